What follows belongs to an exercise in optimizing a design on an open flow for small area, a short achievable clock period and few clock cycles; a production flow would make more cautious choices. Where RTL was checked, it was by simulation tests only, not by an equivalence proof against the original. The runs stand in the order in which they began. Some may have run side by side, so a run need not build on the results above it, and the first need not be the original design. The series may have gaps, and a smaller design here may also do less where the tests do not look. The RTL of runs 2 to 8 was laid out without a check of its function. Power is estimated from default activity; no workload was simulated.

**flow/design.v**
```verilog
module SingleCycleCPU(halt, clk, rst,
                      imem_addr, imem_data,
                      dmem_addr, dmem_size, dmem_wdata, dmem_we, dmem_rdata);
   output halt;
   input clk, rst;
   output [32-1:0] imem_addr;
   input  [32-1:0] imem_data;
   output [32-1:0] dmem_addr;
   output [1:0]             dmem_size;
   output [32-1:0] dmem_wdata;
   output                   dmem_we;
   input  [32-1:0] dmem_rdata;
   wire [32-1:0] PC, InstWord;
   wire [32-1:0] DataAddr, StoreData, DataWord;
   wire [1:0]  MemSize, load_size, store_size;
   wire        MemWrEn;
   wire [4:0]  Rsrc1, Rsrc2, Rdst;
   wire [32-1:0] Rdata1, Rdata2, RWrdata, EU_out;
   wire [32-1 :0] immediate, immediate_i, immediate_j, immediate_b, immediate_st;
   wire        RWrEn;
   wire        ALUSrc, EACalc_control, muldiv_control;
   wire        Inv_R_type, Inv_I_type, Inv_Loads, Inv_B_type, Inv_J_type, Inv_U_type, Inv_S_type, Inv_MulDiv;
   wire [32-1:0] NPC, PC_Plus_4;
   wire [6:0]  opcode;
   wire [6:0]  funct7;
   wire [2:0]  funct3;
   wire branch_taken;
   wire [32-1:0] branch_target;
   wire [32-1:0] jal_target;
   wire [32-1:0] jalr_target;
   wire [31:0] imm_upper;    
   wire [32-1:0] lui_result; 
   wire [32-1:0] auipc_result;
   wire invalid_op;
   assign halt = invalid_op;
   assign Inv_R_type = ((opcode == 7'b0110011) && 
                       (((funct7 == 7'b0100000) && ((funct3 == 3'b000) || (funct3 == 3'b101)))||
                       ((funct7 == 7'b0000000) && ((funct3 == 3'b000)||(funct3 == 3'b100) || (funct3 == 3'b110) || 
                       (funct3 == 3'b111) || (funct3 == 3'b001) || (funct3 == 3'b101) || 
                       (funct3 == 3'b010) || (funct3 == 3'b011)))
                        ));
   assign Inv_I_type = ((opcode == 7'b0010011) && ((funct3 == 3'b000 || funct3 == 3'b100 
                         || funct3 == 3'b110 || funct3 == 3'b111 || funct3 == 3'b001 || funct3 == 3'b101 ||
                         funct3 == 3'b101 || funct3 == 3'b010 || funct3 == 3'b011)))
                        || ((opcode == 7'b1100111) && (funct3 == 3'b000)) ;
   assign Inv_Loads =  ((opcode == 7'b0000011) && ((funct3 == 3'b000 || funct3 == 3'b100) || 
                        ((funct3 == 3'b010) && (DataAddr[1:0] == 2'b00)) || 
                        ((funct3 == 3'b001|| funct3 == 3'b101) && (DataAddr[0] == 1'b0))));
   assign Inv_B_type = ((opcode == 7'b1100011) && ((funct3 == 3'b000) || (funct3 == 3'b001)
                        || (funct3 == 3'b100) || (funct3 == 3'b101) || (funct3 == 3'b110) || (funct3 == 3'b111)));
   assign Inv_J_type = (opcode == 7'b1101111);
   assign Inv_U_type = ((opcode == 7'b0110111) || (opcode == 7'b0010111));
   assign Inv_S_type = ((opcode == 7'b0100011) && ((funct3 == 3'b000) || 
                        ((funct3 == 3'b001) && (DataAddr[0] == 1'b0)) 
                        || ((funct3 == 3'b010) && (DataAddr[1:0] == 2'b00))));
   assign Inv_MulDiv = ((opcode == 7'b0110011) && (funct7 == 7'b0000001) && (funct3 == 3'b000 || funct3 == 3'b001
                        || funct3 == 3'b010 || funct3 == 3'b011 || funct3 == 3'b100 || funct3 == 3'b101 
                        || funct3 == 3'b110 || funct3 == 3'b111));
   assign invalid_op = !(Inv_R_type || Inv_I_type || Inv_Loads || Inv_B_type || Inv_J_type || Inv_U_type || Inv_S_type || Inv_MulDiv ); 
   assign imem_addr = PC;
   assign InstWord = imem_data;
   assign dmem_addr = DataAddr;
   assign dmem_size = MemSize;
   assign dmem_wdata = StoreData;
   assign dmem_we = MemWrEn;
   assign DataWord = dmem_rdata;
   RegFile RF(.AddrA(Rsrc1), .DataOutA(Rdata1), 
	           .AddrB(Rsrc2), .DataOutB(Rdata2), 
	           .AddrW(Rdst), .DataInW(RWrdata), .WenW(RWrEn), .CLK(clk));
   Reg PC_REG(.Din(NPC), .Qout(PC), .WE(1'b1), .CLK(clk), .RST(rst));
   assign opcode = InstWord[6:0];   
   assign Rdst = InstWord[11:7]; 
   assign Rsrc1 = InstWord[19:15]; 
   assign funct3 = InstWord[14:12];   
   assign immediate_i = {{20{InstWord[31]}}, InstWord[31:20]};   
   assign immediate_b = {{19{InstWord[31]}}, InstWord[31], InstWord[7], InstWord[30:25], InstWord[11:8], 1'b0};
   assign immediate_j = {{11{InstWord[31]}}, InstWord[31], InstWord[19:12], InstWord[20], InstWord[30:21], 1'b0};  
   assign immediate_st = {{20{InstWord[31]}}, InstWord[31:25], InstWord[11:7]};  
   assign Rsrc2 = InstWord[24:20];
   assign funct7 = InstWord[31:25];   
   assign imm_upper = {InstWord[31:12], 12'b0}; 
   assign immediate = (opcode == 7'b0100011) ? immediate_st :
                      ((opcode == 7'b0000011 || opcode == 7'b0010011)) ? immediate_i : 32'h00;
   assign ALUSrc = (opcode == 7'b0010011) ? 1'b1 : 1'b0;
   assign EACalc_control =  (opcode == 7'b0000011 || opcode == 7'b0100011) ? 1'b1: 1'b0;
   assign muldiv_control = (opcode == 7'b0110011) && (funct7 == 7'b0000001) ? 1'b1: 1'b0;
   assign MemWrEn = !invalid_op && (opcode == 7'b0100011);
   assign DataAddr = (opcode == 7'b0000011 || opcode == 7'b0100011) ? EU_out: 32'h0000;
   assign StoreData = ((opcode == 7'b0100011) && (funct3 == 3'b000)) ? {{24{Rdata2[7]}}, Rdata2[7:0]} :
                      ((opcode == 7'b0100011) && ((funct3 == 3'b001))) ? {{16{Rdata2[15]}}, Rdata2[15:0]} :
                      ((opcode == 7'b0100011) && (funct3 == 3'b010)) ? Rdata2 : 32'h00;
   assign load_size = ((opcode == 7'b0000011) && ((funct3 == 3'b000) || (funct3 == 3'b100))) ? 2'b00 :
                      ((opcode == 7'b0000011) && ((funct3 == 3'b001) || (funct3 == 3'b101))) ? 2'b01 :
                      ((opcode == 7'b0000011) && (funct3 == 3'b010)) ? 2'b10 : 2'b00;
   assign store_size = ((opcode == 7'b0100011) && (funct3 == 3'b000)) ? 2'b00 :
                       ((opcode == 7'b0100011) && ((funct3 == 3'b001))) ? 2'b01 :
                       ((opcode == 7'b0100011) && (funct3 == 3'b010)) ? 2'b10 : 2'b00;
   assign MemSize = (opcode == 7'b0000011) ? load_size :
                    (opcode == 7'b0100011) ? store_size : 2'b00;
   assign RWrEn = (opcode == 7'b0110011 || opcode == 7'b0010011 || opcode == 7'b0000011 ||
                   opcode == 7'b0110111 || opcode == 7'b0010111 || opcode== 7'b0110011 ||
                   opcode == 7'b1101111 || opcode == 7'b1100111);
   assign RWrdata = (opcode == 7'b0000011 && funct3 == 3'b010) ? DataWord :
                    (opcode == 7'b0000011 && funct3 == 3'b001) ? {{16{DataWord[15]}}, DataWord[15:0]} :
                    (opcode == 7'b0000011 && funct3 == 3'b000) ? {{24{DataWord[7]}}, DataWord[7:0]} :
                    (opcode == 7'b0000011 && funct3 == 3'b100) ? {24'b0, DataWord[7:0]} :
                    (opcode == 7'b0000011 && funct3 == 3'b101) ? {16'b0, DataWord[15:0]} :
                    (opcode == 7'b0110011 || opcode == 7'b0010011 || opcode == 7'b0110011) ? EU_out : 
                    (opcode == 7'b1101111 || opcode == 7'b1100111) ? PC_Plus_4 :
                    (opcode == 7'b0110111) ? lui_result :
                    (opcode == 7'b0010111) ? auipc_result :
                    32'h00000000;
   assign branch_target = PC + immediate_b;
   assign branch_taken = (opcode == 7'b1100011) && (
     (funct3 == 3'b000  && (Rdata1 == Rdata2)) ||    
     (funct3 == 3'b001  && (Rdata1 != Rdata2)) ||    
     (funct3 == 3'b100  && ($signed(Rdata1) < $signed(Rdata2))) ||  
     (funct3 == 3'b101  && ($signed(Rdata1) >= $signed(Rdata2))) ||  
     (funct3 == 3'b110 && (Rdata1 < Rdata2)) ||     
     (funct3 == 3'b111 && (Rdata1 >= Rdata2))       
   );
   assign jal_target = PC + immediate_j;
   assign jalr_target = (Rdata1 + immediate_i) & ~1;
   assign lui_result = imm_upper;
   assign auipc_result = PC + imm_upper;
   ExecutionUnit EU(.out(EU_out),
                    .opA(Rdata1), 
                    .opB(Rdata2), 
                    .func(funct3), 
                    .auxFunc(funct7), 
                    .imm(immediate), 
                    .aluSrc(ALUSrc),
                    .EACalc(EACalc_control),
                    .MulDiv(muldiv_control));
   assign PC_Plus_4 = PC + 4;
   assign NPC = (opcode == 7'b1101111)  ? jal_target :
                (opcode == 7'b1100111) ? jalr_target :
                branch_taken             ? branch_target :
                PC_Plus_4;
endmodule  
module ALU_imm(out1, rs1, imm1, funca, eaCalc);
   output [32-1:0] out1;
   input [32-1:0]  rs1, imm1;
   input [2:0] 	 funca;
   input eaCalc;
   wire [32-1:0] add = rs1 + imm1; 
   wire [32-1:0] subtract = rs1 - imm1;
   wire [32-1:0] ored = rs1 | imm1;
   wire [32-1:0] anded = rs1 & imm1;
   wire [32-1:0] xored = rs1 ^ imm1;
   wire [32-1:0] signed_lt = ($signed(rs1) < $signed(imm1)) ? 32'b1 : 32'b0;  
   wire [32-1:0] unsigned_lt = (rs1 < imm1) ? 32'b1 : 32'b0;
   wire [32-1:0] sll = rs1 << imm1[4:0];
   wire [32-1:0] srl = rs1 >> imm1[4:0];
   wire [32-1:0] sra =($signed(rs1)) >>> imm1[4:0];
   assign out1 = (eaCalc)? add:
                (funca == 3'b000) ? add :
                (funca == 3'b100) ? xored:
                (funca == 3'b110) ? ored :
                (funca == 3'b111) ? anded:
                (funca == 3'b010) ? signed_lt :
                (funca == 3'b011) ? unsigned_lt :
                (funca == 3'b001 && imm1[11:5] == 7'b0000000) ? sll :
                (funca == 3'b101 && imm1[11:5] == 7'b0000000) ? srl :
                (funca == 3'b101 && imm1[11:5] == 7'b0100000) ? sra : 32'h00000000;
endmodule
module MultDiv (out3, inputA, inputB, funcc, auxFuncc);
   output [32-1:0] out3;
   input  [32-1:0]  inputA, inputB;
   input  [2:0] 	 funcc;
   input  [6:0] 	 auxFuncc;
   wire signed [(32 * 2)-1:0] signed_inputA = {{32{inputA[32-1]}}, inputA};
   wire signed [(32 * 2)-1:0] signed_inputB = {{32{inputB[32-1]}}, inputB};
   wire  [(32 * 2)-1:0] unsigned_inputA = {{32{1'b0}}, inputA};
   wire  [(32 * 2)-1:0] unsigned_inputB = {{32{1'b0}}, inputB};
   wire [(32 * 2)-1:0] mul = inputA * inputB;
   wire [(32 * 2)-1:0] mul_ss = signed_inputA * signed_inputB;
   wire [(32 * 2)-1:0] mul_su = signed_inputA * unsigned_inputB;
   wire [(32 * 2)-1:0] mul_uu = unsigned_inputA * unsigned_inputB;
   wire div_by_zero = (inputB == 32'h00000000);
   wire div_ovf = (inputA == 32'h80000000) && (inputB == 32'hffffffff);
   wire [32-1:0] signed_div_raw = $signed(inputA) / $signed(inputB);
   wire [32-1:0] signed_rem_raw = $signed(inputA) % $signed(inputB);
   wire [32-1:0] signed_div = div_by_zero ? 32'hffffffff : div_ovf ? 32'h80000000 : signed_div_raw;
   wire [32-1:0] unsigned_div = div_by_zero ? 32'hffffffff : inputA / inputB;
   wire [32-1:0] signed_remainder = div_by_zero ? inputA : div_ovf ? 32'h00000000 : signed_rem_raw;
   wire [32-1:0] unsigned_remainder = div_by_zero ? inputA : inputA % inputB;
   assign out3 = (funcc == 3'b000 && auxFuncc == 7'b0000001) ? mul[31:0] :
                 (funcc == 3'b001 && auxFuncc == 7'b0000001) ? mul_ss[63:32] :
                 (funcc == 3'b010 && auxFuncc == 7'b0000001) ? mul_su[63:32] :
                 (funcc == 3'b011 && auxFuncc == 7'b0000001) ? mul_uu[63:32] :
                 (funcc == 3'b100 && auxFuncc == 7'b0000001) ? signed_div:
                 (funcc == 3'b101 && auxFuncc == 7'b0000001) ? unsigned_div :
                 (funcc == 3'b110 && auxFuncc == 7'b0000001) ? signed_remainder :
                 (funcc == 3'b111 && auxFuncc == 7'b0000001) ? unsigned_remainder : 32'h00;
endmodule
module ALU_reg(out2, inA, inB, funcb, auxFuncb);
   output [32-1:0] out2;
   input [32-1:0]  inA, inB;
   input [2:0] 	 funcb;
   input [6:0] 	 auxFuncb;
   wire [32-1:0] add = inA + inB; 
   wire [32-1:0] subtract = inA - inB;
   wire [32-1:0] ored = inA | inB;
   wire [32-1:0] anded = inA & inB;
   wire [32-1:0] xored = inA ^ inB;
   wire [32-1:0] signed_lt = ($signed(inA) < $signed(inB)) ? 32'b1 : 32'b0;  
   wire [32-1:0] unsigned_lt = (inA < inB) ? 32'b1 : 32'b0;
   wire [32-1:0] sll = inA << inB[4:0];
   wire [32-1:0] srl = inA >> inB[4:0];
   wire [32-1:0] sra =($signed(inA)) >>> inB[4:0];
   assign out2 = (funcb == 3'b000 && auxFuncb == 7'b0000000) ? add :
                (funcb == 3'b000 && auxFuncb == 7'b0100000) ? subtract :
                (funcb == 3'b001 && auxFuncb == 7'b0000000) ? sll :
                (funcb == 3'b010 && auxFuncb == 7'b0000000) ? signed_lt :
                (funcb == 3'b011 && auxFuncb == 7'b0000000) ? unsigned_lt :
                (funcb == 3'b100 && auxFuncb == 7'b0000000) ? xored:
                (funcb == 3'b101 && auxFuncb == 7'b0000000) ? srl :
                (funcb == 3'b101 && auxFuncb == 7'b0100000) ? sra :
                (funcb == 3'b110 && auxFuncb == 7'b0000000) ? ored :
                (funcb == 3'b111 && auxFuncb == 7'b0000000) ? anded : 32'h00000000;
endmodule
module ALU_mux(out4, aluSrc1, eaCalc, muldiv, immresult, regresult, muldivresult);
   output [32-1 :0] out4;
   input  aluSrc1, eaCalc, muldiv;
   input [32-1:0]  immresult, regresult, muldivresult;
   assign out4 = (muldiv) ? muldivresult :
                 (eaCalc) ? immresult:
                 (aluSrc1)? immresult: regresult;
endmodule
module ExecutionUnit(out, opA, opB, func, auxFunc, imm, aluSrc, EACalc, MulDiv);
   output [32-1:0] out;
   input [32-1:0]  opA, opB, imm;
   input [2:0] 	 func;
   input [6:0] 	 auxFunc;
   input aluSrc, EACalc, MulDiv;
   wire [32-1:0] imm_result;
   wire [32-1:0] reg_result;
   wire [32-1:0] muldiv_result;
   ALU_imm imm_ops(.out1(imm_result), 
                   .rs1(opA), 
                   .imm1(imm), 
                   .funca(func),
                   .eaCalc(EACalc));
   ALU_reg reg_ops(.out2(reg_result),
                   .inA(opA),
                  .inB(opB), 
                  .funcb(func), 
                  .auxFuncb(auxFunc));
   MultDiv multiplier(.out3(muldiv_result),
                      .inputA(opA),
                      .inputB(opB),
                      .funcc(func),
                      .auxFuncc(auxFunc));
   ALU_mux mux (.out4(out),
               .aluSrc1(aluSrc),
               .eaCalc(EACalc),
               .muldiv(MulDiv),
               .immresult(imm_result),
               .regresult(reg_result),
               .muldivresult(muldiv_result));
endmodule  
module RegFile(AddrA, DataOutA,
	       AddrB, DataOutB,
	       AddrW, DataInW, WenW, CLK);
   input [4:0] AddrA, AddrB, AddrW;
   output [31:0] DataOutA, DataOutB;  
   input [31:0]  DataInW;
   input 	 WenW, CLK;
   reg [31:0] 	 Mem[0:31];
   assign DataOutA = (AddrA == 0) ? 32'h00000000 : Mem[AddrA];
   assign DataOutB = (AddrB == 0) ? 32'h00000000 : Mem[AddrB]; 
   always @ (posedge CLK) begin
     if (WenW) begin
       Mem[AddrW] <= DataInW;
     end
      Mem[0] <= 0;  
   end
endmodule  
module Reg(Din, Qout, WE, CLK, RST);
   parameter width = 32;
   parameter init = 0;
   input [width-1:0] Din;
   output [width-1:0] Qout;
   input 	      WE, CLK, RST;
   reg [width-1:0]    Qout;
   always @ (posedge CLK or negedge RST)
     if (!RST)
       Qout <= init;
     else
       if (WE)
	     Qout <= Din;
endmodule  
```
**flow/run.sh**
```bash
#!/bin/bash
# synth_recipe.tcl (not shown) runs the flow's synth.tcl, then flattens the netlist and writes it again
# the make line also repeats each setting of config.mk as NAME=value (left out here)
make -C /OpenROAD-flow-scripts/flow DESIGN_CONFIG=/design/flow/config.mk WORK_HOME=/design/flow/orfs CLKGATE_MAP_FILE= SYNTH_SCRIPT=/design/flow/synth_recipe.tcl finish
```
**flow/config.mk**
```make
export PLATFORM = sky130hd
export DESIGN_NAME = SingleCycleCPU
export DESIGN_NICKNAME = SingleCycleCPU
export VERILOG_FILES = /design/flow/design.v
export SDC_FILE = /design/flow/constraint.sdc
export NUM_CORES = 8
export LEC_CHECK = 0
export CAP_MARGIN = 20
export CORE_MARGIN = 2
export CORE_UTILIZATION = 40
export SLEW_MARGIN = 20
```
**flow/constraint.sdc**
```tcl
create_clock -name core_clock -period 230.0 [get_ports {clk}]
set_input_delay 46.0000 -clock core_clock [delete_from_list [all_inputs] [get_ports {clk}]]
set_output_delay 46.0000 -clock core_clock [all_outputs]
set_load 0.01 [all_outputs]
```
==> impl_metrics.ini, run 1 <==
[synthesis]
ys_types = 126
synthesis.area_um2 = 205000
netlist_instances = 23100
syn_avg_cell_area_um2 = 8.88
yosysTopAreaCell = sky130_fd_sc_hd__fa_1
synth-warning-count = 2
yosysTopAreaCellShare_pct = 22.3
synth.most_common_cell = sky130_fd_sc_hd__inv_1
synth-async-reset-ratio_pct = 3.03
synth.cells.most_frequent = 2969 x sky130_fd_sc_hd__inv_1, 2286 x sky130_fd_sc_hd__fa_1, 2219 x sky130_fd_sc_hd__nor2_1
synth-seq-area-share_pct = 14.9
synth-edff-count = 992
synth_nets = 27400
dominantRegCellSynth = sky130_fd_sc_hd__edfxtp_1
ys_seq_elements = 1023
yosys-top-cells-area = sky130_fd_sc_hd__fa_1 22%, sky130_fd_sc_hd__edfxtp_1 15%, sky130_fd_sc_hd__ha_1 12%

[min_path]
min_path_type = reg2reg
whs_path_depth = 2
hold_start = PC_REG.Qout[1]$_DFFE_PN0P_
whs_endpoint = PC_REG.Qout[1]$_DFFE_PN0P_

[sta]
timing.final.setup_violations = 0
setup_tns_ns = 0
layout_min_cycle_time_ns = 208.45
fmaxAchievable_mhz = 4.80
max_slew_margin_pct = 5.93
min_period_over_period_pct = 90.6
rsz0062_at_grt = false
hold_viol = 0
worst_slew_pin_slew_ns = 1.40
drv_slew = 0
fin_skew_ns = 0.0971

[cts]
post_cts_resized = 0
clk_pin_slew_worst_paths_ns = 0.07
cts_max_path_buffers = 3
cts.hold.buffers_added = 0
ctsRootBufferMaster = sky130_fd_sc_hd__clkbuf_16
cts_buffers = 86
cts_tree = built
cts-htree-levels = 3
cts.repair_timing.setup_buffer_count = 0
clk-insertion-delay-late_ns = 0.73
number_of_clock_sinks = 1023

[global_routing]
grt_antenna_before_repair = 168
grt_pass1_vias = 188000
maximum_number_of_pins_on_one_net_before_global_route_repair = 93
grtUsageTotal_pct = 42.9
total_congestion_overflow = 0
grt_first_pass_wirelength_mm = 1550

[finish]
drive_gt1_share_pct = 9.15
syn2layout_area_growth_pct = 7.95
filler_cell_count = 49900
nNetsFinal = 27400
multiInputGateArea_um2 = 160000
sequential_cell_area_um2 = 30600

[run]
cap_viol_max_count = 0

[placed_design]
finalWeightedCongestion = 1.11
hpwl_after_detailed_placement_mm = 896
portBuffers = 164

[drt]
post_drt_via_cell_ratio = 6.54
drt_first_iter_violations = 27400
drc = 0
final_antenna_net_count = 0
wirelength_mm = 1140
wl_per_cell_um = 38.1
vias = 196000
firstDrtPassIters = 9

[setup_path]
worst-endpoint-required_ns = 184.00
cp_slowest_cell = sky130_fd_sc_hd__o31ai_1
critical_path.max_fanout = 67
worstSetupEndpointType = primary output
critical_path.most_common_cell = sky130_fd_sc_hd__a21oi_1
worstSetupStartpointType = primary input
slack_of_the_worst_reg_to_reg_path_ns = 113.93
cpPeakStageDelay_ns = 1.00
worst-r2r-cell-count = 396
reg2reg_to = RF.Mem[30][28]$_DFFE_PP_
startpoint_of_the_worst_slack_reg_to_reg_timing_path = RF.Mem[2][11]$_DFFE_PP_
crit_type = in2out
timing.critical_path.arrival_ns = 162.45

[die]
fp.coreArea_um2 = 510000
dieArea_um2 = 518000
boundaryPins = 166
floorplan.die.width_um = 720
die_height_um = 720
initial_core_util_pct = 40.2
floorplan.rows = 262

[run_status]
status = no timing/DRC/antenna violations
-- cell families (layout without fill, tap and decap cells) --
| logic type | count (synthesis) | after routing | share of synthesized area (%) |
|---|---|---|---|
| AOI/OAI and AO/OA | 5441 | 5441 | 17.4 |
| xor gates and xnor gates | 956 | 956 | 4.08 |
| adders and majority gates | 4279 | 4279 | 34.5 |
| buffers and inverters | 4043 | 4066 | 7.63 |
| DFF | 1023 | 1023 | 14.9 |
| muxes | 899 | 899 | 7.30 |
| other | 1 | 120 | 0.00183 |
| and+or+nand+nor | 6451 | 6451 | 14.2 |
-- state kept, by name, summed over array words and instances, names as in the netlist --
| register | count |
|---|---|
| RF.Mem | 992 |
| PC_REG.Qout | 31 |
-- critical path, delay by kind of cell --
family	cells	cell delay, ns
and+or+nand+nor	115	33.75
AOI/OAI and AO/OA	214	59.68
muxes	2	0.64
buffers and inverters	34	10.43
xor gates and xnor gates	2	0.70
adders and majority gates	33	10.63
-- worst max-delay path by stage --
stage | end | slack [ns] | from | cells after the start
after floorplan | dmem_addr[30] | 42.97 | imem_data[21] | 436
after global placement | dmem_addr[24] | 26.69 | imem_data[20] | 400
after detailed placement | dmem_addr[24] | 25.08 | imem_data[20] | 397
after CTS | dmem_addr[24] | 24.64 | imem_data[20] | 399
after global routing | dmem_addr[30] | 15.61 | imem_data[20] | 405
final | dmem_addr[24] | 21.55 | imem_data[20] | 400
-- layout make-up --
cell class | count | share of cell area [%]
multi-input combinational | 18000 | 72.4
sequential | 1023 | 13.8
antenna | 119 | 0.135
clock inverter | 64 | 0.396
timing repair buffer | 906 | 3.34
clock buffer | 93 | 0.984
tap | 6732 | 3.81
inverter | 3003 | 5.11
-- per-stage QoR --
step                      std cells  hold WS, ns  area, um^2  util (%)  setup WS (ns)
after detailed placement      29700        0.735      218000      42.7          25.08
after CTS                     29800        0.746      221000      43.3          24.64
final                         30000        0.774      221000      43.4          21.55
after global routing          29900        0.802      221000      43.4          15.61
after floorplan               23100        0.675      205000         -          42.97
after global placement        29700        0.731      218000      42.7          26.69
-- metal layers --
metal / share of wire, % / global-route usage (%)
met5: 0.098 / 0.398
met4: 8.1 / 28.3
met3: 13 / 16.1
met2: 41 / 60.8
met1: 38 / 54.3
-- cell usage in the layout (no fill, tap or decap), drive strengths merged, types with 142 or more instances in the layout --
| cell type | netlist | final |
|---|---|---|
| inv | 2982 | 2991 |
| fa | 2286 | 2286 |
| nor2 | 2221 | 2221 |
| nand2 | 2016 | 2016 |
| ha | 1993 | 1993 |
| a21oi | 1406 | 1406 |
| o21ai | 1153 | 1153 |
| edfxtp | 992 | 992 |
| buf | 385 | 755 |
| xnor2 | 621 | 621 |
| nor3 | 558 | 558 |
| mux4 | 457 | 457 |
| o21a | 403 | 403 |
| nand3 | 365 | 365 |
| a21o | 364 | 364 |
| xor2 | 335 | 335 |
| a31oi | 254 | 254 |
| mux2i | 242 | 242 |
| a211oi | 222 | 222 |
| mux2 | 200 | 200 |
| o211ai | 180 | 180 |
| or3 | 173 | 173 |
| and3 | 161 | 161 |
| nand2b | 156 | 156 |
| clkdlybuf4s50 | 0 | 151 |
| nand4 | 146 | 146 |
| o31ai | 142 | 142 |
Power of run 1 is not shown: default switching activity piles up to over one toggle a cycle in this logic, so the estimate is an artifact.
==> run 2, diff against run 1 <==
==> flow/design.v (replaced) <==
module SingleCycleCPU(halt, clk, rst,
                      imem_addr, imem_data,
                      dmem_addr, dmem_size, dmem_wdata, dmem_we, dmem_rdata);
   output halt;
   input  clk, rst;
   output [31:0] imem_addr;
   input  [31:0] imem_data;
   output [31:0] dmem_addr;
   output [1:0]  dmem_size;
   output [31:0] dmem_wdata;
   output        dmem_we;
   input  [31:0] dmem_rdata;
   reg [31:0] fpc;           
   reg [31:0] ir;            
   reg        ir_v;
   reg        halt_r;
   reg        w_v;           
   reg        w_ld;          
   reg [4:0]  w_rd;
   reg [2:0]  w_f3;
   reg [31:0] w_data;        
   reg [31:0] st_data;
   reg        st_we;
   reg        m_busy;
   reg [32:0] m_acc;         
   reg [35:0] m_lo;          
   reg [3:0]  m_cnt;         
   reg        m_bp;          
   reg [31:0] rf [1:31];
   assign imem_addr  = fpc;
   assign dmem_addr  = w_data;
   assign dmem_size  = w_f3[1:0];
   assign dmem_wdata = st_data;
   assign dmem_we    = st_we;
   assign halt       = halt_r;
   wire [6:0] op  = ir[6:0];
   wire [2:0] f3  = ir[14:12];
   wire [6:0] f7  = ir[31:25];
   wire [4:0] rd  = ir[11:7];
   wire [4:0] rs1 = ir[19:15];
   wire [4:0] rs2 = ir[24:20];
   wire is_op    = (op == 7'b0110011);
   wire is_opimm = (op == 7'b0010011);
   wire is_load  = (op == 7'b0000011);
   wire is_store = (op == 7'b0100011);
   wire is_br    = (op == 7'b1100011);
   wire is_jal   = (op == 7'b1101111);
   wire is_jalr  = (op == 7'b1100111);
   wire is_lui   = (op == 7'b0110111);
   wire is_auipc = (op == 7'b0010111);
   wire f7_zero  = (f7 == 7'b0000000);
   wire f7_alt   = (f7 == 7'b0100000);
   wire f7_m     = (f7 == 7'b0000001);
   wire is_m     = is_op & f7_m;
   wire [31:0] imm_i = {{20{ir[31]}}, ir[31:20]};
   wire [31:0] imm_s = {{20{ir[31]}}, ir[31:25], ir[11:7]};
   wire [31:0] imm_b = {{19{ir[31]}}, ir[31], ir[7], ir[30:25], ir[11:8], 1'b0};
   wire [31:0] imm_j = {{11{ir[31]}}, ir[31], ir[19:12], ir[20], ir[30:21], 1'b0};
   wire [31:0] imm_u = {ir[31:12], 12'b0};
   wire [31:0] rf_a = (rs1 == 5'd0) ? 32'd0 : rf[rs1];
   wire [31:0] rf_b = (rs2 == 5'd0) ? 32'd0 : rf[rs2];
   wire fwd_a = w_v & ~w_ld & (w_rd == rs1);
   wire fwd_b = w_v & ~w_ld & (w_rd == rs2);
   wire [31:0] a = fwd_a ? w_data : rf_a;
   wire [31:0] b = fwd_b ? w_data : rf_b;
   wire uses1 = ~(is_lui | is_auipc | is_jal);
   wire uses2 = is_op | is_store | is_br;
   wire lu_stall = ir_v & w_v & w_ld &
                   (((w_rd == rs1) & uses1) | ((w_rd == rs2) & uses2));
   wire [31:0] opb = (is_op | is_br) ? b : (is_store ? imm_s : imm_i);
   wire alu_sub = is_br | (is_op & f7[5] & (f3 == 3'b000)) |
                  ((is_op | is_opimm) & (f3[2:1] == 2'b01));
   wire [32:0] sum33;
   rca #(32) u_add(.a(a), .b(alu_sub ? ~opb : opb), .ci(alu_sub), .s(sum33));
   wire [31:0] sum = sum33[31:0];
   wire ltu = ~sum33[32];
   wire lt  = (a[31] ^ opb[31]) ? a[31] : sum[31];
   wire eq  = (sum == 32'd0);
   reg br_t;
   always @* begin
      case (f3)
        3'b000: br_t = eq;
        3'b001: br_t = ~eq;
        3'b100: br_t = lt;
        3'b101: br_t = ~lt;
        3'b110: br_t = ltu;
        3'b111: br_t = ~ltu;
        default: br_t = 1'b0;
      endcase
   end
   wire sh_ok  = is_op | (f3[2] ? (f7_zero | f7_alt) : f7_zero);
   wire sh_sra = f3[2] & f7[5];
   wire mul_sa = (f3[1:0] != 2'b11);       
   wire mul_sb = ~f3[1];                   
   wire [32:0] xa = {mul_sa & a[31], a};
   wire [32:0] xb = {mul_sb & b[31], b};
   wire [31:0] ea = ~(xa[31:0] ^ {32{xa[32]}});
   wire [31:0] eb = ~(xb[31:0] ^ {32{xb[32]}});
   wire [7:0] ta, tb;
   genvar gi;
   generate for (gi = 1; gi <= 8; gi = gi + 1) begin : g_fit
      assign ta[gi-1] = &ea[31:4*gi-1];
      assign tb[gi-1] = &eb[31:4*gi-1];
   end endgenerate
   wire mul_swap = |(ta & ~tb);            
   wire [32:0] mier  = mul_swap ? xa : xb;
   wire [32:0] mcand = mul_swap ? xb : xa;
   wire [8:0]  tm = {1'b1, ta | tb};       
   wire [8:0]  mchunks = tm & ~{tm[7:0], 1'b0};
   wire [3:0]  mbits = m_busy ? m_lo[3:0] : mier[3:0];
   wire [32:0] acc0  = m_busy ? m_acc : 33'd0;
   wire [35:0] lo_in = m_busy ? m_lo : {{3{mier[32]}}, mier};
   wire [33:0] bsum0, bsum1, bsum2, bsum3;
   wire [32:0] acc1 = bsum0[33:1], acc2 = bsum1[33:1], acc3 = bsum2[33:1], acc4 = bsum3[33:1];
   booth_row u_b0(.acc(acc0), .m(mcand), .cur(mbits[0]), .prev(m_busy & m_bp), .s(bsum0));
   booth_row u_b1(.acc(acc1), .m(mcand), .cur(mbits[1]), .prev(mbits[0]), .s(bsum1));
   booth_row u_b2(.acc(acc2), .m(mcand), .cur(mbits[2]), .prev(mbits[1]), .s(bsum2));
   booth_row u_b3(.acc(acc3), .m(mcand), .cur(mbits[3]), .prev(mbits[2]), .s(bsum3));
   wire [35:0] lo_nx = {bsum3[0], bsum2[0], bsum1[0], bsum0[0], lo_in[35:4]};
   wire [3:0] mul_ci = m_busy ? m_cnt : 4'd0;     
   wire mul_last = tm[mul_ci];
   wire mul_c9 = mchunks[8];
   reg [5:0] mul_amt;
   always @* begin
      case (1'b1)
        mchunks[0]: mul_amt = 6'd28;
        mchunks[1]: mul_amt = 6'd24;
        mchunks[2]: mul_amt = 6'd20;
        mchunks[3]: mul_amt = 6'd16;
        mchunks[4]: mul_amt = 6'd12;
        mchunks[5]: mul_amt = 6'd8;
        mchunks[6]: mul_amt = 6'd4;
        mchunks[7]: mul_amt = 6'd0;
        default:    mul_amt = 6'd28;
      endcase
   end
   wire mul_low = (f3[1:0] == 2'b00) | mul_c9;    
   wire dsgn = ~f3[0];
   wire negA = dsgn & a[31];
   wire negB = dsgn & b[31];
   wire [31:0] absA = negA ? (~a + 32'd1) : a;
   wire [31:0] absB = negB ? (~b + 32'd1) : b;
   wire bz = (b == 32'd0);
   wire [5:0] lzA, lzB;
   clz32 u_lza(.x(absA), .n(lzA));
   clz32 u_lzb(.x(absB), .n(lzB));
   wire a_lt = (lzA > lzB);                   
   wire [5:0] dsh = lzB - lzA;                
   wire [5:0] dn  = (dsh + 6'd2) & 6'b111110;  
   wire [3:0] dpairs_m1 = dn[4:1] - 4'd1;     
   wire [3:0] dj = m_cnt;
   wire [31:0] absA_sh = absA >> {dj, 1'b0};
   wire dbit1 = absA_sh[1];
   wire dbit0 = absA_sh[0];
   wire [32:0] dt1, dt2;
   wire dge1_c, dge2_c;
   wire [32:0] dr1 = {m_acc[31:0], dbit1};
   rca #(33) u_ds1(.a(dr1), .b(~{1'b0, absB}), .ci(1'b1), .s({dge1_c, dt1}));
   wire [31:0] drem1 = dge1_c ? dt1[31:0] : dr1[31:0];
   wire [32:0] dr2 = {drem1, dbit0};
   rca #(33) u_ds2(.a(dr2), .b(~{1'b0, absB}), .ci(1'b1), .s({dge2_c, dt2}));
   wire [31:0] drem2 = dge2_c ? dt2[31:0] : dr2[31:0];
   wire [31:0] dquo2 = {m_lo[29:0], dge1_c, dge2_c};
   wire div_last = (m_cnt == 4'd0);
   wire is_rem = f3[1];
   wire dneg = is_rem ? negA : (negA ^ negB);
   wire [31:0] dres_raw = is_rem ? drem2 : dquo2;
   wire [31:0] dres = dneg ? (~dres_raw + 32'd1) : dres_raw;
   wire [31:0] dres_early = is_rem ? a : {32{bz}};
   wire is_mul = is_m & ~f3[2];
   wire is_div = is_m & f3[2];
   reg [31:0] fs_hi, fs_lo;
   reg [5:0]  fs_amt;
   always @* begin
      if (is_mul) begin
         fs_hi  = mul_low ? acc4[31:0] : {32{acc4[32]}};
         fs_lo  = mul_low ? lo_nx[35:4] : acc4[31:0];
         fs_amt = mul_amt;
      end else if (is_div) begin
         fs_hi  = 32'd0;
         fs_lo  = absA;
         fs_amt = dn;
      end else if (f3[2]) begin                  
         fs_hi  = {32{sh_sra & a[31]}};
         fs_lo  = a;
         fs_amt = {1'b0, opb[4:0]};
      end else begin                             
         fs_hi  = a;
         fs_lo  = 32'd0;
         fs_amt = 6'd32 - {1'b0, opb[4:0]};
      end
   end
   wire [31:0] fs_out;
   funnel u_fs(.hi(fs_hi), .lo(fs_lo), .amt(fs_amt), .y(fs_out));
   wire m_go = ir_v & is_m & ~lu_stall & ~halt_r;
   wire m_done = is_mul ? mul_last :
                 (m_busy ? div_last : (bz | a_lt));
   wire m_stall = m_go & ~m_done;
   wire [31:0] m_res = is_mul ? fs_out : (m_busy ? dres : dres_early);
   reg [31:0] alu;
   always @* begin
      case (f3)
        3'b000: alu = sum;
        3'b001: alu = sh_ok ? fs_out : 32'd0;
        3'b010: alu = {31'd0, lt};
        3'b011: alu = {31'd0, ltu};
        3'b100: alu = a ^ opb;
        3'b101: alu = sh_ok ? fs_out : 32'd0;
        3'b110: alu = a | opb;
        default: alu = a & opb;
      endcase
   end
   wire [31:0] imm_pc = is_br ? imm_b : (is_jal ? imm_j : imm_u);
   wire [31:0] imm_pcm4;
   dec4 u_dec(.x(imm_pc), .y(imm_pcm4));
   wire [32:0] pcadd33;
   rca #(32) u_pcadd(.a(fpc), .b(imm_pcm4), .ci(1'b0), .s(pcadd33));
   wire [31:0] pcadd = pcadd33[31:0];
   wire [31:0] x_res = is_lui ? imm_u :
                       is_auipc ? pcadd :
                       (is_jal | is_jalr) ? fpc :
                       is_m ? m_res :
                       (is_load | is_store) ? sum : alu;
   wire ok_op   = is_op & (f7_zero | f7_m | (f7_alt & ((f3 == 3'b000) | (f3 == 3'b101))));
   wire ok_load = is_load & ((f3 == 3'b000) | (f3 == 3'b100) |
                             ((f3 == 3'b010) & (sum[1:0] == 2'b00)) |
                             (((f3 == 3'b001) | (f3 == 3'b101)) & ~sum[0]));
   wire ok_store = is_store & ((f3 == 3'b000) | ((f3 == 3'b001) & ~sum[0]) |
                               ((f3 == 3'b010) & (sum[1:0] == 2'b00)));
   wire legal = ok_op | is_opimm | is_lui | is_auipc | is_jal |
                (is_jalr & (f3 == 3'b000)) | (is_br & (f3[2:1] != 2'b01)) |
                ok_load | ok_store;
   wire stall  = lu_stall | m_stall;
   wire x_go   = ir_v & ~stall & legal & ~halt_r;
   wire x_halt = ir_v & ~lu_stall & ~legal;
   wire take   = is_jal | is_jalr | (is_br & br_t);
   wire redirect = x_go & take;
   wire [31:0] target = is_jalr ? {sum[31:1], 1'b0} : pcadd;
   wire writes_rd = is_op | is_opimm | is_load | is_lui | is_auipc | is_jal | is_jalr;
   wire [31:0] fpc_inc;
   inc4 u_inc(.x(fpc), .y(fpc_inc));
   wire [31:0] ld_val;
   assign ld_val[7:0]   = dmem_rdata[7:0];
   wire ld_fill = ~w_f3[2] & (w_f3[0] ? dmem_rdata[15] : dmem_rdata[7]);
   assign ld_val[15:8]  = (w_f3[1:0] == 2'b00) ? {8{ld_fill}} : dmem_rdata[15:8];
   assign ld_val[31:16] = w_f3[1] ? dmem_rdata[31:16] : {16{ld_fill}};
   wire [31:0] wb_val = w_ld ? ld_val : w_data;
   always @(posedge clk)
      if (w_v) rf[w_rd] <= wb_val;
   always @(posedge clk or negedge rst) begin
      if (!rst) begin
         fpc    <= 32'd0;
         ir_v   <= 1'b0;
         halt_r <= 1'b0;
         w_v    <= 1'b0;
         st_we  <= 1'b0;
         m_busy <= 1'b0;
      end else begin
         if (!halt_r) begin
            if (redirect)
               fpc <= target;
            else if (!stall)
               fpc <= fpc_inc;
            if (!stall)
               ir_v <= ~redirect;
         end
         halt_r <= halt_r | x_halt;
         w_v    <= x_go & writes_rd & (rd != 5'd0);
         st_we  <= x_go & is_store;
         m_busy <= m_stall;
      end
   end
   always @(posedge clk) begin
      if (!stall)
         ir <= imem_data;
      w_ld    <= is_load;
      w_rd    <= rd;
      w_f3    <= f3;
      w_data  <= x_res;
      st_data <= b;
      if (m_go) begin
         if (is_mul) begin
            m_acc <= acc4;
            m_lo  <= lo_nx;
            m_bp  <= mbits[3];
            m_cnt <= mul_ci + 4'd1;
         end else if (!m_busy) begin
            m_acc <= {1'b0, fs_out};
            m_lo  <= 36'd0;
            m_cnt <= dpairs_m1;
         end else begin
            m_acc <= {1'b0, drem2};
            m_lo  <= {4'd0, dquo2};
            m_cnt <= m_cnt - 4'd1;
         end
      end
   end
endmodule
module rca #(parameter W = 32) (a, b, ci, s);
   input  [W-1:0] a, b;
   input          ci;
   output [W:0]   s;
   wire [W:0] c;
   assign c[0] = ci;
   genvar i;
   generate for (i = 0; i < W; i = i + 1) begin : g
      assign s[i]   = a[i] ^ b[i] ^ c[i];
      assign c[i+1] = (a[i] & b[i]) | (c[i] & (a[i] ^ b[i]));
   end endgenerate
   assign s[W] = c[W];
endmodule
module booth_row(acc, m, cur, prev, s);
   input  [32:0] acc, m;
   input         cur, prev;
   output [33:0] s;
   wire sub = cur & ~prev;
   wire add = prev & ~cur;
   wire [32:0] mm = ({33{sub}} ^ m) & {33{sub | add}};
   wire [34:0] t;
   rca #(34) u(.a({acc[32], acc}), .b({mm[32], mm}), .ci(sub), .s(t));
   assign s = t[33:0];
endmodule
module dec4(x, y);
   input  [31:0] x;
   output [31:0] y;
   wire [32:2] z;
   assign z[2] = 1'b1;
   genvar i;
   generate for (i = 2; i < 32; i = i + 1) begin : g
      assign y[i]   = x[i] ^ z[i];
      assign z[i+1] = z[i] & ~x[i];
   end endgenerate
   assign y[1:0] = x[1:0];
endmodule
module inc4(x, y);
   input  [31:0] x;
   output [31:0] y;
   wire [32:2] z;
   assign z[2] = 1'b1;
   genvar i;
   generate for (i = 2; i < 32; i = i + 1) begin : g
      assign y[i]   = x[i] ^ z[i];
      assign z[i+1] = z[i] & x[i];
   end endgenerate
   assign y[1:0] = x[1:0];
endmodule
module clz32(x, n);
   input  [31:0] x;
   output reg [5:0] n;
   integer i;
   always @* begin
      n = 6'd32;
      for (i = 0; i < 32; i = i + 1)
         if (x[i]) n = 6'd31 - i;
   end
endmodule
module funnel(hi, lo, amt, y);
   input  [31:0] hi, lo;
   input  [5:0]  amt;
   output [31:0] y;
   wire [62:0] s5 = amt[5] ? {31'd0, hi} : {hi[30:0], lo};
   wire [46:0] s4 = amt[4] ? s5[62:16] : s5[46:0];
   wire [38:0] s3 = amt[3] ? s4[46:8]  : s4[38:0];
   wire [34:0] s2 = amt[2] ? s3[38:4]  : s3[34:0];
   wire [32:0] s1 = amt[1] ? s2[34:2]  : s2[32:0];
   assign y = amt[0] ? s1[32:1] : s1[31:0];
endmodule
==> run 2 against run 1 <==
Sequential share of layout area rose by 24 points; maximum frequency grew to 4.3 times the previous value; hold slack got worse by 0.22 ns; critical path depth fell by 399.
==> impl_metrics.ini, run 2 <==
[finish]
syn2layout_area_growth_pct = 12.6
design_area_um2 = 93000
drive_gt1_share_pct = 17.6
mostFrequentLayoutCells = 1098 x sky130_fd_sc_hd__edfxtp_1, 561 x sky130_fd_sc_hd__nor2_1, 516 x sky130_fd_sc_hd__nand2_1, 418 x sky130_fd_sc_hd__a21oi_1, 402 x sky130_fd_sc_hd__mux4_2
layout_commonest_cell = sky130_fd_sc_hd__edfxtp_1
largest_registers = rf: 992 flops, m_lo: 36 flops, m_acc: 33 flops
largest_register_ffs = 992
nNetsFinal = 7633
largest_register = rf

[die]
floorplan.rows = 166
initial_core_util_pct = 40.3
fp.coreArea_um2 = 205000
boundaryPins = 166
die_height_um = 458
dieArea_um2 = 210000
floorplan.die.width_um = 458

[setup_path]
cp_top_family = buffers and inverters
worst-endpoint-required_ns = 184.00
critical_path.max_fanout = 6
reg2reg_to = w_data[26]$_DFF_P_
worst_path_buf_inv = 1
worstSetupStartpointType = flip-flop
worst-r2r-cell-count = 101
slack_of_the_worst_reg_to_reg_path_ns = 188.69
cpPeakStageDelay_ns = 0.80
worstSetupEndpointType = primary output
cp_cell_sequence = clkdlybuf4s50_1
crit_type = reg2out
timing.critical_path.arrival_ns = 2.31
cp_slowest_cell = sky130_fd_sc_hd__clkdlybuf4s50_1

[synthesis]
synthesis.area_um2 = 82600
synth-edff-count = 1098
netlist_instances = 7090
yosysTopAreaCell = sky130_fd_sc_hd__edfxtp_1
ys_types = 133
dominantRegCellSynth = sky130_fd_sc_hd__edfxtp_1
synth-seq-area-share_pct = 43.0
syn_avg_cell_area_um2 = 11.7
synth-warning-count = 2
yosys-top-cells-area = sky130_fd_sc_hd__edfxtp_1 40%, sky130_fd_sc_hd__mux4_2 11%, sky130_fd_sc_hd__fa_1 6.2%
synth.most_common_cell = sky130_fd_sc_hd__edfxtp_1
synth_nets = 7560
yosysTopAreaCellShare_pct = 39.9
synth.cells.most_frequent = 1098 x sky130_fd_sc_hd__edfxtp_1, 600 x sky130_fd_sc_hd__nor2_1, 521 x sky130_fd_sc_hd__nand2_1
ys_seq_elements = 1217
synth-async-reset-ratio_pct = 2.96

[sta]
fmaxAchievable_mhz = 20.7
timing.final.setup_violations = 0
hold_viol = 0
setup_tns_ns = 0
max_slew_margin_pct = 14.8
drv_slew = 0
layout_min_cycle_time_ns = 48.31
min_period_over_period_pct = 21.0
fin_skew_ns = 0.105
rsz0062_at_grt = false
worst_slew_pin_slew_ns = 1.28

[cts]
ctsRootBufferMaster = sky130_fd_sc_hd__clkbuf_16
cts_buffers = 139
cts.repair_timing.setup_buffer_count = 0
cts.hold.buffers_added = 0
post_cts_resized = 0
cts-htree-levels = 4
clk_pin_slew_worst_paths_ns = 0.06
number_of_clock_sinks = 1217
clk-insertion-delay-late_ns = 0.88
cts_max_path_buffers = 3
cts_tree = built

[power_and_ir_drop]
relative_contribution_of_combinational_cells_to_total_power_pct = 46.0
power_dens_cells_nw_per_um2 = 9.90
power_switching_share_pct = 43.8
power.static_leakage_nw = 32.7
seq_power_share_pct = 27.5
power_frac_clock_pct = 26.4
ir_drop_uv = 27.0
p_int_mw = 0.517
net-switching-power_mw = 0.404

[global_routing]
total_congestion_overflow = 0
maximum_number_of_pins_on_one_net_before_global_route_repair = 100
grt_antenna_before_repair = 47
grt_first_pass_wirelength_mm = 560
grt_pass1_vias = 65800
grtUsageTotal_pct = 38.8

[drt]
drt_first_iter_violations = 12700
vias = 69900
post_drt_via_cell_ratio = 6.99
wl_per_cell_um = 41.5
drc = 0
final_antenna_net_count = 0
wirelength_mm = 415
firstDrtPassIters = 9

[min_path]
whs_endpoint = fpc[17]$_DFFE_PN0P_
hold_start = fpc[17]$_DFFE_PN0P_
min_path_type = reg2reg
whs_path_depth = 2

[placed_design]
place_area_um2 = 87900
portBuffers = 164
finalWeightedCongestion = 1.07
hpwl_after_detailed_placement_mm = 285

[run_status]
status = no timing/DRC/antenna violations

[run]
cap_viol_max_count = 0
run 2: cell types whose count changed after synthesis, moves of 386 or more:
| cell | delta |
|---|---|
| sky130_fd_sc_hd__inv_1 | -2715 |
| sky130_fd_sc_hd__fa_1 | -2031 |
| sky130_fd_sc_hd__ha_1 | -1844 |
| sky130_fd_sc_hd__nor2_1 | -1619 |
| sky130_fd_sc_hd__nand2_1 | -1495 |
| sky130_fd_sc_hd__a21oi_1 | -960 |
| sky130_fd_sc_hd__o21ai_0 | -766 |
| sky130_fd_sc_hd__xnor2_1 | -449 |
| sky130_fd_sc_hd__nor3_1 | -438 |
| sky130_fd_sc_hd__clkbuf_1 | -386 |
run 2: worst max path at each step:
stage / from / end / slack, ns / depth (start not counted)
floorplan: dmem_rdata[7] / rf[10][10]$_DFFE_PP_ / 181.82 / 3
global placement: dmem_rdata[7] / rf[10][15]$_DFFE_PP_ / 181.04 / 3
detailed placement: dmem_rdata[7] / rf[15][14]$_DFFE_PP_ / 180.93 / 3
CTS: w_data[6]$_SDFF_PP0_ / dmem_addr[6] / 181.71 / 1
global route: w_data[6]$_SDFF_PP0_ / dmem_addr[6] / 181.69 / 1
finish: w_data[6]$_SDFF_PP0_ / dmem_addr[6] / 181.69 / 1
run 2: logic make-up after synthesis:
| kind of cell | share of synthesized area [%] |
|---|---|
| xor gates and xnor gates | 2.99 |
| DFF | 43.0 |
| adders and majority gates | 8.44 |
| AOI/OAI and AO/OA | 14.2 |
| buffers and inverters | 4.70 |
| and+or+nand+nor | 10.0 |
| muxes | 16.6 |
| other | 0.00454 |
run 2: area by class of cell:
cell class / count / area (um^2)
well taps: 2688 / 3360
multi-input cells: 5057 / 44000
inverters: 271 / 1020
flip-flops and latches: 1217 / 35600
fillers: 18500 / 112000
clock inverters: 84 / 1260
diodes: 25 / 62.6
clock buffers: 173 / 3720
repair buffers: 477 / 4070
run 2: power by group through the flow:
stage	Combinational [mW]	Clock (mW)	Sequential (mW)
after floorplan	0.208	0	0.257
after global placement	0.391	0	0.258
after detailed placement	0.396	0	0.258
after CTS	0.397	0.244	0.254
after global routing	0.432	0.253	0.254
final	0.424	0.243	0.254
run 2: layer usage:
layer / GRT usage, % / vias to the layer above / part of all wire [%]
met5: 0 / - / 0.039
li1: - / 27300 / -
met2: 56.8 / 6022 / 43
met4: 32.7 / 26 / 10
met1: 46.3 / 35000 / 33
met3: 12.7 / 1597 / 13
run 2: stage by stage:
stage,instances,hold WS [ns],util (%),worst slack [ns],power (mW)
floorplan,7090,0.346,-,181.82,0.465
global placement,9708,0.519,42.8,181.04,0.649
detailed placement,9709,0.543,42.9,180.93,0.654
CTS,9966,0.562,45.3,181.71,0.895
global route,9970,0.581,45.4,181.69,0.938
finish,9992,0.551,45.4,181.69,0.921
==> run 3, diff against run 2 <==
--- a/flow/design.v
+++ b/flow/design.v
@@ -19,14 +19,13 @@
    reg [4:0]  w_rd;
    reg [2:0]  w_f3;
    reg [31:0] w_data;        
-   reg [31:0] st_data;
+   reg [31:0] st_data;       
    reg        st_we;
    reg        m_busy;
-   reg [32:0] m_acc;         
-   reg [35:0] m_lo;          
-   reg [3:0]  m_cnt;         
-   reg        m_bp;          
-   reg [31:0] rf [1:31];
+   reg        m_acc_hi;      
+   reg [3:0]  m_lo_hi;
+   reg [3:0]  m_cnt;
+   reg        m_bp;
    assign imem_addr  = fpc;
    assign dmem_addr  = w_data;
    assign dmem_size  = w_f3[1:0];
@@ -57,8 +56,10 @@
    wire [31:0] imm_b = {{19{ir[31]}}, ir[31], ir[7], ir[30:25], ir[11:8], 1'b0};
    wire [31:0] imm_j = {{11{ir[31]}}, ir[31], ir[19:12], ir[20], ir[30:21], 1'b0};
    wire [31:0] imm_u = {ir[31:12], 12'b0};
-   wire [31:0] rf_a = (rs1 == 5'd0) ? 32'd0 : rf[rs1];
-   wire [31:0] rf_b = (rs2 == 5'd0) ? 32'd0 : rf[rs2];
+   wire [31:0] wb_val;
+   wire [31:0] rf_a, rf_b;
+   regfile u_rf(.clk(clk), .ra(rs1), .rb(rs2), .qa(rf_a), .qb(rf_b),
+                .we(w_v), .wa(w_rd), .wd(wb_val));
    wire fwd_a = w_v & ~w_ld & (w_rd == rs1);
    wire fwd_b = w_v & ~w_ld & (w_rd == rs2);
    wire [31:0] a = fwd_a ? w_data : rf_a;
@@ -90,96 +91,29 @@
    end
    wire sh_ok  = is_op | (f3[2] ? (f7_zero | f7_alt) : f7_zero);
    wire sh_sra = f3[2] & f7[5];
-   wire mul_sa = (f3[1:0] != 2'b11);       
-   wire mul_sb = ~f3[1];                   
-   wire [32:0] xa = {mul_sa & a[31], a};
-   wire [32:0] xb = {mul_sb & b[31], b};
-   wire [31:0] ea = ~(xa[31:0] ^ {32{xa[32]}});
-   wire [31:0] eb = ~(xb[31:0] ^ {32{xb[32]}});
-   wire [7:0] ta, tb;
-   genvar gi;
-   generate for (gi = 1; gi <= 8; gi = gi + 1) begin : g_fit
-      assign ta[gi-1] = &ea[31:4*gi-1];
-      assign tb[gi-1] = &eb[31:4*gi-1];
-   end endgenerate
-   wire mul_swap = |(ta & ~tb);            
-   wire [32:0] mier  = mul_swap ? xa : xb;
-   wire [32:0] mcand = mul_swap ? xb : xa;
-   wire [8:0]  tm = {1'b1, ta | tb};       
-   wire [8:0]  mchunks = tm & ~{tm[7:0], 1'b0};
-   wire [3:0]  mbits = m_busy ? m_lo[3:0] : mier[3:0];
-   wire [32:0] acc0  = m_busy ? m_acc : 33'd0;
-   wire [35:0] lo_in = m_busy ? m_lo : {{3{mier[32]}}, mier};
-   wire [33:0] bsum0, bsum1, bsum2, bsum3;
-   wire [32:0] acc1 = bsum0[33:1], acc2 = bsum1[33:1], acc3 = bsum2[33:1], acc4 = bsum3[33:1];
-   booth_row u_b0(.acc(acc0), .m(mcand), .cur(mbits[0]), .prev(m_busy & m_bp), .s(bsum0));
-   booth_row u_b1(.acc(acc1), .m(mcand), .cur(mbits[1]), .prev(mbits[0]), .s(bsum1));
-   booth_row u_b2(.acc(acc2), .m(mcand), .cur(mbits[2]), .prev(mbits[1]), .s(bsum2));
-   booth_row u_b3(.acc(acc3), .m(mcand), .cur(mbits[3]), .prev(mbits[2]), .s(bsum3));
-   wire [35:0] lo_nx = {bsum3[0], bsum2[0], bsum1[0], bsum0[0], lo_in[35:4]};
-   wire [3:0] mul_ci = m_busy ? m_cnt : 4'd0;     
-   wire mul_last = tm[mul_ci];
-   wire mul_c9 = mchunks[8];
-   reg [5:0] mul_amt;
-   always @* begin
-      case (1'b1)
-        mchunks[0]: mul_amt = 6'd28;
-        mchunks[1]: mul_amt = 6'd24;
-        mchunks[2]: mul_amt = 6'd20;
-        mchunks[3]: mul_amt = 6'd16;
-        mchunks[4]: mul_amt = 6'd12;
-        mchunks[5]: mul_amt = 6'd8;
-        mchunks[6]: mul_amt = 6'd4;
-        mchunks[7]: mul_amt = 6'd0;
-        default:    mul_amt = 6'd28;
-      endcase
-   end
-   wire mul_low = (f3[1:0] == 2'b00) | mul_c9;    
-   wire dsgn = ~f3[0];
-   wire negA = dsgn & a[31];
-   wire negB = dsgn & b[31];
-   wire [31:0] absA = negA ? (~a + 32'd1) : a;
-   wire [31:0] absB = negB ? (~b + 32'd1) : b;
-   wire bz = (b == 32'd0);
-   wire [5:0] lzA, lzB;
-   clz32 u_lza(.x(absA), .n(lzA));
-   clz32 u_lzb(.x(absB), .n(lzB));
-   wire a_lt = (lzA > lzB);                   
-   wire [5:0] dsh = lzB - lzA;                
-   wire [5:0] dn  = (dsh + 6'd2) & 6'b111110;  
-   wire [3:0] dpairs_m1 = dn[4:1] - 4'd1;     
-   wire [3:0] dj = m_cnt;
-   wire [31:0] absA_sh = absA >> {dj, 1'b0};
-   wire dbit1 = absA_sh[1];
-   wire dbit0 = absA_sh[0];
-   wire [32:0] dt1, dt2;
-   wire dge1_c, dge2_c;
-   wire [32:0] dr1 = {m_acc[31:0], dbit1};
-   rca #(33) u_ds1(.a(dr1), .b(~{1'b0, absB}), .ci(1'b1), .s({dge1_c, dt1}));
-   wire [31:0] drem1 = dge1_c ? dt1[31:0] : dr1[31:0];
-   wire [32:0] dr2 = {drem1, dbit0};
-   rca #(33) u_ds2(.a(dr2), .b(~{1'b0, absB}), .ci(1'b1), .s({dge2_c, dt2}));
-   wire [31:0] drem2 = dge2_c ? dt2[31:0] : dr2[31:0];
-   wire [31:0] dquo2 = {m_lo[29:0], dge1_c, dge2_c};
-   wire div_last = (m_cnt == 4'd0);
-   wire is_rem = f3[1];
-   wire dneg = is_rem ? negA : (negA ^ negB);
-   wire [31:0] dres_raw = is_rem ? drem2 : dquo2;
-   wire [31:0] dres = dneg ? (~dres_raw + 32'd1) : dres_raw;
-   wire [31:0] dres_early = is_rem ? a : {32{bz}};
    wire is_mul = is_m & ~f3[2];
    wire is_div = is_m & f3[2];
+   wire [31:0] fs_out;
+   wire [31:0] md_fs_hi, md_fs_lo;
+   wire [5:0]  md_fs_amt;
+   wire        md_done;
+   wire [31:0] md_res;
+   wire [32:0] md_acc_d;
+   wire [35:0] md_lo_d;
+   wire [3:0]  md_cnt_d;
+   wire        md_bp_d;
+   mdu u_md(.a(a), .b(b), .f3(f3), .busy(m_busy), .cnt(m_cnt), .bp(m_bp),
+            .acc_q({m_acc_hi, w_data}), .lo_q({m_lo_hi, st_data}),
+            .fs_hi(md_fs_hi), .fs_lo(md_fs_lo), .fs_amt(md_fs_amt), .fs_out(fs_out),
+            .done(md_done), .res(md_res),
+            .acc_d(md_acc_d), .lo_d(md_lo_d), .cnt_d(md_cnt_d), .bp_d(md_bp_d));
    reg [31:0] fs_hi, fs_lo;
    reg [5:0]  fs_amt;
    always @* begin
-      if (is_mul) begin
-         fs_hi  = mul_low ? acc4[31:0] : {32{acc4[32]}};
-         fs_lo  = mul_low ? lo_nx[35:4] : acc4[31:0];
-         fs_amt = mul_amt;
-      end else if (is_div) begin
-         fs_hi  = 32'd0;
-         fs_lo  = absA;
-         fs_amt = dn;
+      if (is_m) begin
+         fs_hi  = md_fs_hi;
+         fs_lo  = md_fs_lo;
+         fs_amt = md_fs_amt;
       end else if (f3[2]) begin                  
          fs_hi  = {32{sh_sra & a[31]}};
          fs_lo  = a;
@@ -190,13 +124,9 @@
          fs_amt = 6'd32 - {1'b0, opb[4:0]};
       end
    end
-   wire [31:0] fs_out;
    funnel u_fs(.hi(fs_hi), .lo(fs_lo), .amt(fs_amt), .y(fs_out));
    wire m_go = ir_v & is_m & ~lu_stall & ~halt_r;
-   wire m_done = is_mul ? mul_last :
-                 (m_busy ? div_last : (bz | a_lt));
-   wire m_stall = m_go & ~m_done;
-   wire [31:0] m_res = is_mul ? fs_out : (m_busy ? dres : dres_early);
+   wire m_stall = m_go & ~md_done;
    reg [31:0] alu;
    always @* begin
       case (f3)
@@ -219,7 +149,7 @@
    wire [31:0] x_res = is_lui ? imm_u :
                        is_auipc ? pcadd :
                        (is_jal | is_jalr) ? fpc :
-                       is_m ? m_res :
+                       is_m ? md_res :
                        (is_load | is_store) ? sum : alu;
    wire ok_op   = is_op & (f7_zero | f7_m | (f7_alt & ((f3 == 3'b000) | (f3 == 3'b101))));
    wire ok_load = is_load & ((f3 == 3'b000) | (f3 == 3'b100) |
@@ -244,9 +174,7 @@
    wire ld_fill = ~w_f3[2] & (w_f3[0] ? dmem_rdata[15] : dmem_rdata[7]);
    assign ld_val[15:8]  = (w_f3[1:0] == 2'b00) ? {8{ld_fill}} : dmem_rdata[15:8];
    assign ld_val[31:16] = w_f3[1] ? dmem_rdata[31:16] : {16{ld_fill}};
-   wire [31:0] wb_val = w_ld ? ld_val : w_data;
-   always @(posedge clk)
-      if (w_v) rf[w_rd] <= wb_val;
+   assign wb_val = w_ld ? ld_val : w_data;
    always @(posedge clk or negedge rst) begin
       if (!rst) begin
          fpc    <= 32'd0;
@@ -273,28 +201,161 @@
    always @(posedge clk) begin
       if (!stall)
          ir <= imem_data;
-      w_ld    <= is_load;
-      w_rd    <= rd;
-      w_f3    <= f3;
-      w_data  <= x_res;
-      st_data <= b;
-      if (m_go) begin
-         if (is_mul) begin
-            m_acc <= acc4;
-            m_lo  <= lo_nx;
-            m_bp  <= mbits[3];
-            m_cnt <= mul_ci + 4'd1;
-         end else if (!m_busy) begin
-            m_acc <= {1'b0, fs_out};
-            m_lo  <= 36'd0;
-            m_cnt <= dpairs_m1;
-         end else begin
-            m_acc <= {1'b0, drem2};
-            m_lo  <= {4'd0, dquo2};
-            m_cnt <= m_cnt - 4'd1;
-         end
+      w_ld     <= is_load;
+      w_rd     <= rd;
+      w_f3     <= f3;
+      w_data   <= m_stall ? md_acc_d[31:0] : x_res;
+      st_data  <= m_stall ? md_lo_d[31:0] : b;
+      m_acc_hi <= md_acc_d[32];
+      m_lo_hi  <= md_lo_d[35:32];
+      m_cnt    <= md_cnt_d;
+      m_bp     <= md_bp_d;
+   end
+endmodule
+module regfile(clk, ra, rb, qa, qb, we, wa, wd);
+   input         clk;
+   input  [4:0]  ra, rb, wa;
+   output [31:0] qa, qb;
+   input         we;
+   input  [31:0] wd;
+   reg [31:0] r [1:31];
+   always @(posedge clk)
+      if (we) r[wa] <= wd;
+   reg [31:0] oa, ob;
+   integer k;
+   always @* begin
+      oa = 32'd0;
+      ob = 32'd0;
+      for (k = 1; k < 32; k = k + 1) begin
+         oa = oa | ({32{ra == k}} & r[k]);
+         ob = ob | ({32{rb == k}} & r[k]);
       end
    end
+   assign qa = oa;
+   assign qb = ob;
+endmodule
+module mdu(a, b, f3, busy, cnt, bp, acc_q, lo_q,
+           fs_hi, fs_lo, fs_amt, fs_out,
+           done, res, acc_d, lo_d, cnt_d, bp_d);
+   input  [31:0] a, b;
+   input  [2:0]  f3;
+   input         busy;
+   input  [3:0]  cnt;
+   input         bp;
+   input  [32:0] acc_q;
+   input  [35:0] lo_q;
+   output reg [31:0] fs_hi, fs_lo;
+   output reg [5:0]  fs_amt;
+   input  [31:0] fs_out;
+   output        done;
+   output [31:0] res;
+   output [32:0] acc_d;
+   output [35:0] lo_d;
+   output [3:0]  cnt_d;
+   output        bp_d;
+   wire is_div = f3[2];
+   wire mul_sa = (f3[1:0] != 2'b11);       
+   wire mul_sb = ~f3[1];                   
+   wire [32:0] xa = {mul_sa & a[31], a};
+   wire [32:0] xb = {mul_sb & b[31], b};
+   wire [31:0] ea = ~(xa[31:0] ^ {32{xa[32]}});
+   wire [31:0] eb = ~(xb[31:0] ^ {32{xb[32]}});
+   wire [7:0] ta, tb;
+   genvar gi;
+   generate for (gi = 1; gi <= 8; gi = gi + 1) begin : g_fit
+      assign ta[gi-1] = &ea[31:4*gi-1];
+      assign tb[gi-1] = &eb[31:4*gi-1];
+   end endgenerate
+   wire mul_swap = |(ta & ~tb);            
+   wire [32:0] mier  = mul_swap ? xa : xb;
+   wire [32:0] mcand = mul_swap ? xb : xa;
+   wire [8:0]  tm = {1'b1, ta | tb};       
+   wire [8:0]  mchunks = tm & ~{tm[7:0], 1'b0};
+   wire [3:0]  mbits = busy ? lo_q[3:0] : mier[3:0];
+   wire        mprev = busy & bp;
+   wire [32:0] acc0  = busy ? acc_q : 33'd0;
+   wire [35:0] lo_in = busy ? lo_q : {{3{mier[32]}}, mier};
+   wire [34:0] t0, t1;
+   booth4_row u_r0(.acc(acc0), .m(mcand), .b({mbits[1:0], mprev}), .s(t0));
+   booth4_row u_r1(.acc(t0[34:2]), .m(mcand), .b(mbits[3:1]), .s(t1));
+   wire [32:0] macc = t1[34:2];
+   wire [35:0] mlo = {t1[1:0], t0[1:0], lo_in[35:4]};
+   wire [3:0]  mul_ci = busy ? cnt : 4'd0;    
+   wire        mul_last = tm[mul_ci];
+   wire        mul_c9 = mchunks[8];
+   reg  [5:0]  mul_amt;                       
+   always @* begin
+      case (1'b1)
+        mchunks[1]: mul_amt = 6'd24;
+        mchunks[2]: mul_amt = 6'd20;
+        mchunks[3]: mul_amt = 6'd16;
+        mchunks[4]: mul_amt = 6'd12;
+        mchunks[5]: mul_amt = 6'd8;
+        mchunks[6]: mul_amt = 6'd4;
+        mchunks[7]: mul_amt = 6'd0;
+        default:    mul_amt = 6'd28;
+      endcase
+   end
+   wire mul_low = (f3[1:0] == 2'b00) | mul_c9;    
+   wire dsgn = ~f3[0];
+   wire negA = dsgn & a[31];
+   wire negB = dsgn & b[31];
+   wire [31:0] absA = negA ? (~a + 32'd1) : a;
+   wire [31:0] absB = negB ? (~b + 32'd1) : b;
+   wire bz = (b == 32'd0);
+   wire [5:0] lzA, lzB;
+   clz32 u_lza(.x(absA), .n(lzA));
+   clz32 u_lzb(.x(absB), .n(lzB));
+   wire a_lt = (lzA > lzB);                    
+   wire [5:0] dsh = lzB - lzA;                 
+   wire [5:0] dn  = (dsh + 6'd2) & 6'b111110;  
+   wire [3:0] dpairs_m1 = dn[4:1] - 4'd1;
+   wire [31:0] absA_sh = absA >> {cnt, 1'b0};
+   wire [32:0] dt1, dt2;
+   wire dge1, dge2;
+   wire [32:0] dr1 = {acc_q[31:0], absA_sh[1]};
+   rca #(33) u_ds1(.a(dr1), .b(~{1'b0, absB}), .ci(1'b1), .s({dge1, dt1}));
+   wire [31:0] drem1 = dge1 ? dt1[31:0] : dr1[31:0];
+   wire [32:0] dr2 = {drem1, absA_sh[0]};
+   rca #(33) u_ds2(.a(dr2), .b(~{1'b0, absB}), .ci(1'b1), .s({dge2, dt2}));
+   wire [31:0] drem2 = dge2 ? dt2[31:0] : dr2[31:0];
+   wire [31:0] dquo2 = {lo_q[29:0], dge1, dge2};
+   wire is_rem = f3[1];
+   wire dneg = is_rem ? negA : (negA ^ negB);
+   wire [31:0] dres_raw = is_rem ? drem2 : dquo2;
+   wire [31:0] dres = dneg ? (~dres_raw + 32'd1) : dres_raw;
+   wire [31:0] dres_early = is_rem ? a : {32{bz}};
+   always @* begin
+      if (!is_div) begin
+         fs_hi  = mul_low ? macc[31:0] : {32{macc[32]}};
+         fs_lo  = mul_low ? mlo[35:4] : macc[31:0];
+         fs_amt = mul_amt;
+      end else begin
+         fs_hi  = 32'd0;
+         fs_lo  = absA;
+         fs_amt = dn;
+      end
+   end
+   assign done  = is_div ? (busy ? (cnt == 4'd0) : (bz | a_lt)) : mul_last;
+   assign res   = is_div ? (busy ? dres : dres_early) : fs_out;
+   assign acc_d = is_div ? {1'b0, busy ? drem2 : fs_out} : macc;
+   assign lo_d  = is_div ? {4'd0, busy ? dquo2 : 32'd0} : mlo;
+   assign cnt_d = is_div ? (busy ? cnt - 4'd1 : dpairs_m1) : mul_ci + 4'd1;
+   assign bp_d  = mbits[3];
+endmodule
+module booth4_row(acc, m, b, s);
+   input  [32:0] acc, m;
+   input  [2:0]  b;
+   output [34:0] s;
+   wire one = b[1] ^ b[0];
+   wire two = (b[2] & ~b[1] & ~b[0]) | (~b[2] & b[1] & b[0]);
+   wire neg = b[2];
+   wire [34:0] m1 = {{2{m[32]}}, m};
+   wire [34:0] m2 = {m[32], m, 1'b0};
+   wire [34:0] mm = (({35{one}} & m1) | ({35{two}} & m2)) ^ {35{neg}};
+   wire [35:0] t;
+   rca #(35) u(.a({{2{acc[32]}}, acc}), .b(mm), .ci(neg), .s(t));
+   assign s = t[34:0];
 endmodule
 module rca #(parameter W = 32) (a, b, ci, s);
    input  [W-1:0] a, b;
@@ -309,17 +370,6 @@
    end endgenerate
    assign s[W] = c[W];
 endmodule
-module booth_row(acc, m, cur, prev, s);
-   input  [32:0] acc, m;
-   input         cur, prev;
-   output [33:0] s;
-   wire sub = cur & ~prev;
-   wire add = prev & ~cur;
-   wire [32:0] mm = ({33{sub}} ^ m) & {33{sub | add}};
-   wire [34:0] t;
-   rca #(34) u(.a({acc[32], acc}), .b({mm[32], mm}), .ci(sub), .s(t));
-   assign s = t[33:0];
-endmodule
 module dec4(x, y);
    input  [31:0] x;
    output [31:0] y;
==> flow/flow/run.sh (new file) <==
#!/bin/bash
# Standard layout (standard.sh), with abc mapping for area (flow/area.abc).
set -euo pipefail
here=$(pwd)
export MY_ABC_SCRIPT=$here/flow/area.abc
sed "s#SYNTH_SCRIPT=[^ ]*#SYNTH_SCRIPT=$here/flow/synth.tcl#" standard.sh > my_standard.sh
grep -q "SYNTH_SCRIPT=$here/flow/synth.tcl" my_standard.sh
bash my_standard.sh > flow_make.log 2>&1
==> flow/flow/area.abc (new file) <==
&get -n
&st
&dch
&nf -R 1000
&put
==> flow/flow/synth.tcl (new file) <==
# The standard flow's synthesis script (synth_recipe.tcl), with abc run on flow/area.abc
proc synth {args} { yosys synth -nofsm -noshare {*}$args }
proc abc {args} {
  set i [lsearch -exact $args -script]
  if { $i >= 0 } { lset args [expr {$i + 1}] $::env(MY_ABC_SCRIPT) }
  yosys abc {*}$args
}
source $::env(SCRIPTS_DIR)/synth.tcl
# left out here: clear keep_hierarchy, flatten, clean up, hide names made inside functions, write 1_2_yosys.v
==> flow/standard.sh (new file) <==
#!/bin/bash
# synth_recipe.tcl (not shown) runs the flow's synth.tcl, then flattens the netlist and writes it again
# the make line also repeats each setting of config.mk as NAME=value (left out here)
make -C /OpenROAD-flow-scripts/flow DESIGN_CONFIG=/design/flow/config.mk WORK_HOME=/design/flow/orfs CLKGATE_MAP_FILE= SYNTH_SCRIPT=/design/flow/synth_recipe.tcl "${@:-finish}"
removed: flow/run.sh
==> run 3 against run 2 <==
Critical path depth unchanged; final cell count fell by 10%; register-to-register slack got worse by 2.9 ns; sequential share of layout area rose by 4.0 points; clock power down 16%; sequential power fell by 4%; total power down 12%; critical endpoint is now dmem_addr[11]; sequential cell count shrank 74; cell area is 15% lower; area after synthesis decreased by 19%.
==> impl_metrics.ini, run 3 <==
[drt]
wirelength_mm = 376
wl_per_cell_um = 42.0
post_drt_via_cell_ratio = 7.41
final_antenna_net_count = 0
drc = 0
vias = 66400
firstDrtPassIters = 11
drt_first_iter_violations = 14800

[power_and_ir_drop]
relative_contribution_of_combinational_cells_to_total_power_pct = 44.4
power_frac_clock_pct = 25.4
net-switching-power_mw = 0.348
power.static_leakage_nw = 26.1
ir_drop_uv = 7.69
p_int_mw = 0.459
power_switching_share_pct = 43.1
seq_power_share_pct = 30.2
power_dens_cells_nw_per_um2 = 10.2

[finish]
drive_gt1_share_pct = 9.48
mostFrequentLayoutCells = 1024 x sky130_fd_sc_hd__edfxtp_1, 614 x sky130_fd_sc_hd__nand2_1, 480 x sky130_fd_sc_hd__nor2_1, 453 x sky130_fd_sc_hd__o21ai_0, 389 x sky130_fd_sc_hd__a21oi_1
largest_register = u_rf.r
nNetsFinal = 7052
largest_register_ffs = 992
syn2layout_area_growth_pct = 18.0
filler_cell_count = 15300
layout_commonest_cell = sky130_fd_sc_hd__edfxtp_1
design_area_um2 = 78900
finalNonFillerCells = 8969

[setup_path]
reg2reg_to = w_data[27]$_DFF_P_
slack_of_the_worst_reg_to_reg_path_ns = 185.76
cpPeakStageDelay_ns = 0.91
worst-endpoint-required_ns = 184.00
cp_slowest_cell = sky130_fd_sc_hd__dfxtp_1
startpoint_of_the_worst_slack_reg_to_reg_timing_path = ir[18]$_DFFE_PN_
timing.critical_path.depth = 1
worst_path_buf_inv = 1
timing.critical_path.arrival_ns = 2.44
cp_cell_sequence = clkdlybuf4s50_1
worst_setup_path_endpoint = dmem_addr[11]
critical_path.max_fanout = 7
cp_top_family = flip-flops
worst-r2r-cell-count = 115
worstSetupEndpointType = primary output
critical_path.startpoint = w_data[11]$_DFF_P_
crit_type = reg2out
worstSetupStartpointType = flip-flop

[cts]
clk-insertion-delay-late_ns = 0.82
ctsRootBufferMaster = sky130_fd_sc_hd__clkbuf_16
clk_pin_slew_worst_paths_ns = 0.06
number_of_clock_sinks = 1143
cts_max_path_buffers = 3
cts-htree-levels = 4
post_cts_resized = 0
cts_buffers = 130
cts.hold.buffers_added = 0
cts_tree = built
cts.repair_timing.setup_buffer_count = 0

[synthesis]
ys_seq_elements = 1143
ys_types = 65
synth-edff-count = 1024
dominantRegCellSynth = sky130_fd_sc_hd__edfxtp_1
yosysTopAreaCell = sky130_fd_sc_hd__edfxtp_1
yosysTopAreaCellShare_pct = 46.0
synth-seq-area-share_pct = 49.8
synth.cells.most_frequent = 1024 x sky130_fd_sc_hd__edfxtp_1, 615 x sky130_fd_sc_hd__nand2_1, 533 x sky130_fd_sc_hd__nor2_1
netlist_instances = 6052
synth-async-reset-ratio_pct = 3.15
yosys-top-cells-area = sky130_fd_sc_hd__edfxtp_1 46%, sky130_fd_sc_hd__fa_1 5.7%, sky130_fd_sc_hd__a222oi_1 3.8%
synth.most_common_cell = sky130_fd_sc_hd__edfxtp_1
synth_nets = 6452
synth-warning-count = 4
synthesis.area_um2 = 66900
syn_avg_cell_area_um2 = 11.1

[sta]
worst_slew_pin_slew_ns = 1.33
hold_viol = 0
setup_tns_ns = 0
fin_skew_ns = 0.0381
fmaxAchievable_mhz = 20.6
rsz0062_at_grt = false
min_period_over_period_pct = 21.1
timing.final.setup_violations = 0
layout_min_cycle_time_ns = 48.44
max_slew_margin_pct = 10.7
drv_slew = 0
setup_ws_ns = 181.56

[die]
initial_core_util_pct = 40.1
floorplan.die.width_um = 413
boundaryPins = 166
fp.coreArea_um2 = 167000
die_height_um = 413
floorplan.rows = 150
dieArea_um2 = 170000

[global_routing]
grtUsageTotal_pct = 42.9
total_congestion_overflow = 0
grt_pass1_vias = 61900
maximum_number_of_pins_on_one_net_before_global_route_repair = 76
grt_first_pass_wirelength_mm = 504
grt_antenna_before_repair = 28

[placed_design]
finalWeightedCongestion = 1.08
dp_cells = 8720
place_ws_ns = 180.58
portBuffers = 164
hpwl_after_detailed_placement_mm = 245
place_area_um2 = 74500

[min_path]
min_path_type = reg2reg

[run]
cap_viol_max_count = 0

[run_status]
status = no timing/DRC/antenna violations
## run 3: worst min-delay path by stage
stage / from / to / slack, ns / depth (start not counted)
final: ir[10]$_DFFE_PN_ / w_rd[3]$_DFF_P_ / 0.51 / 0
after global routing: ir[10]$_DFFE_PN_ / w_rd[3]$_DFF_P_ / 0.52 / 0
after CTS: ir[10]$_DFFE_PN_ / w_rd[3]$_DFF_P_ / 0.51 / 0
after global placement: ir[10]$_DFFE_PN_ / w_rd[3]$_DFF_P_ / 0.50 / 0
after detailed placement: ir[10]$_DFFE_PN_ / w_rd[3]$_DFF_P_ / 0.49 / 0
after floorplan: ir[9]$_DFFE_PN_ / w_rd[2]$_DFF_P_ / 0.38 / 0
## run 3: cell families after synthesis
| logic type | Yosys count | share of synthesized area, % |
|---|---|---|
| AOI/OAI and AO/OA | 2254 | 24.0 |
| buffers and inverters | 247 | 1.40 |
| DFF | 1143 | 49.8 |
| adders and majority gates | 334 | 8.37 |
| xor gates and xnor gates | 183 | 2.40 |
| other | 1 | 0.00561 |
| and+or+nand+nor | 1741 | 11.7 |
| muxes | 149 | 2.36 |
## run 3: final cells by class
class | count | area, um^2 | area share, %
Tap cell | 2204 | 2760 | 3.49
Sequential cell | 1143 | 33300 | 42.2
Antenna cell | 13 | 32.5 | 0.0412
Timing Repair Buffer | 471 | 3980 | 5.04
Clock buffer | 168 | 3470 | 4.39
Inverter | 244 | 916 | 1.16
Clock inverter | 64 | 627 | 0.794
Multi-Input combinational cell | 4662 | 33800 | 42.9
## run 3: per-layer routing
| layer | global-route usage, % | share of wire (%) | vias up |
|---|---|---|---|
| met5 | 0 | 0.020 | - |
| met4 | 33.4 | 9.6 | 10 |
| met3 | 16.2 | 15 | 1711 |
| met2 | 62.8 | 42 | 6478 |
| met1 | 50.8 | 33 | 32200 |
| li1 | - | - | 26000 |
## run 3: power by group through the flow
stage | clock (mW) | combinational (mW) | sequential [mW]
after CTS | 0.204 | 0.335 | 0.243
after floorplan | 0 | 0.184 | 0.246
after global placement | 0 | 0.332 | 0.247
after global routing | 0.213 | 0.367 | 0.244
final | 0.205 | 0.358 | 0.243
after detailed placement | 0 | 0.334 | 0.248
## run 3: per-stage QoR
step | utilization [%] | hold WS, ns | power (mW)
after global placement | 44.7 | 0.499 | 0.580
after floorplan | - | 0.384 | 0.430
final | 47.4 | 0.515 | 0.807
after global routing | 47.3 | 0.515 | 0.823
after CTS | 47.2 | 0.511 | 0.783
after detailed placement | 44.7 | 0.492 | 0.581
==> run 4, diff against run 3 <==
--- a/flow/design.v
+++ b/flow/design.v
@@ -26,6 +26,10 @@
    reg [3:0]  m_lo_hi;
    reg [3:0]  m_cnt;
    reg        m_bp;
+   reg        btb_v;
+   reg [12:2] btb_tag;
+   reg [12:2] btb_tgt;
+   reg        ir_pred;       
    assign imem_addr  = fpc;
    assign dmem_addr  = w_data;
    assign dmem_size  = w_f3[1:0];
@@ -164,8 +168,15 @@
    wire x_go   = ir_v & ~stall & legal & ~halt_r;
    wire x_halt = ir_v & ~lu_stall & ~legal;
    wire take   = is_jal | is_jalr | (is_br & br_t);
-   wire redirect = x_go & take;
-   wire [31:0] target = is_jalr ? {sum[31:1], 1'b0} : pcadd;
+   wire mispred  = ir_pred & ~(is_br & br_t);
+   wire redirect = x_go & (ir_pred ? mispred : take);
+   wire [12:2] fall_lo = btb_tag + 11'd1;
+   wire [31:0] fall = {18'd0, (btb_tag == 11'h7ff), fall_lo, 2'b00};
+   wire [31:0] target = ir_pred ? fall : (is_jalr ? {sum[31:1], 1'b0} : pcadd);
+   wire [12:2] xpc_lo = fpc[12:2] - 11'd1;
+   wire btb_install = x_go & ~ir_pred & is_br & br_t & ir[31] &
+                      (fpc[31:13] == 19'd0) & (pcadd[31:13] == 19'd0) & (fpc[12:2] != 11'd0);
+   wire pred_hit = btb_v & (fpc[31:13] == 19'd0) & (fpc[12:2] == btb_tag);
    wire writes_rd = is_op | is_opimm | is_load | is_lui | is_auipc | is_jal | is_jalr;
    wire [31:0] fpc_inc;
    inc4 u_inc(.x(fpc), .y(fpc_inc));
@@ -183,15 +194,20 @@
          w_v    <= 1'b0;
          st_we  <= 1'b0;
          m_busy <= 1'b0;
+         btb_v  <= 1'b0;
       end else begin
          if (!halt_r) begin
             if (redirect)
                fpc <= target;
             else if (!stall)
-               fpc <= fpc_inc;
+               fpc <= pred_hit ? {19'd0, btb_tgt, 2'b00} : fpc_inc;
             if (!stall)
                ir_v <= ~redirect;
          end
+         if (btb_install)
+            btb_v <= 1'b1;
+         else if (x_go & mispred)
+            btb_v <= 1'b0;
          halt_r <= halt_r | x_halt;
          w_v    <= x_go & writes_rd & (rd != 5'd0);
          st_we  <= x_go & is_store;
@@ -199,8 +215,14 @@
       end
    end
    always @(posedge clk) begin
-      if (!stall)
-         ir <= imem_data;
+      if (!stall) begin
+         ir      <= imem_data;
+         ir_pred <= pred_hit;
+      end
+      if (btb_install) begin
+         btb_tag <= xpc_lo;
+         btb_tgt <= pcadd[12:2];
+      end
       w_ld     <= is_load;
       w_rd     <= rd;
       w_f3     <= f3;
==> flow/flow/run.sh (replaced) <==
#!/bin/bash
# Standard layout (standard.sh) with: abc mapping for area (flow/area.abc),
# buf_2 port buffers, and repair_timing aiming at the port-bound period.
set -euo pipefail
here=$(pwd)
export MY_ABC_SCRIPT=$here/flow/area.abc
sed -e "s#SYNTH_SCRIPT=[^ ]*#SYNTH_SCRIPT=$here/flow/synth.tcl#" \
    -e 's#"${@:-finish}"#"BUFFER_PORTS_ARGS=-buffer_cell sky130_fd_sc_hd__buf_2" SETUP_SLACK_MARGIN=183 "${@:-finish}"#' \
    standard.sh > my_standard.sh
grep -q "SYNTH_SCRIPT=$here/flow/synth.tcl" my_standard.sh
grep -q "SETUP_SLACK_MARGIN=183" my_standard.sh
bash my_standard.sh > flow_make.log 2>&1
==> run 4 against run 3 <==
Critical path depth stayed put; still clean; sequential cell count rose by 24; clock power fell by 2%; combinational power grew 5%; sequential share of layout area decreased by 0.25 points; register-to-register slack about the same.
==> impl_metrics.ini, run 4 <==
[setup_path]
cp_slowest_cell = sky130_fd_sc_hd__dfrtp_2
cp_top_family = flip-flops
timing.critical_path.arrival_ns = 1.44
worstSetupStartpointType = flip-flop
cp_cell_sequence = buf_6
worst_path_buf_inv = 1
crit_type = reg2out
slack_of_the_worst_reg_to_reg_path_ns = 185.77
critical_path.max_fanout = 2
cpPeakStageDelay_ns = 0.47
worstSetupEndpointType = primary output
worst-endpoint-required_ns = 184.00

[finish]
largest_register = u_rf.r
drive_gt1_share_pct = 15.3
design_area_um2 = 81600
syn2layout_area_growth_pct = 19.3
filler_cell_count = 15400
largest_register_ffs = 992
nNetsFinal = 7371
mostFrequentLayoutCells = 1047 x sky130_fd_sc_hd__edfxtp_1, 649 x sky130_fd_sc_hd__nand2_1, 467 x sky130_fd_sc_hd__a21oi_1, 465 x sky130_fd_sc_hd__nor2_1, 457 x sky130_fd_sc_hd__o21ai_0
finish.utilization_pct = 48.1
layout_commonest_cell = sky130_fd_sc_hd__edfxtp_1

[drt]
post_drt_via_cell_ratio = 7.45
vias = 69300
drt_first_iter_violations = 14100
firstDrtPassIters = 11
drc = 0
final_antenna_net_count = 0
wirelength_mm = 410
wl_per_cell_um = 44.1

[global_routing]
maximum_number_of_pins_on_one_net_before_global_route_repair = 126
grt_first_pass_wirelength_mm = 545
grt_pass1_vias = 64900
grt_antenna_before_repair = 43
grtUsageTotal_pct = 45.6
total_congestion_overflow = 0

[power_and_ir_drop]
power_switching_share_pct = 43.5
power.static_leakage_nw = 28.1
net-switching-power_mw = 0.358
ir_drop_uv = 7.75
total_power_mw = 0.823
power_frac_clock_pct = 24.3
p_int_mw = 0.465
relative_contribution_of_combinational_cells_to_total_power_pct = 45.8
power_dens_cells_nw_per_um2 = 10.1
seq_power_share_pct = 29.9

[cts]
cts_buffers = 119
clk_pin_slew_worst_paths_ns = 0.07
cts.hold.buffers_added = 0
clk-insertion-delay-late_ns = 0.83
cts_tree = built
number_of_clock_sinks = 1167
cts-htree-levels = 3
cts_max_path_buffers = 3
ctsRootBufferMaster = sky130_fd_sc_hd__clkbuf_16

[synthesis]
synth_adder_area_share_pct = 8.24
synth.most_common_cell = sky130_fd_sc_hd__edfxtp_1
synth_nets = 6618
yosysTopAreaCellShare_pct = 46.0
fraction_of_synthesized_cell_area_in_xor_and_xnor_cells_pct = 2.61
synth_simple_gate_area_share_pct = 11.8
yosys-top-cells-area = sky130_fd_sc_hd__edfxtp_1 46%, sky130_fd_sc_hd__fa_1 5.5%, sky130_fd_sc_hd__a222oi_1 3.8%
synth-async-reset-ratio_pct = 3.17
dominantRegCellSynth = sky130_fd_sc_hd__edfxtp_1
synth-edff-count = 1047
syn_avg_cell_area_um2 = 11.0
synth-warning-count = 4
netlist_instances = 6215
ys_seq_elements = 1167
synthesis.area_um2 = 68400
synth-compound-area-share_pct = 23.5
synth-seq-area-share_pct = 49.8
synth_top_family_by_area = compound AO/OA/AOI/OAI gates
yosysTopAreaCell = sky130_fd_sc_hd__edfxtp_1
synth_mux_area_share_pct = 2.65
synth.cells.most_frequent = 1047 x sky130_fd_sc_hd__edfxtp_1, 652 x sky130_fd_sc_hd__nand2_1, 520 x sky130_fd_sc_hd__nor2_1
ys_types = 64

[sta]
timing.final.setup_violations = 0
fin_skew_ns = 0.0687
fmaxAchievable_mhz = 21.1
setup_tns_ns = 0
layout_min_cycle_time_ns = 47.44
min_period_over_period_pct = 20.6
worst_slew_pin_slew_ns = 1.30
rsz0062_at_grt = true
hold_viol = 0
max_slew_margin_pct = 13.3
setup_ws_ns = 182.56
drv_slew = 0

[placed_design]
place_area_um2 = 75600
place_ws_ns = 181.47
hpwl_after_detailed_placement_mm = 270
portBuffers = 164
finalWeightedCongestion = 1.07

[die]
dieArea_um2 = 174000
boundaryPins = 166
die_height_um = 417
floorplan.rows = 151
initial_core_util_pct = 40.3
fp.coreArea_um2 = 170000
floorplan.die.width_um = 417

[run_status]
status = no timing/DRC/antenna violations

[min_path]
min_path_type = reg2reg

[run]
cap_viol_max_count = 0
==> run 4: what timing repair did <==
action	in CTS	in global routing
resized for setup	245	12
setup endpoints to repair	459	318
buffers inserted	101	9
gates cloned	2	5
pin swaps	5	5
==> run 4: cell families after synthesis <==
kind of cell	count (synthesis)
muxes	175
adders and majority gates	337
buffers and inverters	261
other	1
xor gates and xnor gates	204
DFF	1167
and+or+nand+nor	1786
AOI/OAI and AO/OA	2284
==> run 4: per-stage QoR <==
| step | hold WS [ns] | instances |
|---|---|---|
| 2_1_floorplan | 0.377 | 6215 |
| 3_3_place_gp | 0.532 | 8943 |
| 3_5_place_dp | 0.551 | 8944 |
| 4_1_cts | 0.567 | 9270 |
| 5_1_grt | 0.603 | 9295 |
| 6_report | 0.561 | 9310 |
==> run 4: final cells by class <==
class | count | area (um^2) | area share (%)
Sequential cell | 1167 | 34200 | 42.0
Antenna cell | 22 | 55.1 | 0.0675
Timing Repair Buffer | 629 | 5090 | 6.24
Inverter | 257 | 965 | 1.18
Tap cell | 2218 | 2780 | 3.40
Multi-Input combinational cell | 4794 | 34500 | 42.3
Clock inverter | 73 | 733 | 0.899
Clock buffer | 150 | 3200 | 3.92
==> run 4: power by group through the flow <==
stage                     clock, mW  sequential [mW]  combinational, mW
final                         0.200            0.246              0.377
after global routing          0.207            0.246              0.386
after CTS                     0.199            0.246              0.356
after detailed placement          0            0.252              0.346
after global placement            0            0.251              0.345
after floorplan                   0            0.252              0.186
==> run 4: worst paths after layout <==
| kind | cells past startpoint | startpoint | endpoint |
|---|---|---|---|
| max reg2reg | 121 | ir[18]$_DFFE_PN_ | w_data[31]$_DFF_P_ |
| min reg2reg | 2 | btb_v$_DFFE_PN0P_ | btb_v$_DFFE_PN0P_ |
| min in group asynchronous | 1 | rst | fpc[7]$_DFFE_PN0P_ |
| max in group asynchronous | 1 | rst | m_busy$_DFF_PN0_ |
| max | 1 | fpc[13]$_DFFE_PN0P_ | imem_addr[13] |
| min | 2 | btb_v$_DFFE_PN0P_ | btb_v$_DFFE_PN0P_ |
==> run 4: per-layer routing <==
layer  part of all wire, %  GRT usage [%]
met3                    15           18.8
met5                 0.093           1.56
met2                    42           66.4
met4                    12           42.7
met1                    32           50.3
==> run 5, diff against run 4 <==
--- a/flow/design.v
+++ b/flow/design.v
@@ -30,6 +30,10 @@
    reg [12:2] btb_tag;
    reg [12:2] btb_tgt;
    reg        ir_pred;       
+   reg        btb_ev;
+   reg [4:0]  btb_rs;
+   reg        btb_r1;        
+   reg [2:0]  btb_f3;
    assign imem_addr  = fpc;
    assign dmem_addr  = w_data;
    assign dmem_size  = w_f3[1:0];
@@ -177,6 +181,21 @@
    wire btb_install = x_go & ~ir_pred & is_br & br_t & ir[31] &
                       (fpc[31:13] == 19'd0) & (pcadd[31:13] == 19'd0) & (fpc[12:2] != 11'd0);
    wire pred_hit = btb_v & (fpc[31:13] == 19'd0) & (fpc[12:2] == btb_tag);
+   wire ev_use = btb_ev & x_go & (is_opimm | (is_op & ~is_m)) & (rd == btb_rs);
+   wire ev_z = (alu == 32'd0);
+   wire ev_s = alu[31];
+   reg  ev_take;
+   always @* begin
+      case (btb_f3)
+        3'b000: ev_take = ev_z;
+        3'b001: ev_take = ~ev_z;
+        3'b100: ev_take = btb_r1 ? ev_s : (~ev_s & ~ev_z);
+        3'b101: ev_take = btb_r1 ? ~ev_s : (ev_s | ev_z);
+        3'b110: ev_take = btb_r1 ? 1'b0 : ~ev_z;
+        default: ev_take = btb_r1 ? 1'b1 : ev_z;
+      endcase
+   end
+   wire pred_take = pred_hit & (~ev_use | ev_take);
    wire writes_rd = is_op | is_opimm | is_load | is_lui | is_auipc | is_jal | is_jalr;
    wire [31:0] fpc_inc;
    inc4 u_inc(.x(fpc), .y(fpc_inc));
@@ -200,7 +219,7 @@
             if (redirect)
                fpc <= target;
             else if (!stall)
-               fpc <= pred_hit ? {19'd0, btb_tgt, 2'b00} : fpc_inc;
+               fpc <= pred_take ? {19'd0, btb_tgt, 2'b00} : fpc_inc;
             if (!stall)
                ir_v <= ~redirect;
          end
@@ -217,11 +236,15 @@
    always @(posedge clk) begin
       if (!stall) begin
          ir      <= imem_data;
-         ir_pred <= pred_hit;
+         ir_pred <= pred_take;
       end
       if (btb_install) begin
          btb_tag <= xpc_lo;
          btb_tgt <= pcadd[12:2];
+         btb_ev  <= ((rs1 == 5'd0) | (rs2 == 5'd0)) & ((rs1 | rs2) != 5'd0);
+         btb_rs  <= rs1 | rs2;
+         btb_r1  <= (rs2 == 5'd0);
+         btb_f3  <= f3;
       end
       w_ld     <= is_load;
       w_rd     <= rd;
@@ -322,8 +345,9 @@
    wire dsgn = ~f3[0];
    wire negA = dsgn & a[31];
    wire negB = dsgn & b[31];
-   wire [31:0] absA = negA ? (~a + 32'd1) : a;
-   wire [31:0] absB = negB ? (~b + 32'd1) : b;
+   wire [31:0] absA, absB;
+   cneg u_na(.x(a), .n(negA), .y(absA));
+   cneg u_nb(.x(b), .n(negB), .y(absB));
    wire bz = (b == 32'd0);
    wire [5:0] lzA, lzB;
    clz32 u_lza(.x(absA), .n(lzA));
@@ -345,7 +369,8 @@
    wire is_rem = f3[1];
    wire dneg = is_rem ? negA : (negA ^ negB);
    wire [31:0] dres_raw = is_rem ? drem2 : dquo2;
-   wire [31:0] dres = dneg ? (~dres_raw + 32'd1) : dres_raw;
+   wire [31:0] dres;
+   cneg u_nr(.x(dres_raw), .n(dneg), .y(dres));
    wire [31:0] dres_early = is_rem ? a : {32{bz}};
    always @* begin
       if (!is_div) begin
@@ -379,6 +404,18 @@
    rca #(35) u(.a({{2{acc[32]}}, acc}), .b(mm), .ci(neg), .s(t));
    assign s = t[34:0];
 endmodule
+module cneg(x, n, y);
+   input  [31:0] x;
+   input         n;
+   output [31:0] y;
+   wire [32:0] any;
+   assign any[0] = 1'b0;
+   genvar i;
+   generate for (i = 0; i < 32; i = i + 1) begin : g
+      assign any[i+1] = any[i] | x[i];
+      assign y[i] = x[i] ^ (n & any[i]);
+   end endgenerate
+endmodule
 module rca #(parameter W = 32) (a, b, ci, s);
    input  [W-1:0] a, b;
    input          ci;
==> flow/flow/run.sh (replaced) <==
#!/bin/bash
# Standard layout (standard.sh) with: abc mapping for area (flow/area.abc),
# buf_2 port buffers, and a clock tree from clkbuf_4 / clkbuf_8.
set -euo pipefail
here=$(pwd)
export MY_ABC_SCRIPT=$here/flow/area.abc
sed -e "s#SYNTH_SCRIPT=[^ ]*#SYNTH_SCRIPT=$here/flow/synth.tcl#" \
    -e 's#"${@:-finish}"#"BUFFER_PORTS_ARGS=-buffer_cell sky130_fd_sc_hd__buf_2" "CTS_BUF_LIST=sky130_fd_sc_hd__clkbuf_4 sky130_fd_sc_hd__clkbuf_8" "${@:-finish}"#' \
    standard.sh > my_standard.sh
grep -q "SYNTH_SCRIPT=$here/flow/synth.tcl" my_standard.sh
bash my_standard.sh > flow_make.log 2>&1
==> run 5 against run 4 <==
Still clean; global-route usage decreased by 4.2 points; register-to-register slack got worse by 0.26 ns; sequential cell count increased by 10; cell area decreased by 2.5%; setup slack got worse by 0.58 ns; combinational power decreased by 17%; routed wire length decreased by 9.4%; non-clock buffer count decreased by 147; largest cell class is now registers; largest power group unchanged.
==> impl_metrics.ini, run 5 <==
[run_status]
status = no timing/DRC/antenna violations

[power_and_ir_drop]
ir_drop_uv = 6.98
net-switching-power_mw = 0.316
total_power_mw = 0.760
power_frac_clock_pct = 26.2
power_switching_share_pct = 41.5
power.static_leakage_nw = 27.3
relative_contribution_of_combinational_cells_to_total_power_pct = 41.1
seq_power_share_pct = 32.7
p_int_mw = 0.444
power_dens_cells_nw_per_um2 = 9.55

[drt]
wirelength_mm = 372
wl_per_cell_um = 40.0
firstDrtPassIters = 14
final_antenna_net_count = 0
drt_first_iter_violations = 14700
drc = 0
post_drt_via_cell_ratio = 7.28
vias = 67600

[setup_path]
worst-r2r-cell-count = 140
startpoint_of_the_worst_slack_reg_to_reg_timing_path = ir[15]$_DFFE_PN_
timing.critical_path.arrival_ns = 48.58
critical_path.max_fanout = 31
crit_type = in2reg
reg2reg_to = w_data[31]$_DFF_P_
cp_slowest_cell = sky130_fd_sc_hd__or2_0
worstSetupEndpointType = flip-flop
worst-endpoint-required_ns = 230.56
slack_of_the_worst_reg_to_reg_path_ns = 185.51
worstSetupStartpointType = primary input
cp_cell_sequence = buf_2 > mux2i_1 > or3_1 > buf_4 > or2_0 > a31oi_4
cpPeakStageDelay_ns = 0.84

[finish]
drive_gt1_share_pct = 13.4
largest_register = u_rf.r
finish.utilization_pct = 46.9
largest_register_ffs = 992
layout_commonest_cell = sky130_fd_sc_hd__edfxtp_1
syn2layout_area_growth_pct = 16.2
nNetsFinal = 7284
mostFrequentLayoutCells = 1057 x sky130_fd_sc_hd__edfxtp_1, 620 x sky130_fd_sc_hd__nand2_1, 537 x sky130_fd_sc_hd__o21ai_0, 485 x sky130_fd_sc_hd__a21oi_1, 442 x sky130_fd_sc_hd__nor2_1
filler_cell_count = 15700

[sta]
worst_slew_pin_slew_ns = 1.30
drv_slew = 0
fin_skew_ns = 0.0536
rsz0062_at_grt = false
min_period_over_period_pct = 20.9
layout_min_cycle_time_ns = 48.02
max_slew_margin_pct = 12.7
hold_ws_ns = 0.575
fmaxAchievable_mhz = 20.8
setup_tns_ns = 0
hold_viol = 0
timing.final.setup_violations = 0

[cts]
post_cts_resized = 0
cts_buffers = 195
ctsRootBufferMaster = sky130_fd_sc_hd__clkbuf_8
clk_pin_slew_worst_paths_ns = 0.06
cts_max_path_buffers = 3
cts_tree = built
cts.hold.buffers_added = 0
number_of_clock_sinks = 1177
clk-insertion-delay-late_ns = 1.01
cts.repair_timing.setup_buffer_count = 0
cts-htree-levels = 4

[die]
fp.coreArea_um2 = 170000
floorplan.rows = 151
die_height_um = 418
dieArea_um2 = 175000
boundaryPins = 166
floorplan.die.width_um = 418
initial_core_util_pct = 40.4

[synthesis]
yosysTopAreaCellShare_pct = 46.4
synth_nets = 6609
synth-seq-area-share_pct = 50.1
netlist_instances = 6209
syn_avg_cell_area_um2 = 11.0
yosys-top-cells-area = sky130_fd_sc_hd__edfxtp_1 46%, sky130_fd_sc_hd__fa_1 5.5%, sky130_fd_sc_hd__a222oi_1 5.4%
synth.most_common_cell = sky130_fd_sc_hd__edfxtp_1
synth-warning-count = 4
synth-edff-count = 1057
yosysTopAreaCell = sky130_fd_sc_hd__edfxtp_1
ys_seq_elements = 1177
dominantRegCellSynth = sky130_fd_sc_hd__edfxtp_1
synth-async-reset-ratio_pct = 3.14
synthesis.area_um2 = 68500
ys_types = 64
synth.cells.most_frequent = 1057 x sky130_fd_sc_hd__edfxtp_1, 625 x sky130_fd_sc_hd__nand2_1, 556 x sky130_fd_sc_hd__o21ai_0

[min_path]
whs_path_depth = 3
hold_start = btb_tgt[5]$_DFFE_PP_
min_path_type = reg2reg
whs_endpoint = fpc[5]$_DFFE_PN0P_

[placed_design]
portBuffers = 164
hpwl_after_detailed_placement_mm = 243
finalWeightedCongestion = 1.05

[global_routing]
grtUsageTotal_pct = 41.4
maximum_number_of_pins_on_one_net_before_global_route_repair = 117
total_congestion_overflow = 0
grt_antenna_before_repair = 27
grt_pass1_vias = 63900
grt_first_pass_wirelength_mm = 504

[run]
cap_viol_max_count = 0
## run 5: cell types whose count changed after synthesis, moves of 27 or more
cell | previous run | this run
sky130_fd_sc_hd__a222oi_1 | 263 | 372
sky130_fd_sc_hd__o21ai_0 | 484 | 556
sky130_fd_sc_hd__o22ai_1 | 95 | 65
sky130_fd_sc_hd__nand2_1 | 652 | 625
sky130_fd_sc_hd__o221ai_1 | 36 | 9
sky130_fd_sc_hd__a22oi_1 | 219 | 322
sky130_fd_sc_hd__a221oi_1 | 182 | 130
sky130_fd_sc_hd__nor2_1 | 520 | 478
sky130_fd_sc_hd__nand3_1 | 131 | 159
sky130_fd_sc_hd__a22o_1 | 134 | 64
sky130_fd_sc_hd__a221o_1 | 130 | 33
sky130_fd_sc_hd__xnor2_1 | 149 | 176
## run 5: how the worst max path moves through the flow
| stage | from | to | slack (ns) | cells past startpoint |
|---|---|---|---|---|
| final | dmem_rdata[15] | u_rf.r[5][9]$_DFFE_PP_ | 181.98 | 6 |
| after global routing | dmem_rdata[15] | u_rf.r[17][9]$_DFFE_PP_ | 182.02 | 6 |
| after CTS | dmem_rdata[15] | u_rf.r[1][11]$_DFFE_PP_ | 182.02 | 6 |
| after detailed placement | dmem_rdata[15] | u_rf.r[25][11]$_DFFE_PP_ | 180.97 | 6 |
| after global placement | dmem_rdata[7] | u_rf.r[10][9]$_DFFE_PP_ | 181.06 | 6 |
| after floorplan | dmem_rdata[15] | u_rf.r[10][10]$_DFFE_PP_ | 181.63 | 4 |
## run 5: area by class of cell
class,instances,area [um^2],area share (%)
diodes,21,52.6,0.0660
clock buffers,246,3090,3.89
well taps,2218,2780,3.49
flip-flops and latches,1177,34300,43.2
clock inverters,115,993,1.25
inverters,242,908,1.14
multi-input cells,4786,34200,42.9
repair buffers,482,3250,4.08
## run 5: cell families after synthesis
family | Yosys count | synth area share, %
AO/OA/AOI/OAI | 2280 | 23.0
AND/OR/NAND/NOR | 1771 | 11.8
flip-flops | 1177 | 50.1
adder cells (fa/ha/maj) | 334 | 8.17
buffers and inverters | 246 | 1.37
XOR/XNOR | 239 | 3.06
multiplexers | 161 | 2.45
other | 1 | 0.00548
## run 5: stage by stage
| stage | cells | setup WS [ns] | cell area [um^2] |
|---|---|---|---|
| 4_1_cts | 9263 | 182.02 | 79400 |
| 3_5_place_dp | 8902 | 180.97 | 75300 |
| 3_3_place_gp | 8901 | 181.06 | 75200 |
| 2_1_floorplan | 6209 | 181.63 | 68500 |
| 5_1_grt | 9276 | 182.02 | 79500 |
| 6_report | 9287 | 181.98 | 79600 |
## run 5: power by group through the flow
stage	clock (mW)	combinational (mW)	sequential, mW
finish	0.199	0.313	0.248
floorplan	0	0.166	0.253
detailed placement	0	0.295	0.253
CTS	0.199	0.297	0.248
global placement	0	0.293	0.252
global route	0.208	0.324	0.249
## run 5: worst max-delay path, delay by kind of cell
family	cells	cell delay (ns)
buffers and inverters	2	0.52
AO/OA/AOI/OAI	1	0.53
AND/OR/NAND/NOR	2	1.03
multiplexers	1	0.47
## run 5: metal layers
metal / up-vias / track usage [%] / share of wire (%)
met3: 1946 / 15.1 / 14
li1: 26700 / - / -
met4: 16 / 36.5 / 11
met1: 32500 / 46.5 / 32
met2: 6381 / 61.8 / 43
met5: - / 0.361 / 0.035
==> run 6, diff against run 5 <==
==> flow/flow/run.sh (replaced) <==
#!/bin/bash
# Standard layout (standard.sh) with: abc mapping for area (flow/area.abc),
# buf_2 port buffers, a clock tree from clkbuf_4 / clkbuf_8, no timing-driven placement, 5% slew/cap margins.
set -euo pipefail
here=$(pwd)
export MY_ABC_SCRIPT=$here/flow/area.abc
sed -e "s#SYNTH_SCRIPT=[^ ]*#SYNTH_SCRIPT=$here/flow/synth.tcl#" \
    -e 's#"${@:-finish}"#"BUFFER_PORTS_ARGS=-buffer_cell sky130_fd_sc_hd__buf_2" "CTS_BUF_LIST=sky130_fd_sc_hd__clkbuf_4 sky130_fd_sc_hd__clkbuf_8" GPL_TIMING_DRIVEN=0 SLEW_MARGIN=5 CAP_MARGIN=5 "${@:-finish}"#' \
    standard.sh > my_standard.sh
grep -q "SYNTH_SCRIPT=$here/flow/synth.tcl" my_standard.sh
bash my_standard.sh > flow_make.log 2>&1
==> run 6 against run 5 <==
The layout now fails its checks (max-capacitance violations, max-slew violations); core utilization up 1.4 points; synthesized cell count is the same; clock power about the same; first-iteration DRC count decreased by 7.5%; sequential cell count did not move; global-route usage down 5.2 points; critical path type is now reg2out.
==> impl_metrics.ini, run 6 <==
[synthesis]
synth-edff-count = 1057
yosysTopAreaCell = sky130_fd_sc_hd__edfxtp_1
yosysTopAreaCellShare_pct = 46.4
netlist_instances = 6209
yosys-top-cells-area = sky130_fd_sc_hd__edfxtp_1 46%, sky130_fd_sc_hd__fa_1 5.5%, sky130_fd_sc_hd__a222oi_1 5.4%
synth-async-reset-ratio_pct = 3.14
synth.most_common_cell = sky130_fd_sc_hd__edfxtp_1
ys_types = 64
syn_avg_cell_area_um2 = 11.0
synth.cells.most_frequent = 1057 x sky130_fd_sc_hd__edfxtp_1, 625 x sky130_fd_sc_hd__nand2_1, 556 x sky130_fd_sc_hd__o21ai_0
synth-warning-count = 4
dominantRegCellSynth = sky130_fd_sc_hd__edfxtp_1
synth_nets = 6609
ys_seq_elements = 1177
synth-seq-area-share_pct = 50.1
synthesis.area_um2 = 68500

[finish]
design_area_um2 = 82000
largest_register = u_rf.r
sequential_cell_area_um2 = 34300
drive_gt1_share_pct = 14.4
multiInputGateArea_um2 = 34300
nNetsFinal = 7302
filler_cell_count = 15400
mostFrequentLayoutCells = 1057 x sky130_fd_sc_hd__edfxtp_1, 616 x sky130_fd_sc_hd__nand2_1, 537 x sky130_fd_sc_hd__o21ai_0, 485 x sky130_fd_sc_hd__a21oi_1, 436 x sky130_fd_sc_hd__nor2_1
largest_register_ffs = 992
finalNonFillerCells = 9277
layout_commonest_cell = sky130_fd_sc_hd__edfxtp_1
syn2layout_area_growth_pct = 19.7

[run]
cap_viol_max_count = 1

[setup_path]
reg2reg_to = w_data[31]$_DFF_P_
worst-endpoint-required_ns = 184.00
crit_type = reg2out
slack_of_the_worst_reg_to_reg_path_ns = 185.12
worstSetupEndpointType = primary output
startpoint_of_the_worst_slack_reg_to_reg_timing_path = ir[15]$_DFFE_PN_
critical_path.max_fanout = 26
timing.critical_path.arrival_ns = 2.68
worst-r2r-cell-count = 140
worstSetupStartpointType = flip-flop

[cts]
cts_max_path_buffers = 3
number_of_clock_sinks = 1177
cts_buffers = 195
ctsRootBufferMaster = sky130_fd_sc_hd__clkbuf_8
cts-htree-levels = 4
clk_pin_slew_worst_paths_ns = 0.07
post_cts_resized = 0
cts_tree = built
cts.hold.buffers_added = 0
clk-insertion-delay-late_ns = 1.02
cts.repair_timing.setup_buffer_count = 0

[drt]
firstDrtPassIters = 14
drc = 0
wl_per_cell_um = 35.2
final_antenna_net_count = 0
post_drt_via_cell_ratio = 7.03
drt_first_iter_violations = 13600
wirelength_mm = 327
vias = 65200

[die]
floorplan.rows = 151
initial_core_util_pct = 40.4
die_height_um = 418
boundaryPins = 166
dieArea_um2 = 175000
fp.coreArea_um2 = 170000
floorplan.die.width_um = 418

[global_routing]
total_congestion_overflow = 0
maximum_number_of_pins_on_one_net_before_global_route_repair = 86
grt_first_pass_wirelength_mm = 453
grtUsageTotal_pct = 36.2
grt_antenna_before_repair = 7
grt_pass1_vias = 60800

[sta]
fin_skew_ns = 0.0873
worst_slew_pin_slew_ns = 1.52
max_slew_margin_pct = -1.03
drv_slew = 9
timing.final.setup_violations = 0
rsz0062_at_grt = false
min_period_over_period_pct = 21.2
layout_min_cycle_time_ns = 48.68
hold_viol = 0
hold_ws_ns = 0.561
setup_tns_ns = 0
fmaxAchievable_mhz = 20.5

[min_path]
whs_endpoint = w_f3[0]$_DFF_P_
min_path_type = reg2reg
whs_path_depth = 0
hold_start = ir[12]$_DFFE_PN_

[power_and_ir_drop]
ir_drop_uv = 7.23
total_power_mw = 0.752
power.static_leakage_nw = 28.2
power_dens_cells_nw_per_um2 = 9.17

[run_status]
status = failed layout checks
so_faults = max-capacitance violations, max-slew violations

[placed_design]
place_area_um2 = 77700
hpwl_after_detailed_placement_mm = 237
dp_cells = 8915
portBuffers = 164
finalWeightedCongestion = 1.04
-- run 6: cell counts after synthesis --
No cell type changed its count.
-- run 6: area by class of cell --
type	instances	share of cell area, %
repair buffers	496	6.77
clock inverters	79	0.957
inverters	242	1.12
plain buffers	4	0.0366
diodes	6	0.0183
clock buffers	269	3.97
multi-input cells	4786	41.9
flip-flops and latches	1177	41.9
well taps	2218	3.39
-- run 6: worst max-delay path: stages, from the launching register on --
cell and delay, ns:
sky130_fd_sc_hd__dfxtp_1 1.30, sky130_fd_sc_hd__buf_4 0.25, sky130_fd_sc_hd__buf_2 0.12
-- run 6: power by group --
part | switching, mW | total, mW | internal (mW)
clock network | 0.0925 | 0.197 | 0.104
logic | 0.202 | 0.301 | 0.0996
registers | 0.0109 | 0.254 | 0.243
total | 0.305 | 0.752 | 0.447
-- run 6: metrics by stage --
step / setup slack [ns] / utilization (%)
final: 181.32 / 48.3
after global routing: 181.35 / 48.3
after CTS: 181.36 / 48.2
after detailed placement: 181.14 / 45.8
after global placement: 173.05 / 42.5
after floorplan: 181.63 / -
-- run 6: per-layer routing --
metal	wire length, um	track usage (%)	part of all wire (%)	vias up
li1	-	-	-	26700
met1	114000	44.4	35	31800
met2	142000	54.9	43	5462
met3	44000	10.8	13	1243
met4	27100	24.8	8.3	8
met5	144	0.445	0.044	-
-- run 6: worst max-delay path by stage --
stage	from	to	cells after the start
after floorplan	dmem_rdata[15]	u_rf.r[10][10]$_DFFE_PP_	4
after global placement	ir[16]$_DFFE_PN_	fpc[16]$_DFFE_PN0P_	88
after detailed placement	dmem_rdata[7]	u_rf.r[1][8]$_DFFE_PP_	6
after CTS	w_f3[1]$_DFF_P_	dmem_size[1]	2
after global routing	w_f3[1]$_DFF_P_	dmem_size[1]	2
final	w_f3[1]$_DFF_P_	dmem_size[1]	2
-- run 6: logic make-up after synthesis --
kind of cell / after synthesis / share of synthesized area, %
compound gates: 2280 / 23.0
xor+xnor: 239 / 3.06
fa+ha+maj: 334 / 8.17
buf+inv: 246 / 1.37
flops: 1177 / 50.1
mux: 161 / 2.45
other cells: 1 / 0.00548
simple gates: 1771 / 11.8
==> run 7, diff against run 6 <==
--- a/flow/design.v
+++ b/flow/design.v
@@ -199,12 +199,16 @@
    wire writes_rd = is_op | is_opimm | is_load | is_lui | is_auipc | is_jal | is_jalr;
    wire [31:0] fpc_inc;
    inc4 u_inc(.x(fpc), .y(fpc_inc));
-   wire [31:0] ld_val;
-   assign ld_val[7:0]   = dmem_rdata[7:0];
-   wire ld_fill = ~w_f3[2] & (w_f3[0] ? dmem_rdata[15] : dmem_rdata[7]);
-   assign ld_val[15:8]  = (w_f3[1:0] == 2'b00) ? {8{ld_fill}} : dmem_rdata[15:8];
-   assign ld_val[31:16] = w_f3[1] ? dmem_rdata[31:16] : {16{ld_fill}};
-   assign wb_val = w_ld ? ld_val : w_data;
+   wire wb_alu  = ~w_ld;
+   wire wb_r8   = w_ld & (w_f3[1:0] != 2'b00);
+   wire wb_s8   = w_ld & (w_f3[1:0] == 2'b00) & ~w_f3[2];
+   wire wb_r16  = w_ld & w_f3[1];
+   wire wb_s16  = w_ld & ~w_f3[1] & ~w_f3[2];
+   assign wb_val[7:0]   = ({8{wb_alu}} & w_data[7:0]) | ({8{w_ld}} & dmem_rdata[7:0]);
+   assign wb_val[15:8]  = ({8{wb_alu}} & w_data[15:8]) | ({8{wb_r8}} & dmem_rdata[15:8]) |
+                          {8{wb_s8 & dmem_rdata[31]}};
+   assign wb_val[31:16] = ({16{wb_alu}} & w_data[31:16]) | ({16{wb_r16}} & dmem_rdata[31:16]) |
+                          {16{wb_s16 & dmem_rdata[31]}};
    always @(posedge clk or negedge rst) begin
       if (!rst) begin
          fpc    <= 32'd0;
==> flow/flow/run.sh (replaced) <==
#!/bin/bash
# Standard layout (standard.sh) with: abc mapping for area (flow/area.abc),
# buf_2 port buffers, clock tree without dummy loads, and from clock tree
# synthesis on, repair_timing aiming at the port-bound period.
set -euo pipefail
here=$(pwd)
export MY_ABC_SCRIPT=$here/flow/area.abc
common='"BUFFER_PORTS_ARGS=-buffer_cell sky130_fd_sc_hd__buf_2" "CTS_ARGS=-sink_clustering_enable -repair_clock_nets -dont_use_dummy_load"'
sed -e "s#SYNTH_SCRIPT=[^ ]*#SYNTH_SCRIPT=$here/flow/synth.tcl#" \
    -e "s#\"\${@:-finish}\"#$common \"\${@:-finish}\"#" standard.sh > std_a.sh
sed -e "s#\"\${@:-finish}\"#SETUP_SLACK_MARGIN=183 \"\${@:-finish}\"#" std_a.sh > std_b.sh
grep -q "SYNTH_SCRIPT=$here/flow/synth.tcl" std_a.sh
grep -q "dont_use_dummy_load" std_b.sh
grep -q "SETUP_SLACK_MARGIN=183" std_b.sh
bash std_a.sh place > flow_make_a.log 2>&1
bash std_b.sh finish > flow_make_b.log 2>&1
==> run 7 against run 6 <==
Now clean on timing, DRC and antenna; core utilization is 1.0 points lower; critical path depth is 1 lower; synthesized cell count is 0.53% lower; die area hardly changed; area after synthesis hardly changed; maximum frequency is 2.8% higher; count of clock-buffer cells in the layout is 137 lower; sequential power is 3% lower; largest cell class unchanged.
==> impl_metrics.ini, run 7 <==
[drt]
post_drt_via_cell_ratio = 7.41
vias = 67700
detail_route.wirelength.met1_mm = 122
drc = 0
wl_met2_mm = 159
met3_wirelength_mm = 55.0
top_layer_used = met5
wirelength_mm = 375
final_antenna_net_count = 0
drt_first_iter_violations = 14500
wl_per_cell_um = 41.0
firstDrtPassIters = 12

[finish]
design_area_um2 = 80300
finish.utilization_pct = 47.3
sequential_cell_area_um2 = 34500
largest_register = u_rf.r
filler_cell_count = 15600
layout_commonest_cell = sky130_fd_sc_hd__edfxtp_1
largest_register_ffs = 992
mostFrequentLayoutCells = 1057 x sky130_fd_sc_hd__edfxtp_1, 666 x sky130_fd_sc_hd__nand2_1, 490 x sky130_fd_sc_hd__o21ai_0, 428 x sky130_fd_sc_hd__nor2_1
drive_gt1_share_pct = 13.8
multiInputGateArea_um2 = 33900
syn2layout_area_growth_pct = 17.2
nNetsFinal = 7301

[sta]
fmaxAchievable_mhz = 21.1
drv_slew = 0
layout_min_cycle_time_ns = 47.34
hold_viol = 0
timing.final.setup_violations = 0
setup_tns_ns = 0
rsz0062_at_grt = true
worst_slew_pin_slew_ns = 1.27
fin_skew_ns = 0.0977
setup_ws_ns = 182.66
min_period_over_period_pct = 20.6
max_slew_margin_pct = 15.3

[setup_path]
critical_path.max_fanout = 2
cpPeakStageDelay_ns = 0.43
worst-endpoint-required_ns = 184.00
cp_slowest_cell = sky130_fd_sc_hd__dfrtp_2
worstSetupEndpointType = primary output
crit_type = reg2out
cp_cell_sequence = buf_6
worstSetupStartpointType = flip-flop
worst_path_buf_inv = 1
timing.critical_path.arrival_ns = 1.34
cp_top_family = flip-flops

[placed_design]
portBuffers = 164
finalWeightedCongestion = 1.06
place_ws_ns = 182.22
hpwl_after_detailed_placement_mm = 243
place_area_um2 = 75200

[global_routing]
grt_pass1_vias = 63400
grt_first_pass_wirelength_mm = 507
total_congestion_overflow = 0
grt_antenna_before_repair = 34
maximum_number_of_pins_on_one_net_before_global_route_repair = 86
grtUsageTotal_pct = 41.7

[cts]
cts_buffers = 132
cts_max_path_buffers = 3
ctsRootBufferMaster = sky130_fd_sc_hd__clkbuf_16
cts_tree = built
clk_pin_slew_worst_paths_ns = 0.05
clk-insertion-delay-late_ns = 0.83
cts-htree-levels = 4
number_of_clock_sinks = 1177

[die]
dieArea_um2 = 174000
fp.coreArea_um2 = 170000
floorplan.rows = 151
initial_core_util_pct = 40.4
die_height_um = 418
floorplan.die.width_um = 418
boundaryPins = 166

[power_and_ir_drop]
total_power_mw = 0.753
ir_drop_uv = 6.55
power_dens_cells_nw_per_um2 = 9.38
power.static_leakage_nw = 27.4

[synthesis]
synth-edff-count = 1057
synth-warning-count = 4
synth-seq-area-share_pct = 50.1
dominantRegCellSynth = sky130_fd_sc_hd__edfxtp_1
synthesis.area_um2 = 68500
synth.cells.most_frequent = 1057 x sky130_fd_sc_hd__edfxtp_1, 672 x sky130_fd_sc_hd__nand2_1, 508 x sky130_fd_sc_hd__o21ai_0
synth.most_common_cell = sky130_fd_sc_hd__edfxtp_1
ys_types = 66
yosysTopAreaCell = sky130_fd_sc_hd__edfxtp_1
synth_nets = 6576
syn_avg_cell_area_um2 = 11.1
ys_seq_elements = 1177
yosysTopAreaCellShare_pct = 46.4
yosys-top-cells-area = sky130_fd_sc_hd__edfxtp_1 46%, sky130_fd_sc_hd__fa_1 5.5%, sky130_fd_sc_hd__a222oi_1 5.3%
netlist_instances = 6176
synth-async-reset-ratio_pct = 3.14

[run_status]
status = no timing/DRC/antenna violations

[min_path]
min_path_type = reg2reg

[run]
cap_viol_max_count = 0
-- run 7: cell types whose count changed after synthesis, sizes merged, moves of 17 or more --
cell / before / now
nand3: 159 / 140
a21oi: 489 / 432
o21ai: 556 / 508
o221ai: 9 / 26
nand2: 625 / 672
o211ai: 51 / 69
-- run 7: timing repair --
item,4_1_cts,5_1_grt
buffers inserted,96,7
setup endpoints to repair,99,99
hold buffers,0,0
gates resized for setup,257,2
pin swaps,0,0
-- run 7: worst reg2reg max path, delay by kind of cell (launching register included) --
family / cells / cell delay (ns)
compound gates: 12 / 3.74
fa+ha+maj: 63 / 26.20
buf+inv: 14 / 2.92
flops: 1 / 0.33
mux: 3 / 1.29
simple gates: 50 / 9.85
-- run 7: power by group --
| part | leakage, nW | internal (mW) | switching (mW) |
|---|---|---|---|
| Clock | 1.63 | 0.100 | 0.0827 |
| Combinational | 14.9 | 0.102 | 0.221 |
| Sequential | 10.9 | 0.244 | 0.00391 |
-- run 7: final cells by class --
class / count / share of cell area, %
Timing Repair Buffer: 595 / 5.89
Tap cell: 2218 / 3.46
Sequential cell: 1177 / 43.0
Antenna cell: 21 / 0.0655
Multi-Input combinational cell: 4748 / 42.3
Inverter: 247 / 1.16
Clock buffer: 132 / 4.12
-- run 7: per-layer routing --
layer	up-vias	track usage [%]
met1	32800	47.5
met3	1882	15.9
met2	6468	61.9
met4	20	35.0
met5	-	0
li1	26600	-
-- run 7: worst paths after layout --
check,cells after the start,endpoint,start,slack [ns]
min reg2reg,2,btb_v$_DFFE_PN0P_,btb_v$_DFFE_PN0P_,0.56
min,2,btb_v$_DFFE_PN0P_,btb_v$_DFFE_PN0P_,0.56
max reg2reg,142,w_data[30]$_DFF_P_,ir[17]$_DFFE_PN_,185.48
min in group asynchronous,1,fpc[7]$_DFFE_PN0P_,rst,45.41
max in group asynchronous,1,m_busy$_DFF_PN0_,rst,183.84
max,1,imem_addr[4],fpc[4]$_DFFE_PN0P_,182.66
-- run 7: cells by family (layout without fill, tap and decap cells) --
group | Yosys count | after routing | share of synthesized area, %
AOI/OAI and AO/OA | 2230 | 2230 | 22.9
and+or+nand+nor | 1785 | 1785 | 11.9
DFF | 1177 | 1177 | 50.1
adders and majority gates | 334 | 334 | 8.18
buffers and inverters | 251 | 974 | 1.40
xor gates and xnor gates | 236 | 236 | 3.02
muxes | 162 | 162 | 2.48
other | 1 | 22 | 0.00548
-- run 7: stage by stage --
step           std cells  hold slack (ns)
2_1_floorplan       6176            0.419
3_3_place_gp        8880            0.551
3_5_place_dp        8880            0.551
4_1_cts             9108            0.561
5_1_grt             9118            0.594
6_report            9138            0.560
==> run 8, diff against run 7 <==
==> flow/flow/run.sh (replaced) <==
#!/bin/bash
# Standard layout (standard.sh) with: abc mapping for area (flow/area.abc),
# buf_2 port buffers, clock tree without dummy loads.
set -euo pipefail
here=$(pwd)
export MY_ABC_SCRIPT=$here/flow/area.abc
common='"BUFFER_PORTS_ARGS=-buffer_cell sky130_fd_sc_hd__buf_2" "CTS_ARGS=-sink_clustering_enable -repair_clock_nets -dont_use_dummy_load"'
sed -e "s#SYNTH_SCRIPT=[^ ]*#SYNTH_SCRIPT=$here/flow/synth.tcl#" \
    -e "s#\"\${@:-finish}\"#$common \"\${@:-finish}\"#" standard.sh > std_a.sh
grep -q "SYNTH_SCRIPT=$here/flow/synth.tcl" std_a.sh
grep -q "dont_use_dummy_load" std_a.sh
bash std_a.sh finish > flow_make.log 2>&1
==> run 8 against run 7 <==
First-iteration DRC count is 3.5% higher; critical path depth stayed put; total power is 0.86% lower; count of clock-buffer cells in the layout stayed put; critical path type unchanged; largest power group unchanged.
==> impl_metrics.ini, run 8 <==
[synthesis]
synth-edff-count = 1057
yosys-top-cells-area = sky130_fd_sc_hd__edfxtp_1 46%, sky130_fd_sc_hd__fa_1 5.5%, sky130_fd_sc_hd__a222oi_1 5.3%
synth_nets = 6576
synthesis.area_um2 = 68500
synth-async-reset-ratio_pct = 3.14
synth-seq-area-share_pct = 50.1
ys_seq_elements = 1177
syn_avg_cell_area_um2 = 11.1
synth.most_common_cell = sky130_fd_sc_hd__edfxtp_1
yosysTopAreaCell = sky130_fd_sc_hd__edfxtp_1
yosysTopAreaCellShare_pct = 46.4
dominantRegCellSynth = sky130_fd_sc_hd__edfxtp_1
ys_types = 66
synth-warning-count = 4
netlist_instances = 6176
synth.cells.most_frequent = 1057 x sky130_fd_sc_hd__edfxtp_1, 672 x sky130_fd_sc_hd__nand2_1, 508 x sky130_fd_sc_hd__o21ai_0

[cts]
cts_buffers = 132
cts.hold.buffers_added = 0
number_of_clock_sinks = 1177
cts-htree-levels = 4
cts_tree = built
clk-insertion-delay-late_ns = 0.83
clk_pin_slew_worst_paths_ns = 0.05
cts_max_path_buffers = 3
post_cts_resized = 0
cts.repair_timing.setup_buffer_count = 0
ctsRootBufferMaster = sky130_fd_sc_hd__clkbuf_16

[finish]
nNetsFinal = 7199
mostFrequentLayoutCells = 1057 x sky130_fd_sc_hd__edfxtp_1, 666 x sky130_fd_sc_hd__nand2_1, 490 x sky130_fd_sc_hd__o21ai_0, 428 x sky130_fd_sc_hd__nor2_1, 426 x sky130_fd_sc_hd__a21oi_1
filler_cell_count = 15700
largest_register = u_rf.r
drive_gt1_share_pct = 11.1
multiInputGateArea_um2 = 33900
layout_commonest_cell = sky130_fd_sc_hd__edfxtp_1
syn2layout_area_growth_pct = 14.9
finish.utilization_pct = 46.4
sequential_cell_area_um2 = 34300
finalNonFillerCells = 9035
largest_register_ffs = 992

[die]
boundaryPins = 166
die_height_um = 418
floorplan.rows = 151
floorplan.die.width_um = 418
initial_core_util_pct = 40.4
dieArea_um2 = 174000
fp.coreArea_um2 = 170000

[sta]
fin_skew_ns = 0.0958
drv_slew = 0
timing.final.setup_violations = 0
worst_slew_pin_slew_ns = 1.26
setup_tns_ns = 0
rsz0062_at_grt = false
max_slew_margin_pct = 15.1
layout_min_cycle_time_ns = 47.75
min_period_over_period_pct = 20.8
hold_viol = 0
fmaxAchievable_mhz = 20.9

[global_routing]
busiest_layer = met2
grtUsageMet2_pct = 61.8
grt_pass1_vias = 62700
grt_antenna_before_repair = 33
grt_use_met1_pct = 47.4
grtUsageTotal_pct = 41.4
grt_first_pass_wirelength_mm = 503
total_congestion_overflow = 0
met3_usage_pct = 15.5
maximum_number_of_pins_on_one_net_before_global_route_repair = 86

[drt]
drc = 0
final_antenna_net_count = 0
wl_per_cell_um = 41.2
post_drt_via_cell_ratio = 7.46
wirelength_mm = 373
firstDrtPassIters = 14
drt_first_iter_violations = 15000
vias = 67400

[setup_path]
timing.critical_path.arrival_ns = 1.75
worstSetupStartpointType = flip-flop
critical_path.max_fanout = 6
cp_top_family = flip-flops
crit_type = reg2out
cpPeakStageDelay_ns = 0.73
worst-endpoint-required_ns = 184.00
worstSetupEndpointType = primary output
worst_path_buf_inv = 1
cp_slowest_cell = sky130_fd_sc_hd__dfxtp_1
cp_cell_sequence = buf_2

[power_and_ir_drop]
seq_power_share_pct = 33.2
power_dens_cells_nw_per_um2 = 9.49
ir_drop_uv = 6.50
power_frac_clock_pct = 24.5
power.static_leakage_nw = 26.8
net-switching-power_mw = 0.306
p_int_mw = 0.440
total_power_mw = 0.747
power_switching_share_pct = 41.0
relative_contribution_of_combinational_cells_to_total_power_pct = 42.3

[run_status]
status = no timing/DRC/antenna violations

[placed_design]
portBuffers = 164
hpwl_after_detailed_placement_mm = 243
finalWeightedCongestion = 1.06
dp_cells = 8880

[run]
cap_viol_max_count = 0

[min_path]
min_path_type = reg2reg
==> run 8: logic make-up (layout without fill, tap and decap cells) <==
logic type / after synthesis / count (layout) / share of synthesized area (%)
buffers and inverters: 251 / 872 / 1.40
AND/OR/NAND/NOR: 1785 / 1785 / 11.9
XOR/XNOR: 236 / 236 / 3.02
AO/OA/AOI/OAI: 2230 / 2230 / 22.9
adder cells (fa/ha/maj): 334 / 334 / 8.18
multiplexers: 162 / 162 / 2.48
other: 1 / 21 / 0.00548
flip-flops: 1177 / 1177 / 50.1
==> run 8: final cells by class <==
cell class | count | area share [%]
flip-flops and latches | 1177 | 43.6
multi-input cells | 4748 | 43.1
repair buffers | 493 | 4.28
clock buffers | 132 | 4.20
well taps | 2218 | 3.53
inverters | 247 | 1.18
diodes | 20 | 0.0636
==> run 8: stage by stage <==
step                      cell area (um^2)  hold WS, ns  setup WS [ns]
after detailed placement             75200        0.551         182.22
after global routing                 78700        0.594         182.27
after global placement               75200        0.551         182.22
final                                78700        0.560         182.26
after CTS                            78500        0.561         182.31
after floorplan                      68500        0.419         182.28
==> run 8: path summary, 6_finish.rpt <==
check / start / depth (start not counted) / slack, ns / endpoint
max in group asynchronous: rst / 1 / 183.82 / m_busy$_DFF_PN0_
max: w_data[12]$_DFF_P_ / 1 / 182.26 / dmem_addr[12]
min in group asynchronous: rst / 1 / 45.42 / fpc[7]$_DFFE_PN0P_
min reg2reg: btb_v$_DFFE_PN0P_ / 2 / 0.56 / btb_v$_DFFE_PN0P_
min: btb_v$_DFFE_PN0P_ / 2 / 0.56 / btb_v$_DFFE_PN0P_
max reg2reg: ir[17]$_DFFE_PN_ / 140 / 185.55 / w_data[29]$_DFF_P_
==> run 8: metal layers <==
metal  part of all wire (%)  wire [um]
met1                     33     122000
met2                     43     159000
met3                     14      54000
met4                     10      37500
met5                  0.056        207
==> run 8: power by group through the flow <==
stage               registers [mW]  logic (mW)  clock network [mW]
CTS                          0.248       0.300               0.182
global placement             0.252       0.299                   0
finish                       0.248       0.316               0.183
global route                 0.248       0.325               0.190
detailed placement           0.252       0.299                   0
floorplan                    0.253       0.167                   0
==> run 9, diff against run 8 <==
--- a/flow/design.v
+++ b/flow/design.v
@@ -173,7 +173,8 @@
    wire x_halt = ir_v & ~lu_stall & ~legal;
    wire take   = is_jal | is_jalr | (is_br & br_t);
    wire mispred  = ir_pred & ~(is_br & br_t);
-   wire redirect = x_go & (ir_pred ? mispred : take);
+   wire to_next  = (is_br | is_jal) & (imm_pc == 32'd4);
+   wire redirect = x_go & (ir_pred ? mispred : (take & ~to_next));
    wire [12:2] fall_lo = btb_tag + 11'd1;
    wire [31:0] fall = {18'd0, (btb_tag == 11'h7ff), fall_lo, 2'b00};
    wire [31:0] target = ir_pred ? fall : (is_jalr ? {sum[31:1], 1'b0} : pcadd);
==> flow/flow/run.sh (replaced) <==
#!/bin/bash
# Standard layout (standard.sh) with: abc mapping for area (flow/area.abc),
# buf_2 port buffers, clock tree with larger sink clusters and no dummy loads.
set -euo pipefail
here=$(pwd)
export MY_ABC_SCRIPT=$here/flow/area.abc
extra='"BUFFER_PORTS_ARGS=-buffer_cell sky130_fd_sc_hd__buf_2" "CTS_ARGS=-sink_clustering_enable -repair_clock_nets -dont_use_dummy_load -sink_clustering_size 30 -sink_clustering_max_diameter 90"'
sed -e "s#SYNTH_SCRIPT=[^ ]*#SYNTH_SCRIPT=$here/flow/synth.tcl#" \
    -e "s#\"\${@:-finish}\"#$extra \"\${@:-finish}\"#" standard.sh > std_a.sh
grep -q "SYNTH_SCRIPT=$here/flow/synth.tcl" std_a.sh
grep -q "dont_use_dummy_load" std_a.sh
bash std_a.sh finish > flow_make.log 2>&1
==> run 9 against run 8 <==
Still clean on timing, DRC and antenna; routed wire length rose by 5.8%; sequential power about the same; non-clock buffer count is 8 higher; first-iteration DRC count rose by 4.1%; clock power decreased by 38%; core utilization down 1.1 points; area after synthesis up 0.16%; critical path depth did not move; total power shrank 6.6%; sequential share of layout area is 0.99 points higher; count of clock-buffer cells in the layout down 75; critical endpoint is now dmem_addr[26]; highest routed layer unchanged.
==> impl_metrics.ini, run 9 <==
[power_and_ir_drop]
power.static_leakage_nw = 25.8
total_power_mw = 0.698
power_dens_cells_nw_per_um2 = 9.07
ir_drop_uv = 7.58

[synthesis]
synth_nets = 6651
synth-compound-area-share_pct = 23.1
yosysTopAreaCell = sky130_fd_sc_hd__edfxtp_1
synth.most_common_cell = sky130_fd_sc_hd__edfxtp_1
synth_simple_gate_area_share_pct = 11.9
synth_adder_area_share_pct = 8.16
synth_mux_area_share_pct = 2.27
dominantRegCellSynth = sky130_fd_sc_hd__edfxtp_1
synth-edff-count = 1057
synth_top_family_by_area = compound AO/OA/AOI/OAI gates
fraction_of_synthesized_cell_area_in_xor_and_xnor_cells_pct = 3.04
synth.cells.most_frequent = 1057 x sky130_fd_sc_hd__edfxtp_1, 660 x sky130_fd_sc_hd__nand2_1, 519 x sky130_fd_sc_hd__o21ai_0
ys_seq_elements = 1177
synth-warning-count = 4
synth-async-reset-ratio_pct = 3.14
yosys-top-cells-area = sky130_fd_sc_hd__edfxtp_1 46%, sky130_fd_sc_hd__fa_1 5.5%, sky130_fd_sc_hd__a222oi_1 4.9%
ys_types = 65
synthesis.area_um2 = 68600
synth-seq-area-share_pct = 50.1
netlist_instances = 6251
yosysTopAreaCellShare_pct = 46.3
syn_avg_cell_area_um2 = 11.0

[setup_path]
cp_top_family = flip-flops
critical_path.max_fanout = 6
cpPeakStageDelay_ns = 0.82
cp_cell_sequence = buf_2
worst-r2r-cell-count = 138
worst_path_buf_inv = 1
worst-endpoint-required_ns = 184.00
slack_of_the_worst_reg_to_reg_path_ns = 185.55
cp_slowest_cell = sky130_fd_sc_hd__dfxtp_1
worstSetupStartpointType = flip-flop
crit_type = reg2out
timing.critical_path.depth = 1
worstSetupEndpointType = primary output
timing.critical_path.arrival_ns = 1.72

[sta]
timing.final.setup_violations = 0
setup_tns_ns = 0
layout_min_cycle_time_ns = 47.72
drv_slew = 0
fin_skew_ns = 0.163
max_slew_margin_pct = 8.87
rsz0062_at_grt = false
worst_slew_pin_slew_ns = 1.37
fmaxAchievable_mhz = 21.0
hold_viol = 0
min_period_over_period_pct = 20.7

[min_path]
min_path_type = reg2reg
whs_path_depth = 1

[placed_design]
portBuffers = 164
finalWeightedCongestion = 1.09
hpwl_after_detailed_placement_mm = 265

[finish]
layout_commonest_cell = sky130_fd_sc_hd__edfxtp_1
largest_register_ffs = 992
sequential_cell_area_um2 = 34300
largest_register = u_rf.r
multiInputGateArea_um2 = 34000
drive_gt1_share_pct = 10.4
nNetsFinal = 7207
syn2layout_area_growth_pct = 12.2
mostFrequentLayoutCells = 1057 x sky130_fd_sc_hd__edfxtp_1, 654 x sky130_fd_sc_hd__nand2_1, 492 x sky130_fd_sc_hd__o21ai_0, 482 x sky130_fd_sc_hd__a21oi_1, 441 x sky130_fd_sc_hd__nor2_1
filler_cell_count = 15700

[cts]
clk_pin_slew_worst_paths_ns = 0.10
ctsRootBufferMaster = sky130_fd_sc_hd__clkbuf_16
post_cts_resized = 0
cts.repair_timing.setup_buffer_count = 0
cts_buffers = 57
cts.hold.buffers_added = 0
number_of_clock_sinks = 1177
cts_tree = built
cts-htree-levels = 2
cts_max_path_buffers = 3
clk-insertion-delay-late_ns = 0.80

[global_routing]
grt_first_pass_wirelength_mm = 527
grtUsageTotal_pct = 43.7
total_congestion_overflow = 0
maximum_number_of_pins_on_one_net_before_global_route_repair = 99
grt_antenna_before_repair = 24
grt_pass1_vias = 63000

[drt]
post_drt_via_cell_ratio = 7.49
final_antenna_net_count = 0
wl_per_cell_um = 43.6
firstDrtPassIters = 10
drt_first_iter_violations = 15700
vias = 67700
drc = 0
wirelength_mm = 394

[run_status]
status = no timing/DRC/antenna violations

[die]
floorplan.rows = 151
floorplan.die.width_um = 418
initial_core_util_pct = 40.4
dieArea_um2 = 175000
fp.coreArea_um2 = 170000
die_height_um = 418
boundaryPins = 166

[run]
cap_viol_max_count = 0
## run 9: cells by family after synthesis
logic type | Yosys count
AO/OA/AOI/OAI | 2296
AND/OR/NAND/NOR | 1795
flip-flops | 1177
adder cells (fa/ha/maj) | 334
buffers and inverters | 261
XOR/XNOR | 238
multiplexers | 149
other | 1
## run 9: worst paths after layout
kind / start / endpoint
max reg2reg: ir[18]$_DFFE_PN_ / w_data[31]$_DFF_P_
max: w_data[26]$_DFF_P_ / dmem_addr[26]
min: btb_v$_DFFE_PN0P_ / btb_v$_DFFE_PN0P_
min in group asynchronous: rst / st_we$_DFF_PN0_
max in group asynchronous: rst / m_busy$_DFF_PN0_
min reg2reg: btb_v$_DFFE_PN0P_ / btb_v$_DFFE_PN0P_
## run 9: per-stage QoR
step                      setup WS [ns]  cell area [um^2]  cells  hold WS, ns  util [%]
final                            182.28             76900   9036        0.569      45.3
after global routing             182.31             76900   9025        0.583      45.3
after CTS                        182.34             76800   9019        0.554      45.2
after detailed placement         181.60             75300   8962        0.530      44.3
after global placement           181.59             75300   8961        0.525      44.3
after floorplan                  182.28             68600   6251        0.421         -
## run 9: layer usage
| metal | GRT usage (%) | part of all wire (%) | vias up |
|---|---|---|---|
| li1 | - | - | 26400 |
| met1 | 50.6 | 32 | 32900 |
| met2 | 64.9 | 42 | 6465 |
| met3 | 14.6 | 14 | 1919 |
| met4 | 37.9 | 11 | 26 |
| met5 | 0.667 | 0.076 | - |
## run 9: layout make-up
| cell class | instances | share of cell area [%] |
|---|---|---|
| timing repair buffer | 501 | 4.44 |
| antenna | 13 | 0.0423 |
| tap | 2218 | 3.61 |
| sequential | 1177 | 44.6 |
| multi-input combinational | 4813 | 44.2 |
| inverter | 257 | 1.25 |
| clock buffer | 57 | 1.85 |
## run 9: power breakdown
part           leakage (nW)  total [mW]  internal, mW  switching [mW]
Sequential             10.9       0.249         0.243         0.00599
Combinational          14.3       0.335        0.0968           0.238
Clock                 0.702       0.114        0.0439          0.0700
Testbench counts for the RTL of run 9, summed over its fixed seeds: cycles 131,360.
==> run 10, diff against run 9 <==
==> flow/flow/run.sh (replaced) <==
#!/bin/bash
# Standard layout (standard.sh) with: abc mapping for area (flow/area.abc),
# buf_2 port buffers, clock tree with larger sink clusters and no dummy loads.
set -euo pipefail
here=$(pwd)
export MY_ABC_SCRIPT=$here/flow/area.abc
extra='"BUFFER_PORTS_ARGS=-buffer_cell sky130_fd_sc_hd__buf_2" "CTS_ARGS=-sink_clustering_enable -repair_clock_nets -dont_use_dummy_load -sink_clustering_size 24 -sink_clustering_max_diameter 120"'
sed -e "s#SYNTH_SCRIPT=[^ ]*#SYNTH_SCRIPT=$here/flow/synth.tcl#" \
    -e "s#\"\${@:-finish}\"#$extra \"\${@:-finish}\"#" standard.sh > std_a.sh
grep -q "SYNTH_SCRIPT=$here/flow/synth.tcl" std_a.sh
grep -q "dont_use_dummy_load" std_a.sh
bash std_a.sh finish > flow_make.log 2>&1
==> run 10 against run 9 <==
First-iteration DRC count is 2.2% higher; hold slack better by 0.0060 ns; cell area hardly changed; highest routed layer unchanged; maximum frequency hardly changed; clock skew is 0.025 ns lower; critical path depth stayed put; register-to-register slack better by 0.19 ns; clock power hardly changed; total power is 0.37% higher; setup slack worse by 0.018 ns; sequential share of layout area hardly changed; still clean.
==> impl_metrics.ini, run 10 <==
[run_status]
status = no timing/DRC/antenna violations

[sta]
timing.final.setup_violations = 0
fmaxAchievable_mhz = 20.9
hold_viol = 0
drv_slew = 0
worst_slew_pin_slew_ns = 1.32
layout_min_cycle_time_ns = 47.74
max_slew_margin_pct = 11.4
min_period_over_period_pct = 20.8
fin_skew_ns = 0.138
setup_tns_ns = 0
rsz0062_at_grt = false

[placed_design]
hpwl_after_detailed_placement_mm = 265
finalWeightedCongestion = 1.09
portBuffers = 164
dp_cells = 8962

[setup_path]
worstSetupStartpointType = flip-flop
reg2reg_to = w_data[31]$_DFF_P_
worst-r2r-cell-count = 138
cpPeakStageDelay_ns = 0.82
startpoint_of_the_worst_slack_reg_to_reg_timing_path = ir[18]$_DFFE_PN_
cp_top_family = flip-flops
timing.critical_path.arrival_ns = 1.74
critical_path.max_fanout = 6
crit_type = reg2out
worst_path_buf_inv = 1
slack_of_the_worst_reg_to_reg_path_ns = 185.74
worstSetupEndpointType = primary output
cp_slowest_cell = sky130_fd_sc_hd__dfxtp_1
worst-endpoint-required_ns = 184.00
cp_cell_sequence = buf_2

[global_routing]
grt_first_pass_wirelength_mm = 526
total_congestion_overflow = 0
maximum_number_of_pins_on_one_net_before_global_route_repair = 99
grt_antenna_before_repair = 22
grt_pass1_vias = 63200
grtUsageTotal_pct = 43.6

[synthesis]
yosys-top-cells-area = sky130_fd_sc_hd__edfxtp_1 46%, sky130_fd_sc_hd__fa_1 5.5%, sky130_fd_sc_hd__a222oi_1 4.9%
ys_seq_elements = 1177
synth-edff-count = 1057
synth.most_common_cell = sky130_fd_sc_hd__edfxtp_1
syn_avg_cell_area_um2 = 11.0
synth-seq-area-share_pct = 50.1
synth.cells.most_frequent = 1057 x sky130_fd_sc_hd__edfxtp_1, 660 x sky130_fd_sc_hd__nand2_1, 519 x sky130_fd_sc_hd__o21ai_0
dominantRegCellSynth = sky130_fd_sc_hd__edfxtp_1
synthesis.area_um2 = 68600
yosysTopAreaCellShare_pct = 46.3
netlist_instances = 6251
synth-warning-count = 4
synth-async-reset-ratio_pct = 3.14
synth_nets = 6651
yosysTopAreaCell = sky130_fd_sc_hd__edfxtp_1
ys_types = 65

[drt]
final_antenna_net_count = 0
vias = 67800
wl_per_cell_um = 43.5
firstDrtPassIters = 14
post_drt_via_cell_ratio = 7.51
drc = 0
drt_first_iter_violations = 16000
wirelength_mm = 393

[power_and_ir_drop]
power_dens_cells_nw_per_um2 = 9.10
total_power_mw = 0.700
power.static_leakage_nw = 25.9
ir_drop_uv = 8.22

[min_path]
whs_path_depth = 1
min_path_type = reg2reg
whs_endpoint = btb_v$_DFFE_PN0P_
hold_start = btb_v$_DFFE_PN0P_

[cts]
cts.hold.buffers_added = 0
cts.repair_timing.setup_buffer_count = 0
clk_pin_slew_worst_paths_ns = 0.11
post_cts_resized = 0
cts_max_path_buffers = 3
cts_buffers = 59
ctsRootBufferMaster = sky130_fd_sc_hd__clkbuf_16
number_of_clock_sinks = 1177
clk-insertion-delay-late_ns = 0.78
cts-htree-levels = 2
cts_tree = built

[finish]
multiInputGateArea_um2 = 34000
filler_cell_count = 15700
mostFrequentLayoutCells = 1057 x sky130_fd_sc_hd__edfxtp_1, 654 x sky130_fd_sc_hd__nand2_1, 492 x sky130_fd_sc_hd__o21ai_0, 482 x sky130_fd_sc_hd__a21oi_1, 441 x sky130_fd_sc_hd__nor2_1
sequential_cell_area_um2 = 34300
finish.utilization_pct = 45.3
largest_register_ffs = 992
finalNonFillerCells = 9038
largest_register = u_rf.r
drive_gt1_share_pct = 10.4
nNetsFinal = 7209
layout_commonest_cell = sky130_fd_sc_hd__edfxtp_1
syn2layout_area_growth_pct = 12.2

[die]
fp.coreArea_um2 = 170000
floorplan.die.width_um = 418
die_height_um = 418
boundaryPins = 166
dieArea_um2 = 175000
initial_core_util_pct = 40.4
floorplan.rows = 151

[run]
cap_viol_max_count = 0
==> run 10: cell counts after synthesis <==
No cell type changed its count.
==> run 10: how the worst max path moves through the flow <==
stage,slack (ns),from,depth (start not counted),end
finish,182.26,w_data[26]$_DFF_P_,1,dmem_addr[26]
global route,182.32,w_data[26]$_DFF_P_,1,dmem_addr[26]
CTS,182.36,w_data[26]$_DFF_P_,1,dmem_addr[26]
detailed placement,181.60,dmem_rdata[31],5,u_rf.r[14][15]$_DFFE_PP_
global placement,181.59,dmem_rdata[31],5,u_rf.r[13][15]$_DFFE_PP_
floorplan,182.28,dmem_rdata[31],3,u_rf.r[10][10]$_DFFE_PP_
==> run 10: stage by stage <==
stage	setup slack [ns]	area, um^2	hold WS (ns)
final	182.26	77000	0.575
after global placement	181.59	75300	0.525
after global routing	182.32	76900	0.585
after CTS	182.36	76800	0.555
after detailed placement	181.60	75300	0.530
after floorplan	182.28	68600	0.421
==> run 10: cell families (layout without fill, tap and decap cells) <==
group / after synthesis / count (layout) / synth area share (%)
multiplexers: 149 / 149 / 2.27
AND/OR/NAND/NOR: 1795 / 1795 / 11.9
AO/OA/AOI/OAI: 2296 / 2296 / 23.1
adder cells (fa/ha/maj): 334 / 334 / 8.16
XOR/XNOR: 238 / 238 / 3.04
other: 1 / 14 / 0.00547
flip-flops: 1177 / 1177 / 50.1
buffers and inverters: 261 / 817 / 1.45
==> run 10: per-layer routing <==
layer / part of all wire [%] / wire length, um / GRT usage (%)
met1: 32 / 127000 / 50.4
met2: 42 / 165000 / 64.7
met3: 14 / 56100 / 14.5
met4: 11 / 44400 / 38.4
met5: 0.020 / 80 / 0
==> run 10: report_power, final <==
group          switching (mW)  leakage, nW  internal (mW)  total, mW
Clock                  0.0696        0.727         0.0454      0.115
Sequential            0.00603         10.9          0.243      0.249
Combinational           0.240         14.2         0.0970      0.337
Total                   0.315         25.9          0.385      0.700
==> run 10: layout make-up <==
cell class / instances / area share, %
sequential: 1177 / 44.6
clock buffer: 59 / 1.92
multi-input combinational: 4813 / 44.2
timing repair buffer: 501 / 4.42
inverter: 257 / 1.25
tap: 2218 / 3.61
antenna: 13 / 0.0423
==> run 11, diff against run 10 <==
==> flow/flow/run.sh (replaced) <==
#!/bin/bash
# Standard layout (standard.sh) with: abc mapping for area (flow/area.abc),
# buf_2 port buffers, clock tree with larger sink clusters and no dummy loads.
set -euo pipefail
here=$(pwd)
export MY_ABC_SCRIPT=$here/flow/area.abc
extra='"BUFFER_PORTS_ARGS=-buffer_cell sky130_fd_sc_hd__buf_2" "CTS_ARGS=-sink_clustering_enable -repair_clock_nets -dont_use_dummy_load -sink_clustering_size 20 -sink_clustering_max_diameter 100"'
sed -e "s#SYNTH_SCRIPT=[^ ]*#SYNTH_SCRIPT=$here/flow/synth.tcl#" \
    -e "s#\"\${@:-finish}\"#$extra \"\${@:-finish}\"#" standard.sh > std_a.sh
grep -q "SYNTH_SCRIPT=$here/flow/synth.tcl" std_a.sh
grep -q "dont_use_dummy_load" std_a.sh
bash std_a.sh finish > flow_make.log 2>&1
==> run 11 against run 10 <==
Area after synthesis stayed put; count of clock-buffer cells in the layout grew 15; core utilization is 0.21 points higher; clock power grew 13%; routed wire length about the same; critical path depth unchanged; sequential share of layout area decreased by 0.20 points; sequential cell count unchanged; setup slack improved by 0.017 ns; via count fell by 0.36%; maximum frequency barely moved.
==> impl_metrics.ini, run 11 <==
[cts]
clk-insertion-delay-late_ns = 0.76
cts.hold.buffers_added = 0
cts_tree = built
cts_buffers = 74
cts_max_path_buffers = 3
cts.repair_timing.setup_buffer_count = 0
ctsRootBufferMaster = sky130_fd_sc_hd__clkbuf_16
number_of_clock_sinks = 1177
cts-htree-levels = 3
clk_pin_slew_worst_paths_ns = 0.10
post_cts_resized = 0

[power_and_ir_drop]
total_power_mw = 0.713
power_frac_clock_pct = 18.3
power.static_leakage_nw = 26.0
power_dens_cells_nw_per_um2 = 9.22
relative_contribution_of_combinational_cells_to_total_power_pct = 46.9
net-switching-power_mw = 0.316
power_switching_share_pct = 44.4
ir_drop_uv = 7.91
p_int_mw = 0.396
seq_power_share_pct = 34.9

[die]
fp.coreArea_um2 = 170000
die_height_um = 418
initial_core_util_pct = 40.4
dieArea_um2 = 175000
boundaryPins = 166
floorplan.rows = 151
floorplan.die.width_um = 418

[drt]
post_drt_via_cell_ratio = 7.47
wirelength_mm = 394
final_antenna_net_count = 0
firstDrtPassIters = 14
drc = 0
vias = 67600
wl_per_cell_um = 43.5
drt_first_iter_violations = 15500

[synthesis]
ys_types = 65
netlist_instances = 6251
synth.most_common_cell = sky130_fd_sc_hd__edfxtp_1
syn_avg_cell_area_um2 = 11.0
synth-edff-count = 1057
synth_nets = 6651
synth-async-reset-ratio_pct = 3.14
dominantRegCellSynth = sky130_fd_sc_hd__edfxtp_1
yosys-top-cells-area = sky130_fd_sc_hd__edfxtp_1 46%, sky130_fd_sc_hd__fa_1 5.5%, sky130_fd_sc_hd__a222oi_1 4.9%
yosysTopAreaCell = sky130_fd_sc_hd__edfxtp_1
synth-warning-count = 4
yosysTopAreaCellShare_pct = 46.3
ys_seq_elements = 1177
synthesis.area_um2 = 68600
synth.cells.most_frequent = 1057 x sky130_fd_sc_hd__edfxtp_1, 660 x sky130_fd_sc_hd__nand2_1, 519 x sky130_fd_sc_hd__o21ai_0
synth-seq-area-share_pct = 50.1

[sta]
max_slew_margin_pct = 9.16
rsz0062_at_grt = false
hold_viol = 0
drv_slew = 0
setup_tns_ns = 0
timing.final.setup_violations = 0
layout_min_cycle_time_ns = 47.72
fmaxAchievable_mhz = 21.0
setup_ws_ns = 182.28
min_period_over_period_pct = 20.7
fin_skew_ns = 0.0928
worst_slew_pin_slew_ns = 1.36

[setup_path]
crit_type = reg2out
cp_cell_sequence = buf_2
startpoint_of_the_worst_slack_reg_to_reg_timing_path = ir[19]$_DFFE_PN_
cp_top_family = flip-flops
critical_path.startpoint = w_data[26]$_DFF_P_
cpPeakStageDelay_ns = 0.78
worst-endpoint-required_ns = 184.00
timing.critical_path.arrival_ns = 1.72
cp_slowest_cell = sky130_fd_sc_hd__dfxtp_1
critical_path.max_fanout = 6
worstSetupEndpointType = primary output
worstSetupStartpointType = flip-flop
worst_path_buf_inv = 1

[global_routing]
total_congestion_overflow = 0
grt_pass1_vias = 63300
maximum_number_of_pins_on_one_net_before_global_route_repair = 99
grt_antenna_before_repair = 20
grt_first_pass_wirelength_mm = 528
grtUsageTotal_pct = 43.8

[finish]
syn2layout_area_growth_pct = 12.8
layout_commonest_cell = sky130_fd_sc_hd__edfxtp_1
mostFrequentLayoutCells = 1057 x sky130_fd_sc_hd__edfxtp_1, 654 x sky130_fd_sc_hd__nand2_1, 493 x sky130_fd_sc_hd__o21ai_0, 481 x sky130_fd_sc_hd__a21oi_1, 442 x sky130_fd_sc_hd__nor2_1
largest_register_ffs = 992
largest_register = u_rf.r
drive_gt1_share_pct = 10.6
nNetsFinal = 7223

[min_path]
hold_start = btb_v$_DFFE_PN0P_
min_path_type = reg2reg

[placed_design]
hpwl_after_detailed_placement_mm = 265
portBuffers = 164
place_ws_ns = 181.60
finalWeightedCongestion = 1.09

[run_status]
status = no timing/DRC/antenna violations

[run]
cap_viol_max_count = 0
## run 11: worst paths after layout
| check | cells after the start | slack [ns] | endpoint |
|---|---|---|---|
| setup / recovery | 1 | 182.28 | dmem_addr[26] |
| hold / removal | 1 | 0.56 | btb_v$_DFFE_PN0P_ |
| setup reg to reg | 137 | 185.90 | w_data[31]$_DFF_P_ |
| hold reg to reg | 1 | 0.56 | btb_v$_DFFE_PN0P_ |
| max in group asynchronous | 1 | 184.22 | m_busy$_DFF_PN0_ |
| min in group asynchronous | 1 | 45.29 | btb_v$_DFFE_PN0P_ |
## run 11: stage by stage
stage	std cells	area, um^2	util (%)	hold slack [ns]
floorplan	6251	68600	-	0.421
global route	9040	77300	45.5	0.583
global placement	8961	75300	44.3	0.525
finish	9048	77300	45.5	0.564
CTS	9036	77200	45.4	0.554
detailed placement	8962	75300	44.3	0.530
## run 11: area by class of cell
class                      count  area, um^2
sequential                  1177       34300
clock buffer                  74        1850
multi-input combinational   4813       34000
timing repair buffer         500        3390
tap                         2218        2780
inverter                     257         965
fill                       15700       92500
antenna                        9        22.5
## run 11: routing by layer
metal	vias up	global-route usage [%]	routed length, um
met5	-	0.167	186
met3	1911	15.1	55100
met1	32900	50.2	128000
li1	26400	-	-
met4	22	39.3	44400
met2	6384	64.7	166000
## run 11: logic make-up (layout without fill, tap and decap cells)
family	after synthesis	in the layout	synth area share, %
compound gates	2296	2296	23.1
xor+xnor	238	238	3.04
fa+ha+maj	334	334	8.16
buf+inv	261	831	1.45
flops	1177	1177	50.1
mux	149	149	2.27
other cells	1	10	0.00547
simple gates	1795	1795	11.9
## run 11: power by group through the flow
stage / clock network (mW) / registers, mW / logic, mW
2_1_floorplan: 0 / 0.253 / 0.165
3_3_place_gp: 0 / 0.253 / 0.315
3_5_place_dp: 0 / 0.253 / 0.315
4_1_cts: 0.129 / 0.248 / 0.316
5_1_grt: 0.136 / 0.249 / 0.344
6_report: 0.130 / 0.249 / 0.334
==> run 12, diff against run 11 <==
==> flow/flow/run.sh (replaced) <==
#!/bin/bash
# Standard layout (standard.sh) with: abc mapping for area (flow/area.abc),
# buf_2 port buffers, clock tree with larger sink clusters and no dummy loads,
# and from clock tree synthesis on, gate up-sizing aiming at the port-bound period.
set -euo pipefail
here=$(pwd)
export MY_ABC_SCRIPT=$here/flow/area.abc
extra='"BUFFER_PORTS_ARGS=-buffer_cell sky130_fd_sc_hd__buf_2" "CTS_ARGS=-sink_clustering_enable -repair_clock_nets -dont_use_dummy_load -sink_clustering_size 24 -sink_clustering_max_diameter 120"'
sed -e "s#SYNTH_SCRIPT=[^ ]*#SYNTH_SCRIPT=$here/flow/synth.tcl#" \
    -e "s#\"\${@:-finish}\"#$extra \"\${@:-finish}\"#" standard.sh > std_a.sh
sed -e "s#\"\${@:-finish}\"#SETUP_SLACK_MARGIN=182.6 SETUP_MOVE_SEQUENCE=sizeup \"\${@:-finish}\"#" std_a.sh > std_b.sh
grep -q "SYNTH_SCRIPT=$here/flow/synth.tcl" std_a.sh
grep -q "SETUP_MOVE_SEQUENCE=sizeup" std_b.sh
bash std_a.sh place > flow_make_a.log 2>&1
bash std_b.sh finish > flow_make_b.log 2>&1
==> run 12 against run 11 <==
Non-clock buffer count shrank 1; global-route usage fell by 0.17 points; clock skew grew 0.048 ns; sequential share of layout area grew 0.23 points; area after synthesis did not move; via count rose by 0.51%; clock power fell by 12%; first-iteration DRC count increased by 4.6%; sequential power about the same; total power fell by 1.9%; routed wire length about the same.
==> impl_metrics.ini, run 12 <==
[cts]
cts_buffers = 59
cts_tree = built
clk-insertion-delay-late_ns = 0.78
cts.repair_timing.setup_buffer_count = 0
ctsRootBufferMaster = sky130_fd_sc_hd__clkbuf_16
cts.hold.buffers_added = 0
cts-htree-levels = 2
cts_max_path_buffers = 3
clk_pin_slew_worst_paths_ns = 0.10
number_of_clock_sinks = 1177

[setup_path]
worst_path_buf_inv = 1
worstSetupStartpointType = flip-flop
cp_cell_sequence = buf_2
critical_path.max_fanout = 6
worst-endpoint-required_ns = 184.00
crit_type = reg2out
cp_slowest_cell = sky130_fd_sc_hd__dfrtp_1
timing.critical_path.arrival_ns = 1.38
critical_path.startpoint = fpc[25]$_DFFE_PN0P_
cp_top_family = flip-flops
worstSetupEndpointType = primary output
cpPeakStageDelay_ns = 0.52
startpoint_of_the_worst_slack_reg_to_reg_timing_path = ir[19]$_DFFE_PN_

[synthesis]
netlist_instances = 6251
ys_seq_elements = 1177
synthesis.area_um2 = 68600
synth_mux_area_share_pct = 2.27
syn_avg_cell_area_um2 = 11.0
ys_types = 65
synth_nets = 6651
synth-edff-count = 1057
synth-async-reset-ratio_pct = 3.14
synth.cells.most_frequent = 1057 x sky130_fd_sc_hd__edfxtp_1, 660 x sky130_fd_sc_hd__nand2_1, 519 x sky130_fd_sc_hd__o21ai_0
synth-warning-count = 4
yosysTopAreaCell = sky130_fd_sc_hd__edfxtp_1
dominantRegCellSynth = sky130_fd_sc_hd__edfxtp_1
synth_simple_gate_area_share_pct = 11.9
yosys-top-cells-area = sky130_fd_sc_hd__edfxtp_1 46%, sky130_fd_sc_hd__fa_1 5.5%, sky130_fd_sc_hd__a222oi_1 4.9%
yosysTopAreaCellShare_pct = 46.3
synth.most_common_cell = sky130_fd_sc_hd__edfxtp_1
synth-compound-area-share_pct = 23.1
synth_adder_area_share_pct = 8.16
fraction_of_synthesized_cell_area_in_xor_and_xnor_cells_pct = 3.04
synth-seq-area-share_pct = 50.1
synth_top_family_by_area = compound AO/OA/AOI/OAI gates

[drt]
wirelength_mm = 393
drt_first_iter_violations = 16200
post_drt_via_cell_ratio = 7.52
drc = 0
wl_per_cell_um = 43.5
firstDrtPassIters = 11
vias = 67900
final_antenna_net_count = 0

[sta]
max_slew_margin_pct = 12.0
drv_slew = 0
setup_tns_ns = 0
timing.final.setup_violations = 0
worst_slew_pin_slew_ns = 1.28
fin_skew_ns = 0.141
fmaxAchievable_mhz = 21.1
layout_min_cycle_time_ns = 47.38
hold_viol = 0
rsz0062_at_grt = true
min_period_over_period_pct = 20.6

[die]
die_height_um = 418
fp.coreArea_um2 = 170000
floorplan.rows = 151
boundaryPins = 166
dieArea_um2 = 175000
initial_core_util_pct = 40.4
floorplan.die.width_um = 418

[finish]
largest_register = u_rf.r
drive_gt1_share_pct = 11.0
mostFrequentLayoutCells = 1057 x sky130_fd_sc_hd__edfxtp_1, 654 x sky130_fd_sc_hd__nand2_1, 492 x sky130_fd_sc_hd__o21ai_0, 482 x sky130_fd_sc_hd__a21oi_1, 441 x sky130_fd_sc_hd__nor2_1
filler_cell_count = 15800
finish.utilization_pct = 45.4
largest_register_ffs = 992
layout_commonest_cell = sky130_fd_sc_hd__edfxtp_1
syn2layout_area_growth_pct = 12.4
nNetsFinal = 7207

[power_and_ir_drop]
ir_drop_uv = 8.24
power_dens_cells_nw_per_um2 = 9.08
power.static_leakage_nw = 25.8

[global_routing]
grt_antenna_before_repair = 24
grtUsageTotal_pct = 43.6
met3_usage_pct = 14.7
total_congestion_overflow = 0
grt_pass1_vias = 63300
busiest_layer = met2
grtUsageMet2_pct = 64.8
grt_use_met1_pct = 50.3
grt_first_pass_wirelength_mm = 527
maximum_number_of_pins_on_one_net_before_global_route_repair = 99

[placed_design]
portBuffers = 164
hpwl_after_detailed_placement_mm = 265
finalWeightedCongestion = 1.09

[run_status]
status = no timing/DRC/antenna violations

[min_path]
hold_start = btb_v$_DFFE_PN0P_
min_path_type = reg2reg

[run]
cap_viol_max_count = 0
-- run 12: cell counts after synthesis --
Identical to the previous run, type by type.
-- run 12: timing repair --
item	4_1_cts	5_1_grt
gates resized for setup	47	10
endpoints found under the setup margin	287	259
hold endpoints to repair	0	0
-- run 12: cell families after synthesis --
kind of cell / Yosys count
AO/OA/AOI/OAI: 2296
AND/OR/NAND/NOR: 1795
flip-flops: 1177
adder cells (fa/ha/maj): 334
buffers and inverters: 261
XOR/XNOR: 238
multiplexers: 149
other: 1
-- run 12: power breakdown --
group          internal [mW]  total, mW  switching, mW
logic                 0.0969      0.336          0.239
clock network         0.0454      0.115         0.0697
registers              0.243      0.249        0.00596
total                  0.385      0.700          0.314
-- run 12: per-stage QoR --
stage / total power, mW / area (um^2) / std cells / hold WS (ns) / setup WS [ns]
3_5_place_dp: 0.568 / 75300 / 8962 / 0.530 / 181.60
6_report: 0.700 / 77100 / 9036 / 0.571 / 182.62
3_3_place_gp: 0.568 / 75300 / 8961 / 0.525 / 181.59
4_1_cts: 0.679 / 76900 / 9021 / 0.555 / 182.59
2_1_floorplan: 0.418 / 68600 / 6251 / 0.421 / 182.28
5_1_grt: 0.714 / 77000 / 9024 / 0.585 / 182.57
-- run 12: layer usage --
metal / wire length, um / share of wire, %
met1: 127000 / 32
met2: 165000 / 42
met3: 55600 / 14
met4: 44800 / 11
met5: 151 / 0.038
-- run 12: final timing paths --
check,end,slack (ns),cells past startpoint
max in group asynchronous,m_busy$_DFF_PN0_,184.19,1
hold reg to reg,btb_v$_DFFE_PN0P_,0.57,1
hold / removal,btb_v$_DFFE_PN0P_,0.57,1
min in group asynchronous,fpc[21]$_DFFE_PN0P_,45.30,1
setup / recovery,imem_addr[25],182.62,1
setup reg to reg,w_data[31]$_DFF_P_,185.81,137
-- run 12: layout make-up --
class	count	area (um^2)	area share, %
Sequential cell	1177	34400	44.6
Tap cell	2218	2780	3.60
Timing Repair Buffer	499	3430	4.45
Clock buffer	59	1480	1.92
Inverter	257	965	1.25
Multi-Input combinational cell	4813	34000	44.1
Antenna cell	13	32.5	0.0422
==> run 13, diff against run 12 <==
==> flow/flow/run.sh (replaced) <==
#!/bin/bash
# Standard layout (standard.sh) with: abc mapping for area (flow/area.abc),
# buf_2 port buffers, clock tree with larger sink clusters and no dummy loads.
set -euo pipefail
here=$(pwd)
export MY_ABC_SCRIPT=$here/flow/area.abc
extra='"BUFFER_PORTS_ARGS=-buffer_cell sky130_fd_sc_hd__buf_2" "CTS_ARGS=-sink_clustering_enable -repair_clock_nets -dont_use_dummy_load -sink_clustering_size 24 -sink_clustering_max_diameter 120"'
sed -e "s#SYNTH_SCRIPT=[^ ]*#SYNTH_SCRIPT=$here/flow/synth.tcl#" \
    -e "s#\"\${@:-finish}\"#$extra \"\${@:-finish}\"#" standard.sh > std_a.sh
grep -q "SYNTH_SCRIPT=$here/flow/synth.tcl" std_a.sh
grep -q "dont_use_dummy_load" std_a.sh
bash std_a.sh finish > flow_make.log 2>&1
==> flow/flow/area.abc (replaced) <==
&get -n
&st
&dch
&nf -R 1000
&st
&dch
&nf -R 1000
&put
==> run 13 against run 12 <==
Area after synthesis shrank 0.48%; register-to-register slack worse by 0.43 ns; clock power about the same; clock skew grew 0.0036 ns; count of clock-buffer cells in the layout grew 1; sequential power about the same; maximum frequency decreased by 0.42%; global-route usage rose by 3.6 points; synthesized cell count shrank 1.4%; sequential cell count stayed put.
==> impl_metrics.ini, run 13 <==
[synthesis]
synth_top_family_by_area = compound AO/OA/AOI/OAI gates
yosys-top-cells-area = sky130_fd_sc_hd__edfxtp_1 47%, sky130_fd_sc_hd__fa_1 5.5%, sky130_fd_sc_hd__a222oi_1 5.0%
synth-warning-count = 4
yosysTopAreaCell = sky130_fd_sc_hd__edfxtp_1
synth-compound-area-share_pct = 23.1
synthesis.area_um2 = 68300
synth_nets = 6565
netlist_instances = 6165
fraction_of_synthesized_cell_area_in_xor_and_xnor_cells_pct = 2.78
synth-async-reset-ratio_pct = 3.14
synth.cells.most_frequent = 1057 x sky130_fd_sc_hd__edfxtp_1, 596 x sky130_fd_sc_hd__nand2_1, 523 x sky130_fd_sc_hd__a21oi_1
synth-seq-area-share_pct = 50.3
synth_simple_gate_area_share_pct = 11.7
synth_adder_area_share_pct = 8.20
dominantRegCellSynth = sky130_fd_sc_hd__edfxtp_1
syn_avg_cell_area_um2 = 11.1
ys_types = 65
synth.most_common_cell = sky130_fd_sc_hd__edfxtp_1
synth_mux_area_share_pct = 2.50
ys_seq_elements = 1177
synth-edff-count = 1057
yosysTopAreaCellShare_pct = 46.5

[sta]
max_slew_margin_pct = 12.6
worst_slew_pin_slew_ns = 1.31
fmaxAchievable_mhz = 21.0
rsz0062_at_grt = false
setup_tns_ns = 0
min_period_over_period_pct = 20.7
drv_slew = 0
setup_ws_ns = 182.42
hold_viol = 0
timing.final.setup_violations = 0
layout_min_cycle_time_ns = 47.58
fin_skew_ns = 0.144

[global_routing]
maximum_number_of_pins_on_one_net_before_global_route_repair = 61
grt_pass1_vias = 64700
grt_first_pass_wirelength_mm = 563
grt_antenna_before_repair = 36
grtUsageTotal_pct = 47.2
total_congestion_overflow = 0

[finish]
drive_gt1_share_pct = 10.8
largest_register_ffs = 992
filler_cell_count = 15900
finish.utilization_pct = 45.4
largest_register = u_rf.r
sequential_cell_area_um2 = 34300
mostFrequentLayoutCells = 1057 x sky130_fd_sc_hd__edfxtp_1, 595 x sky130_fd_sc_hd__nand2_1, 517 x sky130_fd_sc_hd__a21oi_1, 434 x sky130_fd_sc_hd__a22oi_1, 403 x sky130_fd_sc_hd__nor2_1
syn2layout_area_growth_pct = 12.6
layout_commonest_cell = sky130_fd_sc_hd__edfxtp_1
multiInputGateArea_um2 = 33700
nNetsFinal = 7142

[drt]
wl_per_cell_um = 47.4
final_antenna_net_count = 0
firstDrtPassIters = 19
drt_first_iter_violations = 19200
vias = 70200
drc = 0
wirelength_mm = 426
post_drt_via_cell_ratio = 7.82

[cts]
number_of_clock_sinks = 1177
cts.repair_timing.setup_buffer_count = 0
cts.hold.buffers_added = 0
post_cts_resized = 0
cts_max_path_buffers = 3
clk_pin_slew_worst_paths_ns = 0.09
cts_tree = built
cts-htree-levels = 2
ctsRootBufferMaster = sky130_fd_sc_hd__clkbuf_16
clk-insertion-delay-late_ns = 0.79
cts_buffers = 60

[die]
fp.coreArea_um2 = 169000
dieArea_um2 = 174000
floorplan.die.width_um = 417
initial_core_util_pct = 40.3
floorplan.rows = 151
boundaryPins = 166
die_height_um = 417

[setup_path]
worst-endpoint-required_ns = 184.00
crit_type = reg2out
cpPeakStageDelay_ns = 0.68
startpoint_of_the_worst_slack_reg_to_reg_timing_path = ir[16]$_DFFE_PN_
cp_slowest_cell = sky130_fd_sc_hd__dfrtp_1
cp_cell_sequence = buf_2
timing.critical_path.arrival_ns = 1.58
worstSetupEndpointType = primary output
critical_path.max_fanout = 10
worst_path_buf_inv = 1
slack_of_the_worst_reg_to_reg_path_ns = 185.38
reg2reg_to = w_data[30]$_DFF_P_
worstSetupStartpointType = flip-flop
worst-r2r-cell-count = 131
cp_top_family = flip-flops

[power_and_ir_drop]
total_power_mw = 0.701
power.static_leakage_nw = 25.7
ir_drop_uv = 7.99
power_dens_cells_nw_per_um2 = 9.12

[min_path]
whs_endpoint = btb_v$_DFFE_PN0P_
hold_start = btb_v$_DFFE_PN0P_
whs_path_depth = 2
min_path_type = reg2reg

[placed_design]
hpwl_after_detailed_placement_mm = 277
place_ws_ns = 181.95
portBuffers = 164
finalWeightedCongestion = 1.09

[run]
cap_viol_max_count = 0

[run_status]
status = no timing/DRC/antenna violations
run 13: cell types whose count changed after synthesis, moves of 23 or more:
cell / before / now
sky130_fd_sc_hd__nand2_1: 660 / 596
sky130_fd_sc_hd__nor2_1: 479 / 446
sky130_fd_sc_hd__mux2i_1: 104 / 140
sky130_fd_sc_hd__a22oi_1: 365 / 435
sky130_fd_sc_hd__a31oi_1: 35 / 62
sky130_fd_sc_hd__a21oi_1: 487 / 523
sky130_fd_sc_hd__a221oi_1: 118 / 84
sky130_fd_sc_hd__o21ai_0: 519 / 444
sky130_fd_sc_hd__nand4_1: 193 / 239
sky130_fd_sc_hd__a211oi_1: 57 / 34
sky130_fd_sc_hd__o22ai_1: 77 / 46
run 13: worst max-delay path by stage:
| stage | start | endpoint | slack [ns] | cells past startpoint |
|---|---|---|---|---|
| after floorplan | dmem_rdata[31] | u_rf.r[10][10]$_DFFE_PP_ | 182.13 | 4 |
| after global routing | fpc[8]$_DFFE_PN0P_ | imem_addr[8] | 182.39 | 1 |
| after CTS | w_f3[1]$_DFF_P_ | dmem_size[1] | 182.42 | 1 |
| after global placement | dmem_rdata[31] | u_rf.r[10][8]$_DFFE_PP_ | 181.95 | 6 |
| after detailed placement | dmem_rdata[31] | u_rf.r[10][15]$_DFFE_PP_ | 181.95 | 6 |
| final | fpc[8]$_DFFE_PN0P_ | imem_addr[8] | 182.42 | 1 |
run 13: metal layers:
metal,global-route usage [%],routed length [um]
met5,0.583,471
met1,53.4,135000
met2,67.3,172000
met4,41.6,50300
met3,20.8,68200
run 13: cell families after synthesis:
family                     after synthesis
xor gates and xnor gates               217
muxes                                  167
DFF                                   1177
AOI/OAI and AO/OA                     2282
buffers and inverters                  264
and+or+nand+nor                       1723
adders and majority gates              334
other                                    1
run 13: final cells by class:
type | instances | share of cell area [%]
sequential | 1177 | 44.7
multi-input combinational | 4724 | 43.8
timing repair buffer | 519 | 4.59
tap | 2218 | 3.61
clock buffer | 60 | 1.95
inverter | 260 | 1.27
antenna | 25 | 0.0814
run 13: stage by stage:
| step | std cells | area [um^2] | hold slack, ns |
|---|---|---|---|
| 4_1_cts | 8957 | 76700 | 0.562 |
| 3_5_place_dp | 8897 | 75200 | 0.548 |
| 2_1_floorplan | 6165 | 68300 | 0.425 |
| 6_report | 8983 | 76900 | 0.566 |
| 3_3_place_gp | 8897 | 75200 | 0.537 |
| 5_1_grt | 8960 | 76800 | 0.588 |
run 13: report_power, final:
group / total (mW) / leakage, nW / switching (mW) / internal [mW]
Clock: 0.116 / 0.740 / 0.0702 / 0.0461
Sequential: 0.248 / 10.9 / 0.00570 / 0.243
Combinational: 0.336 / 14.1 / 0.237 / 0.0986
==> run 14, diff against run 13 <==
==> flow/flow/run.sh (replaced) <==
#!/bin/bash
# Standard layout (standard.sh) with: abc mapping for area (flow/area.abc),
# buf_2 port buffers, clock tree with larger sink clusters and no dummy loads,
# and from clock tree synthesis on, gate up-sizing aiming at the port-bound period.
set -euo pipefail
here=$(pwd)
export MY_ABC_SCRIPT=$here/flow/area.abc
extra='"BUFFER_PORTS_ARGS=-buffer_cell sky130_fd_sc_hd__buf_2" "CTS_ARGS=-sink_clustering_enable -repair_clock_nets -dont_use_dummy_load -sink_clustering_size 24 -sink_clustering_max_diameter 120"'
sed -e "s#SYNTH_SCRIPT=[^ ]*#SYNTH_SCRIPT=$here/flow/synth.tcl#" \
    -e "s#\"\${@:-finish}\"#$extra \"\${@:-finish}\"#" standard.sh > std_a.sh
sed -e "s#\"\${@:-finish}\"#SETUP_SLACK_MARGIN=183.5 SETUP_MOVE_SEQUENCE=sizeup \"\${@:-finish}\"#" std_a.sh > std_b.sh
grep -q "SYNTH_SCRIPT=$here/flow/synth.tcl" std_a.sh
grep -q "SETUP_MOVE_SEQUENCE=sizeup" std_b.sh
bash std_a.sh place > flow_make_a.log 2>&1
bash std_b.sh finish > flow_make_b.log 2>&1
==> flow/flow/area.abc (replaced) <==
&get -n
&st
&dch
&nf -R 1000
&put
==> run 14 against run 13 <==
Still clean on timing, DRC and antenna; cell area increased by 1.3%; via count down 3.3%; combinational power hardly changed; clock skew is 0.0022 ns lower; sequential share of layout area down 0.29 points; critical endpoint is now imem_addr[6].
==> impl_metrics.ini, run 14 <==
[power_and_ir_drop]
power.static_leakage_nw = 26.0
seq_power_share_pct = 35.6
relative_contribution_of_combinational_cells_to_total_power_pct = 48.0
power_switching_share_pct = 44.7
p_int_mw = 0.388
net-switching-power_mw = 0.314
power_dens_cells_nw_per_um2 = 9.01
ir_drop_uv = 8.21
power_frac_clock_pct = 16.4

[setup_path]
worstSetupStartpointType = flip-flop
cp_top_family = flip-flops
crit_type = reg2out
cp_cell_sequence = buf_6
startpoint_of_the_worst_slack_reg_to_reg_timing_path = ir[18]$_DFFE_PN_
critical_path.max_fanout = 12
worst-endpoint-required_ns = 184.00
timing.critical_path.arrival_ns = 1.39
worstSetupEndpointType = primary output
critical_path.startpoint = fpc[6]$_DFFE_PN0P_
worst_path_buf_inv = 1
cpPeakStageDelay_ns = 0.54
cp_slowest_cell = sky130_fd_sc_hd__dfrtp_2

[cts]
cts-htree-levels = 2
cts_buffers = 59
ctsRootBufferMaster = sky130_fd_sc_hd__clkbuf_16
cts_tree = built
cts.repair_timing.setup_buffer_count = 0
cts_max_path_buffers = 3
clk-insertion-delay-late_ns = 0.78
clk_pin_slew_worst_paths_ns = 0.10
number_of_clock_sinks = 1177

[die]
initial_core_util_pct = 40.4
die_height_um = 418
dieArea_um2 = 175000
floorplan.die.width_um = 418
fp.coreArea_um2 = 170000
boundaryPins = 166
floorplan.rows = 151

[global_routing]
grtUsageTotal_pct = 43.7
grt_pass1_vias = 63400
grt_antenna_before_repair = 20
total_congestion_overflow = 0
maximum_number_of_pins_on_one_net_before_global_route_repair = 99
grt_first_pass_wirelength_mm = 528

[sta]
fmaxAchievable_mhz = 21.1
rsz0062_at_grt = true
hold_viol = 0
max_slew_margin_pct = 11.9
worst_slew_pin_slew_ns = 1.31
fin_skew_ns = 0.142
min_period_over_period_pct = 20.6
setup_tns_ns = 0
layout_min_cycle_time_ns = 47.39
timing.final.setup_violations = 0
drv_slew = 0
hold_ws_ns = 0.561

[synthesis]
dominantRegCellSynth = sky130_fd_sc_hd__edfxtp_1
ys_types = 65
synth-seq-area-share_pct = 50.1
syn_avg_cell_area_um2 = 11.0
yosysTopAreaCellShare_pct = 46.3
yosysTopAreaCell = sky130_fd_sc_hd__edfxtp_1
ys_seq_elements = 1177
netlist_instances = 6251
synth-async-reset-ratio_pct = 3.14
synth.cells.most_frequent = 1057 x sky130_fd_sc_hd__edfxtp_1, 660 x sky130_fd_sc_hd__nand2_1, 519 x sky130_fd_sc_hd__o21ai_0
synth_nets = 6651
yosys-top-cells-area = sky130_fd_sc_hd__edfxtp_1 46%, sky130_fd_sc_hd__fa_1 5.5%, sky130_fd_sc_hd__a222oi_1 4.9%
synthesis.area_um2 = 68600
synth-edff-count = 1057
synth-warning-count = 4
synth.most_common_cell = sky130_fd_sc_hd__edfxtp_1

[finish]
design_area_um2 = 77900
largest_register_ffs = 992
finish.utilization_pct = 45.8
layout_commonest_cell = sky130_fd_sc_hd__edfxtp_1
finalNonFillerCells = 9039
drive_gt1_share_pct = 11.9
largest_register = u_rf.r
nNetsFinal = 7208
syn2layout_area_growth_pct = 13.5
mostFrequentLayoutCells = 1057 x sky130_fd_sc_hd__edfxtp_1, 654 x sky130_fd_sc_hd__nand2_1, 494 x sky130_fd_sc_hd__o21ai_0, 482 x sky130_fd_sc_hd__a21oi_1, 441 x sky130_fd_sc_hd__nor2_1

[run_status]
status = no timing/DRC/antenna violations

[run]
cap_viol_max_count = 0

[min_path]
min_path_type = reg2reg
hold_start = btb_v$_DFFE_PN0P_

[drt]
wirelength_mm = 394
final_antenna_net_count = 0
wl_per_cell_um = 43.6
post_drt_via_cell_ratio = 7.51
firstDrtPassIters = 14
drc = 0
vias = 67900
drt_first_iter_violations = 15700

[placed_design]
dp_cells = 8962
finalWeightedCongestion = 1.09
portBuffers = 164
hpwl_after_detailed_placement_mm = 265
place_area_um2 = 75300
[run 14: cell types whose count changed after synthesis, sizes merged, moves of 21 or more]
cell	change
a211oi	+23
nand4	-46
a221oi	+34
o21ai	+75
o22ai	+31
a22oi	-70
nand3	+21
mux2i	-36
nor2	+33
a21oi	-36
a31oi	-27
nand2	+64
[run 14: stage by stage]
stage | setup slack (ns) | power (mW)
detailed placement | 181.60 | 0.568
finish | 182.61 | 0.702
global route | 182.57 | 0.718
CTS | 182.59 | 0.682
floorplan | 182.28 | 0.418
global placement | 181.59 | 0.568
[run 14: final timing paths]
kind | slack [ns] | depth (start not counted) | to
setup / recovery | 182.61 | 1 | imem_addr[6]
max in group asynchronous | 184.19 | 1 | m_busy$_DFF_PN0_
setup reg to reg | 185.89 | 138 | w_data[31]$_DFF_P_
hold / removal | 0.56 | 1 | btb_v$_DFFE_PN0P_
hold reg to reg | 0.56 | 1 | btb_v$_DFFE_PN0P_
min in group asynchronous | 45.29 | 1 | fpc[18]$_DFFE_PN0P_
[run 14: layout make-up]
type / instances / area (um^2)
repair buffers: 500 / 4060
inverters: 257 / 965
diodes: 15 / 37.5
well taps: 2218 / 2780
flip-flops and latches: 1177 / 34600
clock buffers: 59 / 1480
multi-input cells: 4813 / 34000
fillers: 15600 / 92000
[run 14: metal layers]
layer,GRT usage [%],share of wire [%],wire length (um),vias to the layer above
met5,0,0.036,140,-
met2,64.8,42,166000,6507
met1,50.3,32,128000,33000
met4,38.9,11,44700,22
met3,14.7,14,54600,1949
li1,-,-,-,26400
[run 14: what timing repair did]
action	CTS	global route
gates cloned	0	0
endpoints found under the setup margin	843	347
gates resized for setup	267	12
hold buffers	0	0
[run 14: kinds of logic after synthesis]
| logic type | synth area share (%) |
|---|---|
| muxes | 2.27 |
| other | 0.00547 |
| adders and majority gates | 8.16 |
| and+or+nand+nor | 11.9 |
| DFF | 50.1 |
| AOI/OAI and AO/OA | 23.1 |
| xor gates and xnor gates | 3.04 |
| buffers and inverters | 1.45 |
[run 14: power groups by stage]
stage / logic (mW) / clock network, mW / registers, mW
floorplan: 0.165 / 0 / 0.253
global placement: 0.315 / 0 / 0.253
detailed placement: 0.315 / 0 / 0.253
CTS: 0.319 / 0.114 / 0.250
global route: 0.347 / 0.120 / 0.250
finish: 0.337 / 0.115 / 0.250
==> run 15, diff against run 14 <==
--- a/flow/flow/run.sh
+++ b/flow/flow/run.sh
@@ -8,7 +8,7 @@
 extra='"BUFFER_PORTS_ARGS=-buffer_cell sky130_fd_sc_hd__buf_2" "CTS_ARGS=-sink_clustering_enable -repair_clock_nets -dont_use_dummy_load -sink_clustering_size 24 -sink_clustering_max_diameter 120"'
 sed -e "s#SYNTH_SCRIPT=[^ ]*#SYNTH_SCRIPT=$here/flow/synth.tcl#" \
     -e "s#\"\${@:-finish}\"#$extra \"\${@:-finish}\"#" standard.sh > std_a.sh
-sed -e "s#\"\${@:-finish}\"#SETUP_SLACK_MARGIN=183.5 SETUP_MOVE_SEQUENCE=sizeup \"\${@:-finish}\"#" std_a.sh > std_b.sh
+sed -e "s#\"\${@:-finish}\"#SETUP_SLACK_MARGIN=182.6 SETUP_MOVE_SEQUENCE=sizeup \"\${@:-finish}\"#" std_a.sh > std_b.sh
 grep -q "SYNTH_SCRIPT=$here/flow/synth.tcl" std_a.sh
 grep -q "SETUP_MOVE_SEQUENCE=sizeup" std_b.sh
 bash std_a.sh place > flow_make_a.log 2>&1
==> flow/flow/area.abc (replaced) <==
&get -n
&st
&dch
&nf -R 1000
&st
&dch
&nf -R 1000
&put
==> run 15 against run 14 <==
Maximum frequency shrank 0.12%; sequential share of layout area increased by 0.30 points; sequential cell count unchanged; final cell count fell by 0.54%; largest power group unchanged.
==> impl_metrics.ini, run 15 <==
[setup_path]
timing.critical_path.arrival_ns = 1.45
worst-r2r-cell-count = 131
worst-endpoint-required_ns = 184.00
cp_cell_sequence = buf_2
crit_type = reg2out
worstSetupEndpointType = primary output
cp_slowest_cell = sky130_fd_sc_hd__dfxtp_1
worstSetupStartpointType = flip-flop
worst_path_buf_inv = 1
cp_top_family = flip-flops
cpPeakStageDelay_ns = 0.54
critical_path.max_fanout = 6
timing.critical_path.depth = 1
slack_of_the_worst_reg_to_reg_path_ns = 185.23

[cts]
cts.repair_timing.setup_buffer_count = 0
cts_tree = built
cts_buffers = 60
clk_pin_slew_worst_paths_ns = 0.09
number_of_clock_sinks = 1177
clk-insertion-delay-late_ns = 0.80
cts-htree-levels = 2
cts.hold.buffers_added = 0
cts_max_path_buffers = 3
ctsRootBufferMaster = sky130_fd_sc_hd__clkbuf_16

[die]
initial_core_util_pct = 40.3
fp.coreArea_um2 = 169000
die_height_um = 417
floorplan.die.width_um = 417
floorplan.rows = 151
dieArea_um2 = 174000
boundaryPins = 166

[finish]
mostFrequentLayoutCells = 1057 x sky130_fd_sc_hd__edfxtp_1, 595 x sky130_fd_sc_hd__nand2_1, 517 x sky130_fd_sc_hd__a21oi_1, 434 x sky130_fd_sc_hd__a22oi_1, 402 x sky130_fd_sc_hd__nor2_1
largest_register_ffs = 992
design_area_um2 = 77000
sequential_cell_area_um2 = 34400
finish.utilization_pct = 45.4
multiInputGateArea_um2 = 33700
drive_gt1_share_pct = 11.4
nNetsFinal = 7142
filler_cell_count = 15900
largest_register = u_rf.r
syn2layout_area_growth_pct = 12.7
layout_commonest_cell = sky130_fd_sc_hd__edfxtp_1

[synthesis]
synth.cells.most_frequent = 1057 x sky130_fd_sc_hd__edfxtp_1, 596 x sky130_fd_sc_hd__nand2_1, 523 x sky130_fd_sc_hd__a21oi_1
syn_avg_cell_area_um2 = 11.1
netlist_instances = 6165
yosys-top-cells-area = sky130_fd_sc_hd__edfxtp_1 47%, sky130_fd_sc_hd__fa_1 5.5%, sky130_fd_sc_hd__a222oi_1 5.0%
synthesis.area_um2 = 68300
synth-edff-count = 1057
synth.most_common_cell = sky130_fd_sc_hd__edfxtp_1
yosysTopAreaCell = sky130_fd_sc_hd__edfxtp_1
synth_nets = 6565
synth-warning-count = 4
ys_types = 65
dominantRegCellSynth = sky130_fd_sc_hd__edfxtp_1
yosysTopAreaCellShare_pct = 46.5
ys_seq_elements = 1177
synth-async-reset-ratio_pct = 3.14
synth-seq-area-share_pct = 50.3

[global_routing]
grt_pass1_vias = 64800
grt_first_pass_wirelength_mm = 563
grtUsageTotal_pct = 47.2
maximum_number_of_pins_on_one_net_before_global_route_repair = 61
total_congestion_overflow = 0
grt_antenna_before_repair = 36

[sta]
layout_min_cycle_time_ns = 47.45
rsz0062_at_grt = true
fmaxAchievable_mhz = 21.1
min_period_over_period_pct = 20.6
max_slew_margin_pct = 14.1
drv_slew = 0
timing.final.setup_violations = 0
hold_ws_ns = 0.560
worst_slew_pin_slew_ns = 1.29
hold_viol = 0
setup_tns_ns = 0
fin_skew_ns = 0.142

[power_and_ir_drop]
ir_drop_uv = 8.04
power_dens_cells_nw_per_um2 = 9.10
total_power_mw = 0.701
power.static_leakage_nw = 25.7

[run_status]
status = no timing/DRC/antenna violations

[drt]
wl_per_cell_um = 47.3
drc = 0
wirelength_mm = 425
firstDrtPassIters = 15
drt_first_iter_violations = 19200
post_drt_via_cell_ratio = 7.83
final_antenna_net_count = 0
vias = 70400

[min_path]
whs_path_depth = 2
min_path_type = reg2reg

[placed_design]
finalWeightedCongestion = 1.09
portBuffers = 164
place_area_um2 = 75200
hpwl_after_detailed_placement_mm = 277

[run]
cap_viol_max_count = 0
[run 15: changes by cell type in the layout (fill, tap and decap cells not counted), moves of 35 or more]
cell / before / now
sky130_fd_sc_hd__o21ai_0: 494 / 391
sky130_fd_sc_hd__nor2_1: 441 / 402
sky130_fd_sc_hd__a22oi_1: 365 / 434
sky130_fd_sc_hd__dfxtp_4: 40 / 0
sky130_fd_sc_hd__mux2i_1: 104 / 140
sky130_fd_sc_hd__dfxtp_1: 16 / 62
sky130_fd_sc_hd__buf_6: 101 / 5
sky130_fd_sc_hd__a21oi_1: 482 / 517
sky130_fd_sc_hd__nand2_1: 654 / 595
sky130_fd_sc_hd__buf_2: 65 / 160
sky130_fd_sc_hd__nand4_1: 193 / 239
[run 15: worst paths after layout]
kind,from,end
worst min-delay path,btb_v$_DFFE_PN0P_,btb_v$_DFFE_PN0P_
min in group asynchronous,rst,fpc[2]$_DFFE_PN0P_
worst max-delay path,w_data[4]$_DFF_P_,dmem_addr[4]
max in group asynchronous,rst,m_busy$_DFF_PN0_
worst max register to register,ir[15]$_DFFE_PN_,w_data[30]$_DFF_P_
worst min register to register,btb_v$_DFFE_PN0P_,btb_v$_DFFE_PN0P_
[run 15: power breakdown]
part / switching, mW / internal (mW)
clock network: 0.0707 / 0.0461
registers: 0.00571 / 0.243
logic: 0.237 / 0.0987
total: 0.313 / 0.388
[run 15: final cells by class]
cell class | instances | share of cell area [%]
Sequential cell | 1177 | 44.7
Multi-Input combinational cell | 4724 | 43.8
Timing Repair Buffer | 519 | 4.62
Tap cell | 2218 | 3.61
Clock buffer | 60 | 1.95
Inverter | 260 | 1.27
Antenna cell | 32 | 0.104
[run 15: repair_timing]
item | in CTS | in global routing
endpoints found under the setup margin | 27 | 30
gates resized for setup | 29 | 12
pin swaps | 0 | 0
cloned | 0 | 0
[run 15: kinds of logic (layout without fill, tap and decap cells)]
family | count (synthesis) | in the layout | synth area share [%]
compound gates | 2282 | 2282 | 23.1
simple gates | 1723 | 1723 | 11.7
flops | 1177 | 1177 | 50.3
fa+ha+maj | 334 | 334 | 8.20
buf+inv | 264 | 839 | 1.47
xor+xnor | 217 | 217 | 2.78
mux | 167 | 167 | 2.50
other cells | 1 | 33 | 0.00549
[run 15: per-stage QoR]
stage	worst slack [ns]	std cells
finish	182.55	8990
global route	182.59	8960
CTS	182.60	8957
detailed placement	181.95	8897
global placement	181.95	8897
floorplan	182.13	6165
[run 15: layer usage]
metal	wire length, um	up-vias	share of wire, %	GRT usage [%]
met2	171000	7925	40	67.3
met3	68000	2654	16	20.9
met5	298	-	0.070	0.583
li1	-	26200	-	-
met4	51300	28	12	41.8
met1	134000	33500	32	53.3
==> run 16, diff against run 15 <==
==> flow/flow/run.sh (replaced) <==
#!/bin/bash
# Standard layout (standard.sh) with: abc mapping for area (flow/area.abc),
# buf_2 port buffers, clock tree with larger sink clusters and no dummy loads, 55% utilisation,
# and from clock tree synthesis on, gate up-sizing aiming at the port-bound period.
set -euo pipefail
here=$(pwd)
export MY_ABC_SCRIPT=$here/flow/area.abc
extra='"BUFFER_PORTS_ARGS=-buffer_cell sky130_fd_sc_hd__buf_2" "CTS_ARGS=-sink_clustering_enable -repair_clock_nets -dont_use_dummy_load -sink_clustering_size 24 -sink_clustering_max_diameter 120" CORE_UTILIZATION=55'
sed -e "s#SYNTH_SCRIPT=[^ ]*#SYNTH_SCRIPT=$here/flow/synth.tcl#" \
    -e "s#\"\${@:-finish}\"#$extra \"\${@:-finish}\"#" standard.sh > std_a.sh
sed -e "s#\"\${@:-finish}\"#SETUP_SLACK_MARGIN=182.6 SETUP_MOVE_SEQUENCE=sizeup \"\${@:-finish}\"#" std_a.sh > std_b.sh
grep -q "SYNTH_SCRIPT=$here/flow/synth.tcl" std_a.sh
grep -q "SETUP_MOVE_SEQUENCE=sizeup" std_b.sh
bash std_a.sh place > flow_make_a.log 2>&1
bash std_b.sh finish > flow_make_b.log 2>&1
==> flow/flow/area.abc (replaced) <==
&get -n
&st
&dch
&nf -R 1000
&put
==> run 16 against run 15 <==
Global-route usage grew 8.9 points; clock skew grew 0.0050 ns; setup slack gained 0.029 ns; critical path type unchanged; area after synthesis grew 0.48%; cell area shrank 1.1%; synthesized cell count grew 1.4%; register-to-register slack gained 1.3 ns; highest routed layer unchanged; sequential cell count is the same; largest power group unchanged; total power shrank 1.7%.
==> impl_metrics.ini, run 16 <==
[placed_design]
portBuffers = 164
place_area_um2 = 74400
finalWeightedCongestion = 1.11
place_ws_ns = 181.46
hpwl_after_detailed_placement_mm = 241

[sta]
fmaxAchievable_mhz = 21.1
hold_ws_ns = 0.562
min_period_over_period_pct = 20.6
setup_tns_ns = 0
fin_skew_ns = 0.147
timing.final.setup_violations = 0
drv_slew = 0
layout_min_cycle_time_ns = 47.42
hold_viol = 0
max_slew_margin_pct = 12.6
setup_ws_ns = 182.58
rsz0062_at_grt = true
worst_slew_pin_slew_ns = 1.30

[cts]
clk_pin_slew_worst_paths_ns = 0.11
cts_max_path_buffers = 3
number_of_clock_sinks = 1177
cts-htree-levels = 2
ctsRootBufferMaster = sky130_fd_sc_hd__clkbuf_16
cts_tree = built
clk-insertion-delay-late_ns = 0.79
cts_buffers = 58
cts.hold.buffers_added = 0

[setup_path]
worst-endpoint-required_ns = 184.00
worstSetupStartpointType = flip-flop
worst_path_buf_inv = 1
cp_slowest_cell = sky130_fd_sc_hd__dfxtp_4
worstSetupEndpointType = primary output
cp_cell_sequence = buf_2
timing.critical_path.arrival_ns = 1.42
critical_path.max_fanout = 6
cpPeakStageDelay_ns = 0.42
crit_type = reg2out
cp_top_family = flip-flops

[global_routing]
grt_antenna_before_repair = 19
grtUsageTotal_pct = 56.1
grt_first_pass_wirelength_mm = 496
maximum_number_of_pins_on_one_net_before_global_route_repair = 104
grt_pass1_vias = 63900
total_congestion_overflow = 0

[min_path]
min_path_type = reg2reg

[power_and_ir_drop]
power_dens_cells_nw_per_um2 = 9.05
total_power_mw = 0.689
power.static_leakage_nw = 25.7
ir_drop_uv = 9.86

[drt]
wirelength_mm = 368
drt_first_iter_violations = 16800
final_antenna_net_count = 0
drc = 0
firstDrtPassIters = 13
post_drt_via_cell_ratio = 8.18
wl_per_cell_um = 43.7
vias = 69000

[finish]
drive_gt1_share_pct = 10.8
syn2layout_area_growth_pct = 11.0
multiInputGateArea_um2 = 34000
mostFrequentLayoutCells = 1057 x sky130_fd_sc_hd__edfxtp_1, 655 x sky130_fd_sc_hd__nand2_1, 498 x sky130_fd_sc_hd__o21ai_0, 482 x sky130_fd_sc_hd__a21oi_1, 442 x sky130_fd_sc_hd__nor2_1
nNetsFinal = 7185
sequential_cell_area_um2 = 34400
design_area_um2 = 76100
largest_register = u_rf.r
filler_cell_count = 10200
largest_register_ffs = 992
layout_commonest_cell = sky130_fd_sc_hd__edfxtp_1

[synthesis]
ys_seq_elements = 1177
synth.most_common_cell = sky130_fd_sc_hd__edfxtp_1
synthesis.area_um2 = 68600
synth-async-reset-ratio_pct = 3.14
synth_nets = 6651
ys_types = 65
netlist_instances = 6251
synth-edff-count = 1057
synth-warning-count = 4
syn_avg_cell_area_um2 = 11.0
yosysTopAreaCell = sky130_fd_sc_hd__edfxtp_1
synth.cells.most_frequent = 1057 x sky130_fd_sc_hd__edfxtp_1, 660 x sky130_fd_sc_hd__nand2_1, 519 x sky130_fd_sc_hd__o21ai_0
synth-seq-area-share_pct = 50.1
dominantRegCellSynth = sky130_fd_sc_hd__edfxtp_1
yosys-top-cells-area = sky130_fd_sc_hd__edfxtp_1 46%, sky130_fd_sc_hd__fa_1 5.5%, sky130_fd_sc_hd__a222oi_1 4.9%
yosysTopAreaCellShare_pct = 46.3

[run_status]
status = no timing/DRC/antenna violations

[die]
boundaryPins = 166
fp.coreArea_um2 = 124000
initial_core_util_pct = 55.5
floorplan.die.width_um = 357
die_height_um = 357
dieArea_um2 = 128000
floorplan.rows = 129

[run]
cap_viol_max_count = 0
run 16: final cells by class:
cell class	count	area share [%]
Antenna cell	17	0.0559
Clock buffer	58	1.91
Inverter	257	1.27
Multi-Input combinational cell	4813	44.6
Sequential cell	1177	45.2
Tap cell	1637	2.69
Timing Repair Buffer	478	4.28
run 16: final timing paths:
check | start | to | slack (ns) | depth (start not counted)
min in group asynchronous | rst | fpc[16]$_DFFE_PN0P_ | 45.44 | 1
worst min register to register | btb_v$_DFFE_PN0P_ | btb_v$_DFFE_PN0P_ | 0.56 | 1
worst min-delay path | btb_v$_DFFE_PN0P_ | btb_v$_DFFE_PN0P_ | 0.56 | 1
max in group asynchronous | rst | m_busy$_DFF_PN0_ | 183.83 | 1
worst max-delay path | w_data[18]$_DFF_P_ | dmem_addr[18] | 182.58 | 1
worst max register to register | ir[17]$_DFFE_PN_ | w_data[27]$_DFF_P_ | 186.51 | 133
run 16: logic make-up after synthesis:
family | share of synthesized area [%]
compound gates | 23.1
simple gates | 11.9
flops | 50.1
fa+ha+maj | 8.16
buf+inv | 1.45
xor+xnor | 3.04
mux | 2.27
other cells | 0.00547
run 16: worst register-to-register path, delay by kind of cell (launching register included):
kind / cells / cell delay [ns]
adders and majority gates: 62 / 25.56
and+or+nand+nor: 45 / 9.62
AOI/OAI and AO/OA: 14 / 4.26
buffers and inverters: 10 / 2.65
DFF: 1 / 0.91
xor gates and xnor gates: 2 / 0.34
run 16: per-stage QoR:
step / util, % / cells
global route: 61.5 / 8423
floorplan: - / 6251
detailed placement: 60.2 / 8360
CTS: 61.5 / 8418
global placement: 60.2 / 8360
finish: 61.6 / 8437
run 16: what timing repair did:
| item | 4_1_cts | 5_1_grt |
|---|---|---|
| gates resized for setup | 39 | 23 |
| buffers inserted | 0 | 0 |
| setup endpoints to repair | 308 | 260 |
| cloned | 0 | 0 |
run 16: report_power, final:
part | total (mW) | internal (mW) | switching [mW]
Clock | 0.113 | 0.0447 | 0.0681
Combinational | 0.328 | 0.0949 | 0.233
Sequential | 0.249 | 0.243 | 0.00579
Total | 0.689 | 0.382 | 0.307
run 16: per-layer routing:
layer / wire (um) / global-route usage (%)
met4: 43700 / 49.4
met3: 66900 / 28.0
met5: 500 / 3.07
met2: 144000 / 76.9
met1: 113000 / 64.3
==> run 17, diff against run 16 <==
==> flow/flow/run.sh (replaced) <==
#!/bin/bash
# Standard layout (standard.sh) with: abc mapping for area (flow/area.abc),
# buf_2 port buffers, clock tree with larger sink clusters and no dummy loads, 70% utilisation,
# and from clock tree synthesis on, gate up-sizing aiming at the port-bound period.
set -euo pipefail
here=$(pwd)
export MY_ABC_SCRIPT=$here/flow/area.abc
extra='"BUFFER_PORTS_ARGS=-buffer_cell sky130_fd_sc_hd__buf_2" "CTS_ARGS=-sink_clustering_enable -repair_clock_nets -dont_use_dummy_load -sink_clustering_size 24 -sink_clustering_max_diameter 120" CORE_UTILIZATION=70'
sed -e "s#SYNTH_SCRIPT=[^ ]*#SYNTH_SCRIPT=$here/flow/synth.tcl#" \
    -e "s#\"\${@:-finish}\"#$extra \"\${@:-finish}\"#" standard.sh > std_a.sh
sed -e "s#\"\${@:-finish}\"#SETUP_SLACK_MARGIN=182.6 SETUP_MOVE_SEQUENCE=sizeup \"\${@:-finish}\"#" std_a.sh > std_b.sh
grep -q "SYNTH_SCRIPT=$here/flow/synth.tcl" std_a.sh
grep -q "SETUP_MOVE_SEQUENCE=sizeup" std_b.sh
bash std_a.sh place > flow_make_a.log 2>&1
bash std_b.sh finish > flow_make_b.log 2>&1
==> run 17 against run 16 <==
The run now fails in 5_1_grt; area after synthesis stayed put; synthesized cell count stayed put.
==> impl_metrics.ini, run 17 <==
[run_status]
status = aborted with a tool error
failing_step = 5_1_grt
run.stop_error = [ERROR GRT-0232] Routing congestion too high. Check the congestion heatmap in the GUI.

[cts]
number_of_clock_sinks = 1177
cts_max_path_buffers = 3
ctsRootBufferMaster = sky130_fd_sc_hd__clkbuf_16
cts_buffers = 57
cts-htree-levels = 2
cts.repair_timing.setup_buffer_count = 0

[placed_design]
portBuffers = 164
hpwl_after_detailed_placement_mm = 230
finalWeightedCongestion = 1.19

[synthesis]
synth-edff-count = 1057
netlist_instances = 6251
synth.cells.most_frequent = 1057 x sky130_fd_sc_hd__edfxtp_1, 660 x sky130_fd_sc_hd__nand2_1, 519 x sky130_fd_sc_hd__o21ai_0
synth.most_common_cell = sky130_fd_sc_hd__edfxtp_1
synth-warning-count = 4
dominantRegCellSynth = sky130_fd_sc_hd__edfxtp_1
syn_avg_cell_area_um2 = 11.0
ys_types = 65
synth_nets = 6651
yosysTopAreaCell = sky130_fd_sc_hd__edfxtp_1
synthesis.area_um2 = 68600
synth-async-reset-ratio_pct = 3.14
synth-seq-area-share_pct = 50.1
yosysTopAreaCellShare_pct = 46.3
yosys-top-cells-area = sky130_fd_sc_hd__edfxtp_1 46%, sky130_fd_sc_hd__fa_1 5.5%, sky130_fd_sc_hd__a222oi_1 4.9%
ys_seq_elements = 1177

[die]
boundaryPins = 166
die_height_um = 317
floorplan.rows = 114
floorplan.die.width_um = 317
initial_core_util_pct = 70.8

[global_routing]
total_congestion_overflow = 10
grt_antenna_before_repair = 43
maximum_number_of_pins_on_one_net_before_global_route_repair = 105
grtUsageTotal_pct = 81.7

[sta]
critical_endpoint_after_global_route_timing_repair = imem_addr[6]
timing.worst_endpoint.kind = top-level output
[run 17: worst max-delay path by stage]
stage / cells after the start / endpoint / slack, ns
after floorplan: 3 / u_rf.r[10][10]$_DFFE_PP_ / 182.28
after global placement: 5 / u_rf.r[13][11]$_DFFE_PP_ / 181.97
after detailed placement: 5 / u_rf.r[6][11]$_DFFE_PP_ / 181.89
after CTS: 1 / imem_addr[6] / 182.60
[run 17: cell families after synthesis]
kind of cell               count (synthesis)  synth area share [%]
other                                      1               0.00547
buffers and inverters                    261                  1.45
AOI/OAI and AO/OA                       2296                  23.1
xor gates and xnor gates                 238                  3.04
adders and majority gates                334                  8.16
DFF                                     1177                  50.1
muxes                                    149                  2.27
and+or+nand+nor                         1795                  11.9
[run 17: stage by stage]
step / cell area (um^2) / std cells / hold WS, ns / setup WS, ns / util, %
floorplan: 68600 / 6251 / 0.421 / 182.28 / -
global placement: 73800 / 7969 / 0.533 / 181.97 / 76.2
detailed placement: 73800 / 7970 / 0.532 / 181.89 / 76.2
CTS: 75200 / 8027 / 0.555 / 182.60 / 77.7
[run 17: what timing repair did]
item | CTS
hold endpoints to repair | 0
pin swaps | 0
hold buffers | 0
endpoints found under the setup margin | 160
gates resized for setup | 33
[run 17: per-layer routing]
metal / overflow / global-route usage [%]
met1: 0 / 82.3
met3: 2 / 71.7
met4: 7 / 79.6
met2: 1 / 93.1
met5: 0 / 47.9
==> run 18, diff against run 17 <==
==> flow/flow/run.sh (replaced) <==
#!/bin/bash
# Standard layout (standard.sh) with: abc mapping for area (flow/area.abc),
# buf_2 port buffers, clock tree with larger sink clusters and no dummy loads, 55% utilisation, 10% slew and cap margins,
# and from clock tree synthesis on, gate up-sizing aiming at the port-bound period.
set -euo pipefail
here=$(pwd)
export MY_ABC_SCRIPT=$here/flow/area.abc
extra='"BUFFER_PORTS_ARGS=-buffer_cell sky130_fd_sc_hd__buf_2" "CTS_ARGS=-sink_clustering_enable -repair_clock_nets -dont_use_dummy_load -sink_clustering_size 24 -sink_clustering_max_diameter 120" CORE_UTILIZATION=55 SLEW_MARGIN=10 CAP_MARGIN=10'
sed -e "s#SYNTH_SCRIPT=[^ ]*#SYNTH_SCRIPT=$here/flow/synth.tcl#" \
    -e "s#\"\${@:-finish}\"#$extra \"\${@:-finish}\"#" standard.sh > std_a.sh
sed -e "s#\"\${@:-finish}\"#SETUP_SLACK_MARGIN=182.6 SETUP_MOVE_SEQUENCE=sizeup \"\${@:-finish}\"#" std_a.sh > std_b.sh
grep -q "SYNTH_SCRIPT=$here/flow/synth.tcl" std_a.sh
grep -q "SETUP_MOVE_SEQUENCE=sizeup" std_b.sh
bash std_a.sh place > flow_make_a.log 2>&1
bash std_b.sh finish > flow_make_b.log 2>&1
==> run 18 against run 17 <==
Area after synthesis is the same; now fails the layout checks on max-capacitance violations, max-slew violations; synthesized cell count is the same.
==> impl_metrics.ini, run 18 <==
[run]
cap_viol_max_count = 1

[finish]
largest_register_ffs = 992
filler_cell_count = 10200
finalNonFillerCells = 8457
drive_gt1_share_pct = 10.8
design_area_um2 = 76200
syn2layout_area_growth_pct = 11.0
nNetsFinal = 7185
largest_register = u_rf.r
finish.utilization_pct = 61.6
mostFrequentLayoutCells = 1057 x sky130_fd_sc_hd__edfxtp_1, 655 x sky130_fd_sc_hd__nand2_1, 501 x sky130_fd_sc_hd__o21ai_0, 482 x sky130_fd_sc_hd__a21oi_1, 442 x sky130_fd_sc_hd__nor2_1
layout_commonest_cell = sky130_fd_sc_hd__edfxtp_1

[sta]
worst_slew_pin_slew_ns = 1.99
layout_min_cycle_time_ns = 47.43
hold_viol = 0
drv_slew = 12
timing.final.setup_violations = 0
setup_ws_ns = 182.57
fmaxAchievable_mhz = 21.1
max_slew_margin_pct = -34.1
hold_ws_ns = 0.564
fin_skew_ns = 0.0884
min_period_over_period_pct = 20.6
rsz0062_at_grt = true
setup_tns_ns = 0

[cts]
clk-insertion-delay-late_ns = 0.76
cts.repair_timing.setup_buffer_count = 0
cts_buffers = 59
number_of_clock_sinks = 1177
cts_tree = built
clk_pin_slew_worst_paths_ns = 0.11
cts.hold.buffers_added = 0
cts-htree-levels = 2
post_cts_resized = 52
cts_max_path_buffers = 3
ctsRootBufferMaster = sky130_fd_sc_hd__clkbuf_16

[drt]
detail_route.wirelength.met1_mm = 113
post_drt_via_cell_ratio = 8.17
final_antenna_net_count = 0
met3_wirelength_mm = 67.4
drc = 0
wl_per_cell_um = 43.7
drt_first_iter_violations = 17100
wl_met2_mm = 144
top_layer_used = met5
firstDrtPassIters = 17
wirelength_mm = 370
vias = 69100

[min_path]
hold_start = btb_v$_DFFE_PN0P_
min_path_type = reg2reg

[power_and_ir_drop]
total_power_mw = 0.690
power_dens_cells_nw_per_um2 = 9.06
ir_drop_uv = 9.14
power.static_leakage_nw = 25.7

[die]
fp.coreArea_um2 = 124000
floorplan.rows = 129
die_height_um = 357
dieArea_um2 = 128000
initial_core_util_pct = 55.5
boundaryPins = 166
floorplan.die.width_um = 357

[synthesis]
synth.cells.most_frequent = 1057 x sky130_fd_sc_hd__edfxtp_1, 660 x sky130_fd_sc_hd__nand2_1, 519 x sky130_fd_sc_hd__o21ai_0
synth-edff-count = 1057
synth_top_family_by_area = compound AO/OA/AOI/OAI gates
ys_seq_elements = 1177
yosysTopAreaCell = sky130_fd_sc_hd__edfxtp_1
dominantRegCellSynth = sky130_fd_sc_hd__edfxtp_1
synth_simple_gate_area_share_pct = 11.9
synthesis.area_um2 = 68600
yosys-top-cells-area = sky130_fd_sc_hd__edfxtp_1 46%, sky130_fd_sc_hd__fa_1 5.5%, sky130_fd_sc_hd__a222oi_1 4.9%
synth.most_common_cell = sky130_fd_sc_hd__edfxtp_1
fraction_of_synthesized_cell_area_in_xor_and_xnor_cells_pct = 3.04
ys_types = 65
synth-seq-area-share_pct = 50.1
synth_nets = 6651
netlist_instances = 6251
synth-warning-count = 4
synth_mux_area_share_pct = 2.27
synth_adder_area_share_pct = 8.16
synth-compound-area-share_pct = 23.1
syn_avg_cell_area_um2 = 11.0
yosysTopAreaCellShare_pct = 46.3
synth-async-reset-ratio_pct = 3.14

[global_routing]
grt_first_pass_wirelength_mm = 499
grtUsageTotal_pct = 56.4
total_congestion_overflow = 0
grt_pass1_vias = 64200
maximum_number_of_pins_on_one_net_before_global_route_repair = 104
grt_antenna_before_repair = 32

[setup_path]
cp_cell_sequence = buf_2
cp_slowest_cell = sky130_fd_sc_hd__dfxtp_2
critical_path.startpoint = w_data[4]$_DFF_P_
cp_top_family = flip-flops
worstSetupEndpointType = primary output
worst-endpoint-required_ns = 184.00
crit_type = reg2out
worst_path_buf_inv = 1
timing.critical_path.arrival_ns = 1.43
startpoint_of_the_worst_slack_reg_to_reg_timing_path = ir[17]$_DFFE_PN_
cpPeakStageDelay_ns = 0.47
critical_path.max_fanout = 6
worstSetupStartpointType = flip-flop

[placed_design]
finalWeightedCongestion = 1.11
place_area_um2 = 74400
hpwl_after_detailed_placement_mm = 241
dp_cells = 8360
portBuffers = 164
place_ws_ns = 181.47

[run_status]
status = failed layout checks
so_faults = max-capacitance violations, max-slew violations
==> run 18: cell counts after synthesis <==
Identical to the previous run, type by type.
==> run 18: path summary, 6_finish.rpt <==
check / end / slack [ns] / cells past startpoint
min in group asynchronous: fpc[16]$_DFFE_PN0P_ / 45.42 / 1
max in group asynchronous: fpc[28]$_DFFE_PN0P_ / 183.85 / 1
worst min register to register: btb_v$_DFFE_PN0P_ / 0.56 / 1
worst min-delay path: btb_v$_DFFE_PN0P_ / 0.56 / 1
worst max register to register: w_data[28]$_DFF_P_ / 186.32 / 133
worst max-delay path: dmem_addr[4] / 182.57 / 1
==> run 18: logic make-up (layout without fill, tap and decap cells) <==
kind of cell	count (synthesis)	after routing
AND/OR/NAND/NOR	1795	1795
multiplexers	149	149
buffers and inverters	261	793
AO/OA/AOI/OAI	2296	2296
flip-flops	1177	1177
adder cells (fa/ha/maj)	334	334
other	1	38
XOR/XNOR	238	238
==> run 18: cell type report <==
type	count	area [um^2]	share of cell area (%)
antenna	37	92.6	0.122
clock buffer	59	1480	1.94
inverter	257	965	1.27
multi-input combinational	4813	33900	44.6
sequential	1177	34400	45.2
tap	1637	2050	2.69
timing repair buffer	477	3240	4.26
==> run 18: per-layer routing <==
metal  track usage [%]  up-vias
li1                  -    26300
met1              64.3    32500
met2              77.4     7830
met3              28.5     2462
met4              49.6       28
met5              3.44        -
==> run 18: power breakdown <==
part	leakage (nW)	switching (mW)	internal [mW]
Clock	0.727	0.0683	0.0454
Sequential	10.8	0.00583	0.243
Combinational	14.1	0.233	0.0948

what the ideal ports hide:
No port has a modelled driver above. Below, the same layouts with a new extraction and two added sets of constraints.
Step 1 assumes that a clkbuf_16 drives the clock port and a buf_2 every other input.
Step 2 times the ports against the registers' clock, not the clock port: input delays grow and output delays shrink by t, the midpoint of the rising clock arrivals with the driver on.
Three values: ideal ports, drivers, drivers and shift; two values: the first two.
run | t, ns | setup WS [ns] | latest minus earliest clock arrival (ns) | worst register clock-pin slew, ns
run 1 | 0.744 | 21.549 / 21.499 / 21.499 | 0.097 / 0.097 | 0.08 / 0.08
run 2 | 0.909 | 181.692 / 181.609 / 181.297 | 0.106 / 0.105 | 0.08 / 0.08
run 3 | 0.886 | 181.563 / 181.473 / 180.768 | 0.039 / 0.038 | 0.08 / 0.08
run 4 | 0.884 | 182.561 / 182.476 / 182.117 | 0.068 / 0.068 | 0.08 / 0.08
run 5 | 1.067 | 181.982 / 181.990 / 180.956 | 0.054 / 0.053 | 0.08 / 0.08
run 6 | 1.055 | 181.321 / 181.238 / 181.011 | 0.087 / 0.087 | 0.08 / 0.08
run 7 | 0.867 | 182.663 / 182.577 / 182.372 | 0.097 / 0.098 | 0.06 / 0.06
run 8 | 0.861 | 182.255 / 182.171 / 182.380 | 0.096 / 0.095 | 0.06 / 0.06
run 9 | 0.804 | 182.281 / 182.195 / 182.002 | 0.163 / 0.163 | 0.12 / 0.12
run 10 | 0.794 | 182.263 / 182.176 / 182.026 | 0.138 / 0.138 | 0.12 / 0.12
run 11 | 0.801 | 182.280 / 182.192 / 182.025 | 0.093 / 0.092 | 0.10 / 0.10
run 12 | 0.797 | 182.618 / 182.529 / 182.065 | 0.141 / 0.141 | 0.12 / 0.12
run 13 | 0.804 | 182.417 / 182.336 / 181.815 | 0.144 / 0.144 | 0.11 / 0.11
run 14 | 0.801 | 182.612 / 182.523 / 182.547 | 0.142 / 0.142 | 0.11 / 0.11
run 15 | 0.809 | 182.553 / 182.471 / 181.919 | 0.142 / 0.142 | 0.11 / 0.11
run 16 | 0.804 | 182.582 / 182.497 / 181.884 | 0.147 / 0.147 | 0.11 / 0.11
run 18 | 0.806 | 182.566 / 182.479 / 181.878 | 0.088 / 0.088 | 0.11 / 0.11
The setup slack of run 5, which loses most, moves by +0.008 ns with the drivers and by -1.026 ns with both steps.
